Source: an optimization exercise on an open RTL-to-GDS flow (aim: small area, a short achievable clock period and few clock cycles). Production flows keep margins and buffers that such runs may drop.
RTL that was checked went through simulation tests only; none was proved equivalent to the original.
The runs stand in the order in which they began. Some may have run side by side, so a run need not build on the results above it, and the first need not be the original design.
The series may have gaps, and a smaller design here may also do less where the tests do not look.
For runs 12, 15, 16, 20 and 23, only the layout was checked, not whether the RTL still works.

## constraint.sdc

```tcl
create_clock -name core_clock -period 11.0 [get_ports {clk}]
set_input_delay 2.2000 -clock core_clock [delete_from_list [all_inputs] [get_ports {clk}]]
set_output_delay 2.2000 -clock core_clock [all_outputs]
set_load 0.01 [all_outputs]
```

## run.sh

```bash
#!/bin/bash
# synth_recipe.tcl (not shown) runs the flow's synth.tcl, then flattens the netlist and writes it again
# the make line also repeats each setting of config.mk as NAME=value (left out here)
make -C /OpenROAD-flow-scripts/flow DESIGN_CONFIG=/design/flow/config.mk WORK_HOME=/design/flow/orfs CLKGATE_MAP_FILE= SYNTH_SCRIPT=/design/flow/synth_recipe.tcl finish
```

## design.v

```verilog
parameter LOOP_BIT = 8;  
parameter MEM_SIZE = 16;
parameter DATA_SIZE = 8;
parameter INTE = 4;
parameter FRAC = DATA_SIZE - INTE;
module cnn_ctrl(
clk,
rst,
en,
pset_done,
conv_done,
eras_done,
maxp_done,
done,
pset_en,
conv_en,
eras_en,
maxp_en
);
parameter LOOP_BIT = 8;  
parameter MEM_SIZE = 16;
parameter DATA_SIZE = 8;
parameter INTE = 4;
parameter FRAC = DATA_SIZE - INTE;
parameter
ST_PSET = 4,
ST_CONV = 0,
ST_ERAS = 1,
ST_MAXP = 2,
ST_DONE = 3;
input clk;
input rst;
input en;
input pset_done;
input conv_done;
input eras_done;
input maxp_done;
output done;
output pset_en;  
output conv_en;  
output eras_en;  
output maxp_en;  
reg done;
reg pset_en;  
reg conv_en;  
reg eras_en;  
reg maxp_en;  
reg [2:0] ns;
reg [2:0] cs;
wire [1:0]  mode;
assign mode = 2'b11;
always@(*) begin
  ns = cs;
  case(cs)
  ST_PSET: begin
    if(!pset_en && pset_done) begin
      if(mode[1]) ns = ST_CONV;
      else        ns = ST_ERAS;
    end
  end
  ST_CONV: begin
    if(!conv_en && conv_done)
      if(mode[0]) ns = ST_ERAS;
      else        ns = ST_DONE;
  end
  ST_ERAS: begin
    if(!eras_en && eras_done)
      ns = ST_MAXP;
  end
  ST_MAXP: begin
    if(!maxp_en && maxp_done)
      ns = ST_DONE;
  end
  ST_DONE: begin
    if(en)
      ns = ST_PSET;
  end
  default: ns = cs;
  endcase
end
always@(posedge clk or posedge rst) begin
  if(rst) begin
    done    <= 0;
    pset_en <= 0;
    conv_en <= 0;
    eras_en <= 0;
    maxp_en <= 0;
  end
  else begin
    case(cs)
    ST_PSET: begin
      pset_en <= 0;
      if(!pset_en && pset_done)
        if(mode[1]) conv_en <= 1;
        else        eras_en <= 1;
    end
    ST_CONV: begin
      conv_en <= 0;
      if(!conv_en && conv_done)
        if(mode[0]) eras_en <= 1;
        else        done    <= 1;
    end
    ST_ERAS: begin
      eras_en <= 0;
      if(!eras_en && eras_done)
        maxp_en <= 1;
    end
    ST_MAXP: begin
      maxp_en <= 0;
      if(!maxp_en && maxp_done)
        done <= 1;
    end
    ST_DONE: begin
      if(en) begin
        done    <= 0;
	      pset_en <= 1;
      end
    end
    default: begin
      done    <= 0;
      pset_en <= 0;
      conv_en <= 0;
      eras_en <= 0;
      maxp_en <= 0;
    end
    endcase
  end
end
always@(posedge clk or posedge rst) begin
  if(rst) begin
    cs <= ST_DONE;
  end
  else begin
    cs <= ns;
  end
end
endmodule
module cnn_mem_sel(
clk,
rst,
conv_en,
eras_en,
maxp_en,
conv_in_ra,
eras_in_we,
eras_in_wa,
eras_in_wd,
maxp_in_we,
maxp_in_wa,
maxp_in_wd,
conv_out_wa,
maxp_out_ra,
in_we,
in_ad,
in_wd,
out_ad
);
parameter LOOP_BIT = 8;  
parameter MEM_SIZE = 16;
parameter DATA_SIZE = 8;
parameter INTE = 4;
parameter FRAC = DATA_SIZE - INTE;
input clk;
input rst;
input conv_en;  
input eras_en;  
input maxp_en;  
input [MEM_SIZE-1:0]  conv_in_ra;
input                 eras_in_we;
input [MEM_SIZE-1:0]  eras_in_wa;
input [DATA_SIZE-1:0] eras_in_wd;
input                 maxp_in_we;
input [MEM_SIZE-1:0]  maxp_in_wa;
input [DATA_SIZE-1:0] maxp_in_wd;
input [MEM_SIZE-1:0]  conv_out_wa;
input [MEM_SIZE-1:0]  maxp_out_ra;
output                 in_we;
output [MEM_SIZE-1:0]  in_ad;
output [DATA_SIZE-1:0] in_wd;
output [MEM_SIZE-1:0]  out_ad;
reg                 in_we;
reg [MEM_SIZE-1:0]  in_ad;
reg [DATA_SIZE-1:0] in_wd;
reg [MEM_SIZE-1:0]  out_ad;
reg       in_we_sel;
reg [1:0] in_ad_sel;
reg out_ad_sel;
always@(*) begin
  in_we  = eras_in_we;
  in_wd  = eras_in_wd;
  in_ad  = conv_in_ra;
  out_ad = conv_out_wa;
  case(in_we_sel)
  0:begin
    in_we = eras_in_we;
    in_wd = eras_in_wd;
  end
  1:begin
    in_we = maxp_in_we; 
    in_wd = maxp_in_wd;
  end
  default: begin
    in_we  = eras_in_we;
    in_wd  = eras_in_wd;
  end
  endcase
  case(in_ad_sel)
  0:in_ad = conv_in_ra;
  1:in_ad = eras_in_wa;
  2:in_ad = maxp_in_wa;
  default: in_ad  = conv_in_ra;
  endcase
  case(out_ad_sel)
  0:out_ad = conv_out_wa;
  1:out_ad = maxp_out_ra;
  default: out_ad = conv_out_wa;
  endcase
end
always@(posedge clk or posedge rst) begin
  if(rst) begin
    in_we_sel  <= 0;
    in_ad_sel  <= 0;
    out_ad_sel <= 0;
  end
  else begin
    if(conv_en) begin
      in_ad_sel  <= 0;
      out_ad_sel <= 0;
    end
    else if(eras_en) begin
      in_we_sel  <= 0;
      in_ad_sel  <= 1;
    end
    else if(maxp_en) begin
      in_we_sel  <= 1;
      in_ad_sel  <= 2;
      out_ad_sel <= 1;
    end
  end
end
endmodule
module cnn_pset(
clk,
rst,
en,
ps_rd,
done,
ps_ra,
R,
C,
M,
N,
K,
S,
IR,
IC,
nIR,
nIC,
nP,
MP
);
parameter LOOP_BIT = 8;  
parameter MEM_SIZE = 16;
parameter DATA_SIZE = 8;
parameter INTE = 4;
parameter FRAC = DATA_SIZE - INTE;
input clk;
input rst;
input en;
input [DATA_SIZE-1:0] ps_rd;
output done;
output [MEM_SIZE-1:0]  ps_ra;
output [DATA_SIZE-1:0] R;
output [DATA_SIZE-1:0] C;
output [DATA_SIZE-1:0] M;
output [DATA_SIZE-1:0] N;
output [DATA_SIZE-1:0] K;
output [DATA_SIZE-1:0] S;
output [DATA_SIZE-1:0] IR;
output [DATA_SIZE-1:0] IC;
output [DATA_SIZE-1:0] nIR;
output [DATA_SIZE-1:0] nIC;
output [DATA_SIZE-1:0] nP;
output [DATA_SIZE-1:0] MP;
reg done;
reg [MEM_SIZE-1:0]  ps_ra;
reg en_reg;
reg [DATA_SIZE-1:0] sf_reg [0:11];
parameter
DONE = 0,
LOAD = 1;
reg ns;
reg cs;
assign R   = sf_reg[0]; 
assign C   = sf_reg[1];
assign M   = sf_reg[2];
assign N   = sf_reg[3];
assign K   = sf_reg[4];
assign S   = sf_reg[5];
assign IR  = sf_reg[6];
assign IC  = sf_reg[7];
assign nIR = sf_reg[8];
assign nIC = sf_reg[9];
assign nP  = sf_reg[10];
assign MP  = sf_reg[11];
always@(*) begin
  ns = cs;
  case(cs)
  LOAD:begin
    if(ps_ra==12)
      ns = DONE;
  end
  DONE:begin
    if(en)
      ns = LOAD;
  end
  default: ns = cs;
  endcase
end
integer i;
always@(posedge clk or posedge rst) begin
  if(rst) begin
    done   <= 1;
    ps_ra  <= 0;
    en_reg <= 0;
  end
  else begin
    case(cs)
    LOAD:begin
      if(ps_ra==12) begin
        en_reg <= 0;
	      done   <= 1; 
      end
      else begin
        ps_ra  <= ps_ra + 1;
        en_reg <= 1;
      end
    end
    DONE:begin
      if(en) begin
        done <= 0;
        ps_ra  <= 0;
      end
    end
    default: begin
      done   <= 1;
      ps_ra  <= 0;
      en_reg <= 0;
    end
    endcase
  end
end
always@(posedge clk or posedge rst) begin
  if(rst) begin
    for(i=0;i<12;i=i+1)
      sf_reg[i] <= 0;
  end
  else begin
    if(en_reg) begin
      sf_reg[11] <= ps_rd;
      for(i=10;i>=0;i=i-1)
        sf_reg[i] <= sf_reg[i+1];
    end
  end
end
always@(posedge clk or posedge rst) begin
  if(rst) begin
    cs <= DONE;
  end
  else begin
    cs <= ns;
  end
end
endmodule
module conv_ctrl(
clk,
rst,
en,
we,
N,
K,
rr,
cc,
mm,
nn,
ii,
jj,
done,
loop_en,
unit_en_d2,
set_b_d2
);
parameter LOOP_BIT = 8;  
parameter MEM_SIZE = 16;
parameter DATA_SIZE = 8;
parameter INTE = 4;
parameter FRAC = DATA_SIZE - INTE;
parameter
ST_LOOP = 0,
ST_BIAS = 1,
ST_DONE = 2;
input clk;
input rst;
input en;
input we;
input [DATA_SIZE-1:0] N;
input [DATA_SIZE-1:0] K;
input [LOOP_BIT-1:0] rr;
input [LOOP_BIT-1:0] cc;
input [LOOP_BIT-1:0] mm;
input [LOOP_BIT-1:0] nn;
input [LOOP_BIT-1:0] ii;
input [LOOP_BIT-1:0] jj;
output done;
output loop_en;
output unit_en_d2;
output set_b_d2;
reg done;
reg loop_en;
reg unit_en_d2;
reg set_b_d2;
reg unit_en;
reg unit_en_d1;
reg set_b;
reg set_b_d1;
reg [1:0] ns;
reg [1:0] cs;
always@(*) begin
  ns = cs;
  case(cs)
  ST_LOOP:begin 
    if( (nn==N-1)&&(ii==K-1)&&(jj==K-1) )
      ns = ST_BIAS;
  end
  ST_BIAS:begin
    if( (rr==0)&&(cc==0)&&(mm==0) )
      ns = ST_DONE;
    else 
      ns = ST_LOOP;
  end
  ST_DONE:begin
    if(en) ns = ST_LOOP;
  end
  default: ns = cs;
  endcase
end
always@(posedge clk or posedge rst) begin
  if(rst) begin
    done       <= 1;
    loop_en    <= 0;
    unit_en    <= 0;
    unit_en_d1 <= 0;
    unit_en_d2 <= 0;
    set_b      <= 0;
    set_b_d1   <= 0;
    set_b_d2   <= 0;
  end
  else begin
    unit_en_d1 <= unit_en;
    unit_en_d2 <= unit_en_d1;
    set_b_d1   <= set_b;
    set_b_d2   <= set_b_d1;
    case(cs)
    ST_LOOP:begin   
      if( (nn==N-1)&&(ii==K-1)&&(jj==K-1) ) begin
        loop_en <= 0;
        set_b   <= 1;
      end
    end
    ST_BIAS:begin
      set_b <= 0;
      if( (rr==0)&&(cc==0)&&(mm==0) ) begin
        loop_en <= 0;
	      unit_en <= 0;
      end
      else begin
        loop_en <= 1;
      end
    end
    ST_DONE:begin
      if(we)
        done    <= 1;
      if(en) begin
        loop_en <= 1;
        done    <= 0;
        unit_en <= 1;
      end
    end
    default:begin
      set_b   <= set_b;
      loop_en <= loop_en;
      done    <= done;
      unit_en <= unit_en;
    end
    endcase
  end
end
always@(posedge clk or posedge rst) begin
  if(rst) begin
    cs <= ST_DONE;
  end
  else begin
    cs <= ns;
  end
end
endmodule
module conv_loop(
clk,
rst,
en,
R,
C,
M,
N,
K,
rr, 
cc,
mm,
nn,
ii,
jj
);
parameter LOOP_BIT = 8;  
parameter MEM_SIZE = 16;
parameter DATA_SIZE = 8;
parameter INTE = 4;
parameter FRAC = DATA_SIZE - INTE;
input clk;
input rst;
input en;
input [DATA_SIZE-1:0] R;
input [DATA_SIZE-1:0] C;
input [DATA_SIZE-1:0] M;
input [DATA_SIZE-1:0] N;
input [DATA_SIZE-1:0] K;
output [LOOP_BIT-1:0] rr;
output [LOOP_BIT-1:0] cc;
output [LOOP_BIT-1:0] mm;
output [LOOP_BIT-1:0] nn;
output [LOOP_BIT-1:0] ii;
output [LOOP_BIT-1:0] jj;
reg [LOOP_BIT-1:0] rr;
reg [LOOP_BIT-1:0] cc;
reg [LOOP_BIT-1:0] mm;
reg [LOOP_BIT-1:0] nn;
reg [LOOP_BIT-1:0] ii;
reg [LOOP_BIT-1:0] jj;
wire	r1;
wire	c1;
wire	m1;
wire	n1;
wire	i1;
wire	j1;
assign	r1 = (jj==K-1) && (ii==K-1) && (nn==N-1) && (mm==M-1) && (cc==C-1) && (rr==R-1);
assign	c1 = (jj==K-1) && (ii==K-1) && (nn==N-1) && (mm==M-1) && (cc==C-1);
assign	m1 = (jj==K-1) && (ii==K-1) && (nn==N-1) && (mm==M-1);
assign	n1 = (jj==K-1) && (ii==K-1) && (nn==N-1);
assign	i1 = (jj==K-1) && (ii==K-1);
assign	j1 = (jj==K-1);
always@(posedge clk or posedge rst) begin
	if(rst) begin
    	jj <= 0;
    	ii <= 0;
    	nn <= 0;
    	mm <= 0;
    	cc <= 0;
    	rr <= 0;
	end
	else begin
		jj <= 	(en) 	   ? (j1 ? 0 : jj + 1) : jj;
		ii <= 	(en && j1) ? (i1 ? 0 : ii + 1) : ii;
		nn <= 	(en && i1) ? (n1 ? 0 : nn + 1) : nn;
		mm <= 	(en && n1) ? (m1 ? 0 : mm + 1) : mm;
		cc <= 	(en && m1) ? (c1 ? 0 : cc + 1) : cc;
		rr <= 	(en && c1) ? (r1 ? 0 : rr + 1) : rr;
	end
end
endmodule
module conv_addr(
clk,
rst,
en,
R,
C,
K,
S,
IR,
IC,
rr, 
cc,
mm,
nn,
ii,
jj,
in_addr,
out_addr_d1,
w_addr,
b_addr
);
parameter LOOP_BIT = 8;  
parameter MEM_SIZE = 16;
parameter DATA_SIZE = 8;
parameter INTE = 4;
parameter FRAC = DATA_SIZE - INTE;
input clk;
input rst;
input en;
input [DATA_SIZE-1:0] R;
input [DATA_SIZE-1:0] C;
input [DATA_SIZE-1:0] K;
input [DATA_SIZE-1:0] S;
input [DATA_SIZE-1:0] IR;
input [DATA_SIZE-1:0] IC;
input [LOOP_BIT-1:0] rr;
input [LOOP_BIT-1:0] cc;
input [LOOP_BIT-1:0] mm;
input [LOOP_BIT-1:0] nn;
input [LOOP_BIT-1:0] ii;
input [LOOP_BIT-1:0] jj;
output [MEM_SIZE-1:0] in_addr;
output [MEM_SIZE-1:0] out_addr_d1;
output [MEM_SIZE-1:0] w_addr;
output [MEM_SIZE-1:0] b_addr;
reg [MEM_SIZE-1:0] in_addr;
reg [MEM_SIZE-1:0] out_addr_d1;
reg [MEM_SIZE-1:0] w_addr;
reg [MEM_SIZE-1:0] b_addr;
reg [MEM_SIZE-1:0] out_addr;
wire r0;
wire c0;
wire m0;
wire n0;
wire i0;
wire j0;
assign r0 = (rr==0);
assign c0 = (cc==0);
assign m0 = (mm==0);
assign n0 = (nn==0);
assign i0 = (ii==0);
assign j0 = (jj==0);
always@(posedge clk or posedge rst) begin
  if(rst) begin
    in_addr <= 0;
  end
  else begin
    if(en) begin
      if(n0 && i0 && j0)
        in_addr <= S*rr*IC + S*cc;
      else if(i0 && j0)
        in_addr <= in_addr + IR*IC - (K-1)*IC - (K-1);
      else if(j0)
        in_addr <= in_addr + IC - (K-1);
      else
        in_addr <= in_addr + 1;
    end
  end
end
always@(posedge clk or posedge rst) begin
  if(rst) begin
    out_addr    <= 0;
    out_addr_d1 <= 0;
  end
  else begin
    out_addr_d1 <= out_addr;
    if(en) begin
      if(r0 && c0 && m0 && n0 && i0 && j0)
        out_addr <= 0;
      else if(m0 && n0 && i0 && j0)
        out_addr <= rr*C + cc;
      else if(n0 && i0 && j0)
        out_addr <= out_addr + R*C;
    end
  end
end
always@(posedge clk or posedge rst) begin
  if(rst) begin
    w_addr <= 0;
  end
  else begin
    if(en) begin
      if(m0 && n0 && i0 && j0)
        w_addr <= 0;
      else
        w_addr <= w_addr + 1;
    end
  end
end
always@(posedge clk or posedge rst) begin
  if(rst) begin
    b_addr <= 0;
  end
  else begin
    if(en) begin
      if(m0 && n0 && i0 && j0)
        b_addr <= 0;
      else if(n0 && i0 && j0)
        b_addr <= b_addr + 1;
    end
  end
end
endmodule
module conv_unit(
clk,
rst,
en,
set_b,
in_data,
w_data,
b_data,
out_wa_in,
out_we_d2,
out_wa_d2,
out_wd_d2
);
parameter LOOP_BIT = 8;  
parameter MEM_SIZE = 16;
parameter DATA_SIZE = 8;
parameter INTE = 4;
parameter FRAC = DATA_SIZE - INTE;
parameter HALF_SIZE = DATA_SIZE/2;
input clk;
input rst;
input set_b;
input en;
input [DATA_SIZE-1:0] in_data;
input [DATA_SIZE-1:0] w_data;
input [DATA_SIZE-1:0] b_data;
input [MEM_SIZE-1:0]  out_wa_in;
output out_we_d2;
output [MEM_SIZE-1:0]  out_wa_d2;
output [DATA_SIZE-1:0] out_wd_d2;
reg r_en;
reg r_set_b;
reg [HALF_SIZE+DATA_SIZE-1:0] r_in_data;
reg [HALF_SIZE+DATA_SIZE-1:0] r_w_data;
reg [HALF_SIZE+DATA_SIZE-1:0] r_b_data;
reg [MEM_SIZE-1:0]         r_out_wa_in;
reg  zero_buf;
reg [HALF_SIZE+DATA_SIZE-1:0] tmp_in_w;
reg [HALF_SIZE+DATA_SIZE-1:0] tmp_data;
reg [HALF_SIZE+DATA_SIZE-1:0] add_num;
reg [HALF_SIZE+DATA_SIZE-1:0] add_num2;
reg out_we_d1;
reg [MEM_SIZE-1:0]  out_wa_d1;
reg [HALF_SIZE+DATA_SIZE-1:0] out_wd_d1;
reg out_we_d2;
reg [MEM_SIZE-1:0]  out_wa_d2;
reg [DATA_SIZE-1:0] out_wd_d2;
wire in0;
assign in0 = (in_data[7:0] == 8'b0);
always@(posedge clk or posedge rst) begin
  if(rst) begin
    r_en          <= 0;
    r_set_b       <= 0;
    r_in_data     <= 0;
    zero_buf      <= 0;
    r_w_data      <= 0;
    r_b_data      <= 0;
    r_out_wa_in   <= 0;
  end
  else begin
    r_en          <= en;
    r_set_b       <= set_b;
    r_in_data     <= (in0) ? 0 : {{HALF_SIZE{in_data[DATA_SIZE-1]}}, in_data};
    r_w_data      <= {{HALF_SIZE{ w_data[DATA_SIZE-1]}},  w_data};            
    r_b_data      <= {{HALF_SIZE{ b_data[DATA_SIZE-1]}},  b_data} << FRAC;    
    r_out_wa_in   <= out_wa_in;
    zero_buf      <= (in0) ? 1 : 0;
  end
end
always@(*) begin
  tmp_in_w = zero_buf ? 0 : r_in_data * r_w_data;
  tmp_data = r_set_b ? r_b_data : tmp_in_w;
  add_num =  tmp_data + out_wd_d1;
  if(out_we_d1)
    add_num = tmp_in_w;
end
always@(posedge clk or posedge rst) begin
  if(rst) begin
    out_we_d1 <= 0;
    out_wa_d1 <= 0;
    out_wd_d1 <= 0;
  end
  else begin
    if(r_en) begin
      out_we_d1 <= r_set_b;
      out_wa_d1 <= r_out_wa_in;
      out_wd_d1 <= add_num;
    end
    else begin
      out_we_d1 <= 0;  
      out_wa_d1 <= 0;
      out_wd_d1 <= 0;
    end
  end
end
always@(posedge clk or posedge rst) begin
  if(rst) begin
    out_we_d2 <= 0;
    out_wa_d2 <= 0;
    out_wd_d2 <= 0;
  end
  else begin
    out_we_d2 <= out_we_d1;
    out_wa_d2 <= out_wa_d1;
    out_wd_d2 <= out_wd_d1[HALF_SIZE+DATA_SIZE-1] ? 0 : 
                 out_wd_d1[HALF_SIZE+DATA_SIZE-1-INTE:FRAC] + out_wd_d1[FRAC-1];
  end
end
endmodule
module conv(
clk,
rst,
en,
R,
C,
M,
N,
K,
S,
IR,
IC,
in_rd,
w_rd,
b_rd,
done,
in_ra,
w_ra,
b_ra,
out_we,
out_wa,
out_wd
);
parameter LOOP_BIT = 8;  
parameter MEM_SIZE = 16;
parameter DATA_SIZE = 8;
parameter INTE = 4;
parameter FRAC = DATA_SIZE - INTE;
input clk;
input rst;
input en;
input [DATA_SIZE-1:0] R;
input [DATA_SIZE-1:0] C;
input [DATA_SIZE-1:0] M;
input [DATA_SIZE-1:0] N;
input [DATA_SIZE-1:0] K;
input [DATA_SIZE-1:0] S;
input [DATA_SIZE-1:0] IR;
input [DATA_SIZE-1:0] IC;
input [DATA_SIZE-1:0] in_rd;
input [DATA_SIZE-1:0] w_rd;
input [DATA_SIZE-1:0] b_rd;
output done;
output [MEM_SIZE-1:0]  in_ra;
output [MEM_SIZE-1:0]  w_ra;
output [MEM_SIZE-1:0]  b_ra;
output                 out_we;
output [MEM_SIZE-1:0]  out_wa;
output [DATA_SIZE-1:0] out_wd;
wire loop_en;
wire unit_en_d2;
wire set_b_d2;
wire [LOOP_BIT-1:0] rr;
wire [LOOP_BIT-1:0] cc;
wire [LOOP_BIT-1:0] mm;
wire [LOOP_BIT-1:0] nn;
wire [LOOP_BIT-1:0] ii;
wire [LOOP_BIT-1:0] jj;
wire [MEM_SIZE-1:0] out_addr_d1;
conv_ctrl ctrl0(
.clk(clk),
.rst(rst),
.en(en),
.we(out_we),
.N(N),
.K(K),
.rr(rr),
.cc(cc),
.mm(mm),
.nn(nn),
.ii(ii),
.jj(jj),
.done(done),
.loop_en(loop_en),
.unit_en_d2(unit_en_d2),
.set_b_d2(set_b_d2)
);
conv_loop loop0(
.clk(clk),
.rst(rst),
.en(loop_en),
.R(R),
.C(C),
.M(M),
.N(N),
.K(K),
.rr(rr), 
.cc(cc),
.mm(mm),
.nn(nn),
.ii(ii),
.jj(jj)
);
conv_addr addr0(
.clk(clk),
.rst(rst),
.en(loop_en),
.R(R),
.C(C),
.K(K),
.S(S),
.IR(IR),
.IC(IC),
.rr(rr), 
.cc(cc),
.mm(mm),
.nn(nn),
.ii(ii),
.jj(jj),
.in_addr(in_ra),
.out_addr_d1(out_addr_d1),
.w_addr(w_ra),
.b_addr(b_ra)
);
conv_unit unit0(
.clk(clk),
.rst(rst),
.en(unit_en_d2),
.set_b(set_b_d2),
.in_data(in_rd),
.w_data(w_rd),
.b_data(b_rd),
.out_wa_in(out_addr_d1),
.out_we_d2(out_we),
.out_wa_d2(out_wa),
.out_wd_d2(out_wd)
);
endmodule
module eras(
clk,
rst,
en,
M,
nIR,
nIC,
done,
in_we,
in_wa,
in_wd
);
parameter LOOP_BIT = 8;  
parameter MEM_SIZE = 16;
parameter DATA_SIZE = 8;
parameter INTE = 4;
parameter FRAC = DATA_SIZE - INTE;
parameter
ST_ERAS = 0,
ST_DONE = 1;
input clk;
input rst;
input en;
input [DATA_SIZE-1:0] M;
input [DATA_SIZE-1:0] nIR;
input [DATA_SIZE-1:0] nIC;
output done;
output                 in_we;
output [MEM_SIZE-1:0]  in_wa;
output [DATA_SIZE-1:0] in_wd;
reg done;
reg                 in_we;
reg [MEM_SIZE-1:0]  in_wa;
reg ns;
reg cs;
always@(*) begin
  ns = cs;
  case(cs)
  ST_ERAS:begin
    if(in_wa == M*nIR*nIC-1)
      ns = ST_DONE;
  end
  ST_DONE:begin
    if(en)
      ns = ST_ERAS;
  end
  default: ns = cs;
  endcase
end
assign in_wd = 0;
always@(posedge clk or posedge rst) begin
  if(rst) begin
    done  <= 1;
    in_we <= 0;
    in_wa <= 0;
  end
  else begin
    case(cs)
    ST_ERAS:begin
      if(in_wa == M*nIR*nIC-1) begin
        done  <= 1;
        in_we <= 0;
        in_wa <= 0;
      end
      else begin
        in_wa <= in_wa + 1;
      end
    end
    ST_DONE:begin
      if(en) begin
        done  <= 0;
	      in_we <= 1;
      end
    end
    default: begin
      done  <= done;
      in_we <= in_we;
      in_wa <= in_wa;
    end
    endcase
  end
end
always@(posedge clk or posedge rst) begin
  if(rst) begin
    cs <= ST_DONE;
  end
  else begin
    cs <= ns;
  end
end
endmodule
module maxp_ctrl(
clk,
rst,
en,
unit_we,
M,
nIR,
nIC,
nP,
MP,
mm,
nirr,
nicc,
ii,
jj,
done,
loop_en,
unit_en_d2,
in_we_d1
);
parameter LOOP_BIT = 8;  
parameter MEM_SIZE = 16;
parameter DATA_SIZE = 8;
parameter INTE = 4;
parameter FRAC = DATA_SIZE - INTE;
parameter
ST_LOOP = 0,
ST_DONE = 1;
input clk;
input rst;
input en;
input unit_we;
input [DATA_SIZE-1:0] M;
input [DATA_SIZE-1:0] nIR;
input [DATA_SIZE-1:0] nIC;
input [DATA_SIZE-1:0] nP;
input [DATA_SIZE-1:0] MP;
input [LOOP_BIT-1:0] mm;
input [LOOP_BIT-1:0] nirr;
input [LOOP_BIT-1:0] nicc;
input [LOOP_BIT-1:0] ii;
input [LOOP_BIT-1:0] jj;
output done;
output loop_en;
output unit_en_d2;
output in_we_d1;
reg done;
reg loop_en;
reg loop_en_d1;
reg unit_en_d2;
reg in_we_d1;
reg in_we;
reg ns;
reg cs;
wire em;
wire enir;
wire enic;
wire ei;
wire ej;
assign em   = (mm==M-1);
assign enir = (nirr==nIR-1-nP);
assign enic = (nicc==nIC-1-nP);
assign ei   = (ii==MP-1);
assign ej   = (jj==MP-1);
always@(*) begin
  ns = cs;
  case(cs)
  ST_LOOP:begin 
    if( em && enir && enic && ei && ej )
      ns = ST_DONE;
  end
  ST_DONE:begin
    if(en) ns = ST_LOOP;
  end
  default: ns = cs;
  endcase
end
always@(posedge clk or posedge rst) begin
  if(rst) begin
    done       <= 1;
    loop_en    <= 0;
    loop_en_d1 <= 0;
    unit_en_d2 <= 0;
    in_we_d1   <= 0;
    in_we      <= 0;
  end
  else begin
    in_we_d1   <= in_we;
    loop_en_d1 <= loop_en;
    unit_en_d2 <= loop_en_d1;
    case(cs)
    ST_LOOP:begin   
      if( em && enir && enic && ei && ej ) begin
        loop_en <= 0;
      end
      in_we <= (ei && ej);
    end
    ST_DONE:begin
      in_we <= 0;
      if(unit_we)
        done    <= 1;
      if(en) begin
        loop_en <= 1;
	      done    <= 0;
      end
    end
    default:begin
      loop_en <= loop_en;   
      in_we   <= in_we; 
      done    <= done; 
    end
    endcase
  end
end
always@(posedge clk or posedge rst) begin
  if(rst) begin
    cs <= ST_DONE;
  end
  else begin
    cs <= ns;
  end
end
endmodule
module maxp_loop(
clk,
rst,
en,
M,
nIR,
nIC,
nP,
MP,
mm,
nirr,
nicc,
niro,
nico,
ii,
jj
);
parameter LOOP_BIT = 8;  
parameter MEM_SIZE = 16;
parameter DATA_SIZE = 8;
parameter INTE = 4;
parameter FRAC = DATA_SIZE - INTE;
input clk;
input rst;
input en;
input [DATA_SIZE-1:0] M;
input [DATA_SIZE-1:0] nIR;
input [DATA_SIZE-1:0] nIC;
input [DATA_SIZE-1:0] nP;
input [DATA_SIZE-1:0] MP;
output [LOOP_BIT-1:0] mm;
output [LOOP_BIT-1:0] nirr;
output [LOOP_BIT-1:0] nicc;
output [LOOP_BIT-1:0] niro;
output [LOOP_BIT-1:0] nico;
output [LOOP_BIT-1:0] ii;
output [LOOP_BIT-1:0] jj;
reg [LOOP_BIT-1:0] mm;
reg [LOOP_BIT-1:0] nirr;
reg [LOOP_BIT-1:0] nicc;
reg [LOOP_BIT-1:0] niro;
reg [LOOP_BIT-1:0] nico;
reg [LOOP_BIT-1:0] ii;
reg [LOOP_BIT-1:0] jj;
always@(posedge clk or posedge rst) begin
  if(rst) begin
    mm   <= 0;
    nirr <= 0;
    nicc <= 0;
    niro <= 0;
    nico <= 0;
    ii   <= 0;
    jj   <= 0;
  end
  else begin
    if(en) begin
      if(jj != MP-1) begin
        jj <= jj + 1;
      end
      else begin
        jj <= 0;
	if(ii != MP-1) begin
          ii <= ii + 1; 
	end
	else begin
          ii <= 0;
	  if(nicc != nIC-1-nP) begin
            nicc <= nicc + 1;
            nico <= nico + 1;
	  end
	  else begin
            nicc <= nP;
            nico <= 0;
	    if(nirr != nIR-1-nP) begin
	      nirr <= nirr + 1;
	      niro <= niro + 1;
	    end
	    else begin
	      nirr <= nP;
	      niro <= 0;
	      if(mm != M-1) begin
	        mm <= mm + 1;
	      end
	      else begin
	        mm <= 0;
	      end
	    end
	  end
	end
      end
    end
    else begin  
      nirr <= nP;
      nicc <= nP;
    end
  end
end
endmodule
module maxp_addr(
clk,
rst,
en,
R,
C,
nIC,
nP,
MP,
mm,
nirr,
nicc,
niro,
nico,
ii,
jj,
in_addr_d1,
out_addr
);
parameter LOOP_BIT = 8;  
parameter MEM_SIZE = 16;
parameter DATA_SIZE = 8;
parameter INTE = 4;
parameter FRAC = DATA_SIZE - INTE;
input clk;
input rst;
input en;
input [DATA_SIZE-1:0] R;
input [DATA_SIZE-1:0] C;
input [DATA_SIZE-1:0] nIC;
input [DATA_SIZE-1:0] nP;
input [DATA_SIZE-1:0] MP;
input [LOOP_BIT-1:0] mm;
input [LOOP_BIT-1:0] nirr;
input [LOOP_BIT-1:0] nicc;
input [LOOP_BIT-1:0] niro;
input [LOOP_BIT-1:0] nico;
input [LOOP_BIT-1:0] ii;
input [LOOP_BIT-1:0] jj;
output [MEM_SIZE-1:0] in_addr_d1;
output [MEM_SIZE-1:0] out_addr;
reg [MEM_SIZE-1:0] in_addr_d1;
reg [MEM_SIZE-1:0] in_addr;
reg [MEM_SIZE-1:0] out_addr;
wire m0;
wire nirp;
wire nicp;
wire nir0;
wire nic0;
wire i0;
wire j0;
assign m0   = (mm==0);
assign nirp = (nirr==nP);
assign nicp = (nicc==nP);
assign nir0 = (niro==0);
assign nic0 = (nico==0);
assign i0   = (ii==0);
assign j0   = (jj==0);
always@(posedge clk or posedge rst) begin
  if(rst) begin
    in_addr  <= 0;
    in_addr_d1 <= 0;
  end
  else begin
    in_addr_d1 <= in_addr;
    if(en) begin
      if(m0 && nirp && nicp && i0 && j0)
        in_addr <= nP*nIC + nP;
      else if(nirp && nicp && i0 && j0)
        in_addr <= in_addr + nP + 1 + 2*nP*nIC + nP;
      else if(nicp && i0 && j0)
        in_addr <= in_addr + 2*nP + 1;
      else if(i0 && j0)
        in_addr <= in_addr + 1;
    end
  end
end
always@(posedge clk or posedge rst) begin
  if(rst) begin
    out_addr    <= 0;
  end
  else begin
    if(en) begin
      if(m0 && nir0 && nic0 && i0 && j0)
        out_addr <= 0;
      else if(nic0 && i0 && j0)
        out_addr <= out_addr + 1;
      else if(i0 && j0)
        out_addr <= out_addr - C + 1;
      else if(j0)
        out_addr <= out_addr + C - MP + 1;
      else
        out_addr <= out_addr + 1;
    end
  end
end
endmodule
module maxp_unit(
clk,
rst,
en,
we_in,
wa_in,
in_data,
we_d1,
wa_d1,
wd_d1
);
parameter LOOP_BIT = 8;  
parameter MEM_SIZE = 16;
parameter DATA_SIZE = 8;
parameter INTE = 4;
parameter FRAC = DATA_SIZE - INTE;
input clk;
input rst;
input en;
input we_in;
input [MEM_SIZE-1:0]  wa_in;
input [DATA_SIZE-1:0] in_data;
output we_d1;
output [MEM_SIZE-1:0]  wa_d1;
output [DATA_SIZE-1:0] wd_d1;
reg we_d1;
reg [MEM_SIZE-1:0]  wa_d1;
reg [DATA_SIZE-1:0] wd_d1;
reg r_en;
reg r_we_in;
reg [MEM_SIZE-1:0]  r_wa_in;
reg [DATA_SIZE-1:0] r_in_data;
reg [DATA_SIZE-1:0] sub_data;
always@(posedge clk or posedge rst) begin
  if(rst) begin
    r_en      <= 0;
    r_we_in   <= 0;
    r_wa_in   <= 0;
    r_in_data <= 0;
  end
  else begin
    r_en      <= en     ;
    r_we_in   <= we_in  ;
    r_wa_in   <= wa_in  ;
    r_in_data <= in_data;
  end
end
always@(*) begin
  sub_data  = wd_d1 - r_in_data;
end
always@(posedge clk or posedge rst) begin
  if(rst) begin
    we_d1 <= 0;
    wa_d1 <= 0;
    wd_d1 <= 0;
  end
  else begin
    we_d1 <= r_we_in;
    wa_d1 <= r_wa_in;
    if(r_en) begin
      if(we_d1 || sub_data[DATA_SIZE-1]) begin
        wd_d1 <= r_in_data;
      end
    end
    else begin
      wd_d1 <= 0;
    end
  end
end
endmodule
module maxp(
clk,
rst,
en,
R,
C,
M,
nIR,
nIC,
nP,
MP,
out_rd,
done,
out_ra,
in_we,
in_wa,
in_wd
);
parameter LOOP_BIT = 8;  
parameter MEM_SIZE = 16;
parameter DATA_SIZE = 8;
parameter INTE = 4;
parameter FRAC = DATA_SIZE - INTE;
input clk;
input rst;
input en;
input [DATA_SIZE-1:0] R;
input [DATA_SIZE-1:0] C;
input [DATA_SIZE-1:0] M;
input [DATA_SIZE-1:0] nIR;
input [DATA_SIZE-1:0] nIC;
input [DATA_SIZE-1:0] nP;
input [DATA_SIZE-1:0] MP;
input [DATA_SIZE-1:0] out_rd;
output done;
output [MEM_SIZE-1:0] out_ra;
output in_we;
output [MEM_SIZE-1:0]  in_wa;
output [DATA_SIZE-1:0] in_wd;
wire loop_en;
wire unit_en;
wire ctrl_in_we;
wire [LOOP_BIT-1:0] mm;
wire [LOOP_BIT-1:0] nirr;
wire [LOOP_BIT-1:0] nicc;
wire [LOOP_BIT-1:0] niro;
wire [LOOP_BIT-1:0] nico;
wire [LOOP_BIT-1:0] ii;
wire [LOOP_BIT-1:0] jj;
wire [MEM_SIZE-1:0] in_addr;
maxp_ctrl ctrl0(
.clk(clk),
.rst(rst),
.en(en),
.unit_we(in_we),
.M(M),
.nIR(nIR),
.nIC(nIC),
.nP(nP),
.MP(MP),
.mm(mm),
.nirr(nirr),
.nicc(nicc),
.ii(ii),
.jj(jj),
.done(done),
.loop_en(loop_en),
.unit_en_d2(unit_en),
.in_we_d1(ctrl_in_we)
);
maxp_loop loop0(
.clk(clk),
.rst(rst),
.en(loop_en),
.M(M),
.nIR(nIR),
.nIC(nIC),
.nP(nP),
.MP(MP),
.mm(mm),
.nirr(nirr),
.nicc(nicc),
.niro(niro),
.nico(nico),
.ii(ii),
.jj(jj)
);
maxp_addr addr0(
.clk(clk),
.rst(rst),
.en(loop_en),
.R(R),
.C(C),
.nIC(nIC),
.nP(nP),
.MP(MP),
.mm(mm),
.nirr(nirr),
.nicc(nicc),
.niro(niro),
.nico(nico),
.ii(ii),
.jj(jj),
.in_addr_d1(in_addr),
.out_addr(out_ra)
);
maxp_unit unit0(
.clk(clk),
.rst(rst),
.en(unit_en),
.we_in(ctrl_in_we),
.wa_in(in_addr),
.in_data(out_rd),
.we_d1(in_we),
.wa_d1(in_wa),
.wd_d1(in_wd)
);
endmodule
module cnn(
clk,
rst,
en,
ps_rd,  
in_rd,  
w_rd,  
b_rd,  
out_rd,  
done,
ps_ra,
in_ad,
in_we,
in_wd,
w_ra,
b_ra,
out_ad,
out_we,
out_wd
);
parameter LOOP_BIT = 8;  
parameter MEM_SIZE = 16;
parameter DATA_SIZE = 8;
parameter INTE = 4;
parameter FRAC = DATA_SIZE - INTE;
input clk;
input rst;
input en;
input [DATA_SIZE-1:0]  ps_rd;
input [DATA_SIZE-1:0]  in_rd;
input [DATA_SIZE-1:0]  w_rd;
input [DATA_SIZE-1:0]  b_rd;
input [DATA_SIZE-1:0]  out_rd;
output done;
output [MEM_SIZE-1:0]  ps_ra;
output [MEM_SIZE-1:0]  in_ad;
output                 in_we;
output [DATA_SIZE-1:0] in_wd;
output [MEM_SIZE-1:0]  w_ra;
output [MEM_SIZE-1:0]  b_ra;
output [MEM_SIZE-1:0]  out_ad;
output                 out_we;
output [DATA_SIZE-1:0] out_wd;
wire pset_en;  
wire conv_en;  
wire eras_en;  
wire maxp_en;  
wire pset_done;
wire [DATA_SIZE-1:0] R;
wire [DATA_SIZE-1:0] C;
wire [DATA_SIZE-1:0] M;
wire [DATA_SIZE-1:0] N;
wire [DATA_SIZE-1:0] K;
wire [DATA_SIZE-1:0] S;
wire [DATA_SIZE-1:0] IR;
wire [DATA_SIZE-1:0] IC;
wire [DATA_SIZE-1:0] nIR;
wire [DATA_SIZE-1:0] nIC;
wire [DATA_SIZE-1:0] nP;
wire [DATA_SIZE-1:0] MP;
wire conv_done;
wire [MEM_SIZE-1:0]  conv_in_ra;
wire [MEM_SIZE-1:0]  conv_out_wa;
wire eras_done;
wire                 eras_in_we;
wire [MEM_SIZE-1:0]  eras_in_wa;
wire [DATA_SIZE-1:0] eras_in_wd;
wire maxp_done;
wire [MEM_SIZE-1:0]  maxp_out_ra;
wire                 maxp_in_we;
wire [MEM_SIZE-1:0]  maxp_in_wa;
wire [DATA_SIZE-1:0] maxp_in_wd;
cnn_ctrl ctrl0(
.clk(clk),
.rst(rst),
.en(en),
.pset_done(pset_done),
.conv_done(conv_done),
.eras_done(eras_done),
.maxp_done(maxp_done),
.done(done),
.pset_en(pset_en),
.conv_en(conv_en),
.eras_en(eras_en),
.maxp_en(maxp_en)
);
cnn_mem_sel mem_sel0(
.clk(clk),
.rst(rst),
.conv_en(conv_en),
.eras_en(eras_en),
.maxp_en(maxp_en),
.conv_in_ra(conv_in_ra),
.eras_in_we(eras_in_we),
.eras_in_wa(eras_in_wa),
.eras_in_wd(eras_in_wd),
.maxp_in_we(maxp_in_we),
.maxp_in_wa(maxp_in_wa),
.maxp_in_wd(maxp_in_wd),
.conv_out_wa(conv_out_wa),
.maxp_out_ra(maxp_out_ra),
.in_we(in_we),
.in_ad(in_ad),
.in_wd(in_wd),
.out_ad(out_ad)
);
cnn_pset pset0(
.clk(clk),
.rst(rst),
.en(pset_en),
.ps_rd(ps_rd),
.done(pset_done),
.ps_ra(ps_ra),
.R(R),
.C(C),
.M(M),
.N(N),
.K(K),
.S(S),
.IR(IR),
.IC(IC),
.nIR(nIR),
.nIC(nIC),
.nP(nP),
.MP(MP)
);
conv conv0(
.clk(clk),
.rst(rst),
.en(conv_en),
.R(R),
.C(C),
.M(M),
.N(N),
.K(K),
.S(S),
.IR(IR),
.IC(IC),
.in_rd(in_rd),
.w_rd(w_rd),
.b_rd(b_rd),
.done(conv_done),
.in_ra(conv_in_ra),
.w_ra(w_ra),
.b_ra(b_ra),
.out_we(out_we),
.out_wa(conv_out_wa),
.out_wd(out_wd)
);
eras eras0(
.clk(clk),
.rst(rst),
.en(eras_en),
.M(M),
.nIR(nIR),
.nIC(nIC),
.done(eras_done),
.in_we(eras_in_we),
.in_wa(eras_in_wa),
.in_wd(eras_in_wd)
);
maxp maxp0(
.clk(clk),
.rst(rst),
.en(maxp_en),
.R(R),
.C(C),
.M(M),
.nIR(nIR),
.nIC(nIC),
.nP(nP),
.MP(MP),
.out_rd(out_rd),
.done(maxp_done),
.out_ra(maxp_out_ra),
.in_we(maxp_in_we),
.in_wa(maxp_in_wa),
.in_wd(maxp_in_wd)
);
endmodule
```

## config.mk

```make
export PLATFORM = sky130hd
export DESIGN_NAME = cnn
export DESIGN_NICKNAME = cnn
export VERILOG_FILES = /design/flow/design.v
export SDC_FILE = /design/flow/constraint.sdc
export NUM_CORES = 4
export LEC_CHECK = 0
export CAP_MARGIN = 20
export CORE_MARGIN = 2
export CORE_UTILIZATION = 40
export PLACE_DENSITY = 0.6
export SLEW_MARGIN = 20
```

==> results.toml, run 1 <==
[timing]
fin_crit_sh_pct = 92.7
maxSlewHeadroom_pct = 24.4
hold_violations = 0
maxSlewViolCount = 0
period_needed_ns = 10.20
setup_viol = 0
fmax_mhz = 98.1
setup-tns-final_ns = 0
fin_ws_ns = 0.801
tightest_slew_ns = 1.13
grt_setup_unrepaired = "no"
finalClockSkew_ns = 0.0286

[clock_tree]
clock_latency_ns = 0.70
clockBufferDepth = 3
clkTransAtPathRegs_ns = 0.06
cts_htree_levels = 3
clock_sinks = 540
cts-root-buf = "clkbuf_16"
cts_made_buffers = 71
cts_tree = "built"

[cells_and_area]
nNetsFinal = 7941
post-route-util_pct = 44.4
area_growth_syn_to_layout_pct = 10.2
drive_gt1_share_pct = 5.28
fill_cells = 14500
antenna_cells = 0
largest_reg_flops = 96

[worst_setup_path]
criticalPathCategory = "reg2reg"
crit_path_end_kind = "flop"
cp_max_fo = 9
slowest_stage = "or4_1"
arrival_ns = 10.80
reg2reg_from = "pset0.sf_reg[2][2]"
required_ns = 11.61
path_common_cell = "fa_1"
cp-start-kind = "flop"
crit_path_start = "pset0.sf_reg[2][2]"
cpPeakStageDelay_ns = 0.62

[grt]
grt_use_total_pct = 21.1
grt_pass1_wl_mm = 259
overflow = 0
first_global_vias = 46900
grt_antenna_before_repair = 4
grt_max_degree = 157

[outcome]
status = "timing/DRC/antenna clean"

[worst_hold_path]
hp-start = "conv0.unit0.out_wa_d1[5]"
hold_class = "reg2reg"

[floorplanning]
dieArea_um2 = 154000
row_count = 142
dieWidth_um = 392
start_util_pct = 40.2
die_h_um = 392
core-area_um2 = 150000
ios = 142

[placed_design]
portBuffers = 138
routabilityCongestion = 0.868
post-place-ws_ns = 0.274
dp_hpwl_mm = 121

[drt]
drtIter0Drc = 2855
routed-via-count = 45800
drtAntennaViolNets = 0
drt_pass1_iterations = 5
via_per_inst = 5.22
routed_wl_mm = 159
drc = 0
wl_per_cell_um = 18.2

[yosys]
ys_types = 99
ys_seq_area_share_pct = 22.5
syn_area_per_cell_um2 = 9.03
syn_inst = 6668
yosys_warnings = 13
synth_edf_count = 0
synthFlopType = "dfrtp_1"
yosys_register_bits = 540
async_reset_ff_share_pct = 100
syn_area_um2 = 60200

[job]
cap_violations = 0
## layout by cell type, fill, tap and decap left out, types with 12 or more instances in the layout
cell type	count
a211oi_1	21
a21boi_0	22
a21o_1	47
a21oi_1	226
a22oi_1	21
a31oi_1	32
and2_1	396
and3_1	53
buf_4	79
clkbuf_16	71
clkdlybuf4s50_1	138
dfrtp_1	526
fa_1	642
ha_1	566
inv_1	1027
mux2_2	88
mux2i_1	53
nand2_1	683
nand2b_1	44
nand3_1	136
nand3b_1	12
nand4_1	55
nor2_1	339
nor2b_1	73
nor3_1	122
nor4_1	29
nor4b_1	14
o211ai_1	22
o21a_1	32
o21ai_0	301
o21bai_1	20
o22ai_1	26
o31ai_1	32
or2_2	18
or3_1	43
or4_1	13
xnor2_1	308
xor2_1	146
## stage by stage
| step | hold slack, ns | cells | cell area, um2 |
|---|---|---|---|
| detailed placement | 0.335 | 8628 | 63700 |
| floorplan | 0.331 | 6670 | 60200 |
| finish | 0.345 | 8763 | 66400 |
| global placement | 0.332 | 8628 | 63700 |
| global route | 0.353 | 8763 | 66400 |
| CTS | 0.347 | 8758 | 66300 |
## worst max-delay path: cells and delay by family (launching register included)
| family | cells | cell delay [ns] |
|---|---|---|
| adder cells (fa/ha/maj) | 9 | 3.88 |
| AO/OA/AOI/OAI | 11 | 2.56 |
| AND/OR/NAND/NOR | 9 | 2.40 |
| buffers and inverters | 7 | 0.60 |
| flip-flops | 1 | 0.55 |
| XOR/XNOR | 1 | 0.12 |
## metal layers
layer  track usage, %  wire length, um  vias up
li1                 -                -    21600
met1             29.8            73700    22900
met2             33.9            73400     1038
met3             2.73             7900      205
met4             5.80             4090        0
met5                0                0        -
## Yosys cell counts (all sizes together), types with 125 or more instances
cell / n / area, um2
inv: 1029 / 3860
nand2: 683 / 2560
fa: 642 / 12900
ha: 566 / 7080
dfrtp: 531 / 13300
and2: 396 / 2480
nor2: 344 / 1300
xnor2: 309 / 2710
o21ai: 304 / 1530
clkbuf: 260 / 976
a21oi: 226 / 1130
xor2: 147 / 1300
nand3: 136 / 681
nor3: 125 / 626
## final timing paths
kind	cells after the start	slack [ns]	endpoint
worst max register to register	37	0.80	eras0.done
min in group asynchronous	2	1.86	maxp0.unit0.r_in_data[3]
worst max-delay path	37	0.80	eras0.done
max in group asynchronous	4	7.08	conv0.addr0.w_addr[1]
worst min register to register	0	0.35	conv0.unit0.out_wa_d2[5]
worst min-delay path	0	0.35	conv0.unit0.out_wa_d2[5]
## repair_timing
item / in CTS / in global routing
buffers inserted: 0 / 4
endpoints found under the hold margin: 0 / 0
resized for setup: 0 / 7
setup endpoints to repair: 0 / 17
hold buffers: 0 / 0
## kinds of logic (layout without fill, tap and decap cells)
logic type | Yosys count | in the layout | synth area share (%)
AOI/OAI and AO/OA | 921 | 921 | 9.53
xor gates and xnor gates | 465 | 465 | 6.99
adders and majority gates | 1208 | 1208 | 33.1
buffers and inverters | 1310 | 1387 | 8.20
DFF | 540 | 540 | 22.5
muxes | 142 | 142 | 2.55
other | 1 | 3 | 0.00623
and+or+nand+nor | 2081 | 2081 | 17.1
## layout make-up
cell class	count	area (um2)	area share, %
inverters	1037	3900	5.87
clock buffers	90	1950	2.94
multi-input cells	4820	41800	63.0
clock inverters	40	597	0.899
repair buffers	220	2040	3.08
well taps	2016	2520	3.80
flip-flops and latches	540	13500	20.4
Testbench counts, summed over its fixed seeds: cycles 9,392,656.
Power of run 1 is not shown: the default activity estimate is doubtful for this run.
==> inputs of run 2 (changes only) <==
==> design.v (replaced) <==
module cnn(
  input             clk,
  input             rst,
  input             en,
  input      [7:0]  ps_rd,
  input      [7:0]  in_rd,
  input      [7:0]  w_rd,
  input      [7:0]  b_rd,
  input      [7:0]  out_rd,
  output reg        done,
  output     [15:0] ps_ra,
  output     [15:0] in_ad,
  output reg        in_we,
  output     [7:0]  in_wd,
  output     [15:0] w_ra,
  output     [15:0] b_ra,
  output     [15:0] out_ad,
  output reg        out_we,
  output     [7:0]  out_wd
);
localparam ST_IDLE = 3'd0, ST_LOAD = 3'd1, ST_CALC = 3'd2, ST_CONV = 3'd3,
           ST_CDRN = 3'd4, ST_POOL = 3'd5, ST_PDRN = 3'd6, ST_INIT = 3'd7;
reg [2:0] st;
reg [7:0] pR, pC, pM, pN, pK, pS, pIR, pIC, pnIR, pnIC, pnP;
reg [3:0] pa;             
assign ps_ra = {12'd0, pa};
wire       pair  = (pS == 8'd1);
wire [7:0] kmax  = pK - 8'd1;
wire [7:0] tmax  = pair ? pK : kmax;           
wire [7:0] nmax  = pN - 8'd1;
wire [7:0] cmax  = pair ? {1'b0, pC[7:1]} - 8'd1 : pC - 8'd1;
wire [7:0] rmax  = pR - 8'd1;
wire [7:0] mmax  = pM - 8'd1;
wire [7:0] dI    = pIC - tmax;                 
wire [7:0] sstep = pair ? 8'd2 : pS;
wire [7:0] itN   = pIR - kmax;                 
wire [7:0] itR   = pS - 8'd1;                  
reg [15:0] dN;    
reg [15:0] dR;    
reg [7:0] t, i, n, c, r, m;
reg [15:0] ia, pb, wa, wb, oa;
reg [7:0] bm;      
wire tl = (t == tmax);
wire il = (i == kmax);
wire nl = (n == nmax);
wire cl = (c == cmax);
wire rl = (r == rmax);
wire ml = (m == mmax);
wire pix_done   = tl & il & nl;
wire plane_done = pix_done & cl & rl;
wire        wv      = ~(pair & tl);            
wire [15:0] wa_inc  = wa + {15'd0, wv};
wire [15:0] pb_next = cl ? (rl ? 16'd0 : pb + dR) : pb + {8'd0, sstep};
assign in_ad  = ia;
assign w_ra   = wa;
assign b_ra   = {8'd0, bm};
assign out_ad = oa;
reg [1:0] q;
wire xl  = (c == pnIC - 8'd1);
wire yl  = (r == pnIR - 8'd1);
wire xin = (c >= pnP) && (c < pnIC - pnP);
wire yin = (r >= pnP) && (r < pnIR - pnP);
wire inner = xin & yin;
wire xlin  = (c == pnIC - pnP - 8'd1);         
wire el    = ~inner | (q == 2'd3);             
wire [7:0] cm1 = pC - 8'd1;
reg v0_1, v1_1, fs_1, pd_1;
reg v0_2, v1_2, fs_2, pd_2;
reg fs_3, pd_3;
reg pd_4;
reg pend;
reg pe_1, pi_1, pf_1;    
reg pe_2, pi_2, pf_2;
reg [7:0]  xr, wr, w1, br;
reg [11:0] p0, p1, acc0, acc1;
reg [4:0]  hold1, owd, iwd, mx;
reg [4:0]  ordr;
assign out_wd = {3'd0, owd};
assign in_wd  = {3'd0, iwd};
wire [11:0] xs = {{4{xr[7]}}, xr};
wire [11:0] ws = {{4{wr[7]}}, wr};
wire [11:0] w1s = {{4{w1[7]}}, w1};
wire [11:0] bias = {br, 4'd0};
function [4:0] relu;
  input [11:0] a;
  relu = a[11] ? 5'd0 : {1'b0, a[7:4]} + {4'd0, a[3]};
endfunction
always @(posedge clk) begin
  xr <= in_rd;
  wr <= w_rd;
  w1 <= wr;
  br <= b_rd;
  bm <= m;
  ordr <= out_rd[4:0];
  p0 <= v0_2 ? xs * ws : 12'd0;
  p1 <= v1_2 ? xs * w1s : 12'd0;
  acc0 <= (fs_3 ? bias : acc0) + p0;
  acc1 <= (fs_3 ? bias : acc1) + p1;
  if (pd_4) hold1 <= relu(acc1);
  mx <= pf_2 ? ordr : (ordr > mx ? ordr : mx);
end
wire [4:0] mxn = (ordr > mx) ? ordr : mx;
wire conv_issue = (st == ST_CONV);
wire pool_issue = (st == ST_POOL);
always @(posedge clk or posedge rst) begin
  if (rst) begin
    st <= ST_IDLE;
    done <= 1'b0;
    pa <= 4'd0;
    pR <= 8'd0; pC <= 8'd0; pM <= 8'd0; pN <= 8'd0; pK <= 8'd0; pS <= 8'd0;
    pIR <= 8'd0; pIC <= 8'd0; pnIR <= 8'd0; pnIC <= 8'd0; pnP <= 8'd0;
    dN <= 16'd0; dR <= 16'd0;
    t <= 8'd0; i <= 8'd0; n <= 8'd0; c <= 8'd0; r <= 8'd0; m <= 8'd0;
    ia <= 16'd0; pb <= 16'd0; wa <= 16'd0; wb <= 16'd0; oa <= 16'd0;
    q <= 2'd0;
    v0_1 <= 1'b0; v1_1 <= 1'b0; fs_1 <= 1'b0; pd_1 <= 1'b0;
    v0_2 <= 1'b0; v1_2 <= 1'b0; fs_2 <= 1'b0; pd_2 <= 1'b0;
    fs_3 <= 1'b0; pd_3 <= 1'b0; pd_4 <= 1'b0; pend <= 1'b0;
    pe_1 <= 1'b0; pi_1 <= 1'b0; pf_1 <= 1'b0;
    pe_2 <= 1'b0; pi_2 <= 1'b0; pf_2 <= 1'b0;
    out_we <= 1'b0; owd <= 5'd0;
    in_we <= 1'b0; iwd <= 5'd0;
  end else begin
    v0_1 <= conv_issue & wv;
    v1_1 <= conv_issue & pair & (t != 8'd0);
    fs_1 <= conv_issue & (t == 8'd0) & (i == 8'd0) & (n == 8'd0);
    pd_1 <= conv_issue & pix_done;
    v0_2 <= v0_1; v1_2 <= v1_1; fs_2 <= fs_1; pd_2 <= pd_1;
    fs_3 <= fs_2; pd_3 <= pd_2;
    pd_4 <= pd_3;
    if (pd_4) begin
      out_we <= 1'b1;
      owd <= relu(acc0);
      pend <= pair;
    end else if (pend) begin
      out_we <= 1'b1;
      owd <= hold1;
      pend <= 1'b0;
    end else begin
      out_we <= 1'b0;
    end
    pe_1 <= pool_issue & el;
    pi_1 <= pool_issue & inner;
    pf_1 <= pool_issue & (q == 2'd0);
    pe_2 <= pe_1; pi_2 <= pi_1; pf_2 <= pf_1;
    in_we <= pe_2;
    if (pe_2) iwd <= pi_2 ? mxn : 5'd0;
    case (st)
    ST_IDLE: begin
      if (en) begin
        done <= 1'b0;
        st <= ST_LOAD;
        pa <= 4'd1;
      end
    end
    ST_LOAD: begin
      pR <= pC; pC <= pM; pM <= pN; pN <= pK; pK <= pS; pS <= pIR; pIR <= pIC;
      pIC <= pnIR; pnIR <= pnIC; pnIC <= pnP; pnP <= ps_rd;
      pa <= pa + 4'd1;
      if (pa == 4'd11) begin
        st <= ST_INIT;
        pa <= 4'd0;
        t <= 8'd0;
      end
    end
    ST_INIT: begin
      dN <= 16'd0 - {8'd0, tmax};
      dR <= {8'd0, pK} + {15'd0, pair};
      st <= ST_CALC;
    end
    ST_CALC: begin
      if (t < itN) dN <= dN + {8'd0, pIC};
      if (t < itR) dR <= dR + {8'd0, pIC};
      if ({1'b0, t} + 9'd1 >= {1'b0, itN} && {1'b0, t} + 9'd1 >= {1'b0, itR}) begin
        st <= ST_CONV;
        t <= 8'd0; i <= 8'd0; n <= 8'd0; c <= 8'd0; r <= 8'd0; m <= 8'd0;
        ia <= 16'd0; pb <= 16'd0; wa <= 16'd0; wb <= 16'd0; oa <= 16'd0;
      end else
        t <= t + 8'd1;
    end
    ST_CONV: begin
      t <= tl ? 8'd0 : t + 8'd1;
      if (tl) i <= il ? 8'd0 : i + 8'd1;
      if (tl & il) n <= nl ? 8'd0 : n + 8'd1;
      if (pix_done) c <= cl ? 8'd0 : c + 8'd1;
      if (pix_done & cl) r <= rl ? 8'd0 : r + 8'd1;
      if (plane_done) m <= m + 8'd1;
      ia <= ~tl ? ia + 16'd1 : ~il ? ia + {8'd0, dI} : ~nl ? ia + dN : pb_next;
      if (pix_done) pb <= pb_next;
      wa <= (pix_done & ~(cl & rl)) ? wb : wa_inc;
      if (plane_done) wb <= wa_inc;
      if (plane_done & ml) st <= ST_CDRN;
    end
    ST_CDRN: begin
      t <= t + 8'd1;
      if (t == 8'd7) begin
        st <= ST_POOL;
        c <= 8'd0; r <= 8'd0; m <= 8'd0; q <= 2'd0;
        ia <= 16'd0; oa <= 16'd0;
      end
    end
    ST_POOL: begin
      if (inner) begin
        q <= q + 2'd1;
        case (q)
        2'd0: oa <= oa + 16'd1;
        2'd1: oa <= oa + {8'd0, cm1};
        2'd2: oa <= oa + 16'd1;
        default: oa <= xlin ? oa + 16'd1 : oa - {8'd0, cm1};
        endcase
      end
      if (el) begin
        c <= xl ? 8'd0 : c + 8'd1;
        if (xl) r <= yl ? 8'd0 : r + 8'd1;
        if (xl & yl) m <= m + 8'd1;
        if (xl & yl & ml) begin
          st <= ST_PDRN;
          t <= 8'd0;
        end
      end
    end
    ST_PDRN: begin
      t <= t + 8'd1;
      if (t == 8'd2) begin
        st <= ST_IDLE;
        done <= 1'b1;
      end
    end
    default: st <= ST_IDLE;
    endcase
    if (st == ST_POOL || st == ST_PDRN) begin
      if (in_we) ia <= ia + 16'd1;
    end
    if (st == ST_CONV || st == ST_CDRN) begin
      if (out_we) oa <= oa + 16'd1;
    end
  end
end
endmodule
==> results.toml, run 2 <==
[grt]
grt_max_degree = 88
overflow = 0
grt_antenna_before_repair = 1
grt_use_total_pct = 20.7
first_global_vias = 24100
grt_pass1_wl_mm = 133

[drt]
wl_per_cell_um = 17.6
routed_wl_mm = 82.6
wl_met3_mm = 4.06
route.met2.wl_mm = 37.0
drtAntennaViolNets = 0
met1Wirelength_mm = 39.1
via_per_inst = 5.37
drc = 0
top_layer = "met4"
drtIter0Drc = 1750
routed-via-count = 25200
drt_pass1_iterations = 7

[floorplanning]
dieArea_um2 = 80000
dieWidth_um = 283
core-area_um2 = 77200
ios = 142
start_util_pct = 40.3
die_h_um = 283
row_count = 102

[placed_design]
routabilityCongestion = 0.886
dp_hpwl_mm = 60.8
portBuffers = 112
dpl_cell_area_um2 = 33000

[timing]
tightest_slew_ns = 1.15
fmax_mhz = 151
maxSlewHeadroom_pct = 22.5
hold_violations = 0
fin_crit_sh_pct = 60.1
period_needed_ns = 6.61
finalClockSkew_ns = 0.0222
setup-tns-final_ns = 0
setup_viol = 0
grt_setup_unrepaired = "no"
hold_ws_ns = 0.348
maxSlewViolCount = 0

[yosys]
synth_edf_count = 5
async_reset_ff_share_pct = 73.7
ys_seq_area_share_pct = 30.0
ys_types = 97
synth_top_area_share_pct = 23.2
syn_area_per_cell_um2 = 8.69
synthTopCellsByCount = "nand2_1 (436), dfrtp_1 (288), ha_1 (277)"
syn_inst = 3575
synth_area_leaders = "dfrtp_1 (23%), ha_1 (11%), dfxtp_1 (6.3%), xnor2_1 (6.2%), fa_1 (5.6%)"
yosys.area.top_type = "dfrtp_1"
yosys_register_bits = 391
syn_area_um2 = 31100
synthFlopType = "dfrtp_1"
yosys_warnings = 1
yosysMostFrequentCell = "nand2_1"

[cells_and_area]
drive_gt1_share_pct = 5.15
design_area_um2 = 34800
antenna_cells = 0
post-route-util_pct = 45.1
nNetsFinal = 4020
final_common_cell = "nand2_1"
fill_cells = 7555
final_cell_mix = "nand2_1 (434), dfrtp_1 (288), ha_1 (277), inv_1 (260), o21ai_0 (255)"
area_growth_syn_to_layout_pct = 12.0

[clock_tree]
post_cts_resized = 0
clkTransAtPathRegs_ns = 0.06
cts_tree = "built"
clock_sinks = 391
cts_htree_levels = 2
clock_latency_ns = 0.61
clockBufferDepth = 3
cts-root-buf = "clkbuf_16"
post-cts-setup-buffer-count = 0
hold_buffers = 0
cts_made_buffers = 49

[worst_setup_path]
cpPeakStageDelay_ns = 0.85
cp_cell_sequence = "inv_1 -> ha_1 -> xnor2_1 -> ha_1 -> o21ai_0 -> nand2b_1 -> maj3_1 -> maj3_1 -> maj3_1 -> a21oi_1 -> xnor2_1 -> ha_1 -> nand4_1 -> a21oi_1 -> o32ai_1 -> a21oi_1 -> nor2_1 -> a21oi_1 -> nand4_1 -> xor2_1 -> nor2_1"
required_ns = 11.48
cp_max_fo = 13
criticalPathCategory = "reg2reg"
slowest_stage = "nor2_1"
cp-start-kind = "flop"
arrival_ns = 7.10
path_common_cell = "a21oi_1"
crit_path_end_kind = "flop"

[worst_hold_path]
hold_class = "reg2reg"

[job]
cap_violations = 0

[outcome]
status = "timing/DRC/antenna clean"
==> run 2: metal layers <==
| metal | vias up | GRT usage [%] |
|---|---|---|
| met5 | - | 0 |
| met4 | 0 | 6.77 |
| met3 | 131 | 2.80 |
| met2 | 583 | 32.9 |
| met1 | 12100 | 29.1 |
| li1 | 12400 | - |
==> run 2: cell type report <==
class	instances	area (um2)	area share (%)
Multi-Input combinational cell	2772	20100	57.8
Tap cell	1040	1300	3.74
Clock inverter	28	377	1.08
Sequential cell	391	9320	26.8
Clock buffer	64	1390	4.01
Inverter	264	1000	2.88
Timing Repair Buffer	135	1290	3.72
==> run 2: path summary, 6_finish.rpt <==
kind                            endpoint  slack (ns)   from  depth (start not counted)
worst max-delay path                i[4]        4.39  pK[0]                         21
worst min-delay path                pe_2        0.35   pe_1                          0
worst max register to register      i[4]        4.39  pK[0]                         21
worst min register to register      pe_2        0.35   pe_1                          0
max in group asynchronous          oa[5]        7.40    rst                          3
min in group asynchronous         ia[12]        2.11    rst                          2
==> run 2: critical path: cells and delay by family, from the launching register on <==
kind	cells	cell delay [ns]
adder cells (fa/ha/maj)	6	2.03
AO/OA/AOI/OAI	6	1.69
AND/OR/NAND/NOR	5	1.32
XOR/XNOR	3	0.76
flip-flops	1	0.53
buffers and inverters	1	0.14
==> run 2: cells by family after synthesis <==
| logic type | synth area share (%) |
|---|---|
| xor+xnor | 9.66 |
| compound gates | 16.3 |
| flops | 30.0 |
| fa+ha+maj | 17.2 |
| simple gates | 18.8 |
| mux | 2.25 |
| other cells | 0.0121 |
| buf+inv | 5.79 |
==> run 2: metrics by stage <==
step / instances / worst slack (ns)
4_1_cts: 4694 / 4.50
6_report: 4694 / 4.39
3_5_place_dp: 4602 / 4.49
2_1_floorplan: 3600 / 0.851
3_3_place_gp: 4602 / 4.53
5_1_grt: 4694 / 4.02
Testbench counts for the RTL of run 2, summed over its fixed seeds: cycles 6,186,320.
Power of run 2 is not shown: the default activity estimate is doubtful for this run.
==> inputs of run 3 (changes only) <==
==> design.v (replaced) <==
module cnn(
  input             clk,
  input             rst,
  input             en,
  input      [7:0]  ps_rd,
  input      [7:0]  in_rd,
  input      [7:0]  w_rd,
  input      [7:0]  b_rd,
  input      [7:0]  out_rd,
  output reg        done,
  output     [15:0] ps_ra,
  output     [15:0] in_ad,
  output reg        in_we,
  output     [7:0]  in_wd,
  output     [15:0] w_ra,
  output     [15:0] b_ra,
  output     [15:0] out_ad,
  output reg        out_we,
  output     [7:0]  out_wd
);
localparam ST_IDLE = 3'd0, ST_LOAD = 3'd1, ST_INIT = 3'd2, ST_CALC = 3'd3,
           ST_CONV = 3'd4, ST_CDRN = 3'd5, ST_POOL = 3'd6, ST_PDRN = 3'd7;
reg [2:0] st;
reg [7:0] pR, pC, pM, pN, pK, pS, pIR, pIC, pnIR, pnIC, pnP;
reg [3:0] pa;
assign ps_ra = {12'd0, pa};
wire [7:0] kmax  = pK - 8'd1;
wire [7:0] nmax  = pN - 8'd1;
wire [7:0] tcmax = {1'b0, pC[7:1]} - 8'd1;
wire [7:0] trmax = {1'b0, pR[7:1]} - 8'd1;
wire [7:0] dI    = pIC - kmax;                  
wire [7:0] cm1   = pC - 8'd1;
reg [15:0] dN;     
reg [15:0] dT;     
reg [15:0] SmS;    
reg [15:0] dCh;    
reg [15:0] NKK;    
reg        nkdone;
reg [1:0]  q;                  
reg [7:0]  j, i, n, tc, tr;    
reg [5:0]  mq;                 
reg [15:0] la, vb, tb;         
wire jl  = (j == kmax);
wire il  = (i == kmax);
wire nl  = (n == nmax);
wire tcl = (tc == tcmax);
wire trl = (tr == trmax);
wire ql  = ({mq, 2'b11} >= {1'b0, pM} - 9'd1) ;   
wire tap_first = (j == 8'd0) & (i == 8'd0) & (n == 8'd0);
wire blk_last  = jl & il & nl;
wire quad_last = blk_last & tcl & trl;
wire conv_last = quad_last & ql;
wire [15:0] tb_next = tcl ? (trl ? 16'd0 : tb + dT) : tb + {7'd0, pS, 1'b0};
wire [15:0] vb_next = blk_last ? tb_next : vb + (~jl ? 16'd1 : ~il ? {8'd0, dI} : dN);
reg [15:0] wv, wa, wb;
reg        wval, wfirst, wlast, wqlast;
reg [5:0]  wmq;
wire [15:0] wa_add = wa + ((q == 2'd3) ? 16'd1 : NKK);
wire [15:0] wv_next = wval ? (wlast ? (wqlast ? wa_add : wb) : wv + 16'd1) : wv;
assign in_ad  = la;
assign w_ra   = wa;
assign b_ra   = {8'd0, wmq, q};
reg [7:0]  wr, br, br2;
reg [31:0] sh, xm;             
reg [11:0] p0, p1, p2, p3;
reg [11:0] a00, a01, a02, a03, a10, a11, a12, a13;
reg [11:0] a20, a21, a22, a23, a30, a31, a32, a33;
reg [19:0] h0, h1, h2, h3;     
reg v1, f1, l1, v2, f2, l2, f3, l3, l4;
wire cap = l4;
function [11:0] mul;
  input [7:0] x, w;
  mul = {{4{x[7]}}, x} * {{4{w[7]}}, w};
endfunction
function [4:0] relu;
  input [11:0] a;
  relu = a[11] ? 5'd0 : {1'b0, a[7:4]} + {4'd0, a[3]};
endfunction
wire [11:0] bias = {br2, 4'd0};
always @(posedge clk) begin
  wr  <= w_rd;
  br  <= b_rd;
  br2 <= br;
  sh  <= {in_rd, sh[31:8]};
  if (q == 2'd1) xm <= sh;
  p0 <= v2 ? mul(xm[7:0],   wr) : 12'd0;
  p1 <= v2 ? mul(xm[15:8],  wr) : 12'd0;
  p2 <= v2 ? mul(xm[23:16], wr) : 12'd0;
  p3 <= v2 ? mul(xm[31:24], wr) : 12'd0;
  a00 <= a01; a01 <= a02; a02 <= a03; a03 <= (f3 ? bias : a00) + p0;
  a10 <= a11; a11 <= a12; a12 <= a13; a13 <= (f3 ? bias : a10) + p1;
  a20 <= a21; a21 <= a22; a22 <= a23; a23 <= (f3 ? bias : a20) + p2;
  a30 <= a31; a31 <= a32; a32 <= a33; a33 <= (f3 ? bias : a30) + p3;
end
reg        wbusy, wfin, wpend;
reg [3:0]  wk;
reg [15:0] wo, ob;
reg        crow, cqend;
reg [5:0]  cmq;
reg [4:0]  owd;
assign out_wd = {3'd0, owd};
assign out_ad = wo;
wire hshift = cap | (wbusy & (wk[1:0] == 2'd3));
always @(posedge clk) begin
  if (hshift) begin
    h0 <= {relu(a03), h0[19:5]};
    h1 <= {relu(a13), h1[19:5]};
    h2 <= {relu(a23), h2[19:5]};
    h3 <= {relu(a33), h3[19:5]};
  end
end
wire [4:0] hsel = (wk[1:0] == 2'd0) ? h0[4:0] : (wk[1:0] == 2'd1) ? h1[4:0] :
                  (wk[1:0] == 2'd2) ? h2[4:0] : h3[4:0];
wire chv = ({1'b0, cmq, wk[3:2]} < {1'b0, pM});
reg [1:0] pq;
wire xl    = (j == pnIC - 8'd1);
wire yl    = (i == pnIR - 8'd1);
wire ml    = (n == pM - 8'd1);
wire xin   = (j >= pnP) && (j < pnIC - pnP);
wire yin   = (i >= pnP) && (i < pnIR - pnP);
wire inner = xin & yin;
wire xlin  = (j == pnIC - pnP - 8'd1);
wire el    = ~inner | (pq == 2'd3);
reg pe_1, pi_1, pf_1, pe_2, pi_2, pf_2;
reg [4:0] ordr, mx, iwd;
assign in_wd = {3'd0, iwd};
wire [4:0] mxn = (ordr > mx) ? ordr : mx;
always @(posedge clk) begin
  ordr <= out_rd[4:0];
  mx <= pf_2 ? ordr : mxn;
  if (pe_2) iwd <= pi_2 ? mxn : 5'd0;
end
wire [15:0] wo_d = (st == ST_POOL) ?
                     ((pq == 2'd1) ? {8'd0, cm1} : (pq == 2'd3 && !xlin) ? 16'd0 - {8'd0, cm1} : 16'd1) :
                     ((wk[1:0] == 2'd0) ? dCh : (wk[1:0] == 2'd2) ? {8'd0, cm1} : 16'd1);
wire [15:0] wo_add = wo + wo_d;
wire conv = (st == ST_CONV);
wire pool_issue = (st == ST_POOL);
wire [8:0] it = la[8:0];
wire calc_done = nkdone && (it >= {1'b0, pIR} - {1'b0, kmax}) && (it >= {pS, 1'b0} - 9'd1) &&
                 (it >= {1'b0, pS} - 9'd1) && (it >= {1'b0, pR});
wire pool_end = el & xl & yl & ml;
wire stall = blk_last & wpend;
wire slot_end = (q == 2'd3);
always @(posedge clk or posedge rst) begin
  if (rst) begin
    st <= ST_IDLE;
    done <= 1'b0;
    pa <= 4'd0;
    wval <= 1'b0;
    v1 <= 1'b0; f1 <= 1'b0; l1 <= 1'b0; v2 <= 1'b0; f2 <= 1'b0; l2 <= 1'b0;
    f3 <= 1'b0; l3 <= 1'b0; l4 <= 1'b0;
    wbusy <= 1'b0; wfin <= 1'b0; wpend <= 1'b0;
    out_we <= 1'b0;
    pe_1 <= 1'b0; pi_1 <= 1'b0; pf_1 <= 1'b0; pe_2 <= 1'b0; pi_2 <= 1'b0; pf_2 <= 1'b0;
    in_we <= 1'b0;
  end else begin
    if (slot_end) wval <= conv & ~stall;
    v1 <= wval; f1 <= wval & wfirst; l1 <= wval & wlast;
    v2 <= v1; f2 <= f1; l2 <= l1;
    f3 <= f2; l3 <= l2;
    l4 <= l3;
    if (conv & slot_end & ~stall & blk_last) wpend <= 1'b1;
    if (l4 & (q == 2'd3)) wbusy <= 1'b1;       
    if (wbusy & (wk == 4'd15)) wbusy <= 1'b0;
    wfin <= wbusy & (wk == 4'd15);
    if (wfin) wpend <= 1'b0;
    out_we <= wbusy & chv;
    pe_1 <= pool_issue & el;
    pi_1 <= pool_issue & inner;
    pf_1 <= pool_issue & (pq == 2'd0);
    pe_2 <= pe_1; pi_2 <= pi_1; pf_2 <= pf_1;
    in_we <= pe_2;
    case (st)
    ST_IDLE: if (en) begin done <= 1'b0; st <= ST_LOAD; pa <= 4'd1; end
    ST_LOAD: begin
      pa <= (pa == 4'd11) ? 4'd0 : pa + 4'd1;
      if (pa == 4'd11) st <= ST_INIT;
    end
    ST_INIT: st <= ST_CALC;
    ST_CALC: if (calc_done) st <= ST_CONV;
    ST_CONV: if (slot_end & ~stall & conv_last) st <= ST_CDRN;
    ST_CDRN: if (~wpend & slot_end & ~wval & ~v1 & ~v2 & ~l3 & ~l4) st <= ST_POOL;
    ST_POOL: if (pool_end) st <= ST_PDRN;
    ST_PDRN: if (pq == 2'd2) begin st <= ST_IDLE; done <= 1'b1; end
    default: st <= ST_IDLE;
    endcase
  end
end
always @(posedge clk) begin
  q <= q + 2'd1;
  if (wbusy) begin
    owd <= hsel;
    wk <= wk + 4'd1;
    wo <= (wk == 4'd0) ? ob : wo_add;
  end else
    wk <= 4'd0;
  if (wfin) ob <= cqend ? wo + 16'd1 : crow ? ob + {8'd0, pC} + 16'd2 : ob + 16'd2;
  case (st)
  ST_LOAD: begin
    pR <= pC; pC <= pM; pM <= pN; pN <= pK; pK <= pS; pS <= pIR; pIR <= pIC;
    pIC <= pnIR; pnIR <= pnIC; pnIC <= pnP; pnP <= ps_rd;
  end
  ST_INIT: begin
    dN  <= 16'd1 - {8'd0, pK};
    dT  <= {8'd0, pK} + {8'd0, pS};
    SmS <= {8'd0, pIC} - {8'd0, pS};
    dCh <= 16'd0 - {8'd0, pC} - 16'd1;
    NKK <= 16'd0;
    nkdone <= 1'b0;
    la <= 16'd0; i <= 8'd0; n <= 8'd0;
  end
  ST_CALC: begin
    la <= la + 16'd1;
    if (it < {1'b0, pIR} - {1'b0, kmax}) dN <= dN + {8'd0, pIC};
    if (it < {pS, 1'b0} - 9'd1) dT <= dT + {8'd0, pIC};
    if (it < {1'b0, pS} - 9'd1) SmS <= SmS + {8'd0, pIC};
    if (it < {1'b0, pR}) dCh <= dCh + {8'd0, pC};
    if (!nkdone) begin
      NKK <= NKK + {8'd0, pK};
      i <= il ? 8'd0 : i + 8'd1;
      if (il) n <= n + 8'd1;
      if (il & nl) nkdone <= 1'b1;
    end
    if (calc_done) begin
      q <= 2'd0;
      j <= 8'd0; i <= 8'd0; n <= 8'd0; tc <= 8'd0; tr <= 8'd0; mq <= 6'd0;
      la <= 16'd0; vb <= 16'd0; tb <= 16'd0;
      wv <= 16'd0; wa <= 16'd0; wb <= 16'd0; ob <= 16'd0;
    end
  end
  ST_CONV: begin
    if (slot_end) begin
      if (~stall) begin
        j <= jl ? 8'd0 : j + 8'd1;
        if (jl) i <= il ? 8'd0 : i + 8'd1;
        if (jl & il) n <= nl ? 8'd0 : n + 8'd1;
        if (blk_last) begin
          tc <= tcl ? 8'd0 : tc + 8'd1;
          if (tcl) tr <= trl ? 8'd0 : tr + 8'd1;
          if (tcl & trl) mq <= mq + 6'd1;
          tb <= tb_next;
          crow <= tcl; cqend <= tcl & trl; cmq <= mq;
        end
        vb <= vb_next;
        la <= vb_next;
      end else
        la <= vb;
      wfirst <= tap_first; wlast <= blk_last; wqlast <= quad_last; wmq <= mq;
    end else
      la <= la + ((q == 2'd1) ? SmS : {8'd0, pS});
  end
  ST_CDRN: begin
    j <= 8'd0; i <= 8'd0; n <= 8'd0; pq <= 2'd0;
    la <= 16'd0;
    if (~wpend & slot_end & ~wval & ~v1 & ~v2 & ~l3 & ~l4) wo <= 16'd0;
  end
  ST_POOL: begin
    la <= la + {15'd0, in_we};
    if (inner) begin
      pq <= pq + 2'd1;
      wo <= wo_add;
    end
    if (el) begin
      j <= xl ? 8'd0 : j + 8'd1;
      if (xl) i <= yl ? 8'd0 : i + 8'd1;
      if (xl & yl) n <= n + 8'd1;
    end
    if (pool_end) pq <= 2'd0;
  end
  ST_PDRN: begin
    la <= la + {15'd0, in_we};
    pq <= pq + 2'd1;
  end
  default: ;
  endcase
  if (st == ST_CONV || st == ST_CDRN) begin
    if (slot_end) begin
      wa <= wv_next;
      wv <= wv_next;
      if (wval & wlast & wqlast) wb <= wa_add;
    end else if (wval)
      wa <= wa_add;
  end
end
endmodule
==> results.toml, run 3 <==
[outcome]
status = "timing/DRC/antenna clean"

[grt]
first_global_vias = 35800
grt_max_degree = 81
grt_antenna_before_repair = 0
grt_pass1_wl_mm = 202
grt_use_total_pct = 19.5
overflow = 0

[yosys]
ys_seq_area_share_pct = 40.5
synthTopCellsByCount = "ha_1 (455), inv_1 (442), edfxtp_1 (404)"
synthXorXnorAreaFrac_pct = 8.00
yosys.area.top_type = "edfxtp_1"
syn_area_per_cell_um2 = 10.0
synthAdderAreaFrac_pct = 17.8
async_reset_ff_share_pct = 3.52
yosys-mux-area-fraction_pct = 1.13
synth-simple-area-share_pct = 14.6
synth_top_area_share_pct = 23.8
yosys_warnings = 1
synth_edf_count = 404
ys_types = 104
synth_area_leaders = "edfxtp_1 (24%), dfxtp_1 (15%), ha_1 (11%), fa_1 (6.7%), xnor2_1 (5.1%)"
synth_compound_area_share_pct = 13.1
synthFlopType = "edfxtp_1"
yosysMostFrequentCell = "ha_1"
yosys_register_bits = 825
synth_top_family_by_area = "adder cells"
syn_inst = 5102
syn_area_um2 = 51100

[cells_and_area]
fill_cells = 12000
reg_top3 = "sh: 32 flops, xm: 32 flops"
area_growth_syn_to_layout_pct = 12.3
post-route-util_pct = 45.1
final_common_cell = "ha_1"
layout.cells.non_filler = 6949
multi_input_area_um2 = 28100
regArea_um2 = 20700
nNetsFinal = 5873
final_cell_mix = "ha_1 (453), inv_1 (441), edfxtp_1 (404), dfxtp_1 (392), nor2_1 (358)"
design_area_um2 = 57300
drive_gt1_share_pct = 4.88

[drt]
drt_pass1_iterations = 8
via_per_inst = 5.25
drtIter0Drc = 2492
drtAntennaViolNets = 0
drc = 0
wl_per_cell_um = 18.4
routed_wl_mm = 128
routed-via-count = 36500

[clock_tree]
post-cts-setup-buffer-count = 0
hold_buffers = 0
clkTransAtPathRegs_ns = 0.07
cts_htree_levels = 3
clockBufferDepth = 3
cts_tree = "built"
post_cts_resized = 0
clock_sinks = 825
clock_latency_ns = 0.73
cts_made_buffers = 95
cts-root-buf = "clkbuf_16"

[worst_hold_path]
hold_class = "reg2reg"

[floorplanning]
row_count = 131
ios = 142
die_h_um = 361
dieWidth_um = 361
core-area_um2 = 127000
start_util_pct = 40.1
dieArea_um2 = 131000

[worst_setup_path]
crit_path_end_kind = "flop"
ff2ff_setup_slack_ns = 3.55
cpPeakStageDelay_ns = 0.72
cp-start-kind = "flop"
required_ns = 11.34
cp_num_buf_inv = 3
cp_max_fo = 23
slowest_stage = "a311oi_1"
crit_family = "compound AO/OA/AOI/OAI gates"
criticalPathCategory = "reg2reg"
arrival_ns = 7.79
cp_cell_sequence = "inv_1 -> ha_1 -> ha_1 -> nor2b_1 -> o21ai_0 -> nand2b_1 -> and2_1 -> o21ai_0 -> nand2b_1 -> a21o_1 -> a21oi_1 -> xor2_1 -> ha_1 -> a21o_1 -> a21oi_1 -> a221oi_1 -> inv_1 -> a311oi_1 -> nand3_1 -> nor2_4 -> buf_4 -> o21ai_0 -> a21oi_1"

[placed_design]
dp_cells = 6767
routabilityCongestion = 0.898
dp_hpwl_mm = 93.4
dpl_cell_area_um2 = 54000
portBuffers = 112

[job]
cap_violations = 0

[timing]
period_needed_ns = 7.45
grt_setup_unrepaired = "no"
maxSlewViolCount = 0
finalClockSkew_ns = 0.0660
fin_crit_sh_pct = 67.7
setup-tns-final_ns = 0
maxSlewHeadroom_pct = 20.1
fmax_mhz = 134
tightest_slew_ns = 1.19
setup_viol = 0
hold_violations = 0
-- run 3: per-stage QoR --
step | setup WS (ns) | hold slack, ns
6_report | 3.55 | 0.314
5_1_grt | 3.03 | 0.317
2_1_floorplan | 5.57 | 0.310
3_5_place_dp | 3.48 | 0.312
4_1_cts | 3.44 | 0.316
3_3_place_gp | 3.50 | 0.310
-- run 3: metal layers --
metal / global-route usage (%) / part of all wire, %
met2: 31.7 / 46
met1: 26.6 / 46
met4: 5.41 / 2.4
met3: 3.43 / 6.0
met5: 0 / 0
-- run 3: final timing paths --
check / cells past startpoint / end / startpoint
max: 23 / mq[4] / pK[1]
min: 0 / a10[10] / a11[10]
max reg2reg: 23 / mq[4] / pK[1]
min reg2reg: 0 / a10[10] / a11[10]
max in group asynchronous: 3 / wval / rst
min in group asynchronous: 3 / out_we / rst
-- run 3: kinds of logic (layout without fill, tap and decap cells) --
family          count (synthesis)  count (layout)
fa+ha+maj                     626             626
simple gates                 1467            1467
buf+inv                       628             787
mux                            56              56
flops                         825             825
compound gates               1051            1051
other cells                     1              27
xor+xnor                      448             448
-- run 3: area by class of cell --
cell class                      instances  share of cell area, %
Antenna cell                            1                0.00436
Clock buffer                          128                   4.61
Clock inverter                         50                   1.12
Inverter                              446                   2.92
Multi-Input combinational cell       3674                   48.9
Sequential cell                       825                   36.1
Tap cell                             1662                   3.63
Timing Repair Buffer                  163                   2.68
Testbench counts for the RTL of run 3, summed over its fixed seeds: cycles 2,423,728.
Power of run 3 is not shown: the default activity estimate is doubtful for this run.
==> inputs of run 4 (changes only) <==
--- a/design.v
+++ b/design.v
@@ -24,11 +24,7 @@
 reg [7:0] pR, pC, pM, pN, pK, pS, pIR, pIC, pnIR, pnIC, pnP;
 reg [3:0] pa;
 assign ps_ra = {12'd0, pa};
-wire [7:0] kmax  = pK - 8'd1;
-wire [7:0] nmax  = pN - 8'd1;
-wire [7:0] tcmax = {1'b0, pC[7:1]} - 8'd1;
-wire [7:0] trmax = {1'b0, pR[7:1]} - 8'd1;
-wire [7:0] dI    = pIC - kmax;                  
+wire [7:0] dI    = pIC - pK + 8'd1;            
 wire [7:0] cm1   = pC - 8'd1;
 reg [15:0] dN;     
 reg [15:0] dT;     
@@ -40,18 +36,24 @@
 reg [7:0]  j, i, n, tc, tr;    
 reg [5:0]  mq;                 
 reg [15:0] la, vb, tb;         
-wire jl  = (j == kmax);
-wire il  = (i == kmax);
-wire nl  = (n == nmax);
-wire tcl = (tc == tcmax);
-wire trl = (tr == trmax);
-wire ql  = ({mq, 2'b11} >= {1'b0, pM} - 9'd1) ;   
-wire tap_first = (j == 8'd0) & (i == 8'd0) & (n == 8'd0);
-wire blk_last  = jl & il & nl;
-wire quad_last = blk_last & tcl & trl;
-wire conv_last = quad_last & ql;
+wire [7:0] j1 = j + 8'd1, i1 = i + 8'd1, n1 = n + 8'd1, tc1 = tc + 8'd1, tr1 = tr + 8'd1;
+wire [6:0] mq1 = {1'b0, mq} + 7'd1;
+wire jl_c  = (j1 == pK);
+wire il    = (i1 == pK);
+wire nl    = (n1 == pN);
+wire tcl_c = (tc1 == {1'b0, pC[7:1]});
+wire trl_c = (tr1 == {1'b0, pR[7:1]});
+reg jl, il_r, nl_r, tcl, trl, ql, tap_first, blk_last, quad_last, conv_last;
+always @(posedge clk) begin
+  jl <= jl_c; il_r <= il; nl_r <= nl; tcl <= tcl_c; trl <= trl_c;
+  ql <= ({mq1, 2'b00} >= {1'b0, pM});
+  tap_first <= (j == 8'd0) & (i == 8'd0) & (n == 8'd0);
+  blk_last  <= jl_c & il & nl;
+  quad_last <= jl_c & il & nl & tcl_c & trl_c;
+  conv_last <= jl_c & il & nl & tcl_c & trl_c & ({mq1, 2'b00} >= {1'b0, pM});
+end
 wire [15:0] tb_next = tcl ? (trl ? 16'd0 : tb + dT) : tb + {7'd0, pS, 1'b0};
-wire [15:0] vb_next = blk_last ? tb_next : vb + (~jl ? 16'd1 : ~il ? {8'd0, dI} : dN);
+wire [15:0] vb_next = blk_last ? tb_next : vb + (~jl ? 16'd1 : ~il_r ? {8'd0, dI} : dN);
 reg [15:0] wv, wa, wb;
 reg        wval, wfirst, wlast, wqlast;
 reg [5:0]  wmq;
@@ -62,15 +64,22 @@
 assign b_ra   = {8'd0, wmq, q};
 reg [7:0]  wr, br, br2;
 reg [31:0] sh, xm;             
-reg [11:0] p0, p1, p2, p3;
+reg [11:0] p0, p1, p2, p3;     
+reg [7:0]  g0, g1, g2, g3;     
 reg [11:0] a00, a01, a02, a03, a10, a11, a12, a13;
 reg [11:0] a20, a21, a22, a23, a30, a31, a32, a33;
 reg [19:0] h0, h1, h2, h3;     
 reg v1, f1, l1, v2, f2, l2, f3, l3, l4;
 wire cap = l4;
-function [11:0] mul;
-  input [7:0] x, w;
-  mul = {{4{x[7]}}, x} * {{4{w[7]}}, w};
+function [11:0] mlo;
+  input [7:0] x;
+  input [3:0] w;
+  mlo = {{4{x[7]}}, x} * {8'd0, w};
+endfunction
+function [7:0] mhi;
+  input [7:0] x;
+  input [3:0] w;
+  mhi = x * {{4{w[3]}}, w};
 endfunction
 function [4:0] relu;
   input [11:0] a;
@@ -83,14 +92,18 @@
   br2 <= br;
   sh  <= {in_rd, sh[31:8]};
   if (q == 2'd1) xm <= sh;
-  p0 <= v2 ? mul(xm[7:0],   wr) : 12'd0;
-  p1 <= v2 ? mul(xm[15:8],  wr) : 12'd0;
-  p2 <= v2 ? mul(xm[23:16], wr) : 12'd0;
-  p3 <= v2 ? mul(xm[31:24], wr) : 12'd0;
-  a00 <= a01; a01 <= a02; a02 <= a03; a03 <= (f3 ? bias : a00) + p0;
-  a10 <= a11; a11 <= a12; a12 <= a13; a13 <= (f3 ? bias : a10) + p1;
-  a20 <= a21; a21 <= a22; a22 <= a23; a23 <= (f3 ? bias : a20) + p2;
-  a30 <= a31; a31 <= a32; a32 <= a33; a33 <= (f3 ? bias : a30) + p3;
+  p0 <= v2 ? mlo(xm[7:0],   wr[3:0]) : 12'd0;
+  p1 <= v2 ? mlo(xm[15:8],  wr[3:0]) : 12'd0;
+  p2 <= v2 ? mlo(xm[23:16], wr[3:0]) : 12'd0;
+  p3 <= v2 ? mlo(xm[31:24], wr[3:0]) : 12'd0;
+  g0 <= v2 ? mhi(xm[7:0],   wr[7:4]) : 8'd0;
+  g1 <= v2 ? mhi(xm[15:8],  wr[7:4]) : 8'd0;
+  g2 <= v2 ? mhi(xm[23:16], wr[7:4]) : 8'd0;
+  g3 <= v2 ? mhi(xm[31:24], wr[7:4]) : 8'd0;
+  a00 <= a01; a01 <= a02; a02 <= a03; a03 <= (f3 ? bias : a00) + p0 + {g0, 4'd0};
+  a10 <= a11; a11 <= a12; a12 <= a13; a13 <= (f3 ? bias : a10) + p1 + {g1, 4'd0};
+  a20 <= a21; a21 <= a22; a22 <= a23; a23 <= (f3 ? bias : a20) + p2 + {g2, 4'd0};
+  a30 <= a31; a31 <= a32; a32 <= a33; a33 <= (f3 ? bias : a30) + p3 + {g3, 4'd0};
 end
 reg        wbusy, wfin, wpend;
 reg [3:0]  wk;
@@ -113,13 +126,14 @@
                   (wk[1:0] == 2'd2) ? h2[4:0] : h3[4:0];
 wire chv = ({1'b0, cmq, wk[3:2]} < {1'b0, pM});
 reg [1:0] pq;
-wire xl    = (j == pnIC - 8'd1);
-wire yl    = (i == pnIR - 8'd1);
-wire ml    = (n == pM - 8'd1);
-wire xin   = (j >= pnP) && (j < pnIC - pnP);
-wire yin   = (i >= pnP) && (i < pnIR - pnP);
-wire inner = xin & yin;
-wire xlin  = (j == pnIC - pnP - 8'd1);
+wire xl    = (j1 == pnIC);
+wire yl    = (i1 == pnIR);
+wire ml    = (n1 == pM);
+wire [7:0] xn = xl ? 8'd0 : j1;                 
+wire [7:0] yn = xl ? (yl ? 8'd0 : i1) : i;
+wire [8:0] xd = {1'b0, xn} - {1'b0, pnP};
+wire [8:0] yd = {1'b0, yn} - {1'b0, pnP};
+reg inner, xlin;
 wire el    = ~inner | (pq == 2'd3);
 reg pe_1, pi_1, pf_1, pe_2, pi_2, pf_2;
 reg [4:0] ordr, mx, iwd;
@@ -136,9 +150,11 @@
 wire [15:0] wo_add = wo + wo_d;
 wire conv = (st == ST_CONV);
 wire pool_issue = (st == ST_POOL);
-wire [8:0] it = la[8:0];
-wire calc_done = nkdone && (it >= {1'b0, pIR} - {1'b0, kmax}) && (it >= {pS, 1'b0} - 9'd1) &&
-                 (it >= {1'b0, pS} - 9'd1) && (it >= {1'b0, pR});
+wire cN = (j == pIR);
+wire cT = (la[8:0] == {pS, 1'b0});
+wire cS = (tc == pS);
+wire cR = (tr == pR);
+wire calc_done = nkdone & cN & cT & cS & cR;
 wire pool_end = el & xl & yl & ml;
 wire stall = blk_last & wpend;
 wire slot_end = (q == 2'd3);
@@ -208,18 +224,18 @@
     dCh <= 16'd0 - {8'd0, pC} - 16'd1;
     NKK <= 16'd0;
     nkdone <= 1'b0;
-    la <= 16'd0; i <= 8'd0; n <= 8'd0;
+    la <= 16'd1; i <= 8'd0; n <= 8'd0;
+    j <= pK - 8'd1; tc <= 8'd1; tr <= 8'd0;
   end
   ST_CALC: begin
-    la <= la + 16'd1;
-    if (it < {1'b0, pIR} - {1'b0, kmax}) dN <= dN + {8'd0, pIC};
-    if (it < {pS, 1'b0} - 9'd1) dT <= dT + {8'd0, pIC};
-    if (it < {1'b0, pS} - 9'd1) SmS <= SmS + {8'd0, pIC};
-    if (it < {1'b0, pR}) dCh <= dCh + {8'd0, pC};
+    if (!cN) begin dN <= dN + {8'd0, pIC}; j <= j1; end
+    if (!cT) begin dT <= dT + {8'd0, pIC}; la <= la + 16'd1; end
+    if (!cS) begin SmS <= SmS + {8'd0, pIC}; tc <= tc1; end
+    if (!cR) begin dCh <= dCh + {8'd0, pC}; tr <= tr1; end
     if (!nkdone) begin
       NKK <= NKK + {8'd0, pK};
-      i <= il ? 8'd0 : i + 8'd1;
-      if (il) n <= n + 8'd1;
+      i <= il ? 8'd0 : i1;
+      if (il) n <= n1;
       if (il & nl) nkdone <= 1'b1;
     end
     if (calc_done) begin
@@ -232,13 +248,13 @@
   ST_CONV: begin
     if (slot_end) begin
       if (~stall) begin
-        j <= jl ? 8'd0 : j + 8'd1;
-        if (jl) i <= il ? 8'd0 : i + 8'd1;
-        if (jl & il) n <= nl ? 8'd0 : n + 8'd1;
+        j <= jl ? 8'd0 : j1;
+        if (jl) i <= il_r ? 8'd0 : i1;
+        if (jl & il_r) n <= nl_r ? 8'd0 : n1;
         if (blk_last) begin
-          tc <= tcl ? 8'd0 : tc + 8'd1;
-          if (tcl) tr <= trl ? 8'd0 : tr + 8'd1;
-          if (tcl & trl) mq <= mq + 6'd1;
+          tc <= tcl ? 8'd0 : tc1;
+          if (tcl) tr <= trl ? 8'd0 : tr1;
+          if (tcl & trl) mq <= mq1[5:0];
           tb <= tb_next;
           crow <= tcl; cqend <= tcl & trl; cmq <= mq;
         end
@@ -252,6 +268,8 @@
   end
   ST_CDRN: begin
     j <= 8'd0; i <= 8'd0; n <= 8'd0; pq <= 2'd0;
+    inner <= (pnP == 8'd0);
+    xlin  <= (pnP == 8'd0) && (pC[7:1] == 7'd1);
     la <= 16'd0;
     if (~wpend & slot_end & ~wval & ~v1 & ~v2 & ~l3 & ~l4) wo <= 16'd0;
   end
@@ -262,9 +280,11 @@
       wo <= wo_add;
     end
     if (el) begin
-      j <= xl ? 8'd0 : j + 8'd1;
-      if (xl) i <= yl ? 8'd0 : i + 8'd1;
-      if (xl & yl) n <= n + 8'd1;
+      inner <= (xd < {2'b0, pC[7:1]}) & (yd < {2'b0, pR[7:1]});
+      xlin  <= (xd[7:0] + 8'd1 == {1'b0, pC[7:1]});
+      j <= xl ? 8'd0 : j1;
+      if (xl) i <= yl ? 8'd0 : i1;
+      if (xl & yl) n <= n1;
     end
     if (pool_end) pq <= 2'd0;
   end
==> results.toml, run 4 <==
[floorplanning]
start_util_pct = 40.2
row_count = 131
dieArea_um2 = 131000
die_h_um = 362
dieWidth_um = 362
ios = 142
core-area_um2 = 127000

[worst_hold_path]
worstHoldPathCells = 0
hold_class = "reg2reg"

[cells_and_area]
drive_gt1_share_pct = 5.39
fill_cells = 11900
antenna_cells = 0
nNetsFinal = 5798
reg_top3 = "sh: 32 flops, xm: 32 flops"
final_cell_mix = "ha_1 (440), dfxtp_1 (433), edfxtp_1 (406), inv_1 (402), nand2_1 (339)"
final_common_cell = "ha_1"
area_growth_syn_to_layout_pct = 12.3

[worst_setup_path]
arrival_ns = 6.32
required_ns = 11.44
criticalPathCategory = "reg2reg"
rr_worst_depth = 22
ff2ff_setup_slack_ns = 5.12
cp_max_fo = 9
crit_path_end_kind = "flop"
cp-start-kind = "flop"

[drt]
route.met2.wl_mm = 60.1
drtIter0Drc = 2750
routed-via-count = 36600
routed_wl_mm = 128
drc = 0
drt_pass1_iterations = 6
drtAntennaViolNets = 0
wl_per_cell_um = 18.5
met1Wirelength_mm = 57.8
top_layer = "met4"
wl_met3_mm = 6.98
via_per_inst = 5.30

[clock_tree]
cts_tree = "built"
post-cts-setup-buffer-count = 0
clock_sinks = 868
cts-root-buf = "clkbuf_16"
post_cts_resized = 0
clockBufferDepth = 3
cts_htree_levels = 3
clock_latency_ns = 0.72
clkTransAtPathRegs_ns = 0.06
cts_made_buffers = 98
hold_buffers = 0

[timing]
finalClockSkew_ns = 0.0465
maxSlewViolCount = 0
maxSlewHeadroom_pct = 28.0
fmax_mhz = 170
grt_setup_unrepaired = "no"
setup_viol = 0
period_needed_ns = 5.88
fin_crit_sh_pct = 53.4
hold_violations = 0
tightest_slew_ns = 1.08
setup-tns-final_ns = 0

[placed_design]
dp_hpwl_mm = 94.4
portBuffers = 112
routabilityCongestion = 0.901

[yosys]
synth_edf_count = 406
ys_seq_area_share_pct = 42.1
syn_area_per_cell_um2 = 10.1
syn_inst = 5062
yosys_register_bits = 868
yosys.area.top_type = "edfxtp_1"
synth_area_leaders = "edfxtp_1 (24%), dfxtp_1 (17%), ha_1 (11%), fa_1 (6.0%), xnor2_1 (5.6%)"
syn_area_um2 = 51300
yosys_warnings = 1
yosysMostFrequentCell = "ha_1"
synthTopCellsByCount = "ha_1 (441), dfxtp_1 (433), edfxtp_1 (406)"
synthFlopType = "dfxtp_1"
ys_types = 97
async_reset_ff_share_pct = 3.34
synth_top_area_share_pct = 23.8

[grt]
grt_pass1_wl_mm = 202
grt_use_total_pct = 19.4
first_global_vias = 36100
grt_max_degree = 82
grt_antenna_before_repair = 2
overflow = 0

[outcome]
status = "timing/DRC/antenna clean"

[job]
cap_violations = 0
run 4: cell types whose count changed after synthesis, moves of 19 or more:
cell	previous run	this run
nor2_1	363	317
inv_1	442	402
nand2b_1	67	45
o21bai_1	24	43
xnor2_1	299	329
dfxtp_1	392	433
o21ai_0	303	265
run 4: per-layer routing:
metal | GRT usage [%] | vias to the layer above
met2 | 32.6 | 977
met4 | 5.51 | 0
met1 | 26.1 | 17600
met3 | 2.77 | 184
li1 | - | 17800
met5 | 0 | -
run 4: metrics by stage:
stage | cell area [um2] | setup WS [ns] | hold slack [ns] | std cells | utilization, %
after floorplan | 51300 | 5.79 | 0.310 | 5087 | -
after global placement | 54100 | 5.26 | 0.310 | 6723 | 42.5
after detailed placement | 54100 | 5.19 | 0.312 | 6723 | 42.5
after CTS | 57500 | 5.18 | 0.322 | 6908 | 45.2
after global routing | 57500 | 4.76 | 0.326 | 6908 | 45.2
final | 57500 | 5.12 | 0.322 | 6908 | 45.2
run 4: final timing paths:
kind                       startpoint     end
setup / recovery                 i[0]   inner
hold / removal                 a01[7]  a00[7]
setup reg to reg                 i[0]   inner
hold reg to reg                a01[7]  a00[7]
max in group asynchronous         rst      f3
min in group asynchronous         rst    done
run 4: cell type report:
type                       instances  area [um2]  share of cell area [%]
timing repair buffer             165        1520                    2.64
multi-input combinational       3624       27400                    47.7
clock buffer                     128        2700                    4.69
clock inverter                    57         699                    1.22
inverter                         404        1520                    2.64
tap                             1662        2080                    3.61
sequential                       868       21600                    37.5
run 4: kinds of logic after synthesis:
kind of cell / Yosys count / synth area share (%)
and+or+nand+nor: 1420 / 14.0
AOI/OAI and AO/OA: 1041 / 13.0
DFF: 868 / 42.1
buffers and inverters: 595 / 4.59
adders and majority gates: 594 / 16.7
xor gates and xnor gates: 483 / 8.41
muxes: 60 / 1.20
other: 1 / 0.00732
run 4: critical path, cell delays in order, from the launching register on:
cell	delay, ns
edfxtp_1	0.56
ha_1	0.46
nand3_1	0.15
xor2_1	0.43
xnor2_1	0.12
a211oi_1	0.22
nand4_1	0.29
nand2b_1	0.45
o21a_1	0.19
ha_1	0.16
inv_1	0.05
fa_1	0.39
nand2_1	0.08
nand2_1	0.06
a21oi_1	0.22
o21bai_1	0.09
a21oi_1	0.23
xnor2_1	0.15
ha_1	0.26
a22o_1	0.20
nor4_1	0.17
o2111ai_1	0.16
o31ai_1	0.50
Testbench counts for the RTL of run 4, summed over its fixed seeds: cycles 2,423,728.
Power of run 4 is not shown: the default activity estimate is doubtful for this run.
==> inputs of run 5 (changes only) <==
--- a/config.mk
+++ b/config.mk
@@ -9,4 +9,5 @@
 export CORE_MARGIN = 2
 export CORE_UTILIZATION = 40
 export PLACE_DENSITY = 0.6
+export SETUP_SLACK_MARGIN = 5
 export SLEW_MARGIN = 20
==> results.toml, run 5 <==
[outcome]
status = "timing/DRC/antenna clean"

[drt]
via_per_inst = 5.30
drc = 0
routed-via-count = 36600
drt_pass1_iterations = 6
drtIter0Drc = 2703
wl_per_cell_um = 18.5
drtAntennaViolNets = 0
routed_wl_mm = 128

[placed_design]
dpl_cell_area_um2 = 54100
portBuffers = 112
routabilityCongestion = 0.901
dp_hpwl_mm = 94.4
post-place-ws_ns = 5.19

[clock_tree]
clock_sinks = 868
post-cts-setup-buffer-count = 0
clock_latency_ns = 0.72
cts_tree = "built"
clockBufferDepth = 3
hold_buffers = 0
cts-root-buf = "clkbuf_16"
clkTransAtPathRegs_ns = 0.06
post_cts_resized = 0
cts_htree_levels = 3
cts_made_buffers = 98

[timing]
setup_viol = 0
setup-tns-final_ns = 0
finalClockSkew_ns = 0.0457
tightest_slew_ns = 1.12
maxSlewHeadroom_pct = 25.1
hold_violations = 0
fmax_mhz = 179
period_needed_ns = 5.58
grt_setup_unrepaired = "no"
fin_ws_ns = 5.42
fin_crit_sh_pct = 50.7
maxSlewViolCount = 0

[floorplanning]
dieArea_um2 = 131000
ios = 142
start_util_pct = 40.2
dieWidth_um = 362
row_count = 131
die_h_um = 362
core-area_um2 = 127000

[yosys]
ys_types = 97
synthTopCellsByCount = "ha_1 (441), dfxtp_1 (433), edfxtp_1 (406)"
syn_inst = 5062
ys_seq_area_share_pct = 42.1
async_reset_ff_share_pct = 3.34
yosys_register_bits = 868
yosys.area.top_type = "edfxtp_1"
yosys_warnings = 1
syn_area_per_cell_um2 = 10.1
synth_edf_count = 406
yosysMostFrequentCell = "ha_1"
synthFlopType = "dfxtp_1"
synth_top_area_share_pct = 23.8
synth_area_leaders = "edfxtp_1 (24%), dfxtp_1 (17%), ha_1 (11%), fa_1 (6.0%), xnor2_1 (5.6%)"
syn_area_um2 = 51300

[worst_setup_path]
criticalPathCategory = "reg2reg"
rr_worst_depth = 22
ff2ff_setup_slack_ns = 5.42
required_ns = 11.49
r2r-end = "inner"
cp-start-kind = "flop"
arrival_ns = 6.07
cp_max_fo = 9
reg2reg_from = "i[0]"
crit_path_end_kind = "flop"

[grt]
first_global_vias = 36100
grt_antenna_before_repair = 2
grt_pass1_wl_mm = 202
grt_max_degree = 82
use_met2_pct = 32.6
busiest_layer = "met2"
overflow = 0
grt_use_total_pct = 19.4
met1_usage_pct = 26.1
grt_use_met3_pct = 2.77

[cells_and_area]
regArea_um2 = 21600
design_area_um2 = 57600
nNetsFinal = 5798
multi_input_area_um2 = 27500
reg_top3 = "sh: 32 flops, xm: 32 flops"
fill_cells = 11900
antenna_cells = 0
final_cell_mix = "ha_1 (440), dfxtp_1 (433), edfxtp_1 (406), inv_1 (402), nand2_1 (339)"
area_growth_syn_to_layout_pct = 12.3
final_common_cell = "ha_1"
drive_gt1_share_pct = 5.45

[worst_hold_path]
hp-start = "a23[1]"
hold_end = "a22[1]"
hold_class = "reg2reg"
worstHoldPathCells = 0

[job]
cap_violations = 0
==> run 5: cell counts after synthesis <==
No cell type changed its count.
==> run 5: worst max-delay path, cell delays in order, from the launching register on <==
cell and delay, ns:
edfxtp_1 0.55, ha_1 0.46, nand4_1 0.22, nor2_1 0.38, xnor2_1 0.17, o211a_1 0.16
nand4_1 0.27, nand2b_2 0.33, o21a_1 0.18, ha_1 0.17, inv_1 0.05, fa_1 0.39
nand2_1 0.08, nand2_1 0.06, a21oi_1 0.21, o21bai_1 0.09, a21oi_1 0.24, xnor2_1 0.16
ha_1 0.26, a22o_1 0.20, nor4_1 0.17, o2111ai_1 0.18, o31ai_2 0.36
==> run 5: area by class of cell <==
cell class              count  share of cell area, %
multi-input cells        3624                   47.7
clock inverters            57                   1.22
clock buffers             128                   4.68
repair buffers            165                   2.64
inverters                 404                   2.63
well taps                1662                   3.61
flip-flops and latches    868                   37.5
==> run 5: routing by layer <==
| metal | routed length (um) | share of wire, % | vias to the layer above |
|---|---|---|---|
| met1 | 57700 | 45 | 17600 |
| met2 | 60200 | 47 | 1002 |
| li1 | - | - | 17800 |
| met5 | 0 | 0 | - |
| met3 | 6980 | 5.5 | 184 |
| met4 | 3130 | 2.4 | 0 |
==> run 5: worst max-delay path by stage <==
stage	slack [ns]	from	cells after the start	end
3_5_place_dp	5.19	j[0]	20	inner
5_1_grt	5.06	i[0]	22	inner
2_1_floorplan	5.79	st[0]	4	pC[0]
4_1_cts	5.18	j[0]	20	inner
3_3_place_gp	5.26	j[0]	20	inner
6_report	5.42	i[0]	22	inner
==> run 5: cells by family (layout without fill, tap and decap cells) <==
kind of cell	after synthesis	count (layout)	synth area share, %
and+or+nand+nor	1420	1420	14.0
AOI/OAI and AO/OA	1041	1041	13.0
DFF	868	868	42.1
buffers and inverters	595	754	4.59
adders and majority gates	594	594	16.7
xor gates and xnor gates	483	483	8.41
muxes	60	60	1.20
other	1	26	0.00732
==> run 5: metrics by stage <==
stage	cells	utilization (%)	hold WS, ns
after floorplan	5087	-	0.310
after global placement	6723	42.5	0.310
after detailed placement	6723	42.5	0.312
after CTS	6908	45.2	0.322
after global routing	6908	45.2	0.326
final	6908	45.2	0.321
Power of run 5 is not shown: the default activity estimate is doubtful for this run.
==> inputs of run 6 (changes only) <==
--- a/design.v
+++ b/design.v
@@ -18,14 +18,10 @@
   output reg        out_we,
   output     [7:0]  out_wd
 );
-localparam ST_IDLE = 3'd0, ST_LOAD = 3'd1, ST_INIT = 3'd2, ST_CALC = 3'd3,
-           ST_CONV = 3'd4, ST_CDRN = 3'd5, ST_POOL = 3'd6, ST_PDRN = 3'd7;
-reg [2:0] st;
+reg s_idle, s_load, s_init, s_calc, s_conv, s_cdrn, s_pool, s_pdrn;
 reg [7:0] pR, pC, pM, pN, pK, pS, pIR, pIC, pnIR, pnIC, pnP;
 reg [3:0] pa;
 assign ps_ra = {12'd0, pa};
-wire [7:0] dI    = pIC - pK + 8'd1;            
-wire [7:0] cm1   = pC - 8'd1;
 reg [15:0] dN;     
 reg [15:0] dT;     
 reg [15:0] SmS;    
@@ -38,22 +34,21 @@
 reg [15:0] la, vb, tb;         
 wire [7:0] j1 = j + 8'd1, i1 = i + 8'd1, n1 = n + 8'd1, tc1 = tc + 8'd1, tr1 = tr + 8'd1;
 wire [6:0] mq1 = {1'b0, mq} + 7'd1;
-wire jl_c  = (j1 == pK);
-wire il    = (i1 == pK);
-wire nl    = (n1 == pN);
-wire tcl_c = (tc1 == {1'b0, pC[7:1]});
-wire trl_c = (tr1 == {1'b0, pR[7:1]});
-reg jl, il_r, nl_r, tcl, trl, ql, tap_first, blk_last, quad_last, conv_last;
+wire il  = (i1 == pK);
+wire nl  = (n1 == pN);
+reg jl, il_r, nl_r, tcl, trl, tap_first, blk_last, quad_last, conv_last;
 always @(posedge clk) begin
-  jl <= jl_c; il_r <= il; nl_r <= nl; tcl <= tcl_c; trl <= trl_c;
-  ql <= ({mq1, 2'b00} >= {1'b0, pM});
+  jl <= (j1 == pK); il_r <= il; nl_r <= nl;
+  tcl <= (tc == {1'b0, pC[7:1]});
+  trl <= (tr == {1'b0, pR[7:1]});
   tap_first <= (j == 8'd0) & (i == 8'd0) & (n == 8'd0);
-  blk_last  <= jl_c & il & nl;
-  quad_last <= jl_c & il & nl & tcl_c & trl_c;
-  conv_last <= jl_c & il & nl & tcl_c & trl_c & ({mq1, 2'b00} >= {1'b0, pM});
+  blk_last  <= (j1 == pK) & il & nl;
+  quad_last <= (j1 == pK) & il & nl & (tc == {1'b0, pC[7:1]}) & (tr == {1'b0, pR[7:1]});
+  conv_last <= (j1 == pK) & il & nl & (tc == {1'b0, pC[7:1]}) & (tr == {1'b0, pR[7:1]}) &
+               ({mq1, 2'b00} >= {1'b0, pM});
 end
 wire [15:0] tb_next = tcl ? (trl ? 16'd0 : tb + dT) : tb + {7'd0, pS, 1'b0};
-wire [15:0] vb_next = blk_last ? tb_next : vb + (~jl ? 16'd1 : ~il_r ? {8'd0, dI} : dN);
+wire [15:0] vb_next = blk_last ? tb_next : vb + (~jl ? 16'd1 : ~il_r ? {8'd0, pIC} : dN);
 reg [15:0] wv, wa, wb;
 reg        wval, wfirst, wlast, wqlast;
 reg [5:0]  wmq;
@@ -70,7 +65,6 @@
 reg [11:0] a20, a21, a22, a23, a30, a31, a32, a33;
 reg [19:0] h0, h1, h2, h3;     
 reg v1, f1, l1, v2, f2, l2, f3, l3, l4;
-wire cap = l4;
 function [11:0] mlo;
   input [7:0] x;
   input [3:0] w;
@@ -113,7 +107,7 @@
 reg [4:0]  owd;
 assign out_wd = {3'd0, owd};
 assign out_ad = wo;
-wire hshift = cap | (wbusy & (wk[1:0] == 2'd3));
+wire hshift = l4 | (wbusy & (wk[1:0] == 2'd3));
 always @(posedge clk) begin
   if (hshift) begin
     h0 <= {relu(a03), h0[19:5]};
@@ -126,15 +120,15 @@
                   (wk[1:0] == 2'd2) ? h2[4:0] : h3[4:0];
 wire chv = ({1'b0, cmq, wk[3:2]} < {1'b0, pM});
 reg [1:0] pq;
+reg xin, yin;
 wire xl    = (j1 == pnIC);
 wire yl    = (i1 == pnIR);
 wire ml    = (n1 == pM);
-wire [7:0] xn = xl ? 8'd0 : j1;                 
-wire [7:0] yn = xl ? (yl ? 8'd0 : i1) : i;
-wire [8:0] xd = {1'b0, xn} - {1'b0, pnP};
-wire [8:0] yd = {1'b0, yn} - {1'b0, pnP};
-reg inner, xlin;
+wire inner = xin & yin;
+wire xlin  = (tc == {1'b0, pC[7:1]});           
+wire ylin  = (tr == {1'b0, pR[7:1]});           
 wire el    = ~inner | (pq == 2'd3);
+wire np0   = (pnP == 8'd0);
 reg pe_1, pi_1, pf_1, pe_2, pi_2, pf_2;
 reg [4:0] ordr, mx, iwd;
 assign in_wd = {3'd0, iwd};
@@ -144,12 +138,10 @@
   mx <= pf_2 ? ordr : mxn;
   if (pe_2) iwd <= pi_2 ? mxn : 5'd0;
 end
-wire [15:0] wo_d = (st == ST_POOL) ?
-                     ((pq == 2'd1) ? {8'd0, cm1} : (pq == 2'd3 && !xlin) ? 16'd0 - {8'd0, cm1} : 16'd1) :
-                     ((wk[1:0] == 2'd0) ? dCh : (wk[1:0] == 2'd2) ? {8'd0, cm1} : 16'd1);
+wire [15:0] wo_d = s_pool ?
+                     ((pq == 2'd1) ? {8'd0, pC} : (pq == 2'd3 && !xlin) ? 16'd0 - {8'd0, pC} : 16'd1) :
+                     ((wk[1:0] == 2'd0) ? dCh : (wk[1:0] == 2'd2) ? {8'd0, pC} : 16'd1);
 wire [15:0] wo_add = wo + wo_d;
-wire conv = (st == ST_CONV);
-wire pool_issue = (st == ST_POOL);
 wire cN = (j == pIR);
 wire cT = (la[8:0] == {pS, 1'b0});
 wire cS = (tc == pS);
@@ -158,9 +150,11 @@
 wire pool_end = el & xl & yl & ml;
 wire stall = blk_last & wpend;
 wire slot_end = (q == 2'd3);
+wire cdrn_done = ~wpend & slot_end & ~wval & ~v1 & ~v2 & ~l3 & ~l4;
 always @(posedge clk or posedge rst) begin
   if (rst) begin
-    st <= ST_IDLE;
+    s_idle <= 1'b1; s_load <= 1'b0; s_init <= 1'b0; s_calc <= 1'b0;
+    s_conv <= 1'b0; s_cdrn <= 1'b0; s_pool <= 1'b0; s_pdrn <= 1'b0;
     done <= 1'b0;
     pa <= 4'd0;
     wval <= 1'b0;
@@ -171,36 +165,33 @@
     pe_1 <= 1'b0; pi_1 <= 1'b0; pf_1 <= 1'b0; pe_2 <= 1'b0; pi_2 <= 1'b0; pf_2 <= 1'b0;
     in_we <= 1'b0;
   end else begin
-    if (slot_end) wval <= conv & ~stall;
+    if (slot_end) wval <= s_conv & ~stall;
     v1 <= wval; f1 <= wval & wfirst; l1 <= wval & wlast;
     v2 <= v1; f2 <= f1; l2 <= l1;
     f3 <= f2; l3 <= l2;
     l4 <= l3;
-    if (conv & slot_end & ~stall & blk_last) wpend <= 1'b1;
+    if (s_conv & slot_end & ~stall & blk_last) wpend <= 1'b1;
     if (l4 & (q == 2'd3)) wbusy <= 1'b1;       
     if (wbusy & (wk == 4'd15)) wbusy <= 1'b0;
     wfin <= wbusy & (wk == 4'd15);
     if (wfin) wpend <= 1'b0;
     out_we <= wbusy & chv;
-    pe_1 <= pool_issue & el;
-    pi_1 <= pool_issue & inner;
-    pf_1 <= pool_issue & (pq == 2'd0);
+    pe_1 <= s_pool & el;
+    pi_1 <= s_pool & inner;
+    pf_1 <= s_pool & (pq == 2'd0);
     pe_2 <= pe_1; pi_2 <= pi_1; pf_2 <= pf_1;
     in_we <= pe_2;
-    case (st)
-    ST_IDLE: if (en) begin done <= 1'b0; st <= ST_LOAD; pa <= 4'd1; end
-    ST_LOAD: begin
+    if (s_idle & en) begin s_idle <= 1'b0; s_load <= 1'b1; done <= 1'b0; pa <= 4'd1; end
+    if (s_load) begin
       pa <= (pa == 4'd11) ? 4'd0 : pa + 4'd1;
-      if (pa == 4'd11) st <= ST_INIT;
+      if (pa == 4'd11) begin s_load <= 1'b0; s_init <= 1'b1; end
     end
-    ST_INIT: st <= ST_CALC;
-    ST_CALC: if (calc_done) st <= ST_CONV;
-    ST_CONV: if (slot_end & ~stall & conv_last) st <= ST_CDRN;
-    ST_CDRN: if (~wpend & slot_end & ~wval & ~v1 & ~v2 & ~l3 & ~l4) st <= ST_POOL;
-    ST_POOL: if (pool_end) st <= ST_PDRN;
-    ST_PDRN: if (pq == 2'd2) begin st <= ST_IDLE; done <= 1'b1; end
-    default: st <= ST_IDLE;
-    endcase
+    if (s_init) begin s_init <= 1'b0; s_calc <= 1'b1; end
+    if (s_calc & calc_done) begin s_calc <= 1'b0; s_conv <= 1'b1; end
+    if (s_conv & slot_end & ~stall & conv_last) begin s_conv <= 1'b0; s_cdrn <= 1'b1; end
+    if (s_cdrn & cdrn_done) begin s_cdrn <= 1'b0; s_pool <= 1'b1; end
+    if (s_pool & pool_end) begin s_pool <= 1'b0; s_pdrn <= 1'b1; end
+    if (s_pdrn & (pq == 2'd2)) begin s_pdrn <= 1'b0; s_idle <= 1'b1; done <= 1'b1; end
   end
 end
 always @(posedge clk) begin
@@ -211,13 +202,12 @@
     wo <= (wk == 4'd0) ? ob : wo_add;
   end else
     wk <= 4'd0;
-  if (wfin) ob <= cqend ? wo + 16'd1 : crow ? ob + {8'd0, pC} + 16'd2 : ob + 16'd2;
-  case (st)
-  ST_LOAD: begin
+  if (wfin) ob <= cqend ? wo + 16'd1 : crow ? ob + {8'd0, pC} + 16'd3 : ob + 16'd2;
+  if (s_load) begin
     pR <= pC; pC <= pM; pM <= pN; pN <= pK; pK <= pS; pS <= pIR; pIR <= pIC;
     pIC <= pnIR; pnIR <= pnIC; pnIC <= pnP; pnP <= ps_rd;
   end
-  ST_INIT: begin
+  if (s_init) begin
     dN  <= 16'd1 - {8'd0, pK};
     dT  <= {8'd0, pK} + {8'd0, pS};
     SmS <= {8'd0, pIC} - {8'd0, pS};
@@ -227,7 +217,7 @@
     la <= 16'd1; i <= 8'd0; n <= 8'd0;
     j <= pK - 8'd1; tc <= 8'd1; tr <= 8'd0;
   end
-  ST_CALC: begin
+  if (s_calc) begin
     if (!cN) begin dN <= dN + {8'd0, pIC}; j <= j1; end
     if (!cT) begin dT <= dT + {8'd0, pIC}; la <= la + 16'd1; end
     if (!cS) begin SmS <= SmS + {8'd0, pIC}; tc <= tc1; end
@@ -239,13 +229,16 @@
       if (il & nl) nkdone <= 1'b1;
     end
     if (calc_done) begin
+      pIC <= pIC - pK + 8'd1;
+      pC <= pC - 8'd1;
+      pR <= pR - 8'd1;
       q <= 2'd0;
       j <= 8'd0; i <= 8'd0; n <= 8'd0; tc <= 8'd0; tr <= 8'd0; mq <= 6'd0;
       la <= 16'd0; vb <= 16'd0; tb <= 16'd0;
       wv <= 16'd0; wa <= 16'd0; wb <= 16'd0; ob <= 16'd0;
     end
   end
-  ST_CONV: begin
+  if (s_conv) begin
     if (slot_end) begin
       if (~stall) begin
         j <= jl ? 8'd0 : j1;
@@ -266,35 +259,43 @@
     end else
       la <= la + ((q == 2'd1) ? SmS : {8'd0, pS});
   end
-  ST_CDRN: begin
-    j <= 8'd0; i <= 8'd0; n <= 8'd0; pq <= 2'd0;
-    inner <= (pnP == 8'd0);
-    xlin  <= (pnP == 8'd0) && (pC[7:1] == 7'd1);
+  if (s_cdrn) begin
+    j <= 8'd0; i <= 8'd0; n <= 8'd0; tc <= 8'd0; tr <= 8'd0; pq <= 2'd0;
+    xin <= np0; yin <= np0;
     la <= 16'd0;
-    if (~wpend & slot_end & ~wval & ~v1 & ~v2 & ~l3 & ~l4) wo <= 16'd0;
+    if (cdrn_done) wo <= 16'd0;
   end
-  ST_POOL: begin
+  if (s_pool) begin
     la <= la + {15'd0, in_we};
     if (inner) begin
       pq <= pq + 2'd1;
       wo <= wo_add;
     end
     if (el) begin
-      inner <= (xd < {2'b0, pC[7:1]}) & (yd < {2'b0, pR[7:1]});
-      xlin  <= (xd[7:0] + 8'd1 == {1'b0, pC[7:1]});
-      j <= xl ? 8'd0 : j1;
-      if (xl) i <= yl ? 8'd0 : i1;
-      if (xl & yl) n <= n1;
+      if (xl) begin
+        j <= 8'd0; tc <= 8'd0; xin <= np0;
+        if (yl) begin
+          i <= 8'd0; tr <= 8'd0; yin <= np0; n <= n1;
+        end else begin
+          i <= i1;
+          if (yin) tr <= tr1;
+          if (i1 == pnP) yin <= 1'b1;
+          else if (yin & ylin) yin <= 1'b0;
+        end
+      end else begin
+        j <= j1;
+        if (xin) tc <= tc1;
+        if (j1 == pnP) xin <= 1'b1;
+        else if (xin & xlin) xin <= 1'b0;
+      end
     end
     if (pool_end) pq <= 2'd0;
   end
-  ST_PDRN: begin
+  if (s_pdrn) begin
     la <= la + {15'd0, in_we};
     pq <= pq + 2'd1;
   end
-  default: ;
-  endcase
-  if (st == ST_CONV || st == ST_CDRN) begin
+  if (s_conv | s_cdrn) begin
     if (slot_end) begin
       wa <= wv_next;
       wv <= wv_next;
--- a/config.mk
+++ b/config.mk
@@ -9,5 +9,4 @@
 export CORE_MARGIN = 2
 export CORE_UTILIZATION = 40
 export PLACE_DENSITY = 0.6
-export SETUP_SLACK_MARGIN = 5
 export SLEW_MARGIN = 20
==> results.toml, run 6 <==
[timing]
maxSlewViolCount = 0
tightest_slew_ns = 1.13
fin_crit_sh_pct = 43.5
hold_ws_ns = 0.297
fmax_mhz = 209
grt_setup_unrepaired = "no"
hold_violations = 0
period_needed_ns = 4.79
setup-tns-final_ns = 0
maxSlewHeadroom_pct = 23.9
setup_viol = 0
finalClockSkew_ns = 0.0622

[clock_tree]
clock_sinks = 873
clock_latency_ns = 0.74
cts_tree = "built"
clkTransAtPathRegs_ns = 0.06
hold_buffers = 0
post-cts-setup-buffer-count = 0
post_cts_resized = 0
clockBufferDepth = 3
cts_htree_levels = 3
cts-root-buf = "clkbuf_16"
cts_made_buffers = 99

[worst_setup_path]
arrival_ns = 5.36
reg2reg_from = "pC[7]"
cp_cell_sequence = "xor2_1 -> nor4_1 -> nand2_1 -> nand2_1 -> inv_1 -> o21a_1 -> a21oi_1 -> ha_1 -> inv_1 -> fa_1 -> nand3b_1 -> a21oi_1 -> o31a_1 -> o41ai_1 -> o21ai_0 -> a31oi_1 -> xnor2_1 -> a32oi_1 -> o21ai_0"
rr_worst_depth = 19
crit_family = "compound AO/OA/AOI/OAI gates"
slowest_stage = "dfxtp_1"
cp-start-kind = "flop"
criticalPathCategory = "reg2reg"
r2r-end = "wo[14]"
cp_max_fo = 13
required_ns = 11.57
crit_path_end_kind = "flop"
cpPeakStageDelay_ns = 0.81
ff2ff_setup_slack_ns = 6.21
cp_num_buf_inv = 2

[cells_and_area]
nNetsFinal = 6054
final_cell_mix = "dfxtp_1 (636), nand2_1 (413), ha_1 (408), inv_1 (396), a21oi_1 (374)"
layout.cells.non_filler = 7185
final_common_cell = "dfxtp_1"
area_growth_syn_to_layout_pct = 12.3
drive_gt1_share_pct = 5.55
antenna_cells = 0
fill_cells = 12000
reg_top3 = "sh: 32 flops, xm: 32 flops"

[floorplanning]
die_h_um = 361
row_count = 130
dieArea_um2 = 130000
ios = 142
core-area_um2 = 126000
dieWidth_um = 361
start_util_pct = 40.4

[placed_design]
portBuffers = 112
dp_cells = 6999
routabilityCongestion = 0.894
dp_hpwl_mm = 96.7

[yosys]
synthFlopType = "dfxtp_1"
yosysMostFrequentCell = "dfxtp_1"
syn_area_um2 = 51000
synthTopCellsByCount = "dfxtp_1 (636), nand2_1 (413), ha_1 (410)"
yosys.area.top_type = "dfxtp_1"
yosys_register_bits = 873
synth_edf_count = 203
syn_area_per_cell_um2 = 9.44
ys_seq_area_share_pct = 38.6
synth_area_leaders = "dfxtp_1 (25%), edfxtp_1 (12%), ha_1 (10%), fa_1 (5.9%), xnor2_1 (4.9%)"
synth_top_area_share_pct = 25.0
syn_inst = 5401
ys_types = 113
async_reset_ff_share_pct = 3.89
yosys_warnings = 1

[worst_hold_path]
hold_end = "a10[6]"
hold_class = "reg2reg"
worstHoldPathCells = 0
hp-start = "a11[6]"

[grt]
grt_use_total_pct = 20.2
grt_max_degree = 82
overflow = 0
grt_pass1_wl_mm = 210
grt_antenna_before_repair = 0
first_global_vias = 37100

[drt]
drtIter0Drc = 2955
routed_wl_mm = 133
drc = 0
drt_pass1_iterations = 6
drtAntennaViolNets = 0
via_per_inst = 5.33
routed-via-count = 38300
wl_per_cell_um = 18.5

[outcome]
status = "timing/DRC/antenna clean"

[job]
cap_violations = 0
[run 6: how the worst max path moves through the flow]
| stage | start | end | slack, ns | depth (start not counted) |
|---|---|---|---|---|
| 2_1_floorplan | wr[7] | g1[7] | 7.15 | 17 |
| 4_1_cts | pC[7] | wo[14] | 6.21 | 19 |
| 5_1_grt | pC[7] | wo[14] | 5.87 | 19 |
| 3_5_place_dp | pC[7] | wo[14] | 6.25 | 19 |
| 3_3_place_gp | pC[7] | wo[14] | 6.32 | 19 |
| 6_report | pC[7] | wo[14] | 6.21 | 19 |
[run 6: worst register-to-register path, cell delays in order (launching register included)]
cell and delay (ns):
dfxtp_1 0.81, xor2_1 0.13, nor4_1 0.32, nand2_1 0.20, nand2_1 0.37, inv_1 0.14, o21a_1 0.19, a21oi_1 0.15
ha_1 0.21, inv_1 0.06, fa_1 0.40, nand3b_1 0.20, a21oi_1 0.21, o31a_1 0.20, o41ai_1 0.11, o21ai_0 0.33
a31oi_1 0.16, xnor2_1 0.16, a32oi_1 0.19, o21ai_0 0.10
[run 6: stage by stage]
step | area, um2 | util (%) | setup slack [ns]
2_1_floorplan | 51100 | - | 7.15
6_report | 57200 | 45.4 | 6.21
3_5_place_dp | 53600 | 42.5 | 6.25
4_1_cts | 57200 | 45.4 | 6.21
5_1_grt | 57200 | 45.4 | 5.87
3_3_place_gp | 53600 | 42.5 | 6.32
[run 6: area by class of cell]
| type | instances | area, um2 | area share (%) |
|---|---|---|---|
| multi-input combinational | 3908 | 28800 | 50.3 |
| sequential | 873 | 19700 | 34.4 |
| clock buffer | 133 | 2840 | 4.96 |
| tap | 1650 | 2060 | 3.61 |
| timing repair buffer | 165 | 1520 | 2.65 |
| inverter | 403 | 1510 | 2.64 |
| clock inverter | 53 | 842 | 1.47 |
[run 6: layer usage]
layer,part of all wire (%),vias to the layer above,wire length (um),GRT usage [%]
met4,3.2,0,4280,7.21
met3,5.0,241,6630,2.93
li1,-,18800,-,-
met5,0,-,0,0
met1,46,18300,61400,27.3
met2,46,955,60900,32.9
[run 6: kinds of logic after synthesis]
| group | Yosys count | share of synthesized area, % |
|---|---|---|
| compound gates | 1238 | 15.2 |
| xor+xnor | 446 | 8.08 |
| fa+ha+maj | 561 | 16.0 |
| buf+inv | 645 | 5.13 |
| flops | 873 | 38.6 |
| mux | 77 | 1.54 |
| other cells | 1 | 0.00736 |
| simple gates | 1560 | 15.4 |
Testbench counts for the RTL of run 6, summed over its fixed seeds: cycles 2,423,728.
Power of run 6 is not shown: the default activity estimate is doubtful for this run.
==> inputs of run 7 (changes only) <==
--- a/config.mk
+++ b/config.mk
@@ -5,8 +5,9 @@
 export SDC_FILE = /design/flow/constraint.sdc
 export NUM_CORES = 4
 export LEC_CHECK = 0
-export CAP_MARGIN = 20
+export CAP_MARGIN = 40
 export CORE_MARGIN = 2
 export CORE_UTILIZATION = 40
 export PLACE_DENSITY = 0.6
-export SLEW_MARGIN = 20
+export SETUP_SLACK_MARGIN = 5
+export SLEW_MARGIN = 60
==> results.toml, run 7 <==
[clock_tree]
hold_buffers = 0
clockBufferDepth = 3
post_cts_resized = 0
cts_made_buffers = 98
clkTransAtPathRegs_ns = 0.06
cts_tree = "built"
clock_latency_ns = 0.74
post-cts-setup-buffer-count = 0
clock_sinks = 873
cts_htree_levels = 3
cts-root-buf = "clkbuf_16"

[drt]
drc = 0
wl_per_cell_um = 18.6
drtIter0Drc = 3006
drtAntennaViolNets = 0
routed-via-count = 38500
drt_pass1_iterations = 6
via_per_inst = 5.35
routed_wl_mm = 134

[worst_setup_path]
cpPeakStageDelay_ns = 0.61
crit_path_end_kind = "flop"
cp_cell_sequence = "xor2_1 -> nor4_1 -> nand2_1 -> nand2_1 -> inv_1 -> o21a_1 -> a21oi_1 -> ha_1 -> inv_1 -> fa_1 -> nand3b_1 -> a21oi_1 -> o31a_1 -> o41ai_1 -> o21ai_0 -> a31oi_1 -> xnor2_1 -> a32oi_1 -> o21ai_0"
cp-start-kind = "flop"
required_ns = 11.60
crit_family = "compound AO/OA/AOI/OAI gates"
cp_num_buf_inv = 2
arrival_ns = 5.24
slowest_stage = "dfxtp_2"
cp_max_fo = 13
criticalPathCategory = "reg2reg"

[grt]
first_global_vias = 37100
grt_antenna_before_repair = 2
grt_use_total_pct = 20.3
overflow = 0
grt_max_degree = 82
grt_pass1_wl_mm = 211

[timing]
maxSlewHeadroom_pct = 57.8
setup_viol = 0
maxSlewViolCount = 0
finalClockSkew_ns = 0.0613
grt_setup_unrepaired = "no"
tightest_slew_ns = 0.633
hold_violations = 0
fmax_mhz = 216
period_needed_ns = 4.63
setup-tns-final_ns = 0
fin_crit_sh_pct = 42.1

[floorplanning]
dieWidth_um = 361
dieArea_um2 = 130000
die_h_um = 361
core-area_um2 = 126000
start_util_pct = 40.4
ios = 142
row_count = 130

[worst_hold_path]
hold_class = "reg2reg"

[yosys]
synth_top_area_share_pct = 25.0
yosysMostFrequentCell = "dfxtp_1"
synth_edf_count = 203
ys_types = 113
yosys_register_bits = 873
syn_area_um2 = 51000
yosys_warnings = 1
yosys.area.top_type = "dfxtp_1"
synthTopCellsByCount = "dfxtp_1 (636), nand2_1 (413), ha_1 (410)"
syn_inst = 5401
synthFlopType = "dfxtp_1"
ys_seq_area_share_pct = 38.6
syn_area_per_cell_um2 = 9.44
async_reset_ff_share_pct = 3.89
synth_area_leaders = "dfxtp_1 (25%), edfxtp_1 (12%), ha_1 (10%), fa_1 (5.9%), xnor2_1 (4.9%)"

[cells_and_area]
multi_input_area_um2 = 29000
final_common_cell = "dfxtp_1"
reg_top3 = "sh: 32 flops, xm: 32 flops"
antenna_cells = 0
final_cell_mix = "dfxtp_1 (628), nand2_1 (408), ha_1 (405), inv_1 (392), a21oi_1 (373)"
area_growth_syn_to_layout_pct = 13.0
drive_gt1_share_pct = 6.61
regArea_um2 = 19700
fill_cells = 11900
nNetsFinal = 6067

[outcome]
status = "timing/DRC/antenna clean"

[placed_design]
portBuffers = 112
routabilityCongestion = 0.894
dp_hpwl_mm = 97.3

[job]
cap_violations = 0
==> run 7: changes by cell type in the layout (fill, tap and decap cells not counted), moves of 5 or more <==
cell,delta
buf_6,+12
dfxtp_1,-8
dfxtp_2,+8
nand2_1,-5
nor2_1,-11
nor2_2,+7
==> run 7: metal layers <==
layer  part of all wire (%)  vias to the layer above  track usage [%]  routed length, um
met5                      0                        -                0                  0
met4                    3.1                        0             6.66               4160
met3                    4.8                      230             2.87               6370
met2                     46                      950             33.4              61500
met1                     46                    18500             27.3              61900
li1                       -                    18800                -                  -
==> run 7: kinds of logic after synthesis <==
group / synth area share (%)
compound gates: 15.2
xor+xnor: 8.08
fa+ha+maj: 16.0
buf+inv: 5.13
flops: 38.6
mux: 1.54
other cells: 0.00736
simple gates: 15.4
==> run 7: per-stage QoR <==
step | utilization (%) | setup WS, ns | hold slack [ns] | cell area [um2] | instances
after floorplan | - | 7.15 | 0.310 | 51100 | 5426
after detailed placement | 42.7 | 6.47 | 0.312 | 53900 | 7011
after CTS | 45.6 | 6.37 | 0.272 | 57500 | 7197
after global placement | 42.5 | 6.32 | 0.310 | 53600 | 6999
after global routing | 45.7 | 6.08 | 0.288 | 57600 | 7199
final | 45.7 | 6.37 | 0.274 | 57600 | 7199
==> run 7: worst paths after layout <==
| kind | from | endpoint | slack (ns) | cells after the start |
|---|---|---|---|---|
| hold / removal | a03[8] | a02[8] | 0.27 | 0 |
| hold reg to reg | a03[8] | a02[8] | 0.27 | 0 |
| max in group asynchronous | rst | s_load | 8.63 | 3 |
| setup reg to reg | pC[7] | wo[14] | 6.37 | 19 |
| min in group asynchronous | rst | l2 | 1.97 | 3 |
| setup / recovery | pC[7] | wo[14] | 6.37 | 19 |
==> run 7: cell type report <==
type,instances,share of cell area (%)
clock inverters,58,1.52
inverters,403,2.63
well taps,1650,3.58
flip-flops and latches,873,34.2
repair buffers,179,3.03
multi-input cells,3908,50.3
clock buffers,128,4.75
Power of run 7 is not shown: the default activity estimate is doubtful for this run.
==> inputs of run 8 (changes only) <==
--- a/design.v
+++ b/design.v
@@ -29,6 +29,8 @@
 reg [15:0] NKK;    
 reg        nkdone;
 reg [1:0]  q;                  
+reg        ph1, ph2, ph3;      
+reg        se_conv, adv, adv_blk, adv_row, adv_quad, adv_last;   
 reg [7:0]  j, i, n, tc, tr;    
 reg [5:0]  mq;                 
 reg [15:0] la, vb, tb;         
@@ -52,12 +54,12 @@
 reg [15:0] wv, wa, wb;
 reg        wval, wfirst, wlast, wqlast;
 reg [5:0]  wmq;
-wire [15:0] wa_add = wa + ((q == 2'd3) ? 16'd1 : NKK);
+wire [15:0] wa_add = wa + (ph3 ? 16'd1 : NKK);
 wire [15:0] wv_next = wval ? (wlast ? (wqlast ? wa_add : wb) : wv + 16'd1) : wv;
 assign in_ad  = la;
 assign w_ra   = wa;
 assign b_ra   = {8'd0, wmq, q};
-reg [7:0]  wr, br, br2;
+reg [7:0]  wr0, wr1, wr2, wr3, br, br2;    
 reg [31:0] sh, xm;             
 reg [11:0] p0, p1, p2, p3;     
 reg [7:0]  g0, g1, g2, g3;     
@@ -81,19 +83,22 @@
 endfunction
 wire [11:0] bias = {br2, 4'd0};
 always @(posedge clk) begin
-  wr  <= w_rd;
+  wr0 <= v1 ? w_rd : 8'd0;
+  wr1 <= v1 ? w_rd : 8'd0;
+  wr2 <= v1 ? w_rd : 8'd0;
+  wr3 <= v1 ? w_rd : 8'd0;
   br  <= b_rd;
   br2 <= br;
   sh  <= {in_rd, sh[31:8]};
-  if (q == 2'd1) xm <= sh;
-  p0 <= v2 ? mlo(xm[7:0],   wr[3:0]) : 12'd0;
-  p1 <= v2 ? mlo(xm[15:8],  wr[3:0]) : 12'd0;
-  p2 <= v2 ? mlo(xm[23:16], wr[3:0]) : 12'd0;
-  p3 <= v2 ? mlo(xm[31:24], wr[3:0]) : 12'd0;
-  g0 <= v2 ? mhi(xm[7:0],   wr[7:4]) : 8'd0;
-  g1 <= v2 ? mhi(xm[15:8],  wr[7:4]) : 8'd0;
-  g2 <= v2 ? mhi(xm[23:16], wr[7:4]) : 8'd0;
-  g3 <= v2 ? mhi(xm[31:24], wr[7:4]) : 8'd0;
+  if (ph1) xm <= sh;
+  p0 <= mlo(xm[7:0],   wr0[3:0]);
+  p1 <= mlo(xm[15:8],  wr1[3:0]);
+  p2 <= mlo(xm[23:16], wr2[3:0]);
+  p3 <= mlo(xm[31:24], wr3[3:0]);
+  g0 <= mhi(xm[7:0],   wr0[7:4]);
+  g1 <= mhi(xm[15:8],  wr1[7:4]);
+  g2 <= mhi(xm[23:16], wr2[7:4]);
+  g3 <= mhi(xm[31:24], wr3[7:4]);
   a00 <= a01; a01 <= a02; a02 <= a03; a03 <= (f3 ? bias : a00) + p0 + {g0, 4'd0};
   a10 <= a11; a11 <= a12; a12 <= a13; a13 <= (f3 ? bias : a10) + p1 + {g1, 4'd0};
   a20 <= a21; a21 <= a22; a22 <= a23; a23 <= (f3 ? bias : a20) + p2 + {g2, 4'd0};
@@ -125,8 +130,11 @@
 wire yl    = (i1 == pnIR);
 wire ml    = (n1 == pM);
 wire inner = xin & yin;
-wire xlin  = (tc == {1'b0, pC[7:1]});           
-wire ylin  = (tr == {1'b0, pR[7:1]});           
+reg  xlin, ylin;                                
+always @(posedge clk) begin
+  xlin <= (tc == {1'b0, pC[7:1]});
+  ylin <= (tr == {1'b0, pR[7:1]});
+end
 wire el    = ~inner | (pq == 2'd3);
 wire np0   = (pnP == 8'd0);
 reg pe_1, pi_1, pf_1, pe_2, pi_2, pf_2;
@@ -148,9 +156,19 @@
 wire cR = (tr == pR);
 wire calc_done = nkdone & cN & cT & cS & cR;
 wire pool_end = el & xl & yl & ml;
-wire stall = blk_last & wpend;
-wire slot_end = (q == 2'd3);
-wire cdrn_done = ~wpend & slot_end & ~wval & ~v1 & ~v2 & ~l3 & ~l4;
+wire cdrn_done = ~wpend & ph3 & ~wval & ~v1 & ~v2 & ~l3 & ~l4;
+wire calc_exit = s_calc & calc_done;
+always @(posedge clk) begin
+  ph1 <= ~calc_exit & (q == 2'd0);
+  ph2 <= ~calc_exit & (q == 2'd1);
+  ph3 <= ~calc_exit & (q == 2'd2);
+  se_conv  <= ph2 & s_conv;
+  adv      <= ph2 & s_conv & ~(blk_last & wpend);
+  adv_blk  <= ph2 & s_conv & blk_last & ~wpend;
+  adv_row  <= ph2 & s_conv & blk_last & ~wpend & tcl;
+  adv_quad <= ph2 & s_conv & blk_last & ~wpend & tcl & trl;
+  adv_last <= ph2 & s_conv & blk_last & ~wpend & conv_last;
+end
 always @(posedge clk or posedge rst) begin
   if (rst) begin
     s_idle <= 1'b1; s_load <= 1'b0; s_init <= 1'b0; s_calc <= 1'b0;
@@ -165,13 +183,13 @@
     pe_1 <= 1'b0; pi_1 <= 1'b0; pf_1 <= 1'b0; pe_2 <= 1'b0; pi_2 <= 1'b0; pf_2 <= 1'b0;
     in_we <= 1'b0;
   end else begin
-    if (slot_end) wval <= s_conv & ~stall;
+    if (ph3) wval <= adv;
     v1 <= wval; f1 <= wval & wfirst; l1 <= wval & wlast;
     v2 <= v1; f2 <= f1; l2 <= l1;
     f3 <= f2; l3 <= l2;
     l4 <= l3;
-    if (s_conv & slot_end & ~stall & blk_last) wpend <= 1'b1;
-    if (l4 & (q == 2'd3)) wbusy <= 1'b1;       
+    if (adv_blk) wpend <= 1'b1;
+    if (l4 & ph3) wbusy <= 1'b1;       
     if (wbusy & (wk == 4'd15)) wbusy <= 1'b0;
     wfin <= wbusy & (wk == 4'd15);
     if (wfin) wpend <= 1'b0;
@@ -188,7 +206,7 @@
     end
     if (s_init) begin s_init <= 1'b0; s_calc <= 1'b1; end
     if (s_calc & calc_done) begin s_calc <= 1'b0; s_conv <= 1'b1; end
-    if (s_conv & slot_end & ~stall & conv_last) begin s_conv <= 1'b0; s_cdrn <= 1'b1; end
+    if (adv_last) begin s_conv <= 1'b0; s_cdrn <= 1'b1; end
     if (s_cdrn & cdrn_done) begin s_cdrn <= 1'b0; s_pool <= 1'b1; end
     if (s_pool & pool_end) begin s_pool <= 1'b0; s_pdrn <= 1'b1; end
     if (s_pdrn & (pq == 2'd2)) begin s_pdrn <= 1'b0; s_idle <= 1'b1; done <= 1'b1; end
@@ -239,26 +257,26 @@
     end
   end
   if (s_conv) begin
-    if (slot_end) begin
-      if (~stall) begin
+    if (ph3) begin
+      if (adv) begin
         j <= jl ? 8'd0 : j1;
         if (jl) i <= il_r ? 8'd0 : i1;
         if (jl & il_r) n <= nl_r ? 8'd0 : n1;
-        if (blk_last) begin
-          tc <= tcl ? 8'd0 : tc1;
-          if (tcl) tr <= trl ? 8'd0 : tr1;
-          if (tcl & trl) mq <= mq1[5:0];
-          tb <= tb_next;
-          crow <= tcl; cqend <= tcl & trl; cmq <= mq;
-        end
         vb <= vb_next;
         la <= vb_next;
       end else
         la <= vb;
       wfirst <= tap_first; wlast <= blk_last; wqlast <= quad_last; wmq <= mq;
     end else
-      la <= la + ((q == 2'd1) ? SmS : {8'd0, pS});
+      la <= la + (ph1 ? SmS : {8'd0, pS});
+  end
+  if (adv_blk) begin
+    tc <= adv_row ? 8'd0 : tc1;
+    tb <= tb_next;
+    crow <= tcl; cqend <= tcl & trl; cmq <= mq;
   end
+  if (adv_row) tr <= adv_quad ? 8'd0 : tr1;
+  if (adv_quad) mq <= mq1[5:0];
   if (s_cdrn) begin
     j <= 8'd0; i <= 8'd0; n <= 8'd0; tc <= 8'd0; tr <= 8'd0; pq <= 2'd0;
     xin <= np0; yin <= np0;
@@ -296,7 +314,7 @@
     pq <= pq + 2'd1;
   end
   if (s_conv | s_cdrn) begin
-    if (slot_end) begin
+    if (ph3) begin
       wa <= wv_next;
       wv <= wv_next;
       if (wval & wlast & wqlast) wb <= wa_add;
--- a/config.mk
+++ b/config.mk
@@ -5,9 +5,9 @@
 export SDC_FILE = /design/flow/constraint.sdc
 export NUM_CORES = 4
 export LEC_CHECK = 0
-export CAP_MARGIN = 40
+export CAP_MARGIN = 20
 export CORE_MARGIN = 2
 export CORE_UTILIZATION = 40
 export PLACE_DENSITY = 0.6
 export SETUP_SLACK_MARGIN = 5
-export SLEW_MARGIN = 60
+export SLEW_MARGIN = 20
==> results.toml, run 8 <==
[cells_and_area]
final_common_cell = "dfxtp_1"
layout.cells.non_filler = 7096
area_growth_syn_to_layout_pct = 12.3
antenna_cells = 0
final_cell_mix = "dfxtp_1 (621), inv_1 (429), ha_1 (411), nand2_1 (396), a21oi_1 (359)"
nNetsFinal = 5964
drive_gt1_share_pct = 5.21
reg_top3 = "sh: 32 flops, xm: 32 flops"

[drt]
routed_wl_mm = 133
via_per_inst = 5.33
routed-via-count = 37800
drtAntennaViolNets = 0
drtIter0Drc = 2937
drt_pass1_iterations = 7
wl_per_cell_um = 18.7
drc = 0

[clock_tree]
clkTransAtPathRegs_ns = 0.06
clockBufferDepth = 3
hold_buffers = 0
post-cts-setup-buffer-count = 0
cts_htree_levels = 3
cts_made_buffers = 99
clock_latency_ns = 0.75
cts_tree = "built"
post_cts_resized = 0
cts-root-buf = "clkbuf_16"
clock_sinks = 881

[timing]
tightest_slew_ns = 1.08
maxSlewHeadroom_pct = 28.0
period_needed_ns = 4.50
fin_ws_ns = 6.50
grt_setup_unrepaired = "no"
setup_viol = 0
hold_violations = 0
finalClockSkew_ns = 0.0431
setup-tns-final_ns = 0
fin_crit_sh_pct = 40.9
maxSlewViolCount = 0
fmax_mhz = 222

[placed_design]
dp_cells = 6908
dp_hpwl_mm = 95.8
routabilityCongestion = 0.913
portBuffers = 112
post-place-ws_ns = 6.71

[grt]
first_global_vias = 36200
use_met2_pct = 33.3
overflow = 0
met1_usage_pct = 27.1
grt_use_met3_pct = 3.71
grt_use_total_pct = 20.2
grt_max_degree = 81
grt_pass1_wl_mm = 208
busiest_layer = "met2"
grt_antenna_before_repair = 3

[worst_setup_path]
criticalPathCategory = "reg2reg"
required_ns = 11.58
arrival_ns = 5.07
crit_path_end_kind = "flop"
r2r-end = "la[13]"
cp_max_fo = 7
rr_worst_depth = 14
ff2ff_setup_slack_ns = 6.50
cp-start-kind = "flop"
reg2reg_from = "pIC[1]"

[yosys]
syn_inst = 5294
synthTopCellsByCount = "dfxtp_1 (622), inv_1 (431), ha_1 (411)"
syn_area_per_cell_um2 = 9.56
synthFlopType = "dfxtp_1"
yosys_register_bits = 881
async_reset_ff_share_pct = 3.86
yosys.area.top_type = "dfxtp_1"
ys_seq_area_share_pct = 39.6
synth_area_leaders = "dfxtp_1 (25%), edfxtp_1 (13%), ha_1 (10%), fa_1 (6.0%), xnor2_1 (5.2%)"
ys_types = 96
synth_top_area_share_pct = 24.6
yosysMostFrequentCell = "dfxtp_1"
syn_area_um2 = 50600
yosys_warnings = 1
synth_edf_count = 225

[floorplanning]
row_count = 130
dieArea_um2 = 129000
core-area_um2 = 126000
start_util_pct = 40.3
ios = 142
dieWidth_um = 360
die_h_um = 360

[job]
cap_violations = 0

[worst_hold_path]
hold_end = "a21[3]"
worstHoldPathCells = 0
hold_class = "reg2reg"
hp-start = "a22[3]"

[outcome]
status = "timing/DRC/antenna clean"
[run 8: changes by cell type after synthesis, sizes merged, moves of 22 or more]
cell / delta
edfxtp: +22
and2: -29
a21o: -25
inv: +31
and3: -26
nor2: -26
[run 8: how the worst max path moves through the flow]
stage                     startpoint        to  slack, ns  cells after the start
after CTS                      la[5]  in_ad[5]       6.66                      1
after floorplan                  ph1    la[14]       7.36                     12
after detailed placement       pS[5]     pR[5]       6.71                      8
final                         pIC[1]    la[13]       6.50                     14
after global routing          pIC[1]    la[13]       6.29                     14
after global placement         pS[5]     pR[5]       6.73                      8
[run 8: metrics by stage]
stage	hold slack (ns)	utilization, %	cell area, um2
floorplan	0.310	-	50700
global placement	0.310	42.4	53300
detailed placement	0.312	42.4	53300
CTS	0.317	45.3	56800
global route	0.325	45.3	56800
finish	0.321	45.3	56800
[run 8: area by class of cell]
type,instances,area (um2)
flip-flops and latches,881,20100
well taps,1650,2060
clock inverters,58,738
multi-input cells,3778,28000
inverters,433,1630
repair buffers,166,1530
clock buffers,130,2820
fillers,11900,68700
[run 8: cells by family after synthesis]
family                     Yosys count  share of synthesized area, %
and+or+nand+nor                   1452                          14.3
AOI/OAI and AO/OA                 1224                          15.1
DFF                                881                          39.6
buffers and inverters              660                          5.24
adders and majority gates          562                          16.1
xor gates and xnor gates           444                          8.17
muxes                               70                          1.41
other                                1                       0.00741
[run 8: worst max-delay path, cell delays in order, from the launching register on]
cell       delay (ns)
dfxtp_1          0.61
inv_1            0.37
o21ai_0          0.25
nand2_1          0.11
inv_1            0.09
ha_1             0.23
a211oi_1         0.25
o21ai_0          0.24
nor2_1           0.21
o31ai_1          0.13
o41ai_1          0.48
xnor2_1          0.13
mux2_2           0.30
a2111oi_0        0.88
nor2_1           0.08
[run 8: routing by layer]
layer | part of all wire [%] | up-vias | wire length, um
met1 | 45 | 18100 | 60200
met2 | 46 | 968 | 60900
met5 | 0.0098 | - | 13
met3 | 6.1 | 194 | 8130
li1 | - | 18500 | -
met4 | 2.5 | 2 | 3290
Testbench counts for the RTL of run 8, summed over its fixed seeds: cycles 2,423,728.
Power of run 8 is not shown: the default activity estimate is doubtful for this run.
==> inputs of run 9 (changes only) <==
--- a/config.mk
+++ b/config.mk
@@ -7,7 +7,8 @@
 export LEC_CHECK = 0
 export CAP_MARGIN = 20
 export CORE_MARGIN = 2
-export CORE_UTILIZATION = 40
-export PLACE_DENSITY = 0.6
+export CORE_UTILIZATION = 65
+export CTS_BUF_LIST = sky130_fd_sc_hd__clkbuf_8
+export PLACE_DENSITY = 0.75
 export SETUP_SLACK_MARGIN = 5
 export SLEW_MARGIN = 20
==> results.toml, run 9 <==
[outcome]
status = "timing/DRC/antenna clean"

[grt]
grt_use_total_pct = 31.5
overflow = 0
first_global_vias = 37600
grt_pass1_wl_mm = 201
grt_max_degree = 81
grt_antenna_before_repair = 4

[drt]
routed_wl_mm = 128
drt_pass1_iterations = 6
wl_per_cell_um = 19.4
routed-via-count = 38800
drtAntennaViolNets = 0
via_per_inst = 5.90
drc = 0
drtIter0Drc = 3292

[cells_and_area]
multi_input_area_um2 = 28000
reg_top3 = "sh: 32 flops, xm: 32 flops"
area_growth_syn_to_layout_pct = 9.90
fill_cells = 5825
drive_gt1_share_pct = 5.98
final_common_cell = "dfxtp_1"
nNetsFinal = 6011
final_cell_mix = "dfxtp_1 (621), inv_1 (467), ha_1 (411), nand2_1 (396), a21oi_1 (359)"
regArea_um2 = 20100

[worst_setup_path]
crit_path_start = "pC[1]"
crit_family = "compound AO/OA/AOI/OAI gates"
cp_max_fo = 7
arrival_ns = 5.18
r2r-end = "ob[13]"
slowest_stage = "a2111oi_0"
ff2ff_setup_slack_ns = 6.48
crit_path_end_kind = "flop"
cp_num_buf_inv = 2
cp-start-kind = "flop"
criticalPathCategory = "reg2reg"
required_ns = 11.66
cp_cell_sequence = "inv_1 -> ha_1 -> inv_1 -> ha_1 -> fa_1 -> a21o_1 -> a21oi_1 -> o21bai_1 -> a21o_1 -> a2111oi_0 -> nor3_1 -> a31o_2 -> a21oi_1 -> a211oi_1"
cpPeakStageDelay_ns = 0.94
rr_worst_depth = 14
reg2reg_from = "pC[1]"

[clock_tree]
cts_made_buffers = 147
cts_htree_levels = 4
hold_buffers = 0
clockBufferDepth = 3
clock_sinks = 881
cts-root-buf = "clkbuf_8"
clock_latency_ns = 0.85
post-cts-setup-buffer-count = 0
cts_tree = "built"
clkTransAtPathRegs_ns = 0.07
post_cts_resized = 0

[yosys]
synthFlopType = "dfxtp_1"
async_reset_ff_share_pct = 3.86
synth_top_area_share_pct = 24.6
yosys_warnings = 1
synthTopCellsByCount = "dfxtp_1 (622), inv_1 (431), ha_1 (411)"
yosys_register_bits = 881
syn_area_um2 = 50600
syn_area_per_cell_um2 = 9.56
ys_types = 96
syn_inst = 5294
yosys.area.top_type = "dfxtp_1"
ys_seq_area_share_pct = 39.6
synth_edf_count = 225
synth_area_leaders = "dfxtp_1 (25%), edfxtp_1 (13%), ha_1 (10%), fa_1 (6.0%), xnor2_1 (5.2%)"
yosysMostFrequentCell = "dfxtp_1"

[job]
cap_violations = 0

[timing]
maxSlewHeadroom_pct = 15.7
tightest_slew_ns = 1.26
maxSlewViolCount = 0
setup-tns-final_ns = 0
period_needed_ns = 4.52
fmax_mhz = 221
grt_setup_unrepaired = "no"
setup_viol = 0
finalClockSkew_ns = 0.0440
hold_violations = 0
fin_crit_sh_pct = 41.1

[floorplanning]
start_util_pct = 65.5
dieArea_um2 = 80100
die_h_um = 283
dieWidth_um = 283
ios = 142
row_count = 102
core-area_um2 = 77200

[worst_hold_path]
worstHoldPathCells = 0
hp-start = "a22[10]"
hold_class = "reg2reg"
hold_end = "a21[10]"

[placed_design]
portBuffers = 112
routabilityCongestion = 0.952
dp_hpwl_mm = 92.7
## run 9: cell types whose count changed in the layout (fill, tap and decap cells not counted), moves of 3 or more
cell / previous run / this run
clkbuf_1: 11 / 0
clkbuf_16: 103 / 0
clkbuf_8: 13 / 169
clkinv_1: 6 / 19
clkinv_16: 6 / 0
clkinv_2: 20 / 27
clkinv_4: 4 / 0
clkinv_8: 1 / 5
inv_1: 429 / 467
inv_12: 0 / 3
inv_4: 3 / 0
## run 9: how the worst max path moves through the flow
| stage | to | cells past startpoint |
|---|---|---|
| floorplan | la[14] | 12 |
| global placement | ob[13] | 14 |
| detailed placement | ob[13] | 14 |
| CTS | in_ad[8] | 1 |
| global route | wo[15] | 16 |
| finish | ob[13] | 14 |
## run 9: cells by family after synthesis
family / Yosys count / synth area share, %
AND/OR/NAND/NOR: 1452 / 14.3
AO/OA/AOI/OAI: 1224 / 15.1
flip-flops: 881 / 39.6
buffers and inverters: 660 / 5.24
adder cells (fa/ha/maj): 562 / 16.1
XOR/XNOR: 444 / 8.17
multiplexers: 70 / 1.41
other: 1 / 0.00741
## run 9: final cells by class
type	instances	area share, %
well taps	1040	2.34
flip-flops and latches	881	36.1
repair buffers	165	2.73
diodes	2	0.00900
clock inverters	107	1.39
multi-input cells	3778	50.3
inverters	433	2.92
clock buffers	169	4.18
## run 9: metal layers
layer | part of all wire [%] | track usage (%) | wire (um)
met5 | 0 | 0 | 0
met4 | 4.2 | 14.4 | 5420
met3 | 7.2 | 5.03 | 9230
met2 | 47 | 53.1 | 60600
met1 | 41 | 39.9 | 52500
## run 9: stage by stage
step	cell area, um2	hold WS, ns	worst slack [ns]	cells	utilization (%)
after floorplan	50700	0.310	7.36	5319	-
after global placement	52500	0.310	6.71	6297	68.0
after detailed placement	52500	0.312	6.59	6297	68.0
after CTS	55600	0.300	6.48	6573	72.0
after global routing	55600	0.294	6.23	6574	72.0
final	55600	0.296	6.48	6575	72.0
Power of run 9 is not shown: the default activity estimate is doubtful for this run.
==> inputs of run 10 (changes only) <==
--- a/design.v
+++ b/design.v
@@ -50,7 +50,8 @@
                ({mq1, 2'b00} >= {1'b0, pM});
 end
 wire [15:0] tb_next = tcl ? (trl ? 16'd0 : tb + dT) : tb + {7'd0, pS, 1'b0};
-wire [15:0] vb_next = blk_last ? tb_next : vb + (~jl ? 16'd1 : ~il_r ? {8'd0, pIC} : dN);
+reg  [15:0] vb_next;    
+always @(posedge clk) vb_next <= blk_last ? tb_next : vb + (~jl ? 16'd1 : ~il_r ? {8'd0, pIC} : dN);
 reg [15:0] wv, wa, wb;
 reg        wval, wfirst, wlast, wqlast;
 reg [5:0]  wmq;
@@ -154,7 +155,9 @@
 wire cT = (la[8:0] == {pS, 1'b0});
 wire cS = (tc == pS);
 wire cR = (tr == pR);
-wire calc_done = nkdone & cN & cT & cS & cR;
+wire calc_done_c = nkdone & cN & cT & cS & cR;
+reg  calc_done;    
+always @(posedge clk) calc_done <= s_calc & calc_done_c;
 wire pool_end = el & xl & yl & ml;
 wire cdrn_done = ~wpend & ph3 & ~wval & ~v1 & ~v2 & ~l3 & ~l4;
 wire calc_exit = s_calc & calc_done;
@@ -220,7 +223,8 @@
     wo <= (wk == 4'd0) ? ob : wo_add;
   end else
     wk <= 4'd0;
-  if (wfin) ob <= cqend ? wo + 16'd1 : crow ? ob + {8'd0, pC} + 16'd3 : ob + 16'd2;
+  if ((wbusy & (wk == 4'd1) & ~crow) | (wbusy & (wk == 4'd3) & crow) | (wfin & cqend))
+    ob <= wo + (wfin ? 16'd1 : 16'd2);
   if (s_load) begin
     pR <= pC; pC <= pM; pM <= pN; pN <= pK; pK <= pS; pS <= pIR; pIR <= pIC;
     pIC <= pnIR; pnIR <= pnIC; pnIC <= pnP; pnP <= ps_rd;
==> results.toml, run 10 <==
[outcome]
status = "timing/DRC/antenna clean"

[yosys]
syn_area_per_cell_um2 = 9.59
yosys-mux-area-fraction_pct = 1.81
synth_top_family_by_area = "adder cells"
synthAdderAreaFrac_pct = 15.8
yosys_warnings = 1
synth_area_leaders = "dfxtp_1 (25%), edfxtp_1 (13%), ha_1 (9.8%), fa_1 (6.0%), xnor2_1 (5.0%)"
yosysMostFrequentCell = "dfxtp_1"
syn_inst = 5266
synthXorXnorAreaFrac_pct = 7.75
syn_area_um2 = 50500
yosys.area.top_type = "dfxtp_1"
yosys_register_bits = 898
ys_seq_area_share_pct = 40.4
synth_top_area_share_pct = 25.3
async_reset_ff_share_pct = 3.79
synth-simple-area-share_pct = 15.0
synthFlopType = "dfxtp_1"
synth_compound_area_share_pct = 14.3
synthTopCellsByCount = "dfxtp_1 (639), nand2_1 (431), ha_1 (395)"
ys_types = 99
synth_edf_count = 225

[cells_and_area]
drive_gt1_share_pct = 6.04
nNetsFinal = 5946
final_common_cell = "dfxtp_1"
final_cell_mix = "dfxtp_1 (637), nand2_1 (430), inv_1 (429), ha_1 (395), a21oi_1 (330)"
area_growth_syn_to_layout_pct = 9.91
design_area_um2 = 55500
reg_top3 = "sh: 32 flops, xm: 32 flops"

[clock_tree]
cts_made_buffers = 151
clockBufferDepth = 3
cts-root-buf = "clkbuf_8"
cts_htree_levels = 4
clock_sinks = 898
cts_tree = "built"
post_cts_resized = 0
post-cts-setup-buffer-count = 0
clkTransAtPathRegs_ns = 0.06
hold_buffers = 0
clock_latency_ns = 0.82

[timing]
maxSlewViolCount = 0
maxSlewHeadroom_pct = 36.8
fin_crit_sh_pct = 41.0
grt_setup_unrepaired = "no"
tightest_slew_ns = 0.944
hold_violations = 0
hold_ws_ns = 0.319
period_needed_ns = 4.52
setup_viol = 0
fmax_mhz = 221
finalClockSkew_ns = 0.0380
setup-tns-final_ns = 0

[worst_setup_path]
cp_max_fo = 26
cpPeakStageDelay_ns = 0.75
cp_num_buf_inv = 2
criticalPathCategory = "reg2reg"
crit_family = "compound AO/OA/AOI/OAI gates"
crit_path_end_kind = "flop"
required_ns = 11.71
cp_cell_sequence = "inv_1 -> ha_1 -> inv_1 -> and3_1 -> a211oi_1 -> a31oi_1 -> ha_1 -> o21ai_0 -> a21oi_1 -> and3_1 -> a221oi_1 -> o2111ai_1 -> a31oi_1 -> xnor2_1 -> a21o_1"
cp-start-kind = "flop"
arrival_ns = 5.22
slowest_stage = "ha_1"

[grt]
overflow = 0
grt_use_total_pct = 31.0
grt_antenna_before_repair = 3
grt_pass1_wl_mm = 196
first_global_vias = 37300
grt_max_degree = 81

[worst_hold_path]
hold_class = "reg2reg"

[floorplanning]
start_util_pct = 65.4
core-area_um2 = 77200
dieWidth_um = 283
ios = 142
row_count = 102
dieArea_um2 = 79900
die_h_um = 283

[drt]
drtIter0Drc = 2781
top_layer = "met5"
met1Wirelength_mm = 50.7
via_per_inst = 5.84
routed-via-count = 38100
routed_wl_mm = 123
drc = 0
drtAntennaViolNets = 0
route.met2.wl_mm = 59.3
wl_met3_mm = 8.34
drt_pass1_iterations = 6
wl_per_cell_um = 18.8

[placed_design]
dp_hpwl_mm = 88.9
routabilityCongestion = 0.903
dpl_cell_area_um2 = 52300
portBuffers = 112

[job]
cap_violations = 0
## run 10: cell types whose count changed in the layout (fill, tap and decap cells not counted), sizes merged, moves of 12 or more
cell	delta
o21ai	-46
ha	-16
a21o	+19
a21oi	-28
nor2	+19
nand2	+34
dfxtp	+17
inv	-38
buf	-12
xnor2	-13
o21bai	-16
## run 10: stage by stage
| stage | utilization (%) | worst slack, ns | cells |
|---|---|---|---|
| after global placement | 67.8 | 6.62 | 6244 |
| after detailed placement | 67.8 | 6.57 | 6244 |
| final | 71.9 | 6.48 | 6524 |
| after floorplan | - | 7.19 | 5291 |
| after CTS | 71.9 | 6.55 | 6523 |
| after global routing | 71.9 | 6.13 | 6524 |
## run 10: cell type report
cell class	instances	area [um2]
Inverter	387	1450
Multi-Input combinational cell	3766	27700
Tap cell	1040	1300
Antenna cell	1	2.50
Clock buffer	179	2460
Timing Repair Buffer	153	1430
Sequential cell	898	20400
Fill cell	5802	21700
Clock inverter	100	703
## run 10: worst reg2reg max path, cell delays in order (launching register included)
cell,delay (ns)
dfxtp_1,0.35
inv_1,0.09
ha_1,0.75
inv_1,0.42
and3_1,0.31
a211oi_1,0.21
a31oi_1,0.09
ha_1,0.35
o21ai_0,0.19
a21oi_1,0.12
and3_1,0.19
a221oi_1,0.61
o2111ai_1,0.22
a31oi_1,0.27
xnor2_1,0.09
a21o_1,0.17
## run 10: kinds of logic (layout without fill, tap and decap cells)
group	after synthesis	after routing
AND/OR/NAND/NOR	1529	1529
AO/OA/AOI/OAI	1147	1147
flip-flops	898	898
buffers and inverters	627	819
adder cells (fa/ha/maj)	546	546
XOR/XNOR	429	429
multiplexers	89	89
other	1	27
## run 10: metal layers
metal | track usage [%] | vias up
met3 | 5.51 | 289
li1 | - | 18400
met2 | 53.1 | 1241
met1 | 39.1 | 18200
met4 | 12.1 | 2
met5 | 0 | -
## run 10: worst paths after layout
check / slack (ns) / to / depth (start not counted) / start
min in group asynchronous: 1.91 / pi_1 / 2 / rst
min reg2reg: 0.32 / a20[1] / 0 / a21[1]
max: 6.48 / wo[15] / 15 / wk[0]
max reg2reg: 6.48 / wo[15] / 15 / wk[0]
min: 0.32 / a20[1] / 0 / a21[1]
max in group asynchronous: 8.42 / s_load / 2 / rst
Testbench counts for the RTL of run 10, summed over its fixed seeds: cycles 2,423,744.
Power of run 10 is not shown: the default activity estimate is doubtful for this run.
==> inputs of run 11 (changes only) <==
==> flow/run.sh (new file) <==
#!/bin/bash
# The standard layout, with the port buffers made of buf_2 cells instead of the
# resizer's default pick; everything else is standard.sh unchanged.
set -euo pipefail
export BUFFER_PORTS_ARGS="-buffer_cell sky130_fd_sc_hd__buf_2"
bash standard.sh > standard.log 2>&1
==> standard.sh (new file) <==
#!/bin/bash
# synth_recipe.tcl (not shown) runs the flow's synth.tcl, then flattens the netlist and writes it again
# the make line also repeats each setting of config.mk as NAME=value (left out here)
make -C /OpenROAD-flow-scripts/flow DESIGN_CONFIG=/design/flow/config.mk WORK_HOME=/design/flow/orfs CLKGATE_MAP_FILE= SYNTH_SCRIPT=/design/flow/synth_recipe.tcl "${@:-finish}"
removed: run.sh
==> results.toml, run 11 <==
[drt]
wl_per_cell_um = 18.8
drc = 0
drt_pass1_iterations = 6
drtAntennaViolNets = 0
routed_wl_mm = 123
via_per_inst = 5.85
drtIter0Drc = 2837
routed-via-count = 38100

[worst_setup_path]
cp_max_fo = 26
ff2ff_setup_slack_ns = 6.51
cp-start-kind = "flop"
r2r-end = "wo[15]"
reg2reg_from = "wk[0]"
criticalPathCategory = "reg2reg"
required_ns = 11.69
crit_path_end_kind = "flop"
arrival_ns = 5.18
rr_worst_depth = 15

[clock_tree]
clkTransAtPathRegs_ns = 0.06
cts-root-buf = "clkbuf_8"
hold_buffers = 0
cts_tree = "built"
cts_htree_levels = 4
post_cts_resized = 0
cts_made_buffers = 148
clock_sinks = 898
post-cts-setup-buffer-count = 0
clock_latency_ns = 0.82
clockBufferDepth = 3

[cells_and_area]
final_cell_mix = "dfxtp_1 (637), nand2_1 (430), inv_1 (423), ha_1 (395), a21oi_1 (330)"
final_common_cell = "dfxtp_1"
reg_top3 = "sh: 32 flops, xm: 32 flops"
nNetsFinal = 5941
drive_gt1_share_pct = 8.03
area_growth_syn_to_layout_pct = 8.83

[floorplanning]
row_count = 102
start_util_pct = 65.4
dieArea_um2 = 79900
die_h_um = 283
core-area_um2 = 77200
ios = 142
dieWidth_um = 283

[yosys]
syn_inst = 5266
async_reset_ff_share_pct = 3.79
synth_area_leaders = "dfxtp_1 (25%), edfxtp_1 (13%), ha_1 (9.8%), fa_1 (6.0%), xnor2_1 (5.0%)"
synthFlopType = "dfxtp_1"
synth_edf_count = 225
synthTopCellsByCount = "dfxtp_1 (639), nand2_1 (431), ha_1 (395)"
yosysMostFrequentCell = "dfxtp_1"
yosys_warnings = 1
yosys.area.top_type = "dfxtp_1"
syn_area_um2 = 50500
yosys_register_bits = 898
ys_types = 99
synth_top_area_share_pct = 25.3
ys_seq_area_share_pct = 40.4
syn_area_per_cell_um2 = 9.59

[timing]
hold_violations = 0
setup_viol = 0
maxSlewViolCount = 0
hold_ws_ns = 0.300
finalClockSkew_ns = 0.0500
fin_crit_sh_pct = 40.8
fmax_mhz = 223
grt_setup_unrepaired = "no"
setup-tns-final_ns = 0
maxSlewHeadroom_pct = 32.8
period_needed_ns = 4.49
tightest_slew_ns = 1.01

[worst_hold_path]
worstHoldPathCells = 0
hold_class = "reg2reg"
hold_end = "a12[1]"
hp-start = "a13[1]"

[grt]
grt_max_degree = 81
grt_antenna_before_repair = 2
overflow = 0
grt_pass1_wl_mm = 197
grt_use_total_pct = 31.2
first_global_vias = 37300

[placed_design]
routabilityCongestion = 0.906
dp_hpwl_mm = 89.1
portBuffers = 112

[job]
cap_violations = 0

[outcome]
status = "timing/DRC/antenna clean"
run 11: through the flow:
step           utilization, %  instance area (um2)  cells  setup slack [ns]
2_1_floorplan               -                50600   5291              7.19
3_3_place_gp             67.0                51700   6242              6.66
3_5_place_dp             67.0                51700   6242              6.58
4_1_cts                  71.2                54900   6518              6.57
5_1_grt                  71.2                54900   6519              6.06
6_report                 71.2                54900   6519              6.51
run 11: worst max-delay path: stages, from the launching register on:
cell,delay (ns)
dfxtp_1,0.35
inv_1,0.09
ha_1,0.77
inv_1,0.38
and3_1,0.29
a211oi_1,0.21
a31oi_1,0.09
ha_1,0.36
o21ai_0,0.18
a21oi_1,0.11
and3_1,0.18
a221oi_1,0.60
o2111ai_1,0.22
a31oi_1,0.27
xnor2_1,0.09
a21o_1,0.17
run 11: worst max path at each step:
stage,startpoint,to,cells after the start
after floorplan,pC[1],wo[15],17
after global placement,pC[1],wo[15],15
after detailed placement,wk[0],wo[15],15
after CTS,wk[0],wo[15],15
after global routing,wk[0],wo[15],15
final,wk[0],wo[15],15
run 11: kinds of logic (layout without fill, tap and decap cells):
kind of cell | count (synthesis) | count (layout) | share of synthesized area (%)
buffers and inverters | 627 | 814 | 4.92
other | 1 | 27 | 0.00743
DFF | 898 | 898 | 40.4
and+or+nand+nor | 1529 | 1529 | 15.0
adders and majority gates | 546 | 546 | 15.8
xor gates and xnor gates | 429 | 429 | 7.75
AOI/OAI and AO/OA | 1147 | 1147 | 14.3
muxes | 89 | 89 | 1.81
run 11: metal layers:
| layer | share of wire [%] | global-route usage (%) |
|---|---|---|
| met1 | 42 | 39.5 |
| met2 | 48 | 52.6 |
| met3 | 6.4 | 5.16 |
| met4 | 4.0 | 13.7 |
| met5 | 0.0082 | 0 |
run 11: cell type report:
| class | count | area, um2 |
|---|---|---|
| diodes | 1 | 2.50 |
| clock buffers | 176 | 2420 |
| clock inverters | 100 | 774 |
| fillers | 5862 | 22300 |
| inverters | 387 | 1450 |
| multi-input cells | 3766 | 27700 |
| flip-flops and latches | 898 | 20400 |
| well taps | 1040 | 1300 |
| repair buffers | 151 | 853 |
Power of run 11 is not shown: the default activity estimate is doubtful for this run.
==> inputs of run 12 (changes only) <==
--- a/design.v
+++ b/design.v
@@ -147,9 +147,14 @@
   mx <= pf_2 ? ordr : mxn;
   if (pe_2) iwd <= pi_2 ? mxn : 5'd0;
 end
-wire [15:0] wo_d = s_pool ?
-                     ((pq == 2'd1) ? {8'd0, pC} : (pq == 2'd3 && !xlin) ? 16'd0 - {8'd0, pC} : 16'd1) :
-                     ((wk[1:0] == 2'd0) ? dCh : (wk[1:0] == 2'd2) ? {8'd0, pC} : 16'd1);
+wire cdrn_done = ~wpend & ph3 & ~wval & ~v1 & ~v2 & ~l3 & ~l4;
+reg  [15:0] wo_d;
+wire [1:0]  pq_n = (s_pool & inner) ? pq + 2'd1 : 2'd0;
+wire [3:0]  wk_n = wbusy ? wk + 4'd1 : 4'd0;
+always @(posedge clk)
+  wo_d <= (s_pool | (s_cdrn & cdrn_done)) ?
+            ((pq_n == 2'd1) ? {8'd0, pC} : (pq_n == 2'd3 && !xlin) ? 16'd0 - {8'd0, pC} : 16'd1) :
+            ((wk_n[1:0] == 2'd0) ? dCh : (wk_n[1:0] == 2'd2) ? {8'd0, pC} : 16'd1);
 wire [15:0] wo_add = wo + wo_d;
 wire cN = (j == pIR);
 wire cT = (la[8:0] == {pS, 1'b0});
@@ -159,7 +164,6 @@
 reg  calc_done;    
 always @(posedge clk) calc_done <= s_calc & calc_done_c;
 wire pool_end = el & xl & yl & ml;
-wire cdrn_done = ~wpend & ph3 & ~wval & ~v1 & ~v2 & ~l3 & ~l4;
 wire calc_exit = s_calc & calc_done;
 always @(posedge clk) begin
   ph1 <= ~calc_exit & (q == 2'd0);
==> flow/run.sh (replaced) <==
#!/bin/bash
set -euo pipefail
export BUFFER_PORTS_ARGS="-buffer_cell sky130_fd_sc_hd__buf_2"
export SETUP_SLACK_MARGIN=7
bash standard.sh > standard.log 2>&1
--- a/config.mk
+++ b/config.mk
@@ -10,5 +10,4 @@
 export CORE_UTILIZATION = 65
 export CTS_BUF_LIST = sky130_fd_sc_hd__clkbuf_8
 export PLACE_DENSITY = 0.75
-export SETUP_SLACK_MARGIN = 5
 export SLEW_MARGIN = 20
==> results.toml, run 12 <==
[outcome]
status = "timing/DRC/antenna clean"

[yosys]
syn_inst = 5186
async_reset_ff_share_pct = 3.72
yosys_register_bits = 914
synthFlopType = "dfxtp_1"
yosysMostFrequentCell = "dfxtp_1"
ys_seq_area_share_pct = 41.0
ys_types = 95
synthTopCellsByCount = "dfxtp_1 (655), inv_1 (406), nand2_1 (404)"
synth_area_leaders = "dfxtp_1 (26%), edfxtp_1 (13%), ha_1 (9.7%), fa_1 (6.0%), xnor2_1 (4.5%)"
syn_area_per_cell_um2 = 9.73
yosys_warnings = 1
syn_area_um2 = 50500
synth_top_area_share_pct = 26.0
synth_edf_count = 225
yosys.area.top_type = "dfxtp_1"

[floorplanning]
start_util_pct = 65.4
ios = 142
die_h_um = 283
dieWidth_um = 283
core-area_um2 = 77200
dieArea_um2 = 79900
row_count = 102

[drt]
drc = 0
drt_pass1_iterations = 6
routed-via-count = 38100
drtAntennaViolNets = 0
drtIter0Drc = 3077
wl_per_cell_um = 19.1
via_per_inst = 5.88
routed_wl_mm = 124

[clock_tree]
clkTransAtPathRegs_ns = 0.06
cts-root-buf = "clkbuf_8"
cts_made_buffers = 153
clock_latency_ns = 0.82
cts_tree = "built"
clock_sinks = 914
clockBufferDepth = 3
cts_htree_levels = 4
hold_buffers = 0

[grt]
overflow = 0
grt_pass1_wl_mm = 194
grt_use_total_pct = 30.9
grt_max_degree = 81
grt_antenna_before_repair = 3
first_global_vias = 36100

[cells_and_area]
drive_gt1_share_pct = 8.51
fill_cells = 5849
final_common_cell = "dfxtp_1"
reg_top3 = "sh: 32 flops, xm: 32 flops"
final_cell_mix = "dfxtp_1 (651), inv_1 (456), nand2_1 (403), ha_1 (392), a21oi_1 (293)"
nNetsFinal = 5897
area_growth_syn_to_layout_pct = 9.61

[worst_setup_path]
crit_path_end_kind = "primary output"
required_ns = 8.80
cp_num_buf_inv = 1
arrival_ns = 1.68
cpPeakStageDelay_ns = 0.64
slowest_stage = "dfxtp_1"
cp_max_fo = 9
criticalPathCategory = "reg2out"
cp-start-kind = "flop"
crit_family = "flip-flops"
cp_cell_sequence = "buf_2"

[placed_design]
post-place-ws_ns = 6.60
dp_hpwl_mm = 88.1
routabilityCongestion = 0.920
portBuffers = 112

[worst_hold_path]
hold_class = "reg2reg"

[timing]
fmax_mhz = 258
fin_crit_sh_pct = 35.3
finalClockSkew_ns = 0.0411
grt_setup_unrepaired = "yes"
maxSlewViolCount = 0
setup_viol = 0
maxSlewHeadroom_pct = 26.8
setup-tns-final_ns = 0
hold_violations = 0
period_needed_ns = 3.88
fin_ws_ns = 7.12
tightest_slew_ns = 1.09

[job]
cap_violations = 0
## run 12: cell count changes after synthesis, sizes merged, moves of 23 or more
cell and delta:
nand2 -27, nor2 -37, inv +23, xnor2 -31, a21oi -37
## run 12: cell type report
type / instances / area (um2) / share of cell area, %
diodes: 5 / 12.5 / 0.0226
clock buffers: 183 / 2520 / 4.55
clock inverters: 102 / 831 / 1.50
inverters: 412 / 1550 / 2.81
multi-input cells: 3664 / 27400 / 49.5
flip-flops and latches: 914 / 20700 / 37.5
well taps: 1040 / 1300 / 2.35
repair buffers: 165 / 973 / 1.76
repair inverters: 1 / 5.00 / 0.00905
## run 12: path summary, 6_finish.rpt
| path | slack (ns) | depth (start not counted) | start | endpoint |
|---|---|---|---|---|
| worst max-delay path | 7.12 | 1 | la[0] | in_ad[0] |
| worst min-delay path | 0.31 | 0 | a12[6] | a11[6] |
| worst max register to register | 7.13 | 7 | pS[6] | tc[4] |
| worst min register to register | 0.31 | 0 | a12[6] | a11[6] |
| max in group asynchronous | 9.06 | 3 | rst | f3 |
| min in group asynchronous | 1.51 | 3 | rst | pa[3] |
## run 12: repair_timing
item | CTS | global route
gates cloned | 0 | 1
hold endpoints to repair | 0 | 0
endpoints found under the setup margin | 11 | 19
pin swaps | 0 | 0
gates resized for setup | 1 | 10
buffers inserted | 0 | 10
## run 12: per-stage QoR
step	std cells	hold slack [ns]	util (%)	cell area, um2
finish	6486	0.315	71.7	55300
global route	6482	0.320	71.6	55300
CTS	6470	0.314	71.5	55200
detailed placement	6185	0.312	67.2	51800
global placement	6185	0.310	67.2	51800
floorplan	5211	0.310	-	50600
## run 12: logic make-up (layout without fill, tap and decap cells)
group | Yosys count | count (layout) | share of synthesized area, %
other | 1 | 31 | 0.00743
adder cells (fa/ha/maj) | 544 | 544 | 15.7
AO/OA/AOI/OAI | 1125 | 1125 | 14.3
buffers and inverters | 633 | 863 | 4.93
AND/OR/NAND/NOR | 1466 | 1466 | 14.6
XOR/XNOR | 411 | 411 | 7.54
flip-flops | 914 | 914 | 41.0
multiplexers | 92 | 92 | 1.87
## run 12: worst register-to-register path, stage by stage, from the launching register on
cell,delay [ns]
edfxtp_1,0.69
xor2_1,0.28
nor4_1,0.55
a21o_1,0.93
nand2_1,0.17
nor4_1,0.79
o21ai_0,0.22
a21oi_1,0.16
## run 12: per-layer routing
layer / up-vias / part of all wire, % / GRT usage (%)
li1: 18300 / - / -
met1: 18100 / 45 / 44.0
met2: 1451 / 44 / 47.6
met3: 237 / 8.1 / 5.62
met4: 4 / 2.8 / 10.2
met5: - / 0.021 / 0
Power of run 12 is not shown: the default activity estimate is doubtful for this run.
==> inputs of run 13 (changes only) <==
--- a/design.v
+++ b/design.v
@@ -60,14 +60,14 @@
 assign in_ad  = la;
 assign w_ra   = wa;
 assign b_ra   = {8'd0, wmq, q};
-reg [7:0]  wr0, wr1, wr2, wr3, br, br2;    
+reg [7:0]  wr0, wr1, wr2, wr3, br;    
 reg [31:0] sh, xm;             
 reg [11:0] p0, p1, p2, p3;     
 reg [7:0]  g0, g1, g2, g3;     
 reg [11:0] a00, a01, a02, a03, a10, a11, a12, a13;
 reg [11:0] a20, a21, a22, a23, a30, a31, a32, a33;
 reg [19:0] h0, h1, h2, h3;     
-reg v1, f1, l1, v2, f2, l2, f3, l3, l4;
+reg v1, f1, l1, v2, f2, l2, l3, l4;
 function [11:0] mlo;
   input [7:0] x;
   input [3:0] w;
@@ -82,14 +82,13 @@
   input [11:0] a;
   relu = a[11] ? 5'd0 : {1'b0, a[7:4]} + {4'd0, a[3]};
 endfunction
-wire [11:0] bias = {br2, 4'd0};
+wire [11:0] bias = {br, 4'd0};
 always @(posedge clk) begin
   wr0 <= v1 ? w_rd : 8'd0;
   wr1 <= v1 ? w_rd : 8'd0;
   wr2 <= v1 ? w_rd : 8'd0;
   wr3 <= v1 ? w_rd : 8'd0;
   br  <= b_rd;
-  br2 <= br;
   sh  <= {in_rd, sh[31:8]};
   if (ph1) xm <= sh;
   p0 <= mlo(xm[7:0],   wr0[3:0]);
@@ -100,10 +99,10 @@
   g1 <= mhi(xm[15:8],  wr1[7:4]);
   g2 <= mhi(xm[23:16], wr2[7:4]);
   g3 <= mhi(xm[31:24], wr3[7:4]);
-  a00 <= a01; a01 <= a02; a02 <= a03; a03 <= (f3 ? bias : a00) + p0 + {g0, 4'd0};
-  a10 <= a11; a11 <= a12; a12 <= a13; a13 <= (f3 ? bias : a10) + p1 + {g1, 4'd0};
-  a20 <= a21; a21 <= a22; a22 <= a23; a23 <= (f3 ? bias : a20) + p2 + {g2, 4'd0};
-  a30 <= a31; a31 <= a32; a32 <= a33; a33 <= (f3 ? bias : a30) + p3 + {g3, 4'd0};
+  a00 <= f2 ? bias : a01; a01 <= a02; a02 <= a03; a03 <= a00 + p0 + {g0, 4'd0};
+  a10 <= f2 ? bias : a11; a11 <= a12; a12 <= a13; a13 <= a10 + p1 + {g1, 4'd0};
+  a20 <= f2 ? bias : a21; a21 <= a22; a22 <= a23; a23 <= a20 + p2 + {g2, 4'd0};
+  a30 <= f2 ? bias : a31; a31 <= a32; a32 <= a33; a33 <= a30 + p3 + {g3, 4'd0};
 end
 reg        wbusy, wfin, wpend;
 reg [3:0]  wk;
@@ -127,9 +126,9 @@
 wire chv = ({1'b0, cmq, wk[3:2]} < {1'b0, pM});
 reg [1:0] pq;
 reg xin, yin;
-wire xl    = (j1 == pnIC);
-wire yl    = (i1 == pnIR);
-wire ml    = (n1 == pM);
+wire xl    = (j == pnIC);      
+wire yl    = (i == pnIR);
+wire ml    = (n == pM);
 wire inner = xin & yin;
 reg  xlin, ylin;                                
 always @(posedge clk) begin
@@ -184,7 +183,7 @@
     pa <= 4'd0;
     wval <= 1'b0;
     v1 <= 1'b0; f1 <= 1'b0; l1 <= 1'b0; v2 <= 1'b0; f2 <= 1'b0; l2 <= 1'b0;
-    f3 <= 1'b0; l3 <= 1'b0; l4 <= 1'b0;
+    l3 <= 1'b0; l4 <= 1'b0;
     wbusy <= 1'b0; wfin <= 1'b0; wpend <= 1'b0;
     out_we <= 1'b0;
     pe_1 <= 1'b0; pi_1 <= 1'b0; pf_1 <= 1'b0; pe_2 <= 1'b0; pi_2 <= 1'b0; pf_2 <= 1'b0;
@@ -193,7 +192,7 @@
     if (ph3) wval <= adv;
     v1 <= wval; f1 <= wval & wfirst; l1 <= wval & wlast;
     v2 <= v1; f2 <= f1; l2 <= l1;
-    f3 <= f2; l3 <= l2;
+    l3 <= l2;
     l4 <= l3;
     if (adv_blk) wpend <= 1'b1;
     if (l4 & ph3) wbusy <= 1'b1;       
@@ -256,6 +255,8 @@
     end
     if (calc_done) begin
       pIC <= pIC - pK + 8'd1;
+      pnIC <= pnIC - 8'd1;
+      pnIR <= pnIR - 8'd1;
       pC <= pC - 8'd1;
       pR <= pR - 8'd1;
       q <= 2'd0;
@@ -289,7 +290,7 @@
     j <= 8'd0; i <= 8'd0; n <= 8'd0; tc <= 8'd0; tr <= 8'd0; pq <= 2'd0;
     xin <= np0; yin <= np0;
     la <= 16'd0;
-    if (cdrn_done) wo <= 16'd0;
+    if (cdrn_done) begin wo <= 16'd0; pM <= pM - 8'd1; end
   end
   if (s_pool) begin
     la <= la + {15'd0, in_we};
==> results.toml, run 13 <==
[outcome]
status = "timing/DRC/antenna clean"

[floorplanning]
core-area_um2 = 77200
start_util_pct = 65.5
ios = 142
dieArea_um2 = 80100
dieWidth_um = 283
row_count = 102
die_h_um = 283

[placed_design]
dp_hpwl_mm = 88.2
portBuffers = 112
routabilityCongestion = 0.941

[grt]
grt_max_degree = 81
grt_antenna_before_repair = 4
overflow = 0
first_global_vias = 36900
grt_use_total_pct = 30.6
grt_pass1_wl_mm = 197

[yosys]
synth_top_area_share_pct = 26.5
synth_edf_count = 201
synthTopCellsByCount = "dfxtp_1 (671), nand2_1 (425), inv_1 (397)"
ys_types = 105
ys_seq_area_share_pct = 40.1
syn_inst = 5306
syn_area_um2 = 50600
yosys_register_bits = 905
synthFlopType = "dfxtp_1"
async_reset_ff_share_pct = 3.65
syn_area_per_cell_um2 = 9.54
yosys_warnings = 1
yosys.area.top_type = "dfxtp_1"
yosysMostFrequentCell = "dfxtp_1"
synth_area_leaders = "dfxtp_1 (27%), edfxtp_1 (12%), ha_1 (9.8%), fa_1 (6.0%), xnor2_1 (5.1%)"

[drt]
drt_pass1_iterations = 6
via_per_inst = 5.92
drtAntennaViolNets = 0
routed-via-count = 38800
wl_met3_mm = 10.6
wl_per_cell_um = 18.9
drtIter0Drc = 3311
routed_wl_mm = 124
met1Wirelength_mm = 54.7
route.met2.wl_mm = 54.3
drc = 0
top_layer = "met4"

[worst_setup_path]
path_common_cell = "o21ai_0"
crit_family = "compound AO/OA/AOI/OAI gates"
cpPeakStageDelay_ns = 0.63
arrival_ns = 4.58
criticalPathCategory = "reg2reg"
cp_cell_sequence = "inv_1 -> o21ai_0 -> fa_1 -> a211o_1 -> o211ai_1 -> nand2_1 -> a41o_1 -> o41ai_1 -> o21ai_0 -> xnor2_1 -> o311ai_0"
cp-start-kind = "flop"
cp_max_fo = 7
slowest_stage = "edfxtp_1"
required_ns = 11.67
crit_path_end_kind = "flop"
cp_num_buf_inv = 1

[cells_and_area]
reg_top3 = "sh: 32 flops, xm: 32 flops"
final_common_cell = "dfxtp_1"
drive_gt1_share_pct = 8.44
nNetsFinal = 5983
final_cell_mix = "dfxtp_1 (667), inv_1 (434), nand2_1 (424), ha_1 (396), nor2_1 (328)"
area_growth_syn_to_layout_pct = 8.86

[timing]
period_needed_ns = 3.92
maxSlewViolCount = 0
maxSlewHeadroom_pct = 25.4
finalClockSkew_ns = 0.0429
tightest_slew_ns = 1.12
setup-tns-final_ns = 0
fin_crit_sh_pct = 35.6
fmax_mhz = 255
hold_violations = 0
setup_viol = 0
grt_setup_unrepaired = "yes"

[clock_tree]
clock_latency_ns = 0.80
clock_sinks = 905
clkTransAtPathRegs_ns = 0.06
cts-root-buf = "clkbuf_8"
cts_made_buffers = 148
hold_buffers = 0
clockBufferDepth = 3
cts_htree_levels = 4
cts_tree = "built"

[worst_hold_path]
hold_class = "reg2reg"

[job]
cap_violations = 0
-- run 13: logic make-up after synthesis --
family                   count (synthesis)  synth area share (%)
other                                    1               0.00741
AND/OR/NAND/NOR                       1521                  14.8
buffers and inverters                  650                  5.14
multiplexers                           103                  2.09
adder cells (fa/ha/maj)                547                  15.8
XOR/XNOR                               437                  7.67
AO/OA/AOI/OAI                         1142                  14.4
flip-flops                             905                  40.1
-- run 13: cell type report --
| class | count | area, um2 |
|---|---|---|
| diodes | 1 | 2.50 |
| clock buffers | 180 | 2480 |
| clock inverters | 96 | 719 |
| fillers | 5917 | 22100 |
| inverters | 400 | 1510 |
| multi-input cells | 3776 | 27800 |
| flip-flops and latches | 905 | 20300 |
| well taps | 1040 | 1300 |
| repair buffers | 162 | 946 |
-- run 13: repair_timing --
action                     4_1_cts  5_1_grt
resized for setup                2        8
setup endpoints to repair        3       10
buffers inserted                 0        4
-- run 13: per-layer routing --
metal	vias up	GRT usage (%)
li1	18600	-
met1	18500	43.5
met2	1499	46.9
met3	307	5.06
met4	0	11.4
met5	-	0
-- run 13: final timing paths --
check | start | endpoint | slack [ns] | depth (start not counted)
max in group asynchronous | rst | f2 | 9.08 | 3
max reg2reg | pS[1] | la[14] | 7.08 | 11
min reg2reg | a02[3] | a01[3] | 0.31 | 0
min in group asynchronous | rst | done | 1.52 | 3
min | a02[3] | a01[3] | 0.31 | 0
max | pS[1] | la[14] | 7.08 | 11
-- run 13: through the flow --
stage	hold WS, ns	util (%)	setup WS [ns]	std cells	instance area [um2]
2_1_floorplan	0.310	-	7.19	5331	50700
3_3_place_gp	0.310	67.1	7.03	6279	51800
3_5_place_dp	0.312	67.1	6.95	6279	51800
4_1_cts	0.314	71.3	7.05	6555	55000
5_1_grt	0.317	71.4	6.77	6560	55100
6_report	0.309	71.4	7.08	6560	55100
Testbench counts for the RTL of run 13, summed over its fixed seeds: cycles 2,423,744.
Power of run 13 is not shown: the default activity estimate is doubtful for this run.
==> inputs of run 14 (changes only) <==
==> flow/run.sh (replaced) <==
#!/bin/bash
set -euo pipefail
export BUFFER_PORTS_ARGS="-buffer_cell sky130_fd_sc_hd__buf_2"
export SETUP_SLACK_MARGIN=8
bash standard.sh > standard.log 2>&1
==> results.toml, run 14 <==
[outcome]
status = "timing/DRC/antenna clean"

[floorplanning]
die_h_um = 283
dieArea_um2 = 80100
row_count = 102
core-area_um2 = 77200
ios = 142
start_util_pct = 65.5
dieWidth_um = 283

[drt]
via_per_inst = 5.94
drtIter0Drc = 3874
drtAntennaViolNets = 0
routed_wl_mm = 135
wl_per_cell_um = 19.9
routed-via-count = 40300
drt_pass1_iterations = 6
drc = 0

[worst_setup_path]
cp-start-kind = "flop"
crit_family = "flip-flops"
ff2ff_setup_slack_ns = 7.45
required_ns = 8.80
rr_worst_depth = 14
cp_max_fo = 2
r2r-end = "g0[7]"
cp_num_buf_inv = 1
cp_cell_sequence = "buf_6"
arrival_ns = 1.37
reg2reg_from = "xm[2]"
cpPeakStageDelay_ns = 0.44
crit_path_end_kind = "primary output"
criticalPathCategory = "reg2out"
slowest_stage = "dfrtp_2"

[yosys]
synth_area_leaders = "dfxtp_1 (27%), edfxtp_1 (12%), ha_1 (9.8%), fa_1 (6.0%), xnor2_1 (5.1%)"
yosysMostFrequentCell = "dfxtp_1"
yosys_register_bits = 905
ys_types = 105
synthFlopType = "dfxtp_1"
yosys_warnings = 1
syn_area_um2 = 50600
async_reset_ff_share_pct = 3.65
syn_inst = 5306
synthTopCellsByCount = "dfxtp_1 (671), nand2_1 (425), inv_1 (397)"
ys_seq_area_share_pct = 40.1
syn_area_per_cell_um2 = 9.54
yosys.area.top_type = "dfxtp_1"
synth_top_area_share_pct = 26.5
synth_edf_count = 201

[clock_tree]
cts_made_buffers = 149
cts-root-buf = "clkbuf_8"
cts_tree = "built"
hold_buffers = 0
clock_latency_ns = 0.83
clockBufferDepth = 3
clock_sinks = 905
clkTransAtPathRegs_ns = 0.06
cts_htree_levels = 4

[grt]
grt_pass1_wl_mm = 208
first_global_vias = 38600
grt_max_degree = 81
overflow = 0
grt_use_total_pct = 32.6
grt_antenna_before_repair = 4

[timing]
fmax_mhz = 280
setup-tns-final_ns = 0
hold_violations = 0
period_needed_ns = 3.57
fin_crit_sh_pct = 32.5
setup_viol = 0
tightest_slew_ns = 1.20
grt_setup_unrepaired = "yes"
maxSlewViolCount = 0
maxSlewHeadroom_pct = 19.5
finalClockSkew_ns = 0.0432

[cells_and_area]
area_growth_syn_to_layout_pct = 16.2
final_common_cell = "dfxtp_1"
layout.cells.non_filler = 6783
post-route-util_pct = 76.2
drive_gt1_share_pct = 16.8
nNetsFinal = 6207
final_cell_mix = "dfxtp_1 (603), nand2_1 (416), inv_1 (411), ha_1 (359), nor2_1 (322)"
design_area_um2 = 58800
reg_top3 = "sh: 32 flops, xm: 32 flops"

[worst_hold_path]
hp-start = "a23[10]"
hold_class = "reg2reg"
worstHoldPathCells = 0
hold_end = "a22[10]"

[placed_design]
dpl_cell_area_um2 = 52000
portBuffers = 112
routabilityCongestion = 0.937
dp_hpwl_mm = 88.6
dp_cells = 6269

[job]
cap_violations = 0
run 14: cell counts after synthesis:
No cell type changed its count.
run 14: worst max path at each step:
stage | from | to | slack (ns) | depth (start not counted)
2_1_floorplan | wr0[7] | g0[7] | 7.65 | 16
3_3_place_gp | wr0[7] | g0[7] | 7.25 | 15
3_5_place_dp | wr0[7] | g0[7] | 7.21 | 15
4_1_cts | pa[2] | ps_ra[2] | 7.37 | 1
5_1_grt | done | done | 7.37 | 1
6_report | in_we | in_we | 7.43 | 1
run 14: area by class of cell:
cell class              instances  area, um2
diodes                          3       7.51
clock buffers                 166       2280
clock inverters               108        752
fillers                      5291      18400
inverters                     400       1520
multi-input cells            3777      29200
flip-flops and latches        905      20500
well taps                    1040       1300
repair buffers                384       3280
run 14: logic make-up after synthesis:
| group | after synthesis | synth area share [%] |
|---|---|---|
| AOI/OAI and AO/OA | 1142 | 14.4 |
| xor gates and xnor gates | 437 | 7.67 |
| adders and majority gates | 547 | 15.8 |
| buffers and inverters | 650 | 5.14 |
| DFF | 905 | 40.1 |
| muxes | 103 | 2.09 |
| other | 1 | 0.00741 |
| and+or+nand+nor | 1521 | 14.8 |
run 14: routing by layer:
layer / global-route usage (%) / share of wire (%) / up-vias
li1: - / - / 19000
met4: 12.8 / 4.0 / 4
met3: 6.29 / 9.0 / 378
met2: 51.2 / 45 / 1792
met5: 0 / 0.12 / -
met1: 44.7 / 42 / 19100
run 14: metrics by stage:
stage          setup slack, ns  hold slack [ns]
3_5_place_dp              7.21            0.312
4_1_cts                   7.37            0.311
2_1_floorplan             7.65            0.310
5_1_grt                   7.37            0.316
6_report                  7.43            0.317
3_3_place_gp              7.25            0.310
run 14: what timing repair did:
action	CTS	global route
buffers inserted	165	68
pin swaps	91	119
hold endpoints to repair	0	0
gates resized for setup	275	174
gates cloned	3	1
setup endpoints to repair	212	212
Power of run 14 is not shown: the default activity estimate is doubtful for this run.
==> inputs of run 15 (changes only) <==
--- a/design.v
+++ b/design.v
@@ -63,20 +63,13 @@
 reg [7:0]  wr0, wr1, wr2, wr3, br;    
 reg [31:0] sh, xm;             
 reg [11:0] p0, p1, p2, p3;     
-reg [7:0]  g0, g1, g2, g3;     
 reg [11:0] a00, a01, a02, a03, a10, a11, a12, a13;
 reg [11:0] a20, a21, a22, a23, a30, a31, a32, a33;
 reg [19:0] h0, h1, h2, h3;     
 reg v1, f1, l1, v2, f2, l2, l3, l4;
-function [11:0] mlo;
-  input [7:0] x;
-  input [3:0] w;
-  mlo = {{4{x[7]}}, x} * {8'd0, w};
-endfunction
-function [7:0] mhi;
-  input [7:0] x;
-  input [3:0] w;
-  mhi = x * {{4{w[3]}}, w};
+function [11:0] mul;
+  input [7:0] x, w;
+  mul = {{4{x[7]}}, x} * {{4{w[7]}}, w};
 endfunction
 function [4:0] relu;
   input [11:0] a;
@@ -91,18 +84,14 @@
   br  <= b_rd;
   sh  <= {in_rd, sh[31:8]};
   if (ph1) xm <= sh;
-  p0 <= mlo(xm[7:0],   wr0[3:0]);
-  p1 <= mlo(xm[15:8],  wr1[3:0]);
-  p2 <= mlo(xm[23:16], wr2[3:0]);
-  p3 <= mlo(xm[31:24], wr3[3:0]);
-  g0 <= mhi(xm[7:0],   wr0[7:4]);
-  g1 <= mhi(xm[15:8],  wr1[7:4]);
-  g2 <= mhi(xm[23:16], wr2[7:4]);
-  g3 <= mhi(xm[31:24], wr3[7:4]);
-  a00 <= f2 ? bias : a01; a01 <= a02; a02 <= a03; a03 <= a00 + p0 + {g0, 4'd0};
-  a10 <= f2 ? bias : a11; a11 <= a12; a12 <= a13; a13 <= a10 + p1 + {g1, 4'd0};
-  a20 <= f2 ? bias : a21; a21 <= a22; a22 <= a23; a23 <= a20 + p2 + {g2, 4'd0};
-  a30 <= f2 ? bias : a31; a31 <= a32; a32 <= a33; a33 <= a30 + p3 + {g3, 4'd0};
+  p0 <= mul(xm[7:0],   wr0);
+  p1 <= mul(xm[15:8],  wr1);
+  p2 <= mul(xm[23:16], wr2);
+  p3 <= mul(xm[31:24], wr3);
+  a00 <= f2 ? bias : a01; a01 <= a02; a02 <= a03; a03 <= a00 + p0;
+  a10 <= f2 ? bias : a11; a11 <= a12; a12 <= a13; a13 <= a10 + p1;
+  a20 <= f2 ? bias : a21; a21 <= a22; a22 <= a23; a23 <= a20 + p2;
+  a30 <= f2 ? bias : a31; a31 <= a32; a32 <= a33; a33 <= a30 + p3;
 end
 reg        wbusy, wfin, wpend;
 reg [3:0]  wk;
==> flow/run.sh (replaced) <==
#!/bin/bash
set -euo pipefail
export BUFFER_PORTS_ARGS="-buffer_cell sky130_fd_sc_hd__buf_2"
export SETUP_SLACK_MARGIN=7.5
bash standard.sh > standard.log 2>&1
==> results.toml, run 15 <==
[grt]
grt_antenna_before_repair = 3
grt_pass1_wl_mm = 206
overflow = 0
grt_use_total_pct = 33.2
first_global_vias = 38100
grt_max_degree = 81

[drt]
drt_pass1_iterations = 9
routed-via-count = 40100
via_per_inst = 5.95
drtAntennaViolNets = 0
routed_wl_mm = 135
drc = 0
drtIter0Drc = 3755
wl_per_cell_um = 20.0

[yosys]
synth_top_area_share_pct = 25.6
yosysMostFrequentCell = "dfxtp_1"
syn_inst = 5356
synth_edf_count = 201
syn_area_per_cell_um2 = 9.32
yosys_warnings = 1
ys_seq_area_share_pct = 39.4
syn_area_um2 = 49900
async_reset_ff_share_pct = 3.78
ys_types = 87
synthTopCellsByCount = "dfxtp_1 (639), nand2_1 (457), inv_1 (449)"
yosys.area.top_type = "dfxtp_1"
yosys_register_bits = 873
synthFlopType = "dfxtp_1"
synth_area_leaders = "dfxtp_1 (26%), edfxtp_1 (12%), ha_1 (8.8%), fa_1 (6.7%), xnor2_1 (4.7%)"

[timing]
setup-tns-final_ns = 0
fin_crit_sh_pct = 37.6
hold_violations = 0
period_needed_ns = 4.14
maxSlewViolCount = 0
maxSlewHeadroom_pct = 31.1
fin_ws_ns = 6.86
grt_setup_unrepaired = "yes"
tightest_slew_ns = 1.03
fmax_mhz = 241
finalClockSkew_ns = 0.0712
setup_viol = 0

[clock_tree]
clkTransAtPathRegs_ns = 0.07
cts-root-buf = "clkbuf_8"
cts_made_buffers = 144
clock_sinks = 873
clock_latency_ns = 0.85
cts_tree = "built"
cts_htree_levels = 4
clockBufferDepth = 3

[worst_setup_path]
crit_path_end_kind = "flop"
slowest_stage = "fa_1"
cp.depth = 19
crit_path_start = "wr0[2]"
reg2reg_from = "wr0[2]"
criticalPathCategory = "reg2reg"
ff2ff_setup_slack_ns = 6.86
cp_max_fo = 6
arrival_ns = 4.81
cpPeakStageDelay_ns = 0.55
cp_num_buf_inv = 5
cp-endpoint = "p2[11]"
cp_cell_sequence = "buf_6 -> buf_4 -> nand2_2 -> fa_2 -> fa_1 -> inv_2 -> ha_4 -> inv_2 -> fa_1 -> inv_1 -> ha_1 -> a21o_1 -> a21oi_4 -> o21bai_4 -> a21oi_4 -> nor2b_1 -> o21ai_1 -> nand2b_1 -> xnor2_1"
required_ns = 11.67
r2r-end = "p2[11]"
rr_worst_depth = 19
cp-start-kind = "flop"
crit_family = "adder cells"

[placed_design]
routabilityCongestion = 0.936
post-place-ws_ns = 6.69
dp_hpwl_mm = 90.2
portBuffers = 112

[cells_and_area]
final_common_cell = "dfxtp_1"
final_cell_mix = "dfxtp_1 (577), inv_1 (464), nand2_1 (446), ha_1 (327), o21ai_0 (324)"
reg_top3 = "sh: 32 flops, xm: 32 flops"
drive_gt1_share_pct = 13.7
nNetsFinal = 6138
area_growth_syn_to_layout_pct = 14.0

[floorplanning]
row_count = 101
core-area_um2 = 75900
dieWidth_um = 281
die_h_um = 281
start_util_pct = 65.8
dieArea_um2 = 79100
ios = 142

[job]
cap_violations = 0

[outcome]
status = "timing/DRC/antenna clean"

[worst_hold_path]
hold_class = "reg2reg"
## run 15: area by class of cell
| cell class | instances | area, um2 |
|---|---|---|
| Multi-Input combinational cell | 3802 | 28400 |
| Sequential cell | 873 | 19900 |
| Fill cell | 5343 | 19000 |
| Timing Repair Buffer | 302 | 2590 |
| Clock buffer | 164 | 2260 |
| Inverter | 453 | 1720 |
| Tap cell | 1030 | 1290 |
| Clock inverter | 104 | 813 |
| Antenna cell | 1 | 2.50 |
## run 15: worst min-delay path by stage
stage	startpoint	to	slack [ns]	cells past startpoint
final	a13[2]	a12[2]	0.31	0
after global routing	a12[11]	a11[11]	0.31	0
after CTS	a12[11]	a11[11]	0.30	0
after detailed placement	a33[10]	a32[10]	0.31	0
after global placement	a32[7]	a31[7]	0.31	0
after floorplan	a02[0]	a01[0]	0.31	0
## run 15: cells by family after synthesis
family / synth area share [%]
AOI/OAI and AO/OA: 14.3
xor gates and xnor gates: 7.33
adders and majority gates: 15.5
buffers and inverters: 5.59
DFF: 39.4
muxes: 1.93
other: 0.00751
and+or+nand+nor: 16.0
## run 15: metrics by stage
step	cells	hold WS (ns)	util, %	area (um2)
after global routing	6729	0.310	74.9	56900
after floorplan	5381	0.310	-	50400
after detailed placement	6308	0.312	67.6	51300
after CTS	6673	0.303	73.5	55800
after global placement	6308	0.310	67.6	51300
final	6729	0.312	74.9	56900
## run 15: per-layer routing
layer,vias to the layer above,track usage [%],routed length [um]
li1,18900,-,-
met1,19100,46.3,57300
met2,1681,51.1,60500
met3,333,6.68,11900
met4,4,12.1,4680
met5,-,0,139
## run 15: timing repair
action | CTS | global route
setup endpoints to repair | 105 | 102
hold endpoints to repair | 0 | 0
pin swaps | 26 | 101
hold buffers | 0 | 0
gates cloned | 1 | 3
setup buffers | 96 | 52
resized for setup | 211 | 153
Power of run 15 is not shown: the default activity estimate is doubtful for this run.
==> inputs of run 16 (changes only) <==
--- a/config.mk
+++ b/config.mk
@@ -8,6 +8,7 @@
 export CAP_MARGIN = 20
 export CORE_MARGIN = 2
 export CORE_UTILIZATION = 65
-export CTS_BUF_LIST = sky130_fd_sc_hd__clkbuf_8
+export CTS_BUF_LIST = sky130_fd_sc_hd__clkbuf_16
+export CTS_CLUSTER_SIZE = 30
 export PLACE_DENSITY = 0.75
 export SLEW_MARGIN = 20
==> results.toml, run 16 <==
[timing]
maxSlewHeadroom_pct = 33.9
setup_viol = 0
maxSlewViolCount = 0
fmax_mhz = 250
setup-tns-final_ns = 0
period_needed_ns = 4.00
tightest_slew_ns = 0.988
hold_violations = 0
finalClockSkew_ns = 0.0462
grt_setup_unrepaired = "yes"
fin_crit_sh_pct = 36.3

[yosys]
synth_edf_count = 201
ys_types = 87
yosys_warnings = 1
syn_area_um2 = 49900
synthFlopType = "dfxtp_1"
synthTopCellsByCount = "dfxtp_1 (639), nand2_1 (457), inv_1 (449)"
syn_area_per_cell_um2 = 9.32
ys_seq_area_share_pct = 39.4
yosys.area.top_type = "dfxtp_1"
async_reset_ff_share_pct = 3.78
syn_inst = 5356
yosys_register_bits = 873
yosysMostFrequentCell = "dfxtp_1"
synth_area_leaders = "dfxtp_1 (26%), edfxtp_1 (12%), ha_1 (8.8%), fa_1 (6.7%), xnor2_1 (4.7%)"
synth_top_area_share_pct = 25.6

[floorplanning]
row_count = 101
die_h_um = 281
dieArea_um2 = 79100
core-area_um2 = 75900
ios = 142
start_util_pct = 65.8
dieWidth_um = 281

[worst_setup_path]
crit_path_end_kind = "flop"
cp-start-kind = "flop"
required_ns = 11.54
criticalPathCategory = "reg2reg"
arrival_ns = 4.53
cp_max_fo = 7

[placed_design]
dp_hpwl_mm = 90.2
routabilityCongestion = 0.936
portBuffers = 112
dp_cells = 6308

[clock_tree]
cts_made_buffers = 91
clockBufferDepth = 3
cts-root-buf = "clkbuf_16"
clock_latency_ns = 0.69
cts_htree_levels = 3
hold_buffers = 0
clock_sinks = 873
cts_tree = "built"
clkTransAtPathRegs_ns = 0.06

[grt]
grt_max_degree = 81
grt_use_total_pct = 32.8
overflow = 0
first_global_vias = 37600
grt_pass1_wl_mm = 204
grt_antenna_before_repair = 7

[cells_and_area]
nNetsFinal = 6059
drive_gt1_share_pct = 11.9
reg_top3 = "sh: 32 flops, xm: 32 flops"
final_cell_mix = "dfxtp_1 (588), nand2_1 (446), inv_1 (434), ha_1 (329), o21ai_0 (324)"
layout.cells.non_filler = 6606
area_growth_syn_to_layout_pct = 12.5
post-route-util_pct = 73.9
final_common_cell = "dfxtp_1"

[worst_hold_path]
hold_class = "reg2reg"

[job]
cap_violations = 0

[drt]
drtIter0Drc = 3837
routed-via-count = 39600
via_per_inst = 5.99
drc = 0
drtAntennaViolNets = 0
drt_pass1_iterations = 6
wl_per_cell_um = 20.1
routed_wl_mm = 133

[outcome]
status = "timing/DRC/antenna clean"
-- run 16: cell types whose count changed in the layout (fill, tap and decap cells not counted), sizes merged --
| cell | delta |
|---|---|
| bufinv | -2 |
| clkinvlp | +1 |
| clkbuf | -70 |
| inv | -41 |
| clkinv | +18 |
| buf | -29 |
-- run 16: timing repair --
action / 4_1_cts / 5_1_grt
gates cloned: 1 / 5
buffers inserted: 66 / 53
resized for setup: 130 / 110
setup endpoints to repair: 74 / 51
pin swaps: 72 / 75
-- run 16: metrics by stage --
step                hold WS (ns)  cell area (um2)  setup slack (ns)
floorplan                  0.310            50400              7.31
global placement           0.310            51300              6.76
detailed placement         0.312            51300              6.69
CTS                        0.303            55200              7.12
global route               0.315            56200              6.88
finish                     0.305            56200              7.00
-- run 16: kinds of logic after synthesis --
| logic type | count (synthesis) | synth area share [%] |
|---|---|---|
| adders and majority gates | 519 | 15.5 |
| muxes | 94 | 1.93 |
| buffers and inverters | 706 | 5.59 |
| other | 1 | 0.00751 |
| and+or+nand+nor | 1624 | 16.0 |
| DFF | 873 | 39.4 |
| xor gates and xnor gates | 413 | 7.33 |
| AOI/OAI and AO/OA | 1126 | 14.3 |
-- run 16: path summary, 6_finish.rpt --
| check | startpoint | to | slack, ns | cells after the start |
|---|---|---|---|---|
| max | xm[19] | p2[11] | 7.00 | 15 |
| min | a12[11] | a11[11] | 0.30 | 0 |
| max reg2reg | xm[19] | p2[11] | 7.00 | 15 |
| min reg2reg | a12[11] | a11[11] | 0.30 | 0 |
| max in group asynchronous | rst | f2 | 8.65 | 2 |
| min in group asynchronous | rst | pa[3] | 1.70 | 2 |
-- run 16: layout make-up --
class	count	area [um2]
multi-input combinational	3802	28300
timing repair buffer	276	2100
tap	1030	1290
antenna	1	2.50
sequential	873	19800
fill	5399	19800
clock buffer	91	2280
clock inverter	80	714
inverter	453	1710
-- run 16: routing by layer --
| layer | GRT usage, % | up-vias | routed length (um) |
|---|---|---|---|
| met2 | 51.3 | 1609 | 60000 |
| met1 | 45.8 | 19000 | 56300 |
| met3 | 6.38 | 302 | 12200 |
| li1 | - | 18700 | - |
| met4 | 10.7 | 10 | 4520 |
| met5 | 0 | - | 50 |
-- run 16: worst max-delay path, stage by stage, from the launching register on --
cell      delay (ns)
edfxtp_1        0.56
and2_1          0.27
fa_1            0.54
inv_1           0.05
fa_1            0.47
inv_1           0.05
fa_1            0.48
inv_1           0.06
fa_1            0.48
inv_1           0.07
ha_4            0.24
a21oi_4         0.17
nor2b_1         0.07
o21ai_1         0.16
nand2b_1        0.09
xnor2_1         0.13
Power of run 16 is not shown: the default activity estimate is doubtful for this run.
==> inputs of run 17 (changes only) <==
--- a/design.v
+++ b/design.v
@@ -63,13 +63,20 @@
 reg [7:0]  wr0, wr1, wr2, wr3, br;    
 reg [31:0] sh, xm;             
 reg [11:0] p0, p1, p2, p3;     
+reg [7:0]  g0, g1, g2, g3;     
 reg [11:0] a00, a01, a02, a03, a10, a11, a12, a13;
 reg [11:0] a20, a21, a22, a23, a30, a31, a32, a33;
 reg [19:0] h0, h1, h2, h3;     
 reg v1, f1, l1, v2, f2, l2, l3, l4;
-function [11:0] mul;
-  input [7:0] x, w;
-  mul = {{4{x[7]}}, x} * {{4{w[7]}}, w};
+function [11:0] mlo;
+  input [7:0] x;
+  input [3:0] w;
+  mlo = {{4{x[7]}}, x} * {8'd0, w};
+endfunction
+function [7:0] mhi;
+  input [7:0] x;
+  input [3:0] w;
+  mhi = x * {{4{w[3]}}, w};
 endfunction
 function [4:0] relu;
   input [11:0] a;
@@ -84,14 +91,18 @@
   br  <= b_rd;
   sh  <= {in_rd, sh[31:8]};
   if (ph1) xm <= sh;
-  p0 <= mul(xm[7:0],   wr0);
-  p1 <= mul(xm[15:8],  wr1);
-  p2 <= mul(xm[23:16], wr2);
-  p3 <= mul(xm[31:24], wr3);
-  a00 <= f2 ? bias : a01; a01 <= a02; a02 <= a03; a03 <= a00 + p0;
-  a10 <= f2 ? bias : a11; a11 <= a12; a12 <= a13; a13 <= a10 + p1;
-  a20 <= f2 ? bias : a21; a21 <= a22; a22 <= a23; a23 <= a20 + p2;
-  a30 <= f2 ? bias : a31; a31 <= a32; a32 <= a33; a33 <= a30 + p3;
+  p0 <= mlo(xm[7:0],   wr0[3:0]);
+  p1 <= mlo(xm[15:8],  wr1[3:0]);
+  p2 <= mlo(xm[23:16], wr2[3:0]);
+  p3 <= mlo(xm[31:24], wr3[3:0]);
+  g0 <= mhi(xm[7:0],   wr0[7:4]);
+  g1 <= mhi(xm[15:8],  wr1[7:4]);
+  g2 <= mhi(xm[23:16], wr2[7:4]);
+  g3 <= mhi(xm[31:24], wr3[7:4]);
+  a00 <= f2 ? bias : a01; a01 <= a02; a02 <= a03; a03 <= a00 + p0 + {g0, 4'd0};
+  a10 <= f2 ? bias : a11; a11 <= a12; a12 <= a13; a13 <= a10 + p1 + {g1, 4'd0};
+  a20 <= f2 ? bias : a21; a21 <= a22; a22 <= a23; a23 <= a20 + p2 + {g2, 4'd0};
+  a30 <= f2 ? bias : a31; a31 <= a32; a32 <= a33; a33 <= a30 + p3 + {g3, 4'd0};
 end
 reg        wbusy, wfin, wpend;
 reg [3:0]  wk;
==> flow/run.sh (replaced) <==
#!/bin/bash
set -euo pipefail
export BUFFER_PORTS_ARGS="-buffer_cell sky130_fd_sc_hd__buf_2"
export SETUP_SLACK_MARGIN=8
bash standard.sh > standard.log 2>&1
==> results.toml, run 17 <==
[outcome]
status = "timing/DRC/antenna clean"

[yosys]
synth_area_leaders = "dfxtp_1 (27%), edfxtp_1 (12%), ha_1 (9.8%), fa_1 (6.0%), xnor2_1 (5.1%)"
yosys_warnings = 1
ys_types = 105
synthFlopType = "dfxtp_1"
ys_seq_area_share_pct = 40.1
synth_edf_count = 201
yosysMostFrequentCell = "dfxtp_1"
syn_inst = 5306
async_reset_ff_share_pct = 3.65
yosys.area.top_type = "dfxtp_1"
synth_top_area_share_pct = 26.5
syn_area_um2 = 50600
syn_area_per_cell_um2 = 9.54
yosys_register_bits = 905
synthTopCellsByCount = "dfxtp_1 (671), nand2_1 (425), inv_1 (397)"

[floorplanning]
ios = 142
dieWidth_um = 283
start_util_pct = 65.5
row_count = 102
dieArea_um2 = 80100
die_h_um = 283
core-area_um2 = 77200

[timing]
period_needed_ns = 3.54
setup-tns-final_ns = 0
fmax_mhz = 282
finalClockSkew_ns = 0.0219
setup_viol = 0
maxSlewHeadroom_pct = 25.9
maxSlewViolCount = 0
tightest_slew_ns = 1.11
hold_violations = 0
grt_setup_unrepaired = "yes"
fin_crit_sh_pct = 32.2

[drt]
drt_pass1_iterations = 8
routed_wl_mm = 136
drtIter0Drc = 3535
drc = 0
via_per_inst = 5.98
wl_per_cell_um = 20.4
routed-via-count = 39900
drtAntennaViolNets = 0

[worst_hold_path]
worstHoldPathCells = 0
hold_class = "reg2reg"

[worst_setup_path]
crit_path_end_kind = "flop"
cp_max_fo = 3
required_ns = 11.55
criticalPathCategory = "reg2reg"
cp-start-kind = "flop"
arrival_ns = 4.09
rr_worst_depth = 14

[cells_and_area]
post-route-util_pct = 76.5
final_cell_mix = "dfxtp_1 (603), nand2_1 (416), inv_1 (371), ha_1 (351), nor2_1 (320)"
drive_gt1_share_pct = 16.2
area_growth_syn_to_layout_pct = 16.7
reg_top3 = "sh: 32 flops, xm: 32 flops"
final_common_cell = "dfxtp_1"
nNetsFinal = 6142

[clock_tree]
cts-root-buf = "clkbuf_16"
clkTransAtPathRegs_ns = 0.07
clockBufferDepth = 3
cts_tree = "built"
cts_made_buffers = 92
clock_sinks = 905
clock_latency_ns = 0.66
cts_htree_levels = 3

[grt]
grt_use_total_pct = 32.7
grt_antenna_before_repair = 3
grt_pass1_wl_mm = 210
first_global_vias = 38600
overflow = 0
grt_max_degree = 81

[placed_design]
portBuffers = 112
dp_hpwl_mm = 88.6
routabilityCongestion = 0.937

[job]
cap_violations = 0
## run 17: critical path, stage by stage (launching register included)
cell	delay, ns
edfxtp_1	0.46
and2_4	0.18
fa_1	0.54
inv_1	0.07
fa_1	0.51
fa_1	0.46
inv_2	0.10
ha_4	0.14
inv_2	0.04
fa_2	0.34
inv_2	0.05
a21o_1	0.12
a21oi_2	0.06
xnor2_1	0.13
xnor2_1	0.24
## run 17: timing repair
action,4_1_cts,5_1_grt
gates cloned,4,3
setup buffers,166,56
endpoints found under the setup margin,215,224
hold buffers,0,0
resized for setup,297,184
pin swaps,100,138
## run 17: per-layer routing
metal / track usage [%] / part of all wire, %
met3: 5.76 / 9.1
met2: 52.0 / 46
met5: 0 / 0.0095
met1: 44.8 / 42
met4: 12.4 / 3.6
## run 17: area by class of cell
cell class / instances / area (um2)
Multi-Input combinational cell: 3778 / 29300
Clock inverter: 78 / 754
Clock buffer: 95 / 2380
Sequential cell: 905 / 20500
Antenna cell: 1 / 2.50
Inverter: 400 / 1520
Timing Repair Buffer: 375 / 3250
Tap cell: 1040 / 1300
Fill cell: 5171 / 18200
## run 17: cells by family (layout without fill, tap and decap cells)
group,after synthesis,in the layout,synth area share [%]
AOI/OAI and AO/OA,1142,1143,14.4
xor gates and xnor gates,437,437,7.67
adders and majority gates,547,547,15.8
buffers and inverters,650,948,5.14
DFF,905,905,40.1
muxes,103,103,2.09
other,1,27,0.00741
and+or+nand+nor,1521,1522,14.8
## run 17: worst paths after layout
path                          from      end  slack [ns]
setup reg to reg             xm[2]    g0[7]        7.46
hold reg to reg            a12[11]  a11[11]        0.32
hold / removal             a12[11]  a11[11]        0.32
min in group asynchronous      rst    pa[1]        1.65
max in group asynchronous      rst    in_we        8.92
setup / recovery             xm[2]    g0[7]        7.46
## run 17: per-stage QoR
| step | cell area [um2] | worst slack (ns) | cells | hold slack, ns |
|---|---|---|---|---|
| floorplan | 51100 | 7.65 | 5331 | 0.310 |
| global placement | 52000 | 7.25 | 6269 | 0.310 |
| detailed placement | 52000 | 7.21 | 6269 | 0.312 |
| CTS | 57800 | 7.55 | 6612 | 0.323 |
| global route | 59100 | 7.40 | 6671 | 0.328 |
| finish | 59100 | 7.46 | 6672 | 0.323 |
Testbench counts for the RTL of run 17, summed over its fixed seeds: cycles 2,423,744.
Power of run 17 is not shown: the default activity estimate is doubtful for this run.
==> inputs of run 18 (changes only) <==
==> flow/run.sh (replaced) <==
#!/bin/bash
set -euo pipefail
export BUFFER_PORTS_ARGS="-buffer_cell sky130_fd_sc_hd__buf_2"
export SETUP_SLACK_MARGIN=7.5
bash standard.sh > standard.log 2>&1
==> results.toml, run 18 <==
[floorplanning]
dieWidth_um = 283
dieArea_um2 = 80100
row_count = 102
die_h_um = 283
start_util_pct = 65.5
ios = 142
core-area_um2 = 77200

[cells_and_area]
drive_gt1_share_pct = 10.5
nNetsFinal = 6002
area_growth_syn_to_layout_pct = 11.1
final_common_cell = "dfxtp_1"
design_area_um2 = 56200
final_cell_mix = "dfxtp_1 (630), nand2_1 (422), inv_1 (400), ha_1 (384), nor2_1 (324)"
layout.cells.non_filler = 6531
reg_top3 = "sh: 32 flops, xm: 32 flops"

[worst_setup_path]
crit_family = "adder cells"
cp_num_buf_inv = 4
cp_max_fo = 5
required_ns = 11.58
crit_path_end_kind = "flop"
arrival_ns = 4.10
criticalPathCategory = "reg2reg"
ff2ff_setup_slack_ns = 7.48
cpPeakStageDelay_ns = 0.50
cp_cell_sequence = "and2_1 -> fa_1 -> inv_1 -> fa_1 -> fa_1 -> inv_1 -> ha_2 -> inv_1 -> fa_2 -> inv_1 -> a21o_1 -> a21oi_2 -> xnor2_1 -> xnor2_1"
slowest_stage = "fa_1"
path_common_cell = "inv_1"
cp-start-kind = "flop"

[clock_tree]
cts-root-buf = "clkbuf_16"
cts_made_buffers = 93
cts_tree = "built"
hold_buffers = 0
clock_sinks = 905
clock_latency_ns = 0.67
clockBufferDepth = 3
clkTransAtPathRegs_ns = 0.07
cts_htree_levels = 3

[grt]
grt_pass1_wl_mm = 198
grt_max_degree = 81
overflow = 0
grt_antenna_before_repair = 5
first_global_vias = 36700
grt_use_total_pct = 30.7

[timing]
period_needed_ns = 3.52
maxSlewHeadroom_pct = 29.8
grt_setup_unrepaired = "yes"
maxSlewViolCount = 0
fin_crit_sh_pct = 32.0
hold_violations = 0
fmax_mhz = 284
setup-tns-final_ns = 0
finalClockSkew_ns = 0.0296
setup_viol = 0
tightest_slew_ns = 1.05

[placed_design]
dp_hpwl_mm = 88.4
routabilityCongestion = 0.941
portBuffers = 112
dpl_cell_area_um2 = 51800
dp_cells = 6274

[drt]
routed-via-count = 38800
drt_pass1_iterations = 8
drtAntennaViolNets = 0
drtIter0Drc = 3403
wl_per_cell_um = 19.6
top_layer = "met5"
drc = 0
route.met2.wl_mm = 55.7
via_per_inst = 5.93
met1Wirelength_mm = 56.4
routed_wl_mm = 128
wl_met3_mm = 11.8

[yosys]
yosys_register_bits = 905
async_reset_ff_share_pct = 3.65
ys_seq_area_share_pct = 40.1
syn_area_um2 = 50600
synth_top_family_by_area = "adder cells"
syn_area_per_cell_um2 = 9.54
synth_area_leaders = "dfxtp_1 (27%), edfxtp_1 (12%), ha_1 (9.8%), fa_1 (6.0%), xnor2_1 (5.1%)"
yosys-mux-area-fraction_pct = 2.09
yosysMostFrequentCell = "dfxtp_1"
synth_top_area_share_pct = 26.5
syn_inst = 5306
synthFlopType = "dfxtp_1"
ys_types = 105
synth_compound_area_share_pct = 14.4
synthAdderAreaFrac_pct = 15.8
synthTopCellsByCount = "dfxtp_1 (671), nand2_1 (425), inv_1 (397)"
synth_edf_count = 201
yosys.area.top_type = "dfxtp_1"
synthXorXnorAreaFrac_pct = 7.67
yosys_warnings = 1
synth-simple-area-share_pct = 14.8

[job]
cap_violations = 0

[outcome]
status = "timing/DRC/antenna clean"

[worst_hold_path]
hold_class = "reg2reg"
[run 18: cell types whose count changed in the layout (fill, tap and decap cells not counted), sizes merged, moves of 3 or more]
cell      delta
clkinvlp     +3
clkbuf       +5
bufinv       -5
buf        -140
bufbuf       -3
[run 18: layout make-up]
type                       instances  area, um2
multi-input combinational       3776      28200
timing repair buffer             236       1690
tap                             1040       1300
antenna                            1       2.50
sequential                       905      20400
clock inverter                    77        713
clock buffer                      96       2400
fill                            5630      21000
inverter                         400       1510
[run 18: per-layer routing]
| metal | GRT usage [%] | up-vias |
|---|---|---|
| met5 | 0 | - |
| met4 | 10.7 | 4 |
| met3 | 6.38 | 251 |
| met2 | 46.7 | 1531 |
| met1 | 43.6 | 18400 |
| li1 | - | 18600 |
[run 18: kinds of logic after synthesis]
group                      count (synthesis)
other                                      1
AOI/OAI and AO/OA                       1142
muxes                                    103
xor gates and xnor gates                 437
buffers and inverters                    650
adders and majority gates                547
and+or+nand+nor                         1521
DFF                                      905
[run 18: final timing paths]
kind,from,end,cells after the start
min in group asynchronous,rst,pa[1],3
setup / recovery,xm[1],g0[7],14
max in group asynchronous,rst,in_we,3
hold reg to reg,a12[4],a11[4],0
setup reg to reg,xm[1],g0[7],14
hold / removal,a12[4],a11[4],0
[run 18: what timing repair did]
| action | in CTS | in global routing |
|---|---|---|
| gates resized for setup | 77 | 86 |
| setup buffers | 30 | 47 |
| pin swaps | 2 | 57 |
| gates cloned | 1 | 4 |
| endpoints found under the setup margin | 80 | 50 |
[run 18: stage by stage]
step                      hold slack (ns)  utilization [%]  setup WS (ns)
after floorplan                     0.310                -           7.51
after global placement              0.310             67.1           6.92
after detailed placement            0.312             67.1           6.83
after CTS                           0.322             71.7           7.41
after global routing                0.319             72.8           7.34
final                               0.320             72.8           7.48
Power of run 18 is not shown: the default activity estimate is doubtful for this run.
==> inputs of run 19 (changes only) <==
--- a/config.mk
+++ b/config.mk
@@ -7,8 +7,8 @@
 export LEC_CHECK = 0
 export CAP_MARGIN = 20
 export CORE_MARGIN = 2
-export CORE_UTILIZATION = 65
+export CORE_UTILIZATION = 75
 export CTS_BUF_LIST = sky130_fd_sc_hd__clkbuf_16
 export CTS_CLUSTER_SIZE = 30
-export PLACE_DENSITY = 0.75
+export PLACE_DENSITY = 0.82
 export SLEW_MARGIN = 20
==> results.toml, run 19 <==
[outcome]
status = "timing/DRC/antenna clean"

[yosys]
syn_inst = 5306
ys_seq_area_share_pct = 40.1
syn_area_per_cell_um2 = 9.54
ys_types = 105
yosys.area.top_type = "dfxtp_1"
synthFlopType = "dfxtp_1"
synth_edf_count = 201
synth_area_leaders = "dfxtp_1 (27%), edfxtp_1 (12%), ha_1 (9.8%), fa_1 (6.0%), xnor2_1 (5.1%)"
async_reset_ff_share_pct = 3.65
synth_top_area_share_pct = 26.5
synthTopCellsByCount = "dfxtp_1 (671), nand2_1 (425), inv_1 (397)"
syn_area_um2 = 50600
yosys_register_bits = 905
yosys_warnings = 1
yosysMostFrequentCell = "dfxtp_1"

[worst_setup_path]
cp-start-kind = "flop"
r2r-end = "g0[7]"
crit_path_end_kind = "flop"
slowest_stage = "fa_1"
rr_worst_depth = 14
reg2reg_from = "xm[1]"
cp-endpoint = "g0[7]"
ff2ff_setup_slack_ns = 7.18
cp_max_fo = 5
cpPeakStageDelay_ns = 0.61
arrival_ns = 4.39
required_ns = 11.57
cp_cell_sequence = "buf_4 -> buf_4 -> nand2b_1 -> fa_1 -> inv_1 -> fa_1 -> ha_4 -> inv_1 -> fa_2 -> inv_2 -> a21o_1 -> a21oi_2 -> xnor2_1 -> xnor2_1"
criticalPathCategory = "reg2reg"
crit_path_start = "xm[1]"

[timing]
maxSlewViolCount = 0
setup_viol = 0
period_needed_ns = 3.82
tightest_slew_ns = 1.19
grt_setup_unrepaired = "yes"
setup-tns-final_ns = 0
finalClockSkew_ns = 0.0161
fin_crit_sh_pct = 34.7
hold_violations = 0
fmax_mhz = 262
maxSlewHeadroom_pct = 20.6

[cells_and_area]
drive_gt1_share_pct = 10.5
nNetsFinal = 6008
area_growth_syn_to_layout_pct = 10.9
reg_top3 = "sh: 32 flops, xm: 32 flops"
final_cell_mix = "dfxtp_1 (629), nand2_1 (422), inv_1 (396), ha_1 (382), nor2_1 (323)"
final_common_cell = "dfxtp_1"

[worst_hold_path]
hold_class = "reg2reg"

[grt]
grt_max_degree = 81
grt_pass1_wl_mm = 209
first_global_vias = 38900
overflow = 0
grt_antenna_before_repair = 4
grt_use_total_pct = 37.8

[clock_tree]
cts_made_buffers = 91
cts_tree = "built"
hold_buffers = 0
cts-root-buf = "clkbuf_16"
clock_sinks = 905
cts_htree_levels = 3
clock_latency_ns = 0.66
clkTransAtPathRegs_ns = 0.07
clockBufferDepth = 3

[placed_design]
routabilityCongestion = 0.951
portBuffers = 112
dp_hpwl_mm = 90.4

[drt]
via_per_inst = 6.41
drc = 0
drt_pass1_iterations = 6
wl_per_cell_um = 22.3
routed-via-count = 40900
drtAntennaViolNets = 0
routed_wl_mm = 142
drtIter0Drc = 4427

[floorplanning]
ios = 142
core-area_um2 = 67000
dieArea_um2 = 69600
die_h_um = 264
row_count = 95
dieWidth_um = 264
start_util_pct = 75.5

[job]
cap_violations = 0
## run 19: cell counts after synthesis
No cell type changed its count.
## run 19: through the flow
step | util [%] | hold slack [ns] | setup WS [ns] | cells | instance area [um2]
3_3_place_gp | 76.9 | 0.310 | 6.95 | 6106 | 51600
4_1_cts | 82.3 | 0.318 | 7.44 | 6315 | 55200
3_5_place_dp | 77.0 | 0.312 | 6.80 | 6107 | 51600
6_report | 83.7 | 0.322 | 7.18 | 6370 | 56100
5_1_grt | 83.7 | 0.317 | 7.14 | 6369 | 56100
2_1_floorplan | - | 0.310 | 7.51 | 5331 | 50700
## run 19: cells by family after synthesis
logic type | after synthesis | synth area share [%]
simple gates | 1521 | 14.8
fa+ha+maj | 547 | 15.8
mux | 103 | 2.09
buf+inv | 650 | 5.14
flops | 905 | 40.1
other cells | 1 | 0.00741
xor+xnor | 437 | 7.67
compound gates | 1142 | 14.4
## run 19: cell type report
cell class	count	area [um2]
multi-input combinational	3776	28200
inverter	400	1510
antenna	1	2.50
sequential	905	20400
clock buffer	92	2300
clock inverter	79	787
tap	873	1090
timing repair buffer	244	1800
fill	3777	10900
## run 19: how the worst min path moves through the flow
stage	startpoint	to	cells after the start
finish	a23[10]	a22[10]	0
global route	a23[10]	a22[10]	0
CTS	a23[10]	a22[10]	0
detailed placement	a13[9]	a12[9]	0
global placement	a32[9]	a31[9]	0
floorplan	a02[0]	a01[0]	0
## run 19: worst max-delay path, delay by kind of cell (launching register included)
| family | cells | cell delay (ns) |
|---|---|---|
| AO/OA/AOI/OAI | 2 | 0.21 |
| XOR/XNOR | 2 | 0.42 |
| adder cells (fa/ha/maj) | 4 | 1.89 |
| buffers and inverters | 5 | 0.57 |
| flip-flops | 1 | 0.44 |
| AND/OR/NAND/NOR | 1 | 0.20 |
## run 19: metal layers
metal | wire, um | vias to the layer above | track usage, %
met3 | 15200 | 519 | 7.80
met4 | 6890 | 4 | 15.0
li1 | - | 18600 | -
met2 | 64600 | 2257 | 59.9
met1 | 55200 | 19500 | 51.1
met5 | 27 | - | 0
## run 19: repair_timing
| item | 4_1_cts | 5_1_grt |
|---|---|---|
| resized for setup | 77 | 106 |
| gates cloned | 2 | 4 |
| endpoints found under the setup margin | 76 | 54 |
| pin swaps | 5 | 57 |
| buffers inserted | 35 | 50 |
Power of run 19 is not shown: the default activity estimate is doubtful for this run.
==> inputs of run 20 (changes only) <==
--- a/design.v
+++ b/design.v
@@ -50,8 +50,7 @@
                ({mq1, 2'b00} >= {1'b0, pM});
 end
 wire [15:0] tb_next = tcl ? (trl ? 16'd0 : tb + dT) : tb + {7'd0, pS, 1'b0};
-reg  [15:0] vb_next;    
-always @(posedge clk) vb_next <= blk_last ? tb_next : vb + (~jl ? 16'd1 : ~il_r ? {8'd0, pIC} : dN);
+wire [15:0] vb_next = blk_last ? tb_next : vb + (~jl ? 16'd1 : ~il_r ? {8'd0, pIC} : dN);
 reg [15:0] wv, wa, wb;
 reg        wval, wfirst, wlast, wqlast;
 reg [5:0]  wmq;
--- a/config.mk
+++ b/config.mk
@@ -7,8 +7,8 @@
 export LEC_CHECK = 0
 export CAP_MARGIN = 20
 export CORE_MARGIN = 2
-export CORE_UTILIZATION = 75
+export CORE_UTILIZATION = 65
 export CTS_BUF_LIST = sky130_fd_sc_hd__clkbuf_16
 export CTS_CLUSTER_SIZE = 30
-export PLACE_DENSITY = 0.82
+export PLACE_DENSITY = 0.75
 export SLEW_MARGIN = 20
==> results.toml, run 20 <==
[timing]
grt_setup_unrepaired = "yes"
setup_viol = 0
setup-tns-final_ns = 0
tightest_slew_ns = 1.12
fmax_mhz = 280
maxSlewHeadroom_pct = 25.2
fin_crit_sh_pct = 32.4
finalClockSkew_ns = 0.0412
period_needed_ns = 3.57
hold_violations = 0
maxSlewViolCount = 0

[grt]
grt_antenna_before_repair = 0
grt_max_degree = 81
grt_pass1_wl_mm = 199
overflow = 0
grt_use_total_pct = 31.9
first_global_vias = 36700

[floorplanning]
row_count = 101
core-area_um2 = 75900
start_util_pct = 65.8
ios = 142
dieWidth_um = 281
dieArea_um2 = 79100
die_h_um = 281

[drt]
via_per_inst = 5.99
routed-via-count = 38700
wl_per_cell_um = 19.9
drc = 0
routed_wl_mm = 129
drtAntennaViolNets = 0
drtIter0Drc = 3429
drt_pass1_iterations = 7

[placed_design]
dp_cells = 6209
portBuffers = 112
dpl_cell_area_um2 = 51100
dp_hpwl_mm = 88.4
routabilityCongestion = 0.942

[yosys]
yosys.area.top_type = "dfxtp_1"
synth_edf_count = 201
synth_top_area_share_pct = 26.3
synth_top_family_by_area = "adder cells"
ys_seq_area_share_pct = 40.0
synthFlopType = "dfxtp_1"
synth_area_leaders = "dfxtp_1 (26%), edfxtp_1 (12%), ha_1 (9.9%), fa_1 (6.1%), xnor2_1 (5.1%)"
synth_compound_area_share_pct = 15.0
ys_types = 90
synthTopCellsByCount = "dfxtp_1 (655), inv_1 (406), ha_1 (396)"
yosysMostFrequentCell = "dfxtp_1"
syn_area_per_cell_um2 = 9.53
yosys_register_bits = 889
syn_area_um2 = 49900
synthAdderAreaFrac_pct = 16.0
yosys-mux-area-fraction_pct = 1.55
syn_inst = 5243
synthXorXnorAreaFrac_pct = 7.82
yosys_warnings = 1
async_reset_ff_share_pct = 3.71
synth-simple-area-share_pct = 14.4

[clock_tree]
clkTransAtPathRegs_ns = 0.07
hold_buffers = 0
clockBufferDepth = 3
clock_sinks = 889
cts-root-buf = "clkbuf_16"
cts_htree_levels = 3
cts_made_buffers = 91
cts_tree = "built"
clock_latency_ns = 0.67

[worst_setup_path]
required_ns = 11.60
ff2ff_setup_slack_ns = 7.43
criticalPathCategory = "reg2reg"
arrival_ns = 4.17
cp_max_fo = 6
crit_path_end_kind = "flop"
cp-start-kind = "flop"

[outcome]
status = "timing/DRC/antenna clean"

[cells_and_area]
area_growth_syn_to_layout_pct = 11.1
nNetsFinal = 5936
reg_top3 = "sh: 32 flops, xm: 32 flops"
post-route-util_pct = 73.0
final_cell_mix = "dfxtp_1 (613), inv_1 (411), ha_1 (385), nand2_1 (350), a21oi_1 (321)"
drive_gt1_share_pct = 10.2
layout.cells.non_filler = 6456
final_common_cell = "dfxtp_1"
design_area_um2 = 55500

[job]
cap_violations = 0

[worst_hold_path]
hold_class = "reg2reg"
[run 20: changes by cell type after synthesis, sizes merged, moves of 14 or more]
| cell | before | now |
|---|---|---|
| nor2 | 329 | 314 |
| nand2 | 428 | 355 |
| dfxtp | 671 | 655 |
| o21bai | 27 | 52 |
| nor3 | 99 | 85 |
| a21oi | 291 | 347 |
| mux2i | 81 | 66 |
[run 20: logic make-up after synthesis]
kind of cell | count (synthesis)
AO/OA/AOI/OAI | 1193
XOR/XNOR | 441
adder cells (fa/ha/maj) | 547
buffers and inverters | 653
flip-flops | 889
multiplexers | 76
other | 1
AND/OR/NAND/NOR | 1443
[run 20: cell type report]
class	count	area, um2
well taps	1030	1290
clock inverters	77	732
repair buffers	227	1640
clock buffers	94	2350
inverters	411	1550
diodes	2	5.00
flip-flops and latches	889	20100
multi-input cells	3726	27800
fillers	5503	20500
[run 20: stage by stage]
stage | hold WS [ns] | setup slack [ns]
after detailed placement | 0.312 | 6.70
after global routing | 0.329 | 7.34
after CTS | 0.322 | 7.34
after floorplan | 0.310 | 7.56
final | 0.325 | 7.43
after global placement | 0.310 | 6.76
[run 20: final timing paths]
check | startpoint | end | cells after the start
min | a12[1] | a11[1] | 0
max reg2reg | xm[0] | g0[7] | 15
min in group asynchronous | rst | s_pool | 2
max in group asynchronous | rst | s_load | 2
max | xm[0] | g0[7] | 15
min reg2reg | a12[1] | a11[1] | 0
[run 20: routing by layer]
metal  routed length, um  global-route usage, %  vias to the layer above
met5                   0                      0                        -
met3               11500                   5.77                      235
met2               57600                   49.8                     1525
met4                3680                   10.1                        0
met1               56000                   45.1                    18600
li1                    -                      -                    18300
[run 20: critical path, cell delays in order (launching register included)]
cell and delay (ns):
edfxtp_1 0.51, buf_4 0.21, nor2_2 0.11, fa_1 0.43, inv_1 0.10, fa_1 0.45
fa_1 0.48, inv_2 0.09, ha_4 0.15, inv_2 0.04, fa_2 0.36, inv_2 0.06
a21o_1 0.12, a21oi_2 0.07, xnor2_1 0.19, xnor2_1 0.13
[run 20: what timing repair did]
item	4_1_cts	5_1_grt
pin swaps	12	64
setup buffers	32	36
endpoints found under the setup margin	79	36
cloned	1	4
gates resized for setup	93	91
Power of run 20 is not shown: the default activity estimate is doubtful for this run.
==> inputs of run 21 (changes only) <==
--- a/design.v
+++ b/design.v
@@ -50,7 +50,8 @@
                ({mq1, 2'b00} >= {1'b0, pM});
 end
 wire [15:0] tb_next = tcl ? (trl ? 16'd0 : tb + dT) : tb + {7'd0, pS, 1'b0};
-wire [15:0] vb_next = blk_last ? tb_next : vb + (~jl ? 16'd1 : ~il_r ? {8'd0, pIC} : dN);
+reg  [15:0] vb_next;    
+always @(posedge clk) vb_next <= blk_last ? tb_next : vb + (~jl ? 16'd1 : ~il_r ? {8'd0, pIC} : dN);
 reg [15:0] wv, wa, wb;
 reg        wval, wfirst, wlast, wqlast;
 reg [5:0]  wmq;
--- a/config.mk
+++ b/config.mk
@@ -9,6 +9,7 @@
 export CORE_MARGIN = 2
 export CORE_UTILIZATION = 65
 export CTS_BUF_LIST = sky130_fd_sc_hd__clkbuf_16
-export CTS_CLUSTER_SIZE = 30
+export CTS_CLUSTER_DIAMETER = 200
+export CTS_CLUSTER_SIZE = 25
 export PLACE_DENSITY = 0.75
 export SLEW_MARGIN = 20
==> results.toml, run 21 <==
[outcome]
status = "timing/DRC/antenna clean"

[cells_and_area]
antenna_cells = 0
drive_gt1_share_pct = 8.07
final_cell_mix = "dfxtp_1 (633), nand2_1 (424), inv_1 (414), ha_1 (387), nor2_1 (325)"
nNetsFinal = 5932
reg_top3 = "sh: 32 flops, xm: 32 flops"
final_common_cell = "dfxtp_1"
area_growth_syn_to_layout_pct = 6.78

[yosys]
yosys_warnings = 1
synth_edf_count = 201
synth_area_leaders = "dfxtp_1 (27%), edfxtp_1 (12%), ha_1 (9.8%), fa_1 (6.0%), xnor2_1 (5.1%)"
yosys.area.top_type = "dfxtp_1"
synthFlopType = "dfxtp_1"
syn_inst = 5306
synth_top_area_share_pct = 26.5
yosysMostFrequentCell = "dfxtp_1"
synthTopCellsByCount = "dfxtp_1 (671), nand2_1 (425), inv_1 (397)"
async_reset_ff_share_pct = 3.65
syn_area_um2 = 50600
ys_seq_area_share_pct = 40.1
syn_area_per_cell_um2 = 9.54
yosys_register_bits = 905
ys_types = 105

[clock_tree]
cts_made_buffers = 42
clkTransAtPathRegs_ns = 0.11
clock_latency_ns = 0.64
cts_htree_levels = 2
cts_tree = "built"
clockBufferDepth = 3
clock_sinks = 905
cts-root-buf = "clkbuf_16"

[grt]
grt_antenna_before_repair = 1
grt_pass1_wl_mm = 194
overflow = 0
grt_max_degree = 81
first_global_vias = 35600
grt_use_total_pct = 29.9

[worst_setup_path]
cp_max_fo = 2
cp-start-kind = "flop"
arrival_ns = 1.27
crit_family = "flip-flops"
cp_cell_sequence = "buf_2"
slowest_stage = "dfrtp_2"
cp_num_buf_inv = 1
required_ns = 8.80
criticalPathCategory = "reg2out"
cpPeakStageDelay_ns = 0.47
crit_path_end_kind = "primary output"

[floorplanning]
dieArea_um2 = 80100
start_util_pct = 65.5
core-area_um2 = 77200
die_h_um = 283
ios = 142
dieWidth_um = 283
row_count = 102

[timing]
maxSlewHeadroom_pct = 30.2
fin_crit_sh_pct = 31.5
grt_setup_unrepaired = "yes"
hold_violations = 0
tightest_slew_ns = 1.04
setup_viol = 0
maxSlewViolCount = 0
finalClockSkew_ns = 0.0375
setup-tns-final_ns = 0
period_needed_ns = 3.47
fmax_mhz = 288

[worst_hold_path]
hold_class = "reg2reg"

[drt]
drtAntennaViolNets = 0
drtIter0Drc = 3338
routed-via-count = 38200
drt_pass1_iterations = 6
drc = 0
via_per_inst = 5.96
wl_per_cell_um = 19.5
routed_wl_mm = 125

[placed_design]
dp_hpwl_mm = 88.4
routabilityCongestion = 0.941
portBuffers = 112

[job]
cap_violations = 0
-- run 21: changes by cell type after synthesis, sizes merged, moves of 10 or more --
cell | previous run | this run
nand3 | 148 | 137
nand2 | 355 | 428
nor2b | 100 | 90
o21ai | 320 | 331
dfxtp | 655 | 671
a21oi | 347 | 291
buf | 73 | 83
mux2i | 66 | 81
a22oi | 35 | 24
o21bai | 52 | 27
mux2 | 10 | 22
nor2 | 314 | 329
nor3 | 85 | 99
-- run 21: cell type report --
class	instances	area (um2)
clock buffer	42	1050
clock inverter	28	169
fill	5950	23200
inverter	400	1510
multi-input combinational	3776	28100
sequential	905	20400
tap	1040	1300
timing repair buffer	217	1510
-- run 21: worst paths after layout --
kind,start,end,slack [ns],cells past startpoint
setup / recovery,in_we,in_we,7.53,1
hold reg to reg,a13[2],a12[2],0.31,0
setup reg to reg,xm[2],g0[7],7.55,14
min in group asynchronous,rst,pa[1],1.67,3
hold / removal,a13[2],a12[2],0.31,0
max in group asynchronous,rst,s_load,8.97,3
-- run 21: metal layers --
metal / share of wire [%] / vias to the layer above / routed length [um] / global-route usage, %
met5: 0 / - / 0 / 0
met1: 46 / 18300 / 57600 / 44.5
met3: 7.4 / 186 / 9240 / 3.62
met4: 2.6 / 0 / 3310 / 8.30
li1: - / 18400 / - / -
met2: 44 / 1309 / 54700 / 46.1
-- run 21: cells by family (layout without fill, tap and decap cells) --
| logic type | count (synthesis) | in the layout | synth area share (%) |
|---|---|---|---|
| AOI/OAI and AO/OA | 1142 | 1142 | 14.4 |
| other | 1 | 26 | 0.00741 |
| xor gates and xnor gates | 437 | 437 | 7.67 |
| and+or+nand+nor | 1521 | 1521 | 14.8 |
| buffers and inverters | 650 | 687 | 5.14 |
| DFF | 905 | 905 | 40.1 |
| muxes | 103 | 103 | 2.09 |
| adders and majority gates | 547 | 547 | 15.8 |
-- run 21: what timing repair did --
item | in CTS | in global routing
setup endpoints to repair | 74 | 51
hold buffers | 0 | 0
resized for setup | 67 | 66
setup buffers | 26 | 33
pin swaps | 1 | 38
gates cloned | 1 | 3
-- run 21: through the flow --
stage	hold WS [ns]	cells	instance area [um2]	utilization (%)	worst slack (ns)
floorplan	0.310	5331	50700	-	7.51
global placement	0.310	6274	51800	67.1	6.92
detailed placement	0.312	6274	51800	67.1	6.83
CTS	0.318	6371	53400	69.2	7.40
global route	0.315	6408	54000	70.0	7.35
finish	0.315	6408	54000	70.0	7.53
Testbench counts for the RTL of run 21, summed over its fixed seeds: cycles 2,423,744.
Power of run 21 is not shown: the default activity estimate is doubtful for this run.
==> inputs of run 22 (changes only) <==
==> flow/run.sh (replaced) <==
#!/bin/bash
set -euo pipefail
export BUFFER_PORTS_ARGS="-buffer_cell sky130_fd_sc_hd__buf_2"
export SETUP_SLACK_MARGIN=7.8
bash standard.sh > standard.log 2>&1
==> results.toml, run 22 <==
[outcome]
status = "timing/DRC/antenna clean"

[yosys]
synth-simple-area-share_pct = 14.8
syn_inst = 5306
synthFlopType = "dfxtp_1"
yosys.area.top_type = "dfxtp_1"
synthTopCellsByCount = "dfxtp_1 (671), nand2_1 (425), inv_1 (397)"
synthXorXnorAreaFrac_pct = 7.67
yosys_register_bits = 905
async_reset_ff_share_pct = 3.65
synth_compound_area_share_pct = 14.4
yosys_warnings = 1
synth_top_area_share_pct = 26.5
syn_area_per_cell_um2 = 9.54
syn_area_um2 = 50600
synthAdderAreaFrac_pct = 15.8
synth_top_family_by_area = "adder cells"
ys_seq_area_share_pct = 40.1
ys_types = 105
yosys-mux-area-fraction_pct = 2.09
synth_area_leaders = "dfxtp_1 (27%), edfxtp_1 (12%), ha_1 (9.8%), fa_1 (6.0%), xnor2_1 (5.1%)"
synth_edf_count = 201
yosysMostFrequentCell = "dfxtp_1"

[worst_setup_path]
crit_family = "flip-flops"
required_ns = 8.80
crit_path_start = "in_we"
cpPeakStageDelay_ns = 0.47
reg2reg_from = "xm[26]"
crit_path_end_kind = "primary output"
cp_max_fo = 2
slowest_stage = "dfrtp_2"
cp_cell_sequence = "buf_6"
criticalPathCategory = "reg2out"
cp-start-kind = "flop"
arrival_ns = 1.23
cp_num_buf_inv = 1

[cells_and_area]
regArea_um2 = 20500
drive_gt1_share_pct = 12.0
reg_top3 = "sh: 32 flops, xm: 32 flops"
fill_cells = 5731
area_growth_syn_to_layout_pct = 10.4
final_cell_mix = "dfxtp_1 (609), nand2_1 (419), inv_1 (398), ha_1 (374), nor2_1 (324)"
multi_input_area_um2 = 28600
final_common_cell = "dfxtp_1"
nNetsFinal = 6050

[timing]
tightest_slew_ns = 0.998
hold_ws_ns = 0.316
fin_crit_sh_pct = 31.2
maxSlewHeadroom_pct = 33.1
hold_violations = 0
finalClockSkew_ns = 0.0305
setup_viol = 0
setup-tns-final_ns = 0
fmax_mhz = 292
maxSlewViolCount = 0
period_needed_ns = 3.43
grt_setup_unrepaired = "yes"
fin_ws_ns = 7.57

[floorplanning]
dieWidth_um = 283
ios = 142
die_h_um = 283
start_util_pct = 65.5
core-area_um2 = 77200
dieArea_um2 = 80100
row_count = 102

[clock_tree]
clock_latency_ns = 0.64
cts_made_buffers = 42
clkTransAtPathRegs_ns = 0.11
cts-root-buf = "clkbuf_16"
cts_tree = "built"
cts_htree_levels = 2
clockBufferDepth = 3
clock_sinks = 905
hold_buffers = 0

[drt]
wl_per_cell_um = 19.7
drt_pass1_iterations = 6
via_per_inst = 5.96
drtAntennaViolNets = 0
routed_wl_mm = 129
routed-via-count = 38900
drc = 0
drtIter0Drc = 3474

[placed_design]
dp_hpwl_mm = 88.1
portBuffers = 112
routabilityCongestion = 0.947
post-place-ws_ns = 7.15

[worst_hold_path]
hold_class = "reg2reg"
hp-start = "a12[2]"

[grt]
overflow = 0
grt_max_degree = 81
first_global_vias = 37000
grt_pass1_wl_mm = 201
grt_use_total_pct = 31.2
grt_antenna_before_repair = 2

[job]
cap_violations = 0
run 22: changes by cell type in the layout (fill, tap and decap cells not counted), moves of 13 or more:
cell     previous run  this run
buf_2             112        59
ha_4                7        21
buf_4              90       203
inv_2               5        22
dfxtp_4            15        46
inv_1             414       398
dfxtp_1           633       609
ha_1              387       374
buf_6               5        60
run 22: logic make-up after synthesis:
family / after synthesis
xor gates and xnor gates: 437
adders and majority gates: 547
DFF: 905
muxes: 103
other: 1
and+or+nand+nor: 1521
buffers and inverters: 650
AOI/OAI and AO/OA: 1142
run 22: per-layer routing:
metal | vias to the layer above | routed length, um | track usage (%)
met1 | 18700 | 56600 | 44.2
met2 | 1342 | 57800 | 49.6
met4 | 2 | 4110 | 10.1
li1 | 18600 | - | -
met5 | - | 10 | 0
met3 | 251 | 10200 | 4.31
run 22: repair_timing:
item | in CTS | in global routing
endpoints found under the hold margin | 0 | 0
cloned | 4 | 2
buffers inserted | 124 | 54
gates resized for setup | 230 | 97
pin swaps | 74 | 58
setup endpoints to repair | 152 | 188
run 22: area by class of cell:
class | instances | area share (%)
antenna | 1 | 0.00448
clock inverter | 29 | 0.269
clock buffer | 43 | 1.93
timing repair buffer | 334 | 4.97
inverter | 400 | 2.70
tap | 1040 | 2.33
sequential | 905 | 36.7
multi-input combinational | 3777 | 51.1
run 22: through the flow:
stage / utilization, % / instances / cell area (um2)
after floorplan: - / 5331 / 50900
after CTS: 71.3 / 6472 / 55000
after global placement: 67.2 / 6272 / 51900
final: 72.4 / 6529 / 55900
after global routing: 72.4 / 6528 / 55900
after detailed placement: 67.2 / 6272 / 51900
run 22: final timing paths:
path / end / slack (ns) / cells past startpoint
min: a11[2] / 0.32 / 0
max in group asynchronous: s_load / 8.93 / 3
max: in_we / 7.57 / 1
max reg2reg: p3[10] / 7.61 / 16
min reg2reg: a11[2] / 0.32 / 0
min in group asynchronous: done / 1.67 / 3
Power of run 22 is not shown: the default activity estimate is doubtful for this run.
==> inputs of run 23 (changes only) <==
--- a/design.v
+++ b/design.v
@@ -50,8 +50,7 @@
                ({mq1, 2'b00} >= {1'b0, pM});
 end
 wire [15:0] tb_next = tcl ? (trl ? 16'd0 : tb + dT) : tb + {7'd0, pS, 1'b0};
-reg  [15:0] vb_next;    
-always @(posedge clk) vb_next <= blk_last ? tb_next : vb + (~jl ? 16'd1 : ~il_r ? {8'd0, pIC} : dN);
+wire [15:0] vb_next = blk_last ? tb_next : vb + (~jl ? 16'd1 : ~il_r ? {8'd0, pIC} : dN);
 reg [15:0] wv, wa, wb;
 reg        wval, wfirst, wlast, wqlast;
 reg [5:0]  wmq;
==> flow/run.sh (replaced) <==
#!/bin/bash
set -euo pipefail
export BUFFER_PORTS_ARGS="-buffer_cell sky130_fd_sc_hd__buf_2"
export SETUP_SLACK_MARGIN=7.5
bash standard.sh > standard.log 2>&1
==> results.toml, run 23 <==
[clock_tree]
cts_htree_levels = 2
clkTransAtPathRegs_ns = 0.11
cts-root-buf = "clkbuf_16"
cts_made_buffers = 41
clock_latency_ns = 0.64
clockBufferDepth = 3
clock_sinks = 889
hold_buffers = 0
cts_tree = "built"

[timing]
setup_viol = 0
fin_ws_ns = 7.45
finalClockSkew_ns = 0.0447
fmax_mhz = 282
maxSlewViolCount = 0
maxSlewHeadroom_pct = 22.9
fin_crit_sh_pct = 32.3
grt_setup_unrepaired = "yes"
period_needed_ns = 3.55
hold_violations = 0
setup-tns-final_ns = 0
tightest_slew_ns = 1.15

[yosys]
synth_compound_area_share_pct = 15.0
synthXorXnorAreaFrac_pct = 7.82
synthTopCellsByCount = "dfxtp_1 (655), inv_1 (406), ha_1 (396)"
ys_seq_area_share_pct = 40.0
yosys.area.top_type = "dfxtp_1"
yosys_register_bits = 889
syn_area_per_cell_um2 = 9.53
synthAdderAreaFrac_pct = 16.0
synthFlopType = "dfxtp_1"
async_reset_ff_share_pct = 3.71
syn_area_um2 = 49900
yosysMostFrequentCell = "dfxtp_1"
synth_top_area_share_pct = 26.3
synth_top_family_by_area = "adder cells"
synth-simple-area-share_pct = 14.4
ys_types = 90
syn_inst = 5243
yosys-mux-area-fraction_pct = 1.55
synth_area_leaders = "dfxtp_1 (26%), edfxtp_1 (12%), ha_1 (9.9%), fa_1 (6.1%), xnor2_1 (5.1%)"
synth_edf_count = 201
yosys_warnings = 1

[worst_setup_path]
criticalPathCategory = "reg2reg"
required_ns = 11.56
rr_worst_depth = 15
arrival_ns = 4.11
ff2ff_setup_slack_ns = 7.45
cp_cell_sequence = "buf_4 -> nor2_1 -> fa_1 -> inv_1 -> fa_1 -> fa_1 -> inv_2 -> ha_4 -> inv_1 -> fa_2 -> inv_1 -> a21o_1 -> a21oi_2 -> xnor2_1 -> xnor2_1"
slowest_stage = "fa_1"
reg2reg_from = "xm[0]"
r2r-end = "g0[7]"
cpPeakStageDelay_ns = 0.52
crit_path_end_kind = "flop"
cp_max_fo = 6
crit_path_start = "xm[0]"
cp-start-kind = "flop"

[job]
cap_violations = 0

[placed_design]
routabilityCongestion = 0.942
portBuffers = 112
dp_hpwl_mm = 88.4
post-place-ws_ns = 6.70

[worst_hold_path]
hold_class = "reg2reg"
hold_end = "a01[0]"
hp-start = "a02[0]"
worstHoldPathCells = 0

[cells_and_area]
post-route-util_pct = 70.6
final_cell_mix = "dfxtp_1 (613), inv_1 (422), ha_1 (385), nand2_1 (351), a21oi_1 (320)"
drive_gt1_share_pct = 8.54
regArea_um2 = 20100
nNetsFinal = 5889
fill_cells = 5759
multi_input_area_um2 = 27800
area_growth_syn_to_layout_pct = 7.30
reg_top3 = "sh: 32 flops, xm: 32 flops"
final_common_cell = "dfxtp_1"

[drt]
routed-via-count = 38000
drtIter0Drc = 3429
drtAntennaViolNets = 0
routed_wl_mm = 125
drc = 0
wl_per_cell_um = 19.7
via_per_inst = 5.97
drt_pass1_iterations = 6

[grt]
grt_max_degree = 81
grt_use_total_pct = 30.8
overflow = 0
grt_antenna_before_repair = 0
grt_pass1_wl_mm = 193
first_global_vias = 35700

[floorplanning]
row_count = 101
die_h_um = 281
dieWidth_um = 281
dieArea_um2 = 79100
core-area_um2 = 75900
ios = 142
start_util_pct = 65.8

[outcome]
status = "timing/DRC/antenna clean"
==> run 23: how the worst max path moves through the flow <==
stage              to  slack (ns)  cells after the start
2_1_floorplan   g3[7]        7.56                     15
3_3_place_gp   p3[11]        6.76                     14
3_5_place_dp   p3[11]        6.70                     14
4_1_cts        p3[11]        7.33                     14
5_1_grt        p3[11]        7.31                     14
6_report        g0[7]        7.45                     15
==> run 23: per-stage QoR <==
stage                     area (um2)  hold slack, ns  std cells
final                          53600           0.314       6359
after detailed placement       51100           0.312       6209
after floorplan                50100           0.310       5268
after CTS                      52800           0.325       6309
after global placement         51100           0.310       6209
after global routing           53600           0.330       6358
==> run 23: worst max-delay path: cells and delay by family (launching register included) <==
family / cells / cell delay, ns
fa+ha+maj: 5 / 1.77
simple gates: 1 / 0.16
flops: 1 / 0.49
buf+inv: 5 / 0.45
compound gates: 2 / 0.34
xor+xnor: 2 / 0.28
==> run 23: layer usage <==
layer	part of all wire [%]	vias to the layer above	track usage (%)
li1	-	18200	-
met1	44	18100	44.6
met2	44	1459	48.2
met3	8.6	203	4.66
met4	2.7	0	7.91
met5	0	-	0
==> run 23: logic make-up (layout without fill, tap and decap cells) <==
family                     count (synthesis)  count (layout)
AOI/OAI and AO/OA                       1193            1193
xor gates and xnor gates                 441             441
adders and majority gates                547             547
buffers and inverters                    653             713
DFF                                      889             889
muxes                                     76              76
other                                      1              27
and+or+nand+nor                         1443            1443
==> run 23: area by class of cell <==
class / instances / area share, %
multi-input combinational: 3726 / 51.9
clock buffer: 42 / 1.96
timing repair buffer: 230 / 3.03
clock inverter: 30 / 0.287
inverter: 411 / 2.90
antenna: 1 / 0.00467
sequential: 889 / 37.5
tap: 1030 / 2.40
==> run 23: repair_timing <==
item | 4_1_cts | 5_1_grt
pin swaps | 8 | 59
gates cloned | 0 | 5
resized for setup | 79 | 95
endpoints found under the setup margin | 74 | 44
buffers inserted | 28 | 43
Power of run 23 is not shown: the default activity estimate is doubtful for this run.
==> inputs of run 24 (changes only) <==
--- a/design.v
+++ b/design.v
@@ -50,7 +50,8 @@
                ({mq1, 2'b00} >= {1'b0, pM});
 end
 wire [15:0] tb_next = tcl ? (trl ? 16'd0 : tb + dT) : tb + {7'd0, pS, 1'b0};
-wire [15:0] vb_next = blk_last ? tb_next : vb + (~jl ? 16'd1 : ~il_r ? {8'd0, pIC} : dN);
+reg  [15:0] vb_next;    
+always @(posedge clk) vb_next <= blk_last ? tb_next : vb + (~jl ? 16'd1 : ~il_r ? {8'd0, pIC} : dN);
 reg [15:0] wv, wa, wb;
 reg        wval, wfirst, wlast, wqlast;
 reg [5:0]  wmq;
==> flow/run.sh (replaced) <==
#!/bin/bash
set -euo pipefail
export BUFFER_PORTS_ARGS="-buffer_cell sky130_fd_sc_hd__buf_2"
export SETUP_SLACK_MARGIN=7.3
bash standard.sh > standard.log 2>&1
==> results.toml, run 24 <==
[grt]
overflow = 0
first_global_vias = 35200
grt_max_degree = 81
grt_antenna_before_repair = 2
grt_use_total_pct = 29.7
grt_pass1_wl_mm = 192

[yosys]
synth_compound_area_share_pct = 14.4
yosys_warnings = 1
yosys.area.top_type = "dfxtp_1"
synthXorXnorAreaFrac_pct = 7.67
synth_top_area_share_pct = 26.5
synth_area_leaders = "dfxtp_1 (27%), edfxtp_1 (12%), ha_1 (9.8%), fa_1 (6.0%), xnor2_1 (5.1%)"
yosysMostFrequentCell = "dfxtp_1"
synthTopCellsByCount = "dfxtp_1 (671), nand2_1 (425), inv_1 (397)"
ys_seq_area_share_pct = 40.1
synth_edf_count = 201
syn_area_um2 = 50600
yosys-mux-area-fraction_pct = 2.09
syn_inst = 5306
ys_types = 105
syn_area_per_cell_um2 = 9.54
yosys_register_bits = 905
synth_top_family_by_area = "adder cells"
async_reset_ff_share_pct = 3.65
synthAdderAreaFrac_pct = 15.8
synth-simple-area-share_pct = 14.8
synthFlopType = "dfxtp_1"

[cells_and_area]
area_growth_syn_to_layout_pct = 5.74
reg_top3 = "sh: 32 flops, xm: 32 flops"
final_cell_mix = "dfxtp_1 (660), nand2_1 (423), inv_1 (418), ha_1 (395), nor2_1 (326)"
drive_gt1_share_pct = 6.42
antenna_cells = 0
nNetsFinal = 5902
final_common_cell = "dfxtp_1"

[floorplanning]
die_h_um = 283
start_util_pct = 65.5
ios = 142
dieWidth_um = 283
dieArea_um2 = 80100
core-area_um2 = 77200
row_count = 102

[worst_hold_path]
hold_class = "reg2reg"
worstHoldPathCells = 0

[clock_tree]
clockBufferDepth = 3
cts_made_buffers = 42
clock_latency_ns = 0.64
cts-root-buf = "clkbuf_16"
clock_sinks = 905
cts_htree_levels = 2
cts_tree = "built"
hold_buffers = 0
clkTransAtPathRegs_ns = 0.11

[job]
cap_violations = 0

[timing]
fin_crit_sh_pct = 33.3
maxSlewHeadroom_pct = 29.1
grt_setup_unrepaired = "yes"
fmax_mhz = 273
hold_violations = 0
finalClockSkew_ns = 0.0386
period_needed_ns = 3.66
setup-tns-final_ns = 0
setup_viol = 0
tightest_slew_ns = 1.06
maxSlewViolCount = 0

[worst_setup_path]
cpPeakStageDelay_ns = 0.62
rr_worst_depth = 15
cp_num_buf_inv = 1
criticalPathCategory = "reg2out"
crit_family = "flip-flops"
arrival_ns = 1.46
required_ns = 8.80
cp.depth = 1
slowest_stage = "dfxtp_1"
crit_path_end_kind = "primary output"
cp_cell_sequence = "buf_2"
cp-start-kind = "flop"
cp_max_fo = 10

[drt]
drtAntennaViolNets = 0
drtIter0Drc = 3472
route.met2.wl_mm = 54.2
drt_pass1_iterations = 5
via_per_inst = 5.92
top_layer = "met4"
wl_met3_mm = 9.73
routed_wl_mm = 122
drc = 0
routed-via-count = 37800
met1Wirelength_mm = 55.5
wl_per_cell_um = 19.2

[placed_design]
routabilityCongestion = 0.961
portBuffers = 112
dp_hpwl_mm = 88.2

[outcome]
status = "timing/DRC/antenna clean"
## run 24: cell count changes in the layout (fill, tap and decap cells not counted), moves of 14 or more
cell      previous run  this run
nand2_1            351       423
dfxtp_1            613       660
a21oi_1            320       279
buf_4               98        63
o21bai_1            52        27
o21ai_0            297       316
nor2_1             308       326
dfxtp_4             21         4
mux2i_1             66        81
dfxtp_2             21         7
## run 24: metrics by stage
stage	hold WS [ns]	utilization [%]	instances	instance area, um2	setup slack, ns
after detailed placement	0.312	67.1	6274	51800	6.94
after floorplan	0.310	-	5331	50700	7.35
after global placement	0.310	67.1	6274	51800	7.01
final	0.305	69.3	6380	53500	7.34
after global routing	0.333	69.3	6380	53500	7.26
after CTS	0.314	68.8	6351	53100	7.28
## run 24: cells by family after synthesis
kind of cell / count (synthesis)
buffers and inverters: 650
AOI/OAI and AO/OA: 1142
xor gates and xnor gates: 437
DFF: 905
muxes: 103
and+or+nand+nor: 1521
adders and majority gates: 547
other: 1
## run 24: cell type report
| class | count | area [um2] |
|---|---|---|
| multi-input combinational | 3776 | 27900 |
| tap | 1040 | 1300 |
| inverter | 400 | 1510 |
| clock buffer | 43 | 1080 |
| fill | 6070 | 23700 |
| timing repair buffer | 187 | 1240 |
| sequential | 905 | 20300 |
| clock inverter | 29 | 146 |
## run 24: worst paths after layout
kind | from | end | slack [ns]
max | la[4] | in_ad[4] | 7.34
min | a13[2] | a12[2] | 0.31
max reg2reg | wr0[5] | g0[7] | 7.44
min reg2reg | a13[2] | a12[2] | 0.31
max in group asynchronous | rst | s_load | 8.99
min in group asynchronous | rst | wfin | 1.66
## run 24: layer usage
metal | global-route usage [%] | up-vias
met5 | 0 | -
met4 | 7.37 | 0
met3 | 3.82 | 178
met2 | 46.2 | 1300
met1 | 43.9 | 18000
li1 | - | 18300
## run 24: repair_timing
| action | in CTS | in global routing |
|---|---|---|
| endpoints found under the setup margin | 21 | 40 |
| gates cloned | 0 | 2 |
| pin swaps | 0 | 9 |
| buffers inserted | 5 | 26 |
| resized for setup | 18 | 45 |
Testbench counts for the RTL of run 24, summed over its fixed seeds: cycles 2,423,744.
Power of run 24 is not shown: the default activity estimate is doubtful for this run.
==> inputs of run 25 (changes only) <==
==> flow/run.sh (replaced) <==
#!/bin/bash
set -euo pipefail
export BUFFER_PORTS_ARGS="-buffer_cell sky130_fd_sc_hd__buf_2"
export SETUP_SLACK_MARGIN=7.5
bash standard.sh > standard.log 2>&1
--- a/config.mk
+++ b/config.mk
@@ -7,9 +7,9 @@
 export LEC_CHECK = 0
 export CAP_MARGIN = 20
 export CORE_MARGIN = 2
-export CORE_UTILIZATION = 65
+export CORE_UTILIZATION = 70
 export CTS_BUF_LIST = sky130_fd_sc_hd__clkbuf_16
 export CTS_CLUSTER_DIAMETER = 200
 export CTS_CLUSTER_SIZE = 25
-export PLACE_DENSITY = 0.75
+export PLACE_DENSITY = 0.78
 export SLEW_MARGIN = 20
==> results.toml, run 25 <==
[outcome]
status = "timing/DRC/antenna clean"

[yosys]
ys_types = 105
synthFlopType = "dfxtp_1"
yosys.area.top_type = "dfxtp_1"
syn_area_per_cell_um2 = 9.54
ys_seq_area_share_pct = 40.1
yosysMostFrequentCell = "dfxtp_1"
syn_inst = 5306
synth_top_area_share_pct = 26.5
async_reset_ff_share_pct = 3.65
synthTopCellsByCount = "dfxtp_1 (671), nand2_1 (425), inv_1 (397)"
synth_area_leaders = "dfxtp_1 (27%), edfxtp_1 (12%), ha_1 (9.8%), fa_1 (6.0%), xnor2_1 (5.1%)"
yosys_warnings = 1
syn_area_um2 = 50600
synth_edf_count = 201
yosys_register_bits = 905

[timing]
fin_crit_sh_pct = 32.4
tightest_slew_ns = 1.14
maxSlewHeadroom_pct = 23.8
maxSlewViolCount = 0
hold_violations = 0
fmax_mhz = 280
period_needed_ns = 3.57
hold_ws_ns = 0.311
setup-tns-final_ns = 0
grt_setup_unrepaired = "yes"
setup_viol = 0
finalClockSkew_ns = 0.0390

[grt]
grt_max_degree = 81
overflow = 0
grt_antenna_before_repair = 3
first_global_vias = 36500
grt_pass1_wl_mm = 197
grt_use_total_pct = 33.1

[worst_setup_path]
cp_cell_sequence = "buf_4 -> nand2_1 -> fa_1 -> fa_1 -> fa_1 -> inv_1 -> ha_1 -> inv_1 -> fa_1 -> inv_1 -> a21o_1 -> a21oi_1 -> xnor2_1 -> xnor2_1"
cp_max_fo = 3
crit_path_end_kind = "flop"
cp-start-kind = "flop"
crit_family = "adder cells"
criticalPathCategory = "reg2reg"
cpPeakStageDelay_ns = 0.52
path_common_cell = "fa_1"
crit_path_start = "xm[25]"
arrival_ns = 4.12
slowest_stage = "fa_1"
required_ns = 11.56
cp_num_buf_inv = 4
reg2reg_from = "xm[25]"

[floorplanning]
dieArea_um2 = 74500
die_h_um = 273
start_util_pct = 70.8
dieWidth_um = 273
core-area_um2 = 71500
ios = 142
row_count = 98

[placed_design]
dpl_cell_area_um2 = 51700
routabilityCongestion = 0.953
portBuffers = 112
dp_hpwl_mm = 88.6

[clock_tree]
clkTransAtPathRegs_ns = 0.12
clockBufferDepth = 3
clock_sinks = 905
cts_made_buffers = 42
cts-root-buf = "clkbuf_16"
cts_tree = "built"
cts_htree_levels = 2
clock_latency_ns = 0.64

[cells_and_area]
reg_top3 = "sh: 32 flops, xm: 32 flops"
design_area_um2 = 54100
antenna_cells = 0
final_cell_mix = "dfxtp_1 (631), nand2_1 (423), inv_1 (410), ha_1 (386), nor2_1 (324)"
drive_gt1_share_pct = 8.53
final_common_cell = "dfxtp_1"
area_growth_syn_to_layout_pct = 6.95
nNetsFinal = 5938

[job]
cap_violations = 0

[drt]
drtIter0Drc = 3931
routed-via-count = 38600
drt_pass1_iterations = 6
drc = 0
via_per_inst = 6.11
wl_per_cell_um = 20.0
drtAntennaViolNets = 0
routed_wl_mm = 127

[worst_hold_path]
hold_class = "reg2reg"
hp-start = "a02[6]"
==> run 25: changes by cell type in the layout (fill, tap and decap cells not counted), sizes merged <==
cell    delta
buf       +31
inv        +3
clkinv     -1
clkbuf     +3
bufbuf     +2
==> run 25: worst paths after layout <==
check                         end  slack, ns  cells after the start
min in group asynchronous   pa[1]       1.67                      3
max reg2reg                 g3[7]       7.43                     14
min reg2reg                a01[6]       0.31                      0
max                         g3[7]       7.43                     14
max in group asynchronous      f2       8.97                      3
min                        a01[6]       0.31                      0
==> run 25: per-stage QoR <==
step                      cells  utilization [%]  setup slack (ns)
after floorplan            5331                -              7.51
after global placement     6181             72.3              6.98
after detailed placement   6181             72.3              6.87
after CTS                  6287             74.7              7.50
after global routing       6328             75.7              7.22
final                      6328             75.7              7.43
==> run 25: metal layers <==
| metal | track usage, % | routed length [um] | part of all wire [%] | vias to the layer above |
|---|---|---|---|---|
| li1 | - | - | - | 18400 |
| met1 | 48.5 | 55300 | 44 | 18500 |
| met2 | 51.3 | 56400 | 45 | 1517 |
| met3 | 4.61 | 11400 | 9.0 | 211 |
| met4 | 9.30 | 3400 | 2.7 | 2 |
| met5 | 0 | 15 | 0.012 | - |
==> run 25: timing repair <==
item,CTS,global route
cloned,2,4
pin swaps,7,63
setup endpoints to repair,78,50
resized for setup,86,86
hold buffers,0,0
setup buffers,30,37
==> run 25: final cells by class <==
| cell class | instances | area [um2] |
|---|---|---|
| Clock inverter | 31 | 154 |
| Sequential cell | 905 | 20400 |
| Clock buffer | 43 | 1080 |
| Fill cell | 5099 | 17400 |
| Multi-Input combinational cell | 3776 | 28200 |
| Inverter | 400 | 1510 |
| Timing Repair Buffer | 223 | 1610 |
| Tap cell | 950 | 1190 |
==> run 25: kinds of logic after synthesis <==
group	share of synthesized area, %
fa+ha+maj	15.8
buf+inv	5.14
other cells	0.00741
flops	40.1
mux	2.09
compound gates	14.4
simple gates	14.8
xor+xnor	7.67
Power of run 25 is not shown: the default activity estimate is doubtful for this run.
==> inputs of run 26 (changes only) <==
==> run.sh (new file) <==
#!/bin/bash
# synth_recipe.tcl (not shown) runs the flow's synth.tcl, then flattens the netlist and writes it again
# the make line also repeats each setting of config.mk as NAME=value (left out here)
make -C /OpenROAD-flow-scripts/flow DESIGN_CONFIG=/design/flow/config.mk WORK_HOME=/design/flow/orfs CLKGATE_MAP_FILE= SYNTH_SCRIPT=/design/flow/synth_recipe.tcl finish
--- a/config.mk
+++ b/config.mk
@@ -7,9 +7,10 @@
 export LEC_CHECK = 0
 export CAP_MARGIN = 20
 export CORE_MARGIN = 2
-export CORE_UTILIZATION = 70
+export CORE_UTILIZATION = 65
 export CTS_BUF_LIST = sky130_fd_sc_hd__clkbuf_16
 export CTS_CLUSTER_DIAMETER = 200
 export CTS_CLUSTER_SIZE = 25
-export PLACE_DENSITY = 0.78
+export PLACE_DENSITY = 0.75
+export SETUP_SLACK_MARGIN = 5
 export SLEW_MARGIN = 20
removed: flow/run.sh
removed: standard.sh
==> results.toml, run 26 <==
[floorplanning]
dieWidth_um = 283
dieArea_um2 = 80100
core-area_um2 = 77200
row_count = 102
ios = 142
die_h_um = 283
start_util_pct = 65.5

[clock_tree]
clkTransAtPathRegs_ns = 0.10
post_cts_resized = 0
cts-root-buf = "clkbuf_16"
cts_made_buffers = 42
clock_sinks = 905
cts_htree_levels = 2
post-cts-setup-buffer-count = 0
clockBufferDepth = 3
cts_tree = "built"
clock_latency_ns = 0.63
hold_buffers = 0

[worst_setup_path]
cp.depth = 15
cp-endpoint = "g0[7]"
r2r-end = "g0[7]"
path_common_cell = "inv_1"
criticalPathCategory = "reg2reg"
cpPeakStageDelay_ns = 0.86
crit_path_start = "wr0[7]"
cp_num_buf_inv = 5
slowest_stage = "dfxtp_1"
crit_family = "adder cells"
crit_path_end_kind = "flop"
rr_worst_depth = 15
cp-start-kind = "flop"
reg2reg_from = "wr0[7]"
required_ns = 11.55
ff2ff_setup_slack_ns = 6.55
cp_max_fo = 16
cp_cell_sequence = "inv_1 -> nor2_1 -> fa_1 -> inv_1 -> fa_1 -> fa_1 -> inv_1 -> ha_1 -> inv_1 -> fa_1 -> inv_1 -> a21o_1 -> a21oi_1 -> xnor2_1 -> xnor2_1"
arrival_ns = 5.00

[yosys]
synthAdderAreaFrac_pct = 15.8
syn_area_per_cell_um2 = 9.54
syn_inst = 5306
ys_types = 105
yosys_warnings = 1
ys_seq_area_share_pct = 40.1
synth_area_leaders = "dfxtp_1 (27%), edfxtp_1 (12%), ha_1 (9.8%), fa_1 (6.0%), xnor2_1 (5.1%)"
synthTopCellsByCount = "dfxtp_1 (671), nand2_1 (425), inv_1 (397)"
synth_top_area_share_pct = 26.5
synth_top_family_by_area = "adder cells"
yosys_register_bits = 905
synth-simple-area-share_pct = 14.8
yosys.area.top_type = "dfxtp_1"
yosys-mux-area-fraction_pct = 2.09
synthXorXnorAreaFrac_pct = 7.67
synthFlopType = "dfxtp_1"
yosysMostFrequentCell = "dfxtp_1"
synth_compound_area_share_pct = 14.4
async_reset_ff_share_pct = 3.65
synth_edf_count = 201
syn_area_um2 = 50600

[drt]
wl_per_cell_um = 19.3
drc = 0
drtAntennaViolNets = 0
routed-via-count = 37800
routed_wl_mm = 122
drt_pass1_iterations = 6
via_per_inst = 5.96
drtIter0Drc = 3526

[timing]
tightest_slew_ns = 1.11
setup-tns-final_ns = 0
grt_setup_unrepaired = "no"
setup_viol = 0
fin_crit_sh_pct = 40.4
hold_violations = 0
period_needed_ns = 4.45
fmax_mhz = 225
hold_ws_ns = 0.321
maxSlewViolCount = 0
finalClockSkew_ns = 0.0223
maxSlewHeadroom_pct = 25.5

[cells_and_area]
final_common_cell = "dfxtp_1"
layout.cells.non_filler = 6348
antenna_cells = 0
nNetsFinal = 5871
final_cell_mix = "dfxtp_1 (669), nand2_1 (424), inv_1 (420), ha_1 (396), nor2_1 (328)"
reg_top3 = "sh: 32 flops, xm: 32 flops"
drive_gt1_share_pct = 3.17
area_growth_syn_to_layout_pct = 5.95
post-route-util_pct = 69.4

[grt]
overflow = 0
grt_max_degree = 81
grt_pass1_wl_mm = 195
grt_use_total_pct = 30.1
first_global_vias = 35700
grt_antenna_before_repair = 1

[placed_design]
portBuffers = 112
dp_cells = 6277
routabilityCongestion = 0.943
dp_hpwl_mm = 89.2

[worst_hold_path]
worstHoldPathCells = 0
hold_class = "reg2reg"
hp-start = "a03[0]"

[outcome]
status = "timing/DRC/antenna clean"

[job]
cap_violations = 0
[run 26: cell counts after synthesis]
No cell type changed its count.
[run 26: kinds of logic (layout without fill, tap and decap cells)]
group | Yosys count | count (layout)
simple gates | 1521 | 1521
compound gates | 1142 | 1142
flops | 905 | 905
buf+inv | 650 | 627
fa+ha+maj | 547 | 547
xor+xnor | 437 | 437
mux | 103 | 103
other cells | 1 | 26
[run 26: routing by layer]
| layer | vias to the layer above | share of wire, % | track usage [%] |
|---|---|---|---|
| met2 | 1392 | 44 | 46.6 |
| li1 | 18200 | - | - |
| met5 | - | 0 | 0 |
| met3 | 207 | 8.3 | 4.43 |
| met1 | 18000 | 45 | 43.9 |
| met4 | 0 | 3.0 | 8.63 |
[run 26: area by class of cell]
class | instances | area, um2
Clock inverter | 29 | 176
Tap cell | 1040 | 1300
Clock buffer | 42 | 1050
Timing Repair Buffer | 156 | 1450
Fill cell | 6098 | 23600
Inverter | 400 | 1500
Sequential cell | 905 | 20300
Multi-Input combinational cell | 3776 | 27800
[run 26: how the worst min path moves through the flow]
stage	to	slack, ns
2_1_floorplan	a01[0]	0.31
3_3_place_gp	a32[10]	0.31
3_5_place_dp	a21[4]	0.31
4_1_cts	a02[0]	0.32
5_1_grt	a12[2]	0.33
6_report	a02[0]	0.32
[run 26: through the flow]
| step | area, um2 | setup slack [ns] |
|---|---|---|
| 3_3_place_gp | 52400 | 6.67 |
| 2_1_floorplan | 50700 | 7.19 |
| 4_1_cts | 53600 | 6.47 |
| 3_5_place_dp | 52400 | 6.49 |
| 6_report | 53600 | 6.55 |
| 5_1_grt | 53600 | 6.29 |
[run 26: worst reg2reg max path: cells and delay by family, from the launching register on]
kind / cells / cell delay [ns]
adder cells (fa/ha/maj): 5 / 1.88
AO/OA/AOI/OAI: 2 / 0.18
flip-flops: 1 / 0.86
XOR/XNOR: 2 / 0.37
AND/OR/NAND/NOR: 1 / 0.26
buffers and inverters: 5 / 0.84
Power of run 26 is not shown: the default activity estimate is doubtful for this run.

## afterwards: timing with drivers on the ports
Ports are ideal in the flow. The routed layouts listed here were re-timed in OpenROAD.
Step 1 assumes that a clkbuf_16 drives the clock port and a buf_2 every other input.
Step 2 also shifts input and output timing later by t, the mid clock arrival at the registers, as if the neighbouring blocks saw the same clock.
Three values: ideal ports, drivers, drivers and shift; two values: the first two.
run	t, ns	slack for setup (ns)	slew at the worst register clock pin (ns)	worst slew at a driven data input, ns
run 1	0.760	0.801 / 0.801 / 0.801	0.07 / 0.07	0.08
run 2	0.669	4.387 / 4.387 / 4.387	0.07 / 0.07	0.09
run 3	0.772	3.550 / 3.550 / 3.550	0.07 / 0.07	0.05
run 4	0.764	5.124 / 5.124 / 5.124	0.06 / 0.06	0.05
run 5	0.764	5.419 / 5.419 / 5.419	0.06 / 0.06	0.05
run 6	0.782	6.211 / 6.211 / 6.211	0.07 / 0.07	0.04
run 7	0.782	6.367 / 6.367 / 6.367	0.07 / 0.07	0.04
run 8	0.793	6.503 / 6.503 / 6.503	0.07 / 0.07	0.05
run 9	0.891	6.481 / 6.447 / 6.481	0.07 / 0.07	0.04
run 10	0.867	6.485 / 6.485 / 6.485	0.07 / 0.07	0.04
run 11	0.859	6.510 / 6.510 / 6.510	0.07 / 0.07	0.03
run 12	0.877	7.118 / 7.048 / 7.134	0.07 / 0.07	0.04
run 13	0.839	7.082 / 7.029 / 7.082	0.07 / 0.07	0.05
run 14	0.870	7.428 / 7.367 / 7.446	0.07 / 0.07	0.05
run 15	0.875	6.859 / 6.859 / 6.859	0.07 / 0.07	0.04
run 16	0.740	7.003 / 7.003 / 7.003	0.07 / 0.07	0.04
run 17	0.718	7.456 / 7.456 / 7.456	0.07 / 0.07	0.06
run 18	0.728	7.476 / 7.461 / 7.476	0.07 / 0.07	0.05
run 19	0.728	7.181 / 7.181 / 7.181	0.07 / 0.07	0.04
run 20	0.726	7.435 / 7.435 / 7.435	0.07 / 0.07	0.05
run 21	0.691	7.530 / 7.458 / 7.545	0.11 / 0.11	0.05
run 22	0.698	7.571 / 7.497 / 7.612	0.11 / 0.11	0.06
run 23	0.693	7.450 / 7.450 / 7.450	0.11 / 0.11	0.04
run 24	0.686	7.335 / 7.266 / 7.438	0.11 / 0.11	0.05
run 25	0.688	7.435 / 7.435 / 7.435	0.12 / 0.12	0.05
run 26	0.692	6.551 / 6.551 / 6.551	0.11 / 0.11	0.05
After both steps setup and hold are still met in every run listed.
